Background: an optimization exercise with open tools, aiming at small area. Do not read the settings as production practice.
In this exercise RTL edits were held to simulation tests only and were not proved equivalent to the original.
Runs are listed by start time; runs that overlapped did not see each other's results, and the first one shown may already differ from the original design.
Not every run is shown, and edits may drop behaviour that the tests do not exercise.
Power figures rest on the tool's default switching activity, not on a simulated workload.

[design/flow/run.sh]
#!/bin/bash
# synth_recipe.tcl (not shown) runs the flow's synth.tcl, then flattens the netlist and writes it again
# the make line also repeats each setting of config.mk as NAME=value (left out here)
make -C /OpenROAD-flow-scripts/flow DESIGN_CONFIG=/design/flow/config.mk WORK_HOME=/design/flow/orfs CLKGATE_MAP_FILE= SYNTH_SCRIPT=/design/flow/synth_recipe.tcl finish
[design/flow/config.mk]
export PLATFORM = sky130hd
export DESIGN_NAME = Interface_BH1750
export DESIGN_NICKNAME = Interface_BH1750
export VERILOG_FILES = /design/flow/design.v
export SDC_FILE = /design/flow/constraint.sdc
export NUM_CORES = 4
export LEC_CHECK = 0
export CAP_MARGIN = 20
export CORE_MARGIN = 2
export CORE_UTILIZATION = 40
export SLEW_MARGIN = 20
[design/flow/constraint.sdc]
create_clock -name core_clock -period 10.0 [get_ports {clk}]
set_input_delay 2.0000 -clock core_clock [delete_from_list [all_inputs] [get_ports {clk}]]
set_output_delay 2.0000 -clock core_clock [all_outputs]
set_load 0.01 [all_outputs]
[design/flow/design.v]
module clk_div #
(
	parameter	COUNTER_NUM = 3464	 
)
(
	input		clk,		 
	input		rst,		 
	output	reg	invert,				 
	output		tick				 
);
	reg		[31:0]		cnt;
	assign tick = (cnt >= COUNTER_NUM - 1) && !invert;
	always @ (posedge clk or negedge rst) 
		begin 
			if(!rst)
				begin
					cnt <= 32'd0;
					invert <= 0;
				end
			else          
				begin
					if(cnt >= COUNTER_NUM - 1)
						begin
							invert <= ~invert;
							cnt <= 1'b0;
						end
					else
						begin
							cnt <= cnt + 1'b1;
						end
				end
		end
endmodule 
module BH1750(clk,rst,scl,sda_i,sda_o,sda_oe,dvi,data_out);
	input			clk;
	input 			rst;
	output 			scl;
	input 			sda_i;		 
	output 			sda_o;		 
	output 			sda_oe;		 
	output  		dvi;
	output	[15:0]	data_out;
	wire	[7:0]	led;
	reg		[7:0]	r_led;
	assign led = r_led;
	reg				r_scl;
	reg 			r_sda;
	reg 			ctl_sda;
	wire			sda;
	assign sda = sda_i;
	assign sda_o = r_sda;
	assign sda_oe = ctl_sda;
	assign scl = r_scl;
	assign dvi = 1;               
	reg		[15:0]	data;
	assign data_out = data;
	reg	[7:0]  cnt_100khz;	
	always@(posedge clk or negedge rst)
		begin
			if(!rst)
				cnt_100khz<=1'b0;
			else if(cnt_100khz==59)
				cnt_100khz<=1'b0;
			else
				cnt_100khz<=cnt_100khz+1'b1;
		end
	reg clk_100khz;
	always@(posedge clk or negedge rst)
		begin	
			if(!rst)
				clk_100khz<=1'b0;
			else if(cnt_100khz==59)
				clk_100khz<=~clk_100khz;
			else
				clk_100khz<=clk_100khz;
		end	
	wire tick_100khz;
	assign tick_100khz = (cnt_100khz==59) && !clk_100khz;
	parameter [7:0] DEVICE_ADDR_W 	 = 8'h46;
	parameter [7:0] DEVICE_ADDR_R 	 = 8'h47;
	parameter [7:0] DEVICE_POWER_OFF = 8'h00;
	parameter [7:0] DEVICE_POWER_ON  = 8'h01;
	parameter [7:0] DEVICE_MEASURE   = 8'h13;
	reg [11:0] cnt;
	always@(posedge clk or negedge rst) begin
		if(!rst) begin
			ctl_sda<=1'b1;r_sda<=1'b1;
			r_scl<=1'b1;
			cnt<=0;
			r_led<=8'b00000000;
			data<=16'h0000;
		end else if(tick_100khz) begin
			cnt<=cnt+1'b1;
			case(cnt)
				0:	begin ctl_sda<=1'b1; r_led<=8'b00000000;	end
				1:	begin r_scl<=1'b1;	 	end
				2:	begin r_sda<=1'b1;		end
				3:	begin r_sda<=1'b0;		end
				4:	begin r_scl<=1'b0;	r_sda<=DEVICE_ADDR_W[7]; end
				5:	begin r_scl<=1'b1;							 end
				6:	begin r_scl<=1'b0;	r_sda<=DEVICE_ADDR_W[6]; end
				7:	begin r_scl<=1'b1;	 end
				8:	begin r_scl<=1'b0;	r_sda<=DEVICE_ADDR_W[5]; end
				9:	begin r_scl<=1'b1;	 end
			   10:	begin r_scl<=1'b0;	r_sda<=DEVICE_ADDR_W[4]; end
			   11:	begin r_scl<=1'b1;	 end				
			   12:	begin r_scl<=1'b0;	r_sda<=DEVICE_ADDR_W[3]; end
			   13:	begin r_scl<=1'b1;	 end
			   14:	begin r_scl<=1'b0;	r_sda<=DEVICE_ADDR_W[2]; end
			   15:	begin r_scl<=1'b1;	 end		
			   16:	begin r_scl<=1'b0;	r_sda<=DEVICE_ADDR_W[1]; end
			   17:	begin r_scl<=1'b1;	 end	
			   18:	begin r_scl<=1'b0;	r_sda<=DEVICE_ADDR_W[0]; end
			   19:	begin r_scl<=1'b1;	 end
			   20:	begin r_scl<=1'b0;	 end
			   21:	begin ctl_sda<=1'b0; end
			   22:	begin r_scl<=1'b1;	 end
			   23: 	begin 
						r_scl<=1'b0;
						if(sda==1'b0) begin
							cnt<=24;r_led[0]<=0;  
						end else
							cnt<=22; 
						end
			   24:	begin ctl_sda<=1'b1; end
			   25:	begin r_scl<=1'b0 ;  r_sda<=DEVICE_POWER_OFF[7]; end
			   26:	begin r_scl<=1'b1 ;   end	
			   27:	begin r_scl<=1'b0 ;  r_sda<=DEVICE_POWER_OFF[6]; end
			   28:	begin r_scl<=1'b1 ;   end	
			   29:	begin r_scl<=1'b0 ;  r_sda<=DEVICE_POWER_OFF[5]; end
			   30:	begin r_scl<=1'b1 ;   end	
			   31:	begin r_scl<=1'b0 ;  r_sda<=DEVICE_POWER_OFF[4]; end
			   32:	begin r_scl<=1'b1 ;   end	
			   33:	begin r_scl<=1'b0 ;  r_sda<=DEVICE_POWER_OFF[3]; end
			   34:	begin r_scl<=1'b1 ;   end	
			   35:	begin r_scl<=1'b0 ;  r_sda<=DEVICE_POWER_OFF[2]; end
			   36:	begin r_scl<=1'b1 ;   end	
			   37:	begin r_scl<=1'b0 ;  r_sda<=DEVICE_POWER_OFF[1]; end
			   38:	begin r_scl<=1'b1 ;   end		
			   39:	begin r_scl<=1'b0 ;  r_sda<=DEVICE_POWER_OFF[0]; end
			   40:	begin r_scl<=1'b1 ;   end	
			   41:  begin r_scl<=1'b0;	  end
			   42:	begin ctl_sda<=1'b0;  end
			   43:	begin r_scl<=1'b1;	  end
			   44:	begin 
						r_scl<=1'b0;
						if(sda==1'b0) begin
							cnt<=45;r_led[1]<=0;  
						end else
							cnt<=43; 
						end				
			   45: 	begin ctl_sda<=1'b1;	end		
			   46:	begin r_scl<=1'b1;	   end
			   47:  begin r_sda<=1'b0;	   end
			   48:	begin r_sda<=1'b1;	   end
				49:	begin ctl_sda<=1'b1;	end
				50:	begin r_scl<=1'b1;	 	end
				51:	begin r_sda<=1'b1;		end
				52:	begin r_sda<=1'b0;		end
				53:	begin r_scl<=1'b0;	r_sda<=DEVICE_ADDR_W[7]; end
				54:	begin r_scl<=1'b1;							 end
				55:	begin r_scl<=1'b0;	r_sda<=DEVICE_ADDR_W[6]; end
				56:	begin r_scl<=1'b1;	 end
				57:	begin r_scl<=1'b0;	r_sda<=DEVICE_ADDR_W[5]; end
				58:	begin r_scl<=1'b1;	 end
			    59:	begin r_scl<=1'b0;	r_sda<=DEVICE_ADDR_W[4]; end
			    60:	begin r_scl<=1'b1;	 end				
			    61:	begin r_scl<=1'b0;	r_sda<=DEVICE_ADDR_W[3]; end
			    62:	begin r_scl<=1'b1;	 end
			    63:	begin r_scl<=1'b0;	r_sda<=DEVICE_ADDR_W[2]; end
			    64:	begin r_scl<=1'b1;	 end		
			    65:	begin r_scl<=1'b0;	r_sda<=DEVICE_ADDR_W[1]; end
			    66:	begin r_scl<=1'b1;	 end	
			    67:	begin r_scl<=1'b0;	r_sda<=DEVICE_ADDR_W[0]; end
			    68:	begin r_scl<=1'b1;	 end
			    69:	begin r_scl<=1'b0;	 end
			    70:	begin ctl_sda<=1'b0; end
			    71:	begin r_scl<=1'b1;	 end
			    72: begin 
						r_scl<=1'b0;
						if(sda==1'b0) begin
							cnt<=73;r_led[2]<=0;  
						end else
							cnt<=71; 
						end
			    73:	begin ctl_sda<=1'b1; end
			    74:	begin r_scl<=1'b0 ;  r_sda<=DEVICE_POWER_ON[7]; end
			    75:	begin r_scl<=1'b1 ;   end	
			    76:	begin r_scl<=1'b0 ;  r_sda<=DEVICE_POWER_ON[6]; end
			    77:	begin r_scl<=1'b1 ;   end	
			    78:	begin r_scl<=1'b0 ;  r_sda<=DEVICE_POWER_ON[5]; end
			    79:	begin r_scl<=1'b1 ;   end	
			    80:	begin r_scl<=1'b0 ;  r_sda<=DEVICE_POWER_ON[4]; end
			    81:	begin r_scl<=1'b1 ;   end	
			    82:	begin r_scl<=1'b0 ;  r_sda<=DEVICE_POWER_ON[3]; end
			    83:	begin r_scl<=1'b1 ;   end	
			    84:	begin r_scl<=1'b0 ;  r_sda<=DEVICE_POWER_ON[2]; end
			    85:	begin r_scl<=1'b1 ;   end	
			    86:	begin r_scl<=1'b0 ;  r_sda<=DEVICE_POWER_ON[1]; end
			    87:	begin r_scl<=1'b1 ;   end		
			    88:	begin r_scl<=1'b0 ;  r_sda<=DEVICE_POWER_ON[0]; end
			    89:	begin r_scl<=1'b1 ;   end	
			    90:  begin r_scl<=1'b0;	  end
			    91:	begin ctl_sda<=1'b0;  end
			    92:	begin r_scl<=1'b1;	  end
			    93:	begin 
						r_scl<=1'b0;
						if(sda==1'b0) begin
							cnt<=94;r_led[3]<=0;  
						end else
							cnt<=92; 
						end				
			    94: begin ctl_sda<=1'b1;	end		
			    95:	begin r_scl<=1'b1;	   end
			    96: begin r_sda<=1'b0;	   end
			    97:	begin r_sda<=1'b1;	   end	
				98:		begin ctl_sda<=1'b1;	end
				99:		begin r_scl<=1'b1;	 	end
				100:	begin r_sda<=1'b1;		end
				101:	begin r_sda<=1'b0;		end
				102:	begin r_scl<=1'b0;	r_sda<=DEVICE_ADDR_W[7]; end
				103:	begin r_scl<=1'b1;							 end
				104:	begin r_scl<=1'b0;	r_sda<=DEVICE_ADDR_W[6]; end
				105:	begin r_scl<=1'b1;	 end
				106:	begin r_scl<=1'b0;	r_sda<=DEVICE_ADDR_W[5]; end
				107:	begin r_scl<=1'b1;	 end
			    108:	begin r_scl<=1'b0;	r_sda<=DEVICE_ADDR_W[4]; end
			    109:	begin r_scl<=1'b1;	 end				
			    110:	begin r_scl<=1'b0;	r_sda<=DEVICE_ADDR_W[3]; end
			    111:	begin r_scl<=1'b1;	 end
			    112:	begin r_scl<=1'b0;	r_sda<=DEVICE_ADDR_W[2]; end
			    113:	begin r_scl<=1'b1;	 end		
			    114:	begin r_scl<=1'b0;	r_sda<=DEVICE_ADDR_W[1]; end
			    115:	begin r_scl<=1'b1;	 end	
			    116:	begin r_scl<=1'b0;	r_sda<=DEVICE_ADDR_W[0]; end
			    117:	begin r_scl<=1'b1;	 end
			    118:	begin r_scl<=1'b0;	 end
			    119:	begin ctl_sda<=1'b0; end
			    120:	begin r_scl<=1'b1;	 end
			    121:	begin 
						r_scl<=1'b0;
						if(sda==1'b0) begin
							cnt<=122;r_led[4]<=0;  
						end else
							cnt<=120; 
						end
			    122:	begin ctl_sda<=1'b1; end
			    123:	begin r_scl<=1'b0 ;  r_sda<=DEVICE_MEASURE[7]; end
			    124:	begin r_scl<=1'b1 ;   end	
			    125:	begin r_scl<=1'b0 ;  r_sda<=DEVICE_MEASURE[6]; end
			    126:	begin r_scl<=1'b1 ;   end	
			    127:	begin r_scl<=1'b0 ;  r_sda<=DEVICE_MEASURE[5]; end
			    128:	begin r_scl<=1'b1 ;   end	
			    129:	begin r_scl<=1'b0 ;  r_sda<=DEVICE_MEASURE[4]; end
			    130:	begin r_scl<=1'b1 ;   end	
			    131:	begin r_scl<=1'b0 ;  r_sda<=DEVICE_MEASURE[3]; end
			    132:	begin r_scl<=1'b1 ;   end	
			    133:	begin r_scl<=1'b0 ;  r_sda<=DEVICE_MEASURE[2]; end
			    134:	begin r_scl<=1'b1 ;   end	
			    135:	begin r_scl<=1'b0 ;  r_sda<=DEVICE_MEASURE[1]; end
			    136:	begin r_scl<=1'b1 ;   end		
			    137:	begin r_scl<=1'b0 ;  r_sda<=DEVICE_MEASURE[0]; end
			    138:	begin r_scl<=1'b1 ;   end	
			    139:    begin r_scl<=1'b0;	  end
			    140:	begin ctl_sda<=1'b0;  end
			    141:	begin r_scl<=1'b1;	  end
			    142:	begin 
						r_scl<=1'b0;
						if(sda==1'b0) begin
							cnt<=143;r_led[5]<=0;  
						end else
							cnt<=141; 
						end				
			    143:    begin ctl_sda<=1'b1;	end		
			    144:	begin r_scl<=1'b1;	   end
			    145:	begin r_sda<=1'b0;	   end
			    146:	begin r_sda<=1'b1;	   end	
				2147:	begin ctl_sda<=1'b1;	end
				2148:	begin r_scl<=1'b1;	 	end
				2149:	begin r_sda<=1'b1;		end
				2150:	begin r_sda<=1'b0;		end
				2151:	begin r_scl<=1'b0;	r_sda<=DEVICE_ADDR_R[7]; end
				2152:	begin r_scl<=1'b1;							 end
				2153:	begin r_scl<=1'b0;	r_sda<=DEVICE_ADDR_R[6]; end
				2154:	begin r_scl<=1'b1;	 end
				2155:	begin r_scl<=1'b0;	r_sda<=DEVICE_ADDR_R[5]; end
				2156:	begin r_scl<=1'b1;	 end
			    2157:	begin r_scl<=1'b0;	r_sda<=DEVICE_ADDR_R[4]; end
			    2158:	begin r_scl<=1'b1;	 end				
			    2159:	begin r_scl<=1'b0;	r_sda<=DEVICE_ADDR_R[3]; end
			    2160:	begin r_scl<=1'b1;	 end
			    2161:	begin r_scl<=1'b0;	r_sda<=DEVICE_ADDR_R[2]; end
			    2162:	begin r_scl<=1'b1;	 end		
			    2163:	begin r_scl<=1'b0;	r_sda<=DEVICE_ADDR_R[1]; end
			    2164:	begin r_scl<=1'b1;	 end	
			    2165:	begin r_scl<=1'b0;	r_sda<=DEVICE_ADDR_R[0]; end
			    2166:	begin r_scl<=1'b1;	 end
			    2167:	begin r_scl<=1'b0;	r_sda<=1; end
			    2168:	begin ctl_sda<=1'b0; end
				2169:	begin r_scl<=1'b1;	 end
			    2170:	begin r_scl<=1'b0;	
						if(sda==1'b0)
							begin 
								cnt<=2171;  	end
							else
								cnt<=2169;
						end			 
			    2171:	begin r_scl<=1'b1 ;    end
			    2172:	begin data[15]<=sda ;   end
			    2173:	begin r_scl<=1'b0 ;   end	
			    2174:	begin r_scl<=1'b1 ;   end
			    2175:	begin data[14]<=sda ;  end	
			    2176:	begin r_scl<=1'b0 ;   end
  			    2177:	begin r_scl<=1'b1 ;   end	
			    2178:	begin data[13]<=sda ;  end
			    2179:	begin r_scl<=1'b0 ;   end	
			    2180:	begin r_scl<=1'b1 ;   end
			    2181:	begin data[12]<=sda ;  end	
			    2182:	begin r_scl<=1'b0 ;   end
				2183:	begin r_scl<=1'b1 ;   end	
			    2184:	begin data[11]<=sda ;  end
			    2185:	begin r_scl<=1'b0 ;   end		
			    2186:	begin r_scl<=1'b1 ;   end
			    2187:	begin data[10]<=sda ;  end	
			    2188:   begin r_scl<=1'b0;	  end
			    2189:	begin r_scl<=1'b1;  end
			    2190:	begin data[9]<=sda ;  end
			    2191:	begin r_scl<=1'b0;  end	
			    2192:   begin r_scl<=1'b1;	end		
				2193:	begin data[8]<=sda ;  end
				2194:	begin r_scl<=1'b0;	  end
				2195:	begin r_scl<=1'b1;ctl_sda<=1'b1;r_sda<=1'b0;end
				2196:	begin r_scl<=1'b1; end           
				2197:	begin r_scl<=1'b0; ctl_sda<=1'b1; r_sda<=1'b1;	end
				2198:	begin ctl_sda<=0;end
				2199:	begin r_scl<=1'b1 ;   end
			    2200:	begin data[7]<=sda ;   end
			    2201:	begin r_scl<=1'b0 ;   end	
			    2202:	begin r_scl<=1'b1 ;   end
			    2203:	begin data[6]<=sda ;   end	
			    2204:	begin r_scl<=1'b0 ;   end
  			    2205:	begin r_scl<=1'b1 ;   end	
			    2206:	begin data[5]<=sda ;   end
			    2207:	begin r_scl<=1'b0 ;   end	
			    2208:	begin r_scl<=1'b1 ;   end
			    2209:	begin data[4]<=sda ;   end	
			    2210:	begin r_scl<=1'b0 ;   end
				2211:	begin r_scl<=1'b1 ;   end	
			    2212:	begin data[3]<=sda ;   end
			    2213:	begin r_scl<=1'b0 ;   end		
			    2214:	begin r_scl<=1'b1 ;   end
			    2215:	begin data[2]<=sda ;   end	
			    2216:   begin r_scl<=1'b0;	  end
			    2217:	begin r_scl<=1'b1;    end
			    2218:	begin data[1]<=sda ;   end
			    2219:	begin r_scl<=1'b0;    end	
			    2220:   begin r_scl<=1'b1;	  end		
				2221:	begin data[0]<=sda ;   end
				2222:	begin r_scl<=1'b0;	  end
				2223:   begin ctl_sda<=1'b1; r_sda<=1;end
			   default:begin r_scl<=1'b1; ctl_sda<=1'b0;  end
			endcase
		end
	end
endmodule 
module Data_Process(data_input,data_output);
	input		[15:0]	data_input;
	output	reg	[7:0]	data_output;
	always@(data_input)
		begin
			data_output<=(data_input>>10);
		end
endmodule
module BIN_To_BCD(number, tens, ones);
   input  		[7:0]	number;
   output	reg	[3:0]	tens;
   output	reg	[3:0]	ones;
   reg 			[19:0]	shift;
   integer i;
   always@(number)
   begin
      shift[19:8] = 0;
	  shift[7:0] = number[7:0];
      for (i=0; i<8; i=i+1) begin
         if (shift[11:8] >= 5)
            shift[11:8] = shift[11:8] + 3;
         if (shift[15:12] >= 5)
            shift[15:12] = shift[15:12] + 3;
         if (shift[19:16] >= 5)
            shift[19:16] = shift[19:16] + 3;
         shift = shift << 1;
      end
      tens     = shift[15:12];
      ones     = shift[11:8];
   end
endmodule
module seg_led(tens,ones,segment_led_1,segment_led_2);
	input	[3:0]	tens;
	input	[3:0]	ones;
	output	[8:0]	segment_led_1;   
	output	[8:0]	segment_led_2;   
	function [8:0] seg;
		input [3:0] d;
		case (d)
			4'd0: seg = 9'h3f;    
			4'd1: seg = 9'h06;    
			4'd2: seg = 9'h5b;    
			4'd3: seg = 9'h4f;    
			4'd4: seg = 9'h66;    
			4'd5: seg = 9'h6d;    
			4'd6: seg = 9'h7d;    
			4'd7: seg = 9'h07;    
			4'd8: seg = 9'h7f;    
			4'd9: seg = 9'h6f;    
			default: seg = 9'h000;
		endcase
	endfunction
	assign segment_led_1 = seg(tens);
	assign segment_led_2 = seg(ones);
endmodule
module led_scan(clk,rst,number,tens,ones,row,line);
	input				clk;
	input				rst;
	input		[7:0]	number;
    input   	[3:0]	tens;
    input   	[3:0]	ones;
	output	reg	[15:0]	row;
	output	reg	[7:0]	line;
	wire	clk16Hz;	
	wire	tick16Hz;
	clk_div #
	(
	.COUNTER_NUM (100000)
	)
	clk16Hz_uut
	(
	.clk(clk),		 
	.rst(rst),		 
	.invert(clk16Hz),		 
	.tick(tick16Hz)
	);
	reg		[3:0] temp_num;
	reg		[3:0] temp_cnt;
	reg			  get_num_flag;
	always@(posedge clk or negedge rst)
		begin
			if (!rst)
				begin
					temp_num <= 0;
					temp_cnt <= 0;
					get_num_flag <= 1;
				end
			else if (tick16Hz)
				begin
					if (get_num_flag == 1)
						begin
							temp_num <= number[5:2];
							get_num_flag <= 0;
						end
					else if (temp_num == 15)
						begin
							temp_num <= 0;
							get_num_flag <= 1;
							temp_cnt <= temp_cnt + 1;
						end
					else
						temp_num <= temp_num + 1;
				end
		end
	wire	clk10KHz;
	wire	tick10KHz;
	clk_div #
	(
	.COUNTER_NUM (1200)		
	)
	clk10KHz_uut
	(
	.clk(clk),		 
	.rst(rst),		 
	.invert(clk10KHz),	 
	.tick(tick10KHz)
	);
	always@(posedge clk or negedge rst)
		begin
			if (!rst)
				row <= 16'h0001;
			else if (tick10KHz)
				row <= {row[14:0],row[15]};
		end
	function [7:0] cache;
		input [3:0] i;
		case (i[2:0])
			3'd0: cache = ~8'h00;
			3'd1: cache = ~8'h18;
			3'd2: cache = ~8'h3C;
			3'd3: cache = ~8'h7E;
			3'd4: cache = ~8'hDB;
			3'd5: cache = ~8'h99;
			3'd6: cache = ~8'h18;
			default: cache = ~8'h18;
		endcase
	endfunction
	always @ (*)
		begin
			case (row)
				16'h0001 : line = cache(temp_cnt+4'd0);
				16'h0002 : line = cache(temp_cnt+4'd1);
				16'h0004 : line = cache(temp_cnt+4'd2);
				16'h0008 : line = cache(temp_cnt+4'd3);
				16'h0010 : line = cache(temp_cnt+4'd4);
				16'h0020 : line = cache(temp_cnt+4'd5);
				16'h0040 : line = cache(temp_cnt+4'd6);
				16'h0080 : line = cache(temp_cnt+4'd7);
				16'h0100 : line = cache(temp_cnt+4'd8);
				16'h0200 : line = cache(temp_cnt+4'd9);
				16'h0400 : line = cache(temp_cnt+4'd10);
				16'h0800 : line = cache(temp_cnt+4'd11);
				16'h1000 : line = cache(temp_cnt+4'd12);
				16'h2000 : line = cache(temp_cnt+4'd13);
				16'h4000 : line = cache(temp_cnt+4'd14);
				16'h8000 : line = cache(temp_cnt+4'd15);
				default  : line = 8'hFF;
			endcase
		end
endmodule
module rgb_led(clk,rst,pwm_duty,led1,led2);
	input				clk;
	input				rst;
	input		[7:0]	pwm_duty;
	output	reg	[2:0]	led1;
	output	reg	[2:0]	led2;
	reg		[5:0]	count;
	localparam	cycle=6'd63;
		always@(posedge clk)
			if (!rst)
				count<=0;
			else if(count==cycle-1)
				count<=0;
			else
				count<=count+1;			
		always@(*)
			begin
			if(count<pwm_duty)
				begin
					led1<=3'b000;
					led2<=3'b000;
				end
			else
				begin
					led1<=3'b111;
					led2<=3'b111;
				end
			end	
endmodule
module Interface_BH1750(clk,rst,scl,sda_i,sda_o,sda_oe,dvi,seg_led1,seg_led2,row,line,rgb_led1,rgb_led2);
	input 			clk;
	input 			rst;
	output 			scl;
	input 			sda_i;		 
	output 			sda_o;		 
	output 			sda_oe;		 
	output  		dvi;
	output	[15:0]	row;
	output	[7:0]	line;
	output	[8:0]	seg_led1;  
	output	[8:0]	seg_led2;
	output	[2:0]	rgb_led1;
	output	[2:0]	rgb_led2;
	wire	[15:0]	BH1750_data_out;
	wire 	[7:0]	BH1750_processed_data;
	wire 	[3:0]	tens;
	wire 	[3:0]	ones;
	BH1750 u1
	(
	.clk(clk),
	.rst(rst),
	.scl(scl),
	.sda_i(sda_i),
	.sda_o(sda_o),
	.sda_oe(sda_oe),
	.dvi(dvi),
	.data_out(BH1750_data_out)
	);
	Data_Process u2
	(
	.data_input(BH1750_data_out),
	.data_output(BH1750_processed_data)
	);
	BIN_To_BCD u3
	(
	.number(BH1750_processed_data), 
	.tens(tens), 
	.ones(ones)
	);
	seg_led u4
	(
	.tens(tens),
	.ones(ones),
	.segment_led_1(seg_led1),   
	.segment_led_2(seg_led2)    
	);
	led_scan u5
	(
	.clk(clk),
	.rst(rst),
	.number(BH1750_processed_data),
	.tens(tens),
	.ones(ones),
	.row(row),
	.line(line)	
	);
	rgb_led u6
	(
	.clk(clk),
	.rst(rst),
	.pwm_duty(BH1750_processed_data),
	.led1(rgb_led1),
	.led2(rgb_led2)
	);
endmodule
==> summary.md, run 1 <==
| Metric | Value |
|---|---|
| Tot Pwr | between 1000 and 1500 µW |
| Met1 GRT Util | 26.91% |
| Nets | approximately 1100 |
| Least-Margin Pin Slew | 1.030 ns |
| Worst vdd ir | about 0.12 mV |
| Vias in the first global route | 7019 |
| RSZ-0062 raised after global routing | false |
| Buffers on Ports | slightly below 50 |
| EDFF count, synth | 0 |
| WP data arrival | 5.32 ns |
| Clock skew | 0.01572 ns |
| Pins over their slew limit | 0 |
| Gr ovfl total | 0 |
| Core ar. | 21690 µm² |
| CTS clk-pin slew, worst paths | 0.06 ns |
| CP max stage delay | 0.60 ns |
| Die ar. | 23200 µm² |
| Switch Pwr | 355.8 µW |
| Leak | approximately 0.0041 µW |
| Die width | 152.3 µm |
| Slew headroom | around 30% |
| Drt wl/cell | 16.55 µm |
| Io pins | 55 |
| Critical path peak fanout | 7 |
| Switching Share | a little over a quarter |
| Cts hold-fix bufs | 0 |
| Post-synth top area share | 32.71% |
| CTS buffer count | 17 |
| CTS tree | done |
| Yosys warns | 8 |
| Ys flop type | dfrtp_1 |
| Critical-path cell list | inv_1 > ha_1 > inv_1 > ha_1 > a21oi_2 > xnor2_1 > inv_1 > ha_1 > nand2b_1 > o211a_1 > nor3_1 > or2_2 > ha_1 > nor2b_1 > o31ai_2 > mux2_4 > nor2b_2 > a2111oi_2 > clkdlybuf4s50_1 |
| Met2 usage | 27.28% |
| Post-synth top cells | 115 x dfrtp_1, 99 x nor2_1, 67 x nand2_1 |
| Max-Cap Viols | 0 |
| Initial core utilization | 40.56% |
| Yosys top cell by area | dfrtp_1 |
| Most Used Layer, Global Route | met2 |
| Largest net degree at the start of global routing | 73 |
| CP max-delay cell | clkdlybuf4s50_1 |
| Clk pwr share | between 40% and 50% |
| Seq/Total Area, Yosys | between 30% and 40% |
| ANT cells | 0 |
| Mapped Cells | 996 |
| Antenna violations before repair | 0 |
| Logic pwr share | between 10 and 15% |
| Most frequent CP cell | ha_1 |
| First-pass GRT wire length | 36.58 mm |
| R2R setup slack | 6.54 ns |
| Crit Path Category | register to output pin |
| Hold WC Path Type | register to register |
| DP HPWL | roughly 15 mm |
| Met3 Use GR | 5.319% |
| Final worst-path cycle share | 73.21% |
| Initial DRC Count | 1011 |
| Synth cell types | 102 |
| P&R area growth vs syn | 14.00% |
| Die height | 152.3 µm |
| H-tree levels | 4 |
| Status | finished clean |
| Crit path capture type | output pin |
| Fillers | between 2000 and 2500 |
| Layout cells sized above 1 | around a tenth |
| Crit path launch type | register |
| Top cells by area, synth | dfrtp_1 33%, ha_1 5.8%, nor2_1 4.2% |
| CTS Buffer Depth | 2 |
| Vias | 7709 |
| Gr usage total | 18.97% |
| Cell Area, Placed | 9452 µm² |
| Most common cell in the netlist | dfrtp_1 |
| Buf+Inv Stages, Crit Path | 4 |
| Final WL | ~22 mm |
| Hold Fails Final Rpt | 0 |
| Clock Sink Count | roughly 130 |
| Critical path's top delay family | compound AO/OA/AOI/OAI gates |
| P per Cell Area | 130.9 nW/µm² |
| GP Congestion | 0.9598 |
| Clock Latency Late Sink | around 0.43 ns |
| Post-route DRC | 0 |
| Seq pwr share | 41.7% |
| Total negative setup slack | 0 ns |
| Antenna-violating nets left | 0 |
| Highest Clock Rate | 0.1366 GHz |
| #FFs+latches synth | ~130 |
| Std cell rows | 54 |
| Final setup vio count | 0 |
| Root Driver | clkbuf_16 |
| DRT Pass-1 Iters | 10 |
| Final min period | 7.321 ns |
| Post-Syn Area | 8797 µm² |
| Vias/cell | 5.788 |
| Share of synthesized registers carrying an async set or reset | a little over nine tenths |
| Internal | 956.7 µW |
| Setup bufs post-CTS | 0 |
| Worst Hold Margin | 0.4565 ns |
| Post-layout util | between 40 and 50% |
| Post_cts resized | 0 |
| Final instance area | between 10000 and 15000 µm² |
| Mean Syn Cell Area | slightly below 9 µm² |
| Crit path required time | 8.00 ns |
## path summary, 6_finish.rpt
check | from | end | cells after the start
setup / recovery | u1.data[14] | seg_led2[6] | 19
hold / removal | u5.clk10KHz_uut.cnt[0] | u5.clk10KHz_uut.cnt[0] | 1
setup reg to reg | u1.cnt[6] | u1.cnt[0] | 7
hold reg to reg | u5.clk10KHz_uut.cnt[0] | u5.clk10KHz_uut.cnt[0] | 1
max in group asynchronous | rst | u1.cnt[3] | 2
min in group asynchronous | rst | u5.clk10KHz_uut.cnt[0] | 1
## per-layer routing
metal,vias to the layer above,share of wire [%]
met1,3562,45
met2,403,43
met5,-,0
li1,3668,-
met4,0,3.2
met3,76,9.2
## per-stage QoR
stage	worst slack (ns)	cells
detailed placement	3.145	1300
global route	2.285	1332
global placement	3.272	1300
floorplan	4.010	1035
finish	2.679	1332
CTS	2.664	1332
## cells in the final DEF, fill, tap and decap left out, types with 4 or more instances in the layout
cell / n
a211oi_1: 11
a21o_1: 4
a21oi_1: 47
a31oi_1: 8
a32oi_1: 5
and2_1: 4
and3_1: 12
buf_4: 10
clkbuf_16: 17
clkdlybuf4s50_1: 48
conb_1: 41
dfrtp_1: 115
dfstp_2: 5
dfxtp_1: 6
ha_1: 41
inv_1: 40
mux2_2: 25
mux2i_1: 16
nand2_1: 67
nand2b_1: 19
nand3_1: 46
nand3b_1: 6
nand4_1: 13
nor2_1: 99
nor2b_1: 10
nor3_1: 22
nor4_1: 20
nor4_2: 4
o211ai_1: 10
o21ai_0: 59
o21ai_1: 7
o22ai_1: 23
o31ai_1: 8
o32ai_1: 6
or4_1: 9
or4b_1: 6
xnor2_1: 23
xor2_1: 27
## cell families after synthesis
logic type | after synthesis | share of synthesized area [%]
AND/OR/NAND/NOR | 373 | 22.93
AO/OA/AOI/OAI | 246 | 18.65
flip-flops | 126 | 35.57
buffers and inverters | 113 | 6.229
XOR/XNOR | 50 | 4.978
multiplexers | 45 | 5.732
adder cells (fa/ha/maj) | 41 | 5.831
other | 2 | 0.08537
## power groups by stage
stage	clock network [µW]	logic (µW)	registers (µW)
2_1_floorplan	0	127	551
3_3_place_gp	0	161	556
3_5_place_dp	0	162	556
4_1_cts	617	163	547
5_1_grt	644	185	552
6_report	602	163	548
## layout make-up
type                            instances  area [µm²]  share of cell area, %
Multi-Input combinational cell        796        5266                  52.51
Sequential cell                       126        3129                  31.20
Timing Repair Buffer                   58       555.5                  5.540
Clock buffer                           22       474.2                  4.729
Tap cell                              280       350.3                  3.493
Inverter                               40       150.1                  1.497
Clock inverter                         10       102.6                  1.023
## worst reg2reg max path, stage by stage (launching register included)
cell      delay (ns)
dfrtp_1         0.89
nand4b_2        0.64
nor4_1          0.83
nor3_1          0.24
nand3_2         0.22
nor2_1          0.06
o41ai_1         0.33
o21ai_1         0.11
## state kept, by name, summed over array words and instances (netlist names)
name and flops:
u1.clk_100khz 1, u1.cnt 12, u1.cnt_100khz 8, u1.ctl_sda 1, u1.data 6, u1.r_scl 1, u1.r_sda 1, u5.clk10KHz_uut.cnt 32
u5.clk10KHz_uut.invert 1, u5.clk16Hz_uut.cnt 32, u5.clk16Hz_uut.invert 1, u5.get_num_flag 1, u5.row 16, u5.temp_cnt 3, u5.temp_num 4, u6.count 6
==> run 2, diff against run 1 <==
==> design/flow/design.v (replaced) <==
module Interface_BH1750(clk, rst, scl, sda_i, sda_o, sda_oe, dvi, seg_led1, seg_led2, row, line, rgb_led1, rgb_led2);
  input clk;
  wire clk;
  input rst;
  wire rst;
  output scl;
  wire scl;
  input sda_i;
  wire sda_i;
  output sda_o;
  wire sda_o;
  output sda_oe;
  wire sda_oe;
  output dvi;
  wire dvi;
  output [8:0] seg_led1;
  wire [8:0] seg_led1;
  output [8:0] seg_led2;
  wire [8:0] seg_led2;
  output [15:0] row;
  wire [15:0] row;
  output [7:0] line;
  wire [7:0] line;
  output [2:0] rgb_led1;
  wire [2:0] rgb_led1;
  output [2:0] rgb_led2;
  wire [2:0] rgb_led2;
  wire _000_;
  wire _001_;
  wire _002_;
  wire _003_;
  wire _004_;
  wire _005_;
  wire _006_;
  wire _007_;
  wire _008_;
  wire _009_;
  wire _010_;
  wire _011_;
  wire _012_;
  wire _013_;
  wire _014_;
  wire _015_;
  wire _016_;
  wire _017_;
  wire _018_;
  wire _019_;
  wire _020_;
  wire _021_;
  wire _022_;
  wire _023_;
  wire _024_;
  wire _025_;
  wire _026_;
  wire _027_;
  wire _028_;
  wire _029_;
  wire _030_;
  wire _031_;
  wire _032_;
  wire _033_;
  wire _034_;
  wire _035_;
  wire _036_;
  wire _037_;
  wire _038_;
  wire _039_;
  wire _040_;
  wire _041_;
  wire _042_;
  wire _043_;
  wire _044_;
  wire _045_;
  wire _046_;
  wire _047_;
  wire _048_;
  wire _049_;
  wire _050_;
  wire _051_;
  wire _052_;
  wire _053_;
  wire _054_;
  wire _055_;
  wire _056_;
  wire _057_;
  wire _058_;
  wire _059_;
  wire _060_;
  wire _061_;
  wire _062_;
  wire _063_;
  wire _064_;
  wire _065_;
  wire _066_;
  wire _067_;
  wire _068_;
  wire _069_;
  wire _070_;
  wire _071_;
  wire _072_;
  wire _073_;
  wire _074_;
  wire _075_;
  wire _076_;
  wire _077_;
  wire _078_;
  wire _079_;
  wire _080_;
  wire _081_;
  wire _082_;
  wire _083_;
  wire _084_;
  wire _085_;
  wire _086_;
  wire _087_;
  wire _088_;
  wire _089_;
  wire _090_;
  wire _091_;
  wire _092_;
  wire _093_;
  wire _094_;
  wire _095_;
  wire _096_;
  wire _097_;
  wire _098_;
  wire _099_;
  wire _100_;
  wire _101_;
  wire _102_;
  wire _103_;
  wire _104_;
  wire _105_;
  wire _106_;
  wire _107_;
  wire _108_;
  wire _109_;
  wire _110_;
  wire _111_;
  wire _112_;
  wire _113_;
  wire _114_;
  wire _115_;
  wire _116_;
  wire _117_;
  wire _118_;
  wire _119_;
  wire _120_;
  wire _121_;
  wire _122_;
  wire _123_;
  wire _124_;
  wire _125_;
  wire _126_;
  wire _127_;
  wire _128_;
  wire _129_;
  wire _130_;
  wire _131_;
  wire _132_;
  wire _133_;
  wire _134_;
  wire _135_;
  wire _136_;
  wire _137_;
  wire _138_;
  wire _139_;
  wire _140_;
  wire _141_;
  wire _142_;
  wire _143_;
  wire _144_;
  wire _145_;
  wire _146_;
  wire _147_;
  wire _148_;
  wire _149_;
  wire _150_;
  wire _151_;
  wire _152_;
  wire _153_;
  wire _154_;
  wire _155_;
  wire _156_;
  wire _157_;
  wire _158_;
  wire _159_;
  wire _160_;
  wire _161_;
  wire _162_;
  wire _163_;
  wire _164_;
  wire _165_;
  wire _166_;
  wire _167_;
  wire _168_;
  wire _169_;
  wire _170_;
  wire _171_;
  wire _172_;
  wire _173_;
  wire _174_;
  wire _175_;
  wire _176_;
  wire _177_;
  wire _178_;
  wire _179_;
  wire _180_;
  wire _181_;
  wire _182_;
  wire _183_;
  wire _184_;
  wire _185_;
  wire _186_;
  wire _187_;
  wire _188_;
  wire _189_;
  wire _190_;
  wire _191_;
  wire _192_;
  wire _193_;
  wire _194_;
  wire _195_;
  wire _196_;
  wire _197_;
  wire _198_;
  wire _199_;
  wire _200_;
  wire _201_;
  wire _202_;
  wire _203_;
  wire _204_;
  wire _205_;
  wire _206_;
  wire _207_;
  wire _208_;
  wire _209_;
  wire _210_;
  wire _211_;
  wire _212_;
  wire _213_;
  wire _214_;
  wire _215_;
  wire _216_;
  wire _217_;
  wire _218_;
  wire _219_;
  wire _220_;
  wire _221_;
  wire _222_;
  wire _223_;
  wire _224_;
  wire _225_;
  wire _226_;
  wire _227_;
  wire _228_;
  wire _229_;
  wire _230_;
  wire _231_;
  wire _232_;
  wire _233_;
  wire _234_;
  wire _235_;
  wire _236_;
  wire _237_;
  wire _238_;
  wire _239_;
  wire _240_;
  wire _241_;
  wire _242_;
  wire _243_;
  wire _244_;
  wire _245_;
  wire _246_;
  wire _247_;
  wire _248_;
  wire _249_;
  wire _250_;
  wire _251_;
  wire _252_;
  wire _253_;
  wire _254_;
  wire _255_;
  wire _256_;
  wire _257_;
  wire _258_;
  wire _259_;
  wire _260_;
  wire _261_;
  wire _262_;
  wire _263_;
  wire _264_;
  wire _265_;
  wire _266_;
  wire _267_;
  wire _268_;
  wire _269_;
  wire _270_;
  wire _271_;
  wire _272_;
  wire _273_;
  wire _274_;
  wire _275_;
  wire _276_;
  wire _277_;
  wire _278_;
  wire _279_;
  wire _280_;
  wire _281_;
  wire _282_;
  wire _283_;
  wire _284_;
  wire _285_;
  wire _286_;
  wire _287_;
  wire _288_;
  wire _289_;
  wire _290_;
  wire _291_;
  wire _292_;
  wire _293_;
  wire _294_;
  wire _295_;
  wire _296_;
  wire _297_;
  wire _298_;
  wire _299_;
  wire _300_;
  wire _301_;
  wire _302_;
  wire _303_;
  wire _304_;
  wire _305_;
  wire _306_;
  wire _307_;
  wire _308_;
  wire _309_;
  wire _310_;
  wire _311_;
  wire _312_;
  wire _313_;
  wire _314_;
  wire _315_;
  wire _316_;
  wire _317_;
  wire _318_;
  wire _319_;
  wire _320_;
  wire _321_;
  wire _322_;
  wire _323_;
  wire _324_;
  wire _325_;
  wire _326_;
  wire _327_;
  wire _328_;
  wire _329_;
  wire _330_;
  wire _331_;
  wire _332_;
  wire _333_;
  wire _334_;
  wire _335_;
  wire _336_;
  wire _337_;
  wire _338_;
  wire _339_;
  wire _340_;
  wire _341_;
  wire _342_;
  wire _343_;
  wire _344_;
  wire _345_;
  wire _346_;
  wire _347_;
  wire _348_;
  wire _349_;
  wire _350_;
  wire _351_;
  wire _352_;
  wire _353_;
  wire _354_;
  wire _355_;
  wire _356_;
  reg [5:0] number;
  reg [19:0] u0_cur ;
  wire [19:0] u0_inc ;
  reg [6:0] u1_hi ;
  wire [6:0] u1_hi_inc ;
  reg [5:0] u1_j ;
  wire [5:0] u1_j_inc ;
  reg u1_retry ;
  reg [3:0] u5_r ;
  wire [3:0] u5_r_inc ;
  reg [2:0] u5_s ;
  wire [2:0] u5_s_inc ;
  reg [4:0] u5_w ;
  reg [5:0] u6_c ;
  wire [5:0] u6_c_inc ;
  assign _027_ = (~(number[2]));
  assign _028_ = (~(number[4]));
  assign _029_ = (~(number[3]));
  assign _030_ = (~(number[5])&~(_029_));
  assign _031_ = (~(_029_)&~(number[1])) | (~(number[5])&~(number[1]));
  assign _032_ = (~(number[2])&~(_030_)&~(_031_)) | (~(_028_)&~(_030_)&~(_031_));
  assign _033_ = (~(number[2])&~(_032_)) | (~(_028_)&~(_032_)) | (~(_030_)&~(_032_));
  assign _034_ = (~(_027_)&~(_033_)) | (~(number[4])&~(_033_));
  assign _035_ = (~(number[0]));
  assign _036_ = (~(number[1]));
  assign _037_ = (~(number[5]));
  assign _038_ = (~(number[3])&~(_036_)&~(_037_));
  assign _039_ = (~(_038_));
  assign _040_ = (~(number[4])&~(_039_));
  assign _041_ = (~(_030_));
  assign _042_ = (~(_041_)) | (~(_031_));
  assign _043_ = (~(_030_)) | (~(number[1]));
  assign _044_ = (~(_042_)) | (~(_043_));
  assign _045_ = (~(_044_)&~(_038_)) | (~(_028_)&~(_038_));
  assign _046_ = (~(_040_)&~(_045_));
  assign _047_ = (~(_046_));
  assign _048_ = (~(number[1])&~(_041_));
  assign _049_ = (~(_048_));
  assign _050_ = (~(_045_)) | (~(_049_)) | (~(_033_));
  assign _051_ = (~(number[2])&~(_047_)) | (~(_050_));
  assign _052_ = (~(_051_));
  assign _053_ = (~(_035_)&~(_052_));
  assign _054_ = (~(number[2])&~(_040_));
  assign _055_ = (~(_028_)&~(_049_)) | (~(_054_));
  assign _056_ = (~(_027_)&~(_046_)) | (~(_055_));
  assign seg_led2[5] = (~(_034_)&~(_053_)) | (~(_056_));
  assign _057_ = (~(_056_));
  assign seg_led2[4] = (~(number[0])&~(_057_));
  assign _058_ = (~(number[0])&~(_056_));
  assign seg_led2[3] = (~(_058_)&~(_053_));
  assign seg_led2[2] = (~(seg_led2[4])) | (~(_034_));
  assign _059_ = (~(u1_j [1]));
  assign _060_ = (~(u1_j [0]));
  assign _061_ = (~(_059_)&~(_060_));
  assign _062_ = (~(_061_));
  assign _063_ = (~(u1_j [2])&~(_062_));
  assign _064_ = (~(u1_j [2])&~(_063_)) | (~(_059_)&~(_063_));
  assign _065_ = (~(_064_));
  assign _066_ = (~(u1_hi [1])&~(u1_hi [0]));
  assign _067_ = (~(u1_j [3]));
  assign _068_ = (~(u1_j [5]));
  assign _069_ = (~(u1_j [4]));
  assign _070_ = (~(_068_)&~(_069_));
  assign _071_ = (~(_070_));
  assign _072_ = (~(_067_)&~(_071_));
  assign _073_ = (~(_072_));
  assign _074_ = (~(u1_hi [6])) | (~(u1_hi [3]));
  assign _075_ = (~(_074_));
  assign _076_ = (~(u1_hi [2]));
  assign _077_ = (~(u1_hi [5]));
  assign _078_ = (~(_075_)) | (~(_076_)) | (~(u1_hi [4])) | (~(_077_));
  assign _079_ = (~(_073_)&~(_078_)) | (~(_066_)&~(_078_));
  assign _080_ = (~(u1_j [2]));
  assign _081_ = (~(u1_j [1])&~(u1_j [0]));
  assign _082_ = (~(_080_)&~(_081_));
  assign _083_ = (~(u1_j [5])&~(_069_));
  assign _084_ = (~(_083_));
  assign _085_ = (~(u1_j [3])&~(_082_)&~(_084_));
  assign _086_ = (~(_080_)&~(_067_));
  assign _087_ = (~(_086_));
  assign _088_ = (~(_062_)&~(_087_));
  assign _089_ = (~(_088_));
  assign _090_ = (~(u1_j [5])&~(u1_j [4])&~(_089_));
  assign _091_ = (~(u1_j [2])&~(u1_j [3]));
  assign _092_ = (~(_091_)&~(_086_));
  assign _093_ = (~(_092_));
  assign _094_ = (~(u1_j [1])&~(_093_)) | (~(_060_)&~(_093_));
  assign _095_ = (~(_094_));
  assign _096_ = (~(_081_));
  assign _097_ = (~(u1_j [2])&~(_096_));
  assign _098_ = (~(_082_)&~(_097_));
  assign _099_ = (~(_063_));
  assign _100_ = (~(u1_j [0])&~(_098_)) | (~(_099_));
  assign _101_ = (~(_067_)&~(_061_)&~(_100_)) | (~(_070_));
  assign _102_ = (~(_065_)&~(_095_)&~(_101_));
  assign _103_ = (~(u1_hi [0]));
  assign _104_ = (~(u1_hi [1])&~(_103_)&~(_078_));
  assign _105_ = (~(_085_)&~(_090_)&~(_102_)) | (~(_104_));
  assign _106_ = (~(_091_));
  assign _107_ = (~(u1_hi [1]));
  assign _108_ = (~(_107_)&~(_103_));
  assign _109_ = (~(_108_));
  assign _110_ = (~(_109_)&~(_089_)) | (~(u1_j [1])&~(_106_));
  assign _111_ = (~(u1_hi [6])&~(_077_));
  assign _112_ = (~(u1_hi [4]));
  assign _113_ = (~(_111_)) | (~(u1_hi [3])) | (~(u1_hi [2])) | (~(_112_));
  assign _114_ = (~(_113_));
  assign _115_ = (~(_068_)&~(_066_)) | (~(_069_)&~(_066_));
  assign _116_ = (~(_114_)) | (~(_115_));
  assign _117_ = (~(_110_)&~(_116_)) | (~(_069_)&~(_116_));
  assign _118_ = (~(u1_j [2])&~(_067_)) | (~(_068_)) | (~(_064_));
  assign _119_ = (~(_103_)&~(_098_)) | (~(_067_));
  assign _120_ = (~(_119_)) | (~(u1_hi [1])) | (~(_070_)) | (~(_089_));
  assign _121_ = (~(_117_)) | (~(_118_)) | (~(_120_));
  assign _122_ = (~(_065_)&~(_095_)&~(_119_)&~(_101_));
  assign _123_ = (~(_105_)&~(_122_)) | (~(_121_)&~(_122_));
  assign sda_o = (~(_065_)&~(_123_)) | (~(_066_)&~(_123_)) | (~(_079_)&~(_123_));
  assign _124_ = (~(number[2])&~(_046_)) | (~(number[4])&~(_046_));
  assign _125_ = (~(_124_)) | (~(_035_));
  assign _126_ = (~(_050_)&~(_125_));
  assign seg_led2[1] = (~(number[0])&~(_126_)) | (~(_057_)&~(_126_));
  assign _127_ = (~(_124_));
  assign seg_led2[0] = (~(_053_)&~(_058_)) | (~(_127_)&~(_058_));
  assign _128_ = (~(_027_)) | (~(_029_)) | (~(number[4]));
  assign _129_ = (~(_128_)) | (~(number[4]));
  assign seg_led1[6] = (~(_129_)) | (~(_037_));
  assign _130_ = ((number[3])&(_129_)) | ((number[4])&(_129_));
  assign _131_ = (~(_128_)) | (~(_036_)) | (~(_027_));
  assign _132_ = (~(number[2])&~(_037_)) | (~(number[3])&~(_037_));
  assign _133_ = (~(_130_)&~(_132_)) | (~(_131_)&~(_132_));
  assign _134_ = (~(_133_)) | (~(_028_));
  assign _135_ = (~(number[3])&~(number[4])) | (~(number[5]));
  assign seg_led1[5] = (~(_134_)) | (~(_135_));
  assign seg_led1[4] = ((_027_)&(_133_)) | ((_043_)&(_133_));
  assign seg_led1[2] = (~(seg_led1[4])) | (~(_134_)) | (~(_135_));
  assign seg_led1[0] = (~(_134_)) | (~(_039_)) | (~(_130_));
  assign seg_led1[1] = (~(number[3])&~(number[4])) | (~(number[5])) | (~(seg_led1[0]));
  assign u0_inc [0] = (~(u0_cur [0]));
  assign _136_ = (~(u0_cur [0])) | (~(u0_cur [1]));
  assign _137_ = (~(_136_));
  assign _138_ = (~(_137_)) | (~(u0_cur [2]));
  assign _139_ = (~(_138_));
  assign _140_ = (~(u0_cur [3])&~(_139_));
  assign _141_ = (~(u0_cur [4]));
  assign _142_ = (~(u0_cur [6]));
  assign _143_ = (~(u0_cur [5])&~(_142_));
  assign _144_ = (~(_140_)) | (~(_141_)) | (~(_137_)) | (~(_143_));
  assign _026_ = (~(_144_));
  assign _145_ = (~(u0_cur [7]));
  assign _146_ = (~(u0_cur [3]));
  assign _147_ = (~(_146_)&~(_141_)&~(_138_));
  assign _148_ = (~(_147_)) | (~(u0_cur [5]));
  assign _149_ = (~(_142_)&~(_148_));
  assign _150_ = (~(_149_));
  assign _151_ = (~(_145_)&~(_150_));
  assign _152_ = (~(u0_cur [11])) | (~(u0_cur [13]));
  assign _153_ = (~(u0_cur [8])&~(u0_cur [17])&~(_152_));
  assign _154_ = (~(u0_cur [12]));
  assign _155_ = (~(u0_cur [19]));
  assign _156_ = (~(u0_cur [16])&~(u0_cur [18])&~(_154_)&~(_155_));
  assign _157_ = (~(u0_cur [9]));
  assign _158_ = (~(u0_cur [10])&~(u0_cur [15])&~(u0_cur [14])&~(_157_));
  assign _159_ = (~(_151_)) | (~(_153_)) | (~(_156_)) | (~(_158_));
  assign _160_ = (~(_142_)) | (~(_141_)) | (~(u0_cur [3])) | (~(u0_cur [5]));
  assign _161_ = (~(u0_cur [15]));
  assign _162_ = (~(u0_cur [14]));
  assign _163_ = (~(_161_)) | (~(_162_)) | (~(u0_cur [17])) | (~(u0_cur [16]));
  assign _164_ = (~(u0_cur [8]));
  assign _165_ = (~(u0_cur [11])&~(u0_cur [13])&~(_164_)&~(_145_));
  assign _166_ = (~(u0_cur [18]));
  assign _167_ = (~(_165_)) | (~(_154_)) | (~(_155_)) | (~(_166_));
  assign _168_ = (~(u0_cur [3])&~(u0_cur [7])&~(u0_cur [12])&~(_141_));
  assign _169_ = (~(_155_)&~(_166_));
  assign _170_ = (~(_168_)) | (~(_143_)) | (~(_169_));
  assign _171_ = (~(_153_)) | (~(_161_)) | (~(u0_cur [14])) | (~(u0_cur [16]));
  assign _172_ = (~(_160_)&~(_163_)&~(_167_)) | (~(_170_)&~(_171_));
  assign _173_ = (~(_172_)) | (~(u0_cur [10])) | (~(u0_cur [9])) | (~(_139_));
  assign _174_ = (~(u5_w [4]));
  assign _175_ = (~(_159_)&~(_174_)) | (~(_173_)&~(_174_));
  assign _176_ = (~(_159_)) | (~(_173_));
  assign _177_ = (~(_176_)) | (~(u5_w [0]));
  assign _178_ = (~(_177_));
  assign _179_ = (~(_178_)) | (~(u5_w [1]));
  assign _180_ = (~(_179_));
  assign _181_ = (~(_180_)) | (~(u5_w [2]));
  assign _182_ = (~(_181_));
  assign _183_ = ((u5_w [3])) | ((_182_));
  assign _184_ = (~(_182_)) | (~(u5_w [3]));
  assign _185_ = (~(_183_)&~(_175_)) | (~(_184_)&~(_175_));
  assign _024_ = (~(_037_)&~(_185_)) | (~(_175_)&~(_185_));
  assign _186_ = (~(u5_w [2])&~(_180_));
  assign _187_ = (~(_175_)) | (~(number[4]));
  assign _023_ = (~(_175_)&~(_186_)&~(_182_)) | (~(_187_));
  assign _188_ = (~(u5_w [1])&~(_178_));
  assign _189_ = (~(_175_)) | (~(number[3]));
  assign _022_ = (~(_175_)&~(_188_)&~(_180_)) | (~(_189_));
  assign _190_ = (~(_178_)) | (~(_174_));
  assign _191_ = (~(u5_w [0])&~(_176_)) | (~(_190_));
  assign _021_ = (~(_027_)&~(_191_)) | (~(_175_)&~(_191_));
  assign _192_ = (~(u5_r [2])) | (~(u5_r [3]));
  assign _193_ = (~(u5_r [0]));
  assign _194_ = (~(u5_r [1]));
  assign _195_ = (~(_193_)&~(_194_));
  assign _196_ = (~(_195_));
  assign row[15] = (~(_192_)&~(_196_));
  assign _197_ = (~(_193_)) | (~(u5_r [1]));
  assign row[14] = (~(_192_)&~(_197_));
  assign _198_ = (~(_194_)) | (~(u5_r [0]));
  assign row[13] = (~(_192_)&~(_198_));
  assign _199_ = (~(_193_)) | (~(_194_));
  assign row[12] = (~(_192_)&~(_199_));
  assign _200_ = (~(u5_r [2]));
  assign _201_ = (~(_200_)) | (~(u5_r [3]));
  assign row[11] = (~(_201_)&~(_196_));
  assign row[10] = (~(_197_)&~(_201_));
  assign row[9] = (~(_198_)&~(_201_));
  assign row[8] = (~(_201_)&~(_199_));
  assign _202_ = (~(u5_r [3]));
  assign _203_ = (~(_202_)) | (~(u5_r [2]));
  assign row[7] = (~(_203_)&~(_196_));
  assign row[6] = (~(_197_)&~(_203_));
  assign row[5] = (~(_198_)&~(_203_));
  assign row[4] = (~(_203_)&~(_199_));
  assign _204_ = (~(_200_)) | (~(_202_));
  assign row[3] = (~(_204_)&~(_196_));
  assign _205_ = (~(_076_)&~(_109_));
  assign _206_ = (~(_205_));
  assign _207_ = (~(u1_j [1])&~(_060_));
  assign _208_ = (~(_207_));
  assign _209_ = (~(u1_hi [1])&~(_103_)&~(_078_));
  assign _210_ = (~(_084_)&~(_087_));
  assign _211_ = (~(_209_)) | (~(_210_));
  assign _212_ = (~(_098_)) | (~(_072_)) | (~(_208_));
  assign _213_ = (~(u1_j [4])&~(_068_));
  assign _214_ = (~(_082_)) | (~(_067_)) | (~(_213_));
  assign _215_ = (~(_212_)) | (~(_214_));
  assign _216_ = (~(_117_)) | (~(_100_)) | (~(_215_));
  assign _217_ = (~(_208_)&~(_211_)) | (~(_216_));
  assign _218_ = (~(_217_)) | (~(sda_i));
  assign _219_ = (~(_104_)) | (~(_207_)) | (~(_210_));
  assign _220_ = (~(_216_)) | (~(_219_));
  assign _221_ = (~(_220_)) | (~(u1_retry ));
  assign _222_ = (~(_218_)) | (~(_221_)) | (~(_026_));
  assign _223_ = (~(_089_)&~(_222_));
  assign _224_ = (~(_223_));
  assign _225_ = (~(_071_)&~(_224_));
  assign _226_ = (~(_225_));
  assign _227_ = (~(_206_)&~(_226_));
  assign _228_ = (~(u1_hi [3])&~(_227_));
  assign _229_ = (~(_227_)) | (~(u1_hi [3]));
  assign _230_ = (~(_229_));
  assign _231_ = (~(_075_)) | (~(u1_hi [4])) | (~(u1_hi [5]));
  assign _001_ = (~(_228_)&~(_230_)) | (~(_231_));
  assign _232_ = (~(_225_)&~(u1_hi [2])) | (~(_108_)&~(u1_hi [2]));
  assign _000_ = (~(_227_)&~(_232_)) | (~(_231_)&~(_232_));
  assign _233_ = (~(_164_)&~(_145_)&~(_150_));
  assign _234_ = (~(_233_)) | (~(u0_cur [9]));
  assign _235_ = (~(_234_));
  assign _236_ = (~(u0_cur [9])&~(_233_));
  assign _237_ = (~(u0_cur [11]));
  assign _238_ = (~(u0_cur [10]));
  assign _239_ = (~(_238_)&~(_234_));
  assign _240_ = (~(_239_));
  assign _241_ = (~(_237_)&~(_240_));
  assign _242_ = (~(_241_));
  assign _004_ = (~(_235_)&~(_236_)) | (~(_242_));
  assign _243_ = (~(_154_)&~(_242_));
  assign _244_ = (~(_243_)) | (~(u0_cur [13]));
  assign _245_ = (~(_244_));
  assign _246_ = (~(u0_cur [15])) | (~(u0_cur [17])) | (~(u0_cur [16]));
  assign _247_ = (~(_162_)&~(_246_));
  assign _248_ = (~(_247_)) | (~(_169_));
  assign _249_ = (~(u0_cur [13])&~(_243_));
  assign _006_ = (~(_245_)&~(_249_)) | (~(_248_)&~(_249_));
  assign _250_ = (~(_062_)&~(_222_));
  assign _251_ = (~(_250_));
  assign _252_ = (~(_080_)&~(_251_));
  assign _253_ = (~(u1_j [3])&~(_252_)) | (~(_224_));
  assign _254_ = (~(_206_)&~(_231_)) | (~(_225_));
  assign _011_ = (~(_253_)) | (~(_254_));
  assign _255_ = (~(u1_j [2])&~(_250_));
  assign _010_ = (~(_252_)&~(_255_)) | (~(_254_));
  assign _256_ = (~(_222_));
  assign _257_ = (~(_222_)) | (~(u1_j [0]));
  assign _258_ = (~(_081_)&~(_061_));
  assign _259_ = (~(_257_)) | (~(_258_));
  assign _009_ = (~(_062_)&~(_256_)) | (~(_259_)) | (~(_226_));
  assign _260_ = (~(_256_)) | (~(_060_));
  assign _008_ = (~(_226_)) | (~(_257_)) | (~(_260_));
  assign row[2] = (~(_197_)&~(_204_));
  assign row[1] = (~(_198_)&~(_204_));
  assign line[3] = (~(u5_s [2])&~(u5_s [1])&~(u5_s [0]));
  assign _261_ = (~(u5_s [1]));
  assign _262_ = (~(u5_s [2])&~(_261_));
  assign line[2] = (~(_262_));
  assign seg_led2[6] = (~(_051_)) | (~(_125_));
  assign line[0] = (~(_261_)) | (~(u5_s [2]));
  assign _263_ = (~(u5_s [1])&~(u5_s [0]));
  assign line[1] = (~(u5_s [2])&~(_262_)) | (~(u5_s [2])&~(u5_s [0])) | (~(_263_)&~(_262_)) | (~(_263_)&~(u5_s [0]));
  assign _264_ = (~(_028_)&~(u6_c [4])) | (~(u6_c [5])&~(_037_));
  assign _265_ = (~(u6_c [3])&~(_029_));
  assign _266_ = (~(u6_c [2]));
  assign _267_ = (~(u6_c [1])&~(_036_));
  assign _268_ = (~(_036_)&~(_035_)) | (~(_036_)&~(u6_c [0])) | (~(u6_c [1])&~(_035_)) | (~(u6_c [1])&~(u6_c [0]));
  assign _269_ = (~(_267_)&~(_268_)) | (~(number[2])&~(_266_));
  assign _270_ = (~(_027_)&~(u6_c [2])) | (~(_269_));
  assign _271_ = (~(_265_)&~(_270_));
  assign _272_ = (~(_029_)&~(_028_)&~(_271_)) | (~(_029_)&~(u6_c [4])&~(_271_)) | (~(u6_c [3])&~(_028_)&~(_271_)) | (~(u6_c [3])&~(u6_c [4])&~(_271_));
  assign _273_ = (~(_037_)) | (~(u6_c [5]));
  assign rgb_led1[0] = (~(_264_)&~(_272_)) | (~(_273_));
  assign _274_ = (~(u5_r [0])&~(_241_));
  assign _275_ = (~(_193_)&~(_242_));
  assign u5_r_inc [0] = (~(_274_)&~(_275_));
  assign _276_ = (~(_196_)&~(_242_));
  assign _277_ = (~(u5_r [1])&~(_275_));
  assign u5_r_inc [1] = (~(_276_)&~(_277_));
  assign u5_r_inc [2] = ((u5_r [2])&~(_276_)) | (~(u5_r [2])&(_276_));
  assign _278_ = (~(_276_));
  assign _279_ = (~(_200_)&~(_278_)) | (~(u5_r [3]));
  assign u5_r_inc [3] = (~(_203_)&~(_278_)) | (~(_279_));
  assign _280_ = (~(u6_c [1])) | (~(u6_c [0]));
  assign _281_ = (~(_280_)&~(_266_));
  assign _282_ = ((_281_)&(u6_c [4])&(u6_c [3]));
  assign _283_ = (~(_282_)) | (~(u6_c [5]));
  assign _013_ = (~(_283_)) | (~(u6_c [0]));
  assign _284_ = (~(_184_)) | (~(_242_));
  assign _285_ = (~(u5_s [0])&~(_284_));
  assign _286_ = (~(_284_)) | (~(u5_s [0]));
  assign _287_ = (~(_286_));
  assign u5_s_inc [0] = (~(_285_)&~(_287_));
  assign _288_ = (~(_261_)&~(_286_));
  assign _289_ = (~(u5_s [1])&~(_287_));
  assign u5_s_inc [1] = (~(_288_)&~(_289_));
  assign u5_s_inc [2] = ((u5_s [2])&~(_288_)) | (~(u5_s [2])&(_288_));
  assign _025_ = (~(_184_)&~(_175_)) | (~(_174_)&~(_175_));
  assign row[0] = (~(_199_)&~(_204_));
  assign _290_ = (~(u1_j [4])&~(_223_));
  assign _291_ = (~(_069_)&~(_224_));
  assign u1_j_inc [4] = (~(_290_)&~(_291_));
  assign _292_ = (~(u1_hi [0])&~(_225_));
  assign _293_ = (~(_103_)&~(_226_));
  assign u1_hi_inc [0] = (~(_292_)&~(_293_));
  assign _294_ = (~(u1_hi [1])&~(_293_));
  assign u1_hi_inc [1] = (~(_108_)&~(_294_)) | (~(_225_)&~(_294_));
  assign _295_ = (~(_112_)&~(_229_));
  assign _296_ = (~(u1_hi [4])&~(_230_));
  assign u1_hi_inc [4] = (~(_295_)&~(_296_));
  assign _297_ = (~(_295_)) | (~(u1_hi [5]));
  assign _298_ = (~(_297_)) | (~(u1_hi [6]));
  assign _299_ = (~(_295_)) | (~(_111_));
  assign u1_hi_inc [6] = (~(_298_)) | (~(_299_));
  assign u6_c_inc [5] = ((u6_c [5])&~(_282_)) | (~(u6_c [5])&(_282_));
  assign _300_ = (~(_207_)&~(_100_)) | (~(_092_));
  assign _301_ = (~(_092_)&~(_207_)) | (~(_213_)) | (~(_300_));
  assign _302_ = (~(_207_)&~(_071_)) | (~(_067_)&~(_071_));
  assign _303_ = (~(_093_)) | (~(u1_j [1])) | (~(_060_));
  assign _304_ = (~(_091_)&~(_258_)) | (~(_302_)) | (~(_303_));
  assign _305_ = (~(_060_)&~(_086_));
  assign _306_ = (~(u1_j [0])&~(_087_));
  assign _307_ = (~(_305_)&~(_306_)) | (~(_083_));
  assign _308_ = (~(_103_)&~(_090_));
  assign _309_ = (~(_301_)) | (~(_304_)) | (~(_307_)) | (~(_308_));
  assign _310_ = (~(u1_j [0])&~(_087_)) | (~(_066_));
  assign _311_ = (~(_213_));
  assign _312_ = (~(_258_));
  assign _313_ = (~(_106_)&~(_311_)&~(_312_));
  assign _314_ = (~(_312_)) | (~(_080_)) | (~(u1_j [3]));
  assign _315_ = (~(_207_)) | (~(u1_j [2])) | (~(_067_));
  assign _316_ = (~(_303_)&~(_084_)) | (~(_314_)&~(_084_)) | (~(_315_)&~(_084_));
  assign _317_ = (~(_313_)&~(_090_)&~(_316_));
  assign _318_ = (~(u1_hi [0])&~(_317_)) | (~(u1_hi [1]));
  assign _319_ = (~(u1_j [0])&~(_091_));
  assign _320_ = (~(_319_)&~(_305_)) | (~(_069_));
  assign _321_ = (~(u1_j [3])&~(_060_));
  assign _322_ = (~(u1_j [5])&~(_319_));
  assign _323_ = (~(_322_)&~(_116_));
  assign _324_ = (~(_321_)&~(_101_)) | (~(_094_)&~(_320_)) | (~(_323_));
  assign _325_ = (~(_221_)) | (~(_324_));
  assign scl = (~(_079_)&~(_325_)) | (~(_309_)&~(_325_)) | (~(_310_)&~(_325_)) | (~(_318_)&~(_325_));
  assign _326_ = (~(_088_)&~(_115_)) | (~(u1_hi [1])&~(_115_));
  assign _327_ = (~(u1_hi [3])&~(u1_hi [2])&~(_112_));
  assign _328_ = (~(_090_)) | (~(_111_)) | (~(_066_)) | (~(_327_));
  assign _329_ = (~(_113_)&~(_215_)&~(_326_)) | (~(_328_));
  assign _330_ = (~(_064_)) | (~(_094_)) | (~(u1_j [4]));
  assign _331_ = (~(_087_)) | (~(_083_));
  assign _332_ = (~(_313_)) | (~(u1_j [1]));
  assign _333_ = (~(_332_)) | (~(u1_hi [1]));
  assign _334_ = (~(_333_)) | (~(_079_));
  assign _335_ = (~(_308_)&~(_334_)) | (~(_330_)&~(_334_)) | (~(_331_)&~(_334_));
  assign sda_oe = ((_216_)&(u1_retry )&(_219_)) | ((_329_)) | ((_335_));
  assign _012_ = ((u1_j [5])&(_254_)) | ((_291_)&(_254_));
  assign _002_ = ((u1_hi [5])&(_299_)) | ((_295_)&(_299_));
  assign _014_ = (~(u1_retry )&~(_218_));
  assign _015_ = (~(_211_)&~(_251_));
  assign _336_ = (~(_026_)) | (~(_209_));
  assign _016_ = (~(_332_)&~(_336_));
  assign _017_ = (~(_311_)&~(_315_)&~(_336_));
  assign _337_ = (~(_026_)) | (~(u1_j [3])) | (~(_209_)) | (~(_213_));
  assign _018_ = (~(u1_j [2])&~(_096_)&~(_337_));
  assign _019_ = (~(_099_)&~(_337_));
  assign _020_ = (~(_303_)&~(_337_));
  assign _338_ = (~(_281_)&~(u6_c [4])) | (~(u6_c [3])&~(u6_c [4]));
  assign u6_c_inc [4] = (~(_338_)&~(_282_));
  assign u6_c_inc [3] = ((u6_c [3])&~(_281_)) | (~(u6_c [3])&(_281_));
  assign _339_ = (~(u0_cur [0])&~(u0_cur [1]));
  assign u0_inc [1] = (~(_339_)&~(_137_));
  assign _340_ = (~(u0_cur [2])&~(_137_));
  assign u0_inc [2] = (~(_340_)&~(_139_));
  assign _341_ = (~(_146_)&~(_138_));
  assign _342_ = (~(u0_cur [4])&~(_341_));
  assign u0_inc [4] = (~(_147_)&~(_342_));
  assign u0_inc [5] = ((u0_cur [5])&~(_147_)) | (~(u0_cur [5])&(_147_));
  assign _343_ = (~(_147_)&~(u0_cur [6])) | (~(u0_cur [5])&~(u0_cur [6]));
  assign u0_inc [6] = (~(_343_)&~(_149_));
  assign _344_ = (~(u0_cur [7])&~(_149_));
  assign u0_inc [7] = (~(_344_)&~(_151_));
  assign _345_ = (~(u0_cur [8])&~(_151_));
  assign u0_inc [8] = (~(_233_)&~(_345_));
  assign u0_inc [11] = ((u0_cur [11])&~(_239_)) | (~(u0_cur [11])&(_239_));
  assign _346_ = (~(u0_cur [12])&~(_241_));
  assign u0_inc [12] = (~(_346_)&~(_243_));
  assign _347_ = (~(_162_)&~(_244_));
  assign _348_ = (~(u0_cur [15])&~(_347_));
  assign _349_ = (~(_347_));
  assign _350_ = (~(_161_)&~(_349_));
  assign u0_inc [15] = (~(_348_)&~(_350_));
  assign u0_inc [16] = ((u0_cur [16])&~(_350_)) | (~(u0_cur [16])&(_350_));
  assign _351_ = (~(_246_)&~(_349_));
  assign _352_ = (~(_350_)&~(u0_cur [17])) | (~(u0_cur [16])&~(u0_cur [17]));
  assign u0_inc [17] = (~(_351_)&~(_352_));
  assign u0_inc [18] = ((u0_cur [18])&~(_351_)) | (~(u0_cur [18])&(_351_));
  assign _353_ = (~(_351_)&~(u0_cur [19])) | (~(u0_cur [18])&~(u0_cur [19]));
  assign u0_inc [19] = (~(_169_)&~(_353_)) | (~(_351_)&~(_353_));
  assign _354_ = (~(u6_c [1])&~(u6_c [2])) | (~(u6_c [0])&~(u6_c [2]));
  assign u6_c_inc [2] = (~(_354_)&~(_281_));
  assign _003_ = (~(_140_)&~(_341_)) | (~(_150_));
  assign _355_ = (~(u0_cur [10])&~(_235_));
  assign _005_ = (~(_237_)&~(_355_)) | (~(_239_)&~(_355_));
  assign _356_ = (~(u0_cur [14])&~(_245_));
  assign _007_ = (~(_347_)&~(_356_)) | (~(_248_));
  assign u6_c_inc [1] = ((u6_c [1])&~(u6_c [0])) | (~(u6_c [1])&(u6_c [0]));
  always @(posedge clk, negedge rst)
    if (!rst) u1_retry  <= 1'h1;
    else if (_026_) u1_retry  <= _014_;
  always @(posedge clk, negedge rst)
    if (!rst) number[5] <= 1'h0;
    else if (_015_) number[5] <= sda_i;
  always @(posedge clk, negedge rst)
    if (!rst) number[4] <= 1'h0;
    else if (_016_) number[4] <= sda_i;
  always @(posedge clk, negedge rst)
    if (!rst) number[3] <= 1'h0;
    else if (_017_) number[3] <= sda_i;
  always @(posedge clk, negedge rst)
    if (!rst) number[2] <= 1'h0;
    else if (_018_) number[2] <= sda_i;
  always @(posedge clk, negedge rst)
    if (!rst) number[1] <= 1'h0;
    else if (_019_) number[1] <= sda_i;
  always @(posedge clk, negedge rst)
    if (!rst) number[0] <= 1'h0;
    else if (_020_) number[0] <= sda_i;
  always @(posedge clk)
    if (!rst) u6_c [0] <= 1'h1;
    else u6_c [0] <= _013_;
  always @(posedge clk)
    if (!rst) u6_c [1] <= 1'h0;
    else u6_c [1] <= u6_c_inc [1];
  always @(posedge clk)
    if (!rst) u6_c [2] <= 1'h0;
    else u6_c [2] <= u6_c_inc [2];
  always @(posedge clk)
    if (!rst) u6_c [3] <= 1'h0;
    else u6_c [3] <= u6_c_inc [3];
  always @(posedge clk)
    if (!rst) u6_c [4] <= 1'h0;
    else u6_c [4] <= u6_c_inc [4];
  always @(posedge clk)
    if (!rst) u6_c [5] <= 1'h0;
    else u6_c [5] <= u6_c_inc [5];
  always @(posedge clk, negedge rst)
    if (!rst) u0_cur [12] <= 1'h0;
    else u0_cur [12] <= u0_inc [12];
  always @(posedge clk, negedge rst)
    if (!rst) u0_cur [13] <= 1'h1;
    else u0_cur [13] <= _006_;
  always @(posedge clk, negedge rst)
    if (!rst) u0_cur [14] <= 1'h1;
    else u0_cur [14] <= _007_;
  always @(posedge clk, negedge rst)
    if (!rst) u0_cur [15] <= 1'h0;
    else u0_cur [15] <= u0_inc [15];
  always @(posedge clk, negedge rst)
    if (!rst) u0_cur [16] <= 1'h0;
    else u0_cur [16] <= u0_inc [16];
  always @(posedge clk, negedge rst)
    if (!rst) u0_cur [17] <= 1'h0;
    else u0_cur [17] <= u0_inc [17];
  always @(posedge clk, negedge rst)
    if (!rst) u0_cur [18] <= 1'h0;
    else u0_cur [18] <= u0_inc [18];
  always @(posedge clk, negedge rst)
    if (!rst) u0_cur [19] <= 1'h0;
    else u0_cur [19] <= u0_inc [19];
  always @(posedge clk, negedge rst)
    if (!rst) u0_cur [0] <= 1'h0;
    else u0_cur [0] <= u0_inc [0];
  always @(posedge clk, negedge rst)
    if (!rst) u0_cur [1] <= 1'h0;
    else u0_cur [1] <= u0_inc [1];
  always @(posedge clk, negedge rst)
    if (!rst) u0_cur [2] <= 1'h0;
    else u0_cur [2] <= u0_inc [2];
  always @(posedge clk, negedge rst)
    if (!rst) u0_cur [3] <= 1'h1;
    else u0_cur [3] <= _003_;
  always @(posedge clk, negedge rst)
    if (!rst) u0_cur [4] <= 1'h0;
    else u0_cur [4] <= u0_inc [4];
  always @(posedge clk, negedge rst)
    if (!rst) u0_cur [5] <= 1'h0;
    else u0_cur [5] <= u0_inc [5];
  always @(posedge clk, negedge rst)
    if (!rst) u0_cur [6] <= 1'h0;
    else u0_cur [6] <= u0_inc [6];
  always @(posedge clk, negedge rst)
    if (!rst) u0_cur [7] <= 1'h0;
    else u0_cur [7] <= u0_inc [7];
  always @(posedge clk, negedge rst)
    if (!rst) u0_cur [8] <= 1'h1;
    else u0_cur [8] <= u0_inc [8];
  always @(posedge clk, negedge rst)
    if (!rst) u0_cur [9] <= 1'h1;
    else u0_cur [9] <= _004_;
  always @(posedge clk, negedge rst)
    if (!rst) u0_cur [10] <= 1'h0;
    else u0_cur [10] <= _005_;
  always @(posedge clk, negedge rst)
    if (!rst) u0_cur [11] <= 1'h1;
    else u0_cur [11] <= u0_inc [11];
  always @(posedge clk, negedge rst)
    if (!rst) u1_j [0] <= 1'h1;
    else u1_j [0] <= _008_;
  always @(posedge clk, negedge rst)
    if (!rst) u1_j [1] <= 1'h1;
    else u1_j [1] <= _009_;
  always @(posedge clk, negedge rst)
    if (!rst) u1_j [2] <= 1'h1;
    else u1_j [2] <= _010_;
  always @(posedge clk, negedge rst)
    if (!rst) u1_j [3] <= 1'h1;
    else u1_j [3] <= _011_;
  always @(posedge clk, negedge rst)
    if (!rst) u1_j [4] <= 1'h0;
    else u1_j [4] <= u1_j_inc [4];
  always @(posedge clk, negedge rst)
    if (!rst) u1_j [5] <= 1'h0;
    else u1_j [5] <= _012_;
  always @(posedge clk, negedge rst)
    if (!rst) u1_hi [0] <= 1'h1;
    else u1_hi [0] <= u1_hi_inc [0];
  always @(posedge clk, negedge rst)
    if (!rst) u1_hi [1] <= 1'h0;
    else u1_hi [1] <= u1_hi_inc [1];
  always @(posedge clk, negedge rst)
    if (!rst) u1_hi [2] <= 1'h1;
    else u1_hi [2] <= _000_;
  always @(posedge clk, negedge rst)
    if (!rst) u1_hi [3] <= 1'h1;
    else u1_hi [3] <= _001_;
  always @(posedge clk, negedge rst)
    if (!rst) u1_hi [4] <= 1'h0;
    else u1_hi [4] <= u1_hi_inc [4];
  always @(posedge clk, negedge rst)
    if (!rst) u1_hi [5] <= 1'h1;
    else u1_hi [5] <= _002_;
  always @(posedge clk, negedge rst)
    if (!rst) u1_hi [6] <= 1'h0;
    else u1_hi [6] <= u1_hi_inc [6];
  always @(posedge clk, negedge rst)
    if (!rst) u5_w [0] <= 1'h0;
    else u5_w [0] <= _021_;
  always @(posedge clk, negedge rst)
    if (!rst) u5_w [1] <= 1'h0;
    else u5_w [1] <= _022_;
  always @(posedge clk, negedge rst)
    if (!rst) u5_w [2] <= 1'h0;
    else u5_w [2] <= _023_;
  always @(posedge clk, negedge rst)
    if (!rst) u5_w [3] <= 1'h0;
    else u5_w [3] <= _024_;
  always @(posedge clk, negedge rst)
    if (!rst) u5_w [4] <= 1'h1;
    else u5_w [4] <= _025_;
  always @(posedge clk, negedge rst)
    if (!rst) u5_s [0] <= 1'h0;
    else u5_s [0] <= u5_s_inc [0];
  always @(posedge clk, negedge rst)
    if (!rst) u5_s [1] <= 1'h0;
    else u5_s [1] <= u5_s_inc [1];
  always @(posedge clk, negedge rst)
    if (!rst) u5_s [2] <= 1'h0;
    else u5_s [2] <= u5_s_inc [2];
  always @(posedge clk, negedge rst)
    if (!rst) u5_r [0] <= 1'h0;
    else u5_r [0] <= u5_r_inc [0];
  always @(posedge clk, negedge rst)
    if (!rst) u5_r [1] <= 1'h0;
    else u5_r [1] <= u5_r_inc [1];
  always @(posedge clk, negedge rst)
    if (!rst) u5_r [2] <= 1'h0;
    else u5_r [2] <= u5_r_inc [2];
  always @(posedge clk, negedge rst)
    if (!rst) u5_r [3] <= 1'h0;
    else u5_r [3] <= u5_r_inc [3];
  assign rgb_led2 = { rgb_led1[0], rgb_led1[0], rgb_led1[0] };
  assign rgb_led1[2:1] = { rgb_led1[0], rgb_led1[0] };
  assign seg_led2[8:7] = 2'h0;
  assign { seg_led1[8:7], seg_led1[3] } = { 2'h0, seg_led1[0] };
  assign line[7:4] = { line[0], line[1], line[2], line[3] };
  assign dvi = 1'h1;
endmodule
--- a/design/flow/config.mk
+++ b/design/flow/config.mk
@@ -5,6 +5,7 @@
 export SDC_FILE = /design/flow/constraint.sdc
 export NUM_CORES = 4
 export LEC_CHECK = 0
+export ABC_AREA = 1
 export CAP_MARGIN = 20
 export CORE_MARGIN = 2
 export CORE_UTILIZATION = 40
==> summary.md, run 2 <==
| Metric | Value |
|---|---|
| RSZ-0062 raised after global routing | false |
| Area taken by multi-input logic gates | approximately 2000 µm² |
| Yosys top cell by area | dfrtp_1 |
| Share of synthesized registers carrying an async set or reset | 89.66% |
| Cts hold-fix bufs | 0 |
| Post-synthesis compound-gate area fraction | between 10% and 20% |
| Hold Startpoint | u0_cur[0] |
| Layout cells sized above 1 | 10.85% |
| Synth cell types | 47 |
| Max-Cap Viols | 0 |
| Setup crit start | u1_j[0] |
| Final min period | 5.043 ns |
| Die width | between 100 and 150 µm |
| First-pass GRT wire length | 14.52 mm |
| Post-Syn Area | 3899 µm² |
| Post-layout util | 48.15% |
| DRT Pass-1 Iters | 5 |
| Post-synth top cells | 88 x inv_1, 82 x nand2_1, 65 x nor2_1 |
| Setup bufs post-CTS | 0 |
| Final setup vio count | 0 |
| Internal | 352.5 µW |
| Nets | 596 |
| Crit path launch type | register |
| Logic pwr share | about 3.9% |
| Yosys warns | 1 |
| CTS tree | done |
| Commonest non-fill, non-tap cells in the layout | 88 x inv_1, 82 x nand2_1, 65 x nor2_1, 48 x clkdlybuf4s50_1 |
| Die ar. | 10550 µm² |
| Std cell rows | 36 |
| Pins over their slew limit | 0 |
| XOR/XNOR Fraction of Synth Area | 0.6739% |
| Seq. cell area | 1441 µm² |
| Slew headroom | a little over half |
| Gr ovfl total | 0 |
| Core ar. | about 9600 µm² |
| Vias | around 3400 |
| Vias in the first global route | 3203 |
| Clock Sink Count | 58 |
| Seq/Total Area, Yosys | 36.97% |
| Crit path capture type | output pin |
| Initial core utilization | 40.64% |
| Critical path peak fanout | 7 |
| Vias/cell | 4.917 |
| Fillers | 962 |
| Mean Syn Cell Area | 7.630 µm² |
| Post-route DRC | 0 |
| R2R Path Start | u0_cur[0] |
| GP Congestion | 0.8996 |
| Most common cell after layout, fill and taps aside | inv_1 |
| Drt wl/cell | around 12 µm |
| Most common cell in the netlist | inv_1 |
| Antenna violations before repair | 0 |
| Clock Latency Late Sink | about 0.33 ns |
| Largest family of logic cells by synthesized area | simple AND/OR/NAND/NOR gates |
| Final WL | 8.578 mm |
| #FFs+latches synth | 58 |
| Die height | just over 100 µm |
| Status | finished clean |
| Gr usage total | 17.61% |
| Max reg flops | 20 |
| Post-synth top area share | 23.11% |
| Clock skew | between 0.005 and 0.006 ns |
| WP data arrival | 3.04 ns |
| Largest net degree at the start of global routing | 57 |
| Least-Margin Pin Slew | 0.7110 ns |
| Ys flop type | dfrtp_1 |
| Io pins | 55 |
| Switching Share | 22.64% |
| CTS buffer count | 9 |
| Top cells by area, synth | dfrtp_1 23%, ha_1 12%, dfstp_2 11% |
| Crit Path Category | register to output pin |
| Final worst-path cycle share | 50.43% |
| DP HPWL | 6.612 mm |
| Mapped Cells | around 510 |
| ANT cells | 0 |
| Initial DRC Count | 130 |
| Worst vdd ir | 0.05165 mV |
| Hold WC Path Type | register to register |
| Synth Area in Simple Gates | ~25% |
| Buffers on Ports | 49 |
| Highest Clock Rate | 0.1983 GHz |
| Total negative setup slack | 0 ns |
| CTS clk-pin slew, worst paths | 0.07 ns |
| Seq pwr share | a little over half |
| Antenna-violating nets left | 0 |
| Largest Register | u0_cur |
| Switch Pwr | 103.2 µW |
| Root Driver | clkbuf_8 |
| Post_cts resized | 0 |
| Leak | 0.002287 µW |
| Adder-cell share of the synthesized area | 11.55% |
| Clk pwr share | 43.7% |
| CTS Buffer Depth | 2 |
| P&R area growth vs syn | 18.49% |
| Hold Fails Final Rpt | 0 |
| P per Cell Area | 98.63 nW/µm² |
| Multiplexer area fraction after synthesis | 0.2567% |
| EDFF count, synth | 0 |
| H-tree levels | 3 |
| Crit path required time | 8.00 ns |
==> run 2: changes by cell type in the layout (fill, tap and decap cells not counted), moves of 19 or more <==
| cell | previous run | this run |
|---|---|---|
| a21oi_1 | 47 | 19 |
| conb_1 | 41 | 5 |
| dfrtp_1 | 115 | 36 |
| inv_1 | 40 | 88 |
| mux2_2 | 25 | 0 |
| nand2b_1 | 19 | 0 |
| nand3_1 | 46 | 19 |
| nor2_1 | 99 | 65 |
| o21ai_0 | 59 | 24 |
| xnor2_1 | 23 | 0 |
| xor2_1 | 27 | 3 |
==> run 2: metrics by stage <==
stage / instance area [µm²] / setup slack (ns) / power, µW / cells / hold slack, ns
after floorplan: 3910 / 6.014 / 251.7 / 514 / 0.4006
after global placement: 4437 / 5.367 / 260.7 / 679 / 0.4134
after detailed placement: 4437 / 5.325 / 261.1 / 679 / 0.4256
after CTS: 4619 / 4.937 / 464.4 / 695 / 0.4355
after global routing: 4619 / 4.763 / 478.2 / 695 / 0.4757
final: 4619 / 4.957 / 455.6 / 695 / 0.4239
==> run 2: worst paths after layout <==
check / slack [ns] / cells past startpoint / endpoint
worst min register to register: 0.42 / 1 / u0_cur[0]
worst max register to register: 6.90 / 16 / u0_cur[17]
min in group asynchronous: 1.80 / 2 / u1_hi[4]
worst min-delay path: 0.42 / 1 / u0_cur[0]
max in group asynchronous: 7.72 / 2 / number[1]
worst max-delay path: 4.96 / 11 / scl
==> run 2: layout make-up <==
type | instances | area share [%]
Multi-Input combinational cell | 345 | 43.01
Clock buffer | 14 | 3.738
Timing Repair Buffer | 50 | 10.67
Clock inverter | 2 | 0.2167
Tap cell | 133 | 3.602
Sequential cell | 58 | 31.20
Inverter | 93 | 7.557
==> run 2: power by group through the flow <==
stage / clock, µW / sequential (µW) / combinational, µW
5_1_grt: 219 / 239 / 20.6
3_5_place_dp: 0 / 243 / 18.2
4_1_cts: 207 / 239 / 18.3
3_3_place_gp: 0 / 243 / 17.9
6_report: 199 / 239 / 17.7
2_1_floorplan: 0 / 242 / 9.91
==> run 2: kinds of logic after synthesis <==
logic type,after synthesis
other cells,2
compound gates,81
buf+inv,111
fa+ha+maj,36
xor+xnor,3
flops,58
mux,1
simple gates,219
==> run 2: layer usage <==
| layer | global-route usage, % | vias to the layer above | part of all wire (%) |
|---|---|---|---|
| met5 | 0 | - | 0 |
| li1 | - | 1728 | - |
| met1 | 22.15 | 1575 | 46 |
| met3 | 4.271 | 18 | 4.4 |
| met2 | 28.91 | 96 | 47 |
| met4 | 7.590 | 0 | 2.6 |
==> run 2: worst max-delay path, stage by stage (launching register included) <==
cell	delay [ns]
dfstp_2	0.58
inv_1	0.14
ha_1	0.24
ha_1	0.27
inv_1	0.09
nand2_1	0.08
nand2_1	0.10
o21ai_0	0.08
a2111oi_0	0.41
nor2_1	0.08
nor2_1	0.11
clkdlybuf4s50_1	0.54
==> run 3, diff against run 2 <==
==> design/flow/design.v (replaced) <==
module clk_div(clk,rst,tick_seq,tick_row,tick_temp);
	input	clk;
	input	rst;
	output	tick_seq;
	output	tick_row;
	output	tick_temp;
	reg	[6:0]	p;
	reg	[4:0]	q1;
	reg	[7:0]	q2;
	wire [19:0]	cur = {q2, q1, p};
	reg	[19:0]	inc;
	reg			c;
	integer		i;
	always @(*) begin
		c = 1'b1;
		for (i = 0; i < 20; i = i + 1) begin
			inc[i] = cur[i] ^ c;
			c = c & cur[i];
		end
	end
	wire c1 = &p;
	wire c2 = c1 & (&q1);
	wire c3 = c2 & (&q2);
	always @(posedge clk or negedge rst) begin
		if (!rst) begin
			p  <= 7'd8;
			q1 <= 5'd22;
			q2 <= 8'd6;
		end else begin
			p  <= inc[6:0]   | (c1 ? 7'd8  : 7'd0);
			q1 <= inc[11:7]  | (c2 ? 5'd12 : 5'd0);
			q2 <= inc[19:12] | (c3 ? 8'd6  : 8'd0);
		end
	end
	assign tick_seq  = (p == 7'd67);
	assign tick_row  = c2;
	assign tick_temp = (p == 7'd47  && q1 == 5'd15 && q2 == 8'd48)
	                || (c1          && q1 == 5'd21 && q2 == 8'd131)
	                || (p == 7'd87  && q1 == 5'd28 && q2 == 8'd214);
endmodule
module BH1750(clk,rst,tick,scl,sda_i,sda_o,sda_oe,data_out);
	input			clk;
	input			rst;
	input			tick;		 
	output			scl;
	input			sda_i;
	output			sda_o;
	output			sda_oe;
	output	[5:0]	data_out;
	reg		[6:0]	hi;
	reg		[5:0]	j;
	reg				retry;
	reg		[5:0]	data;
	assign data_out = data;
	wire ack = (hi == 7'd45 && j == 6'd38) || (hi == 7'd45 && j == 6'd59) || (hi == 7'd46 && j == 6'd38) || (hi == 7'd46 && j == 6'd59) || (hi == 7'd47 && j == 6'd38) || (hi == 7'd47 && j == 6'd59) || (hi == 7'd89 && j == 6'd29);
	wire adv = tick & ~(ack & (retry | sda_i));
	reg [5:0] j_inc;
	reg [6:0] hi_inc;
	reg c;
	integer i;
	always @(*) begin
		c = adv;
		for (i = 0; i < 6; i = i + 1) begin
			j_inc[i] = j[i] ^ c;
			c = c & j[i];
		end
		for (i = 0; i < 7; i = i + 1) begin
			hi_inc[i] = hi[i] ^ c;
			c = c & hi[i];
		end
	end
	wire jc = adv & (&j);		 
	wire gc = jc & (&hi);		 
	reg [2:0] fW, fR;
	always @(*) begin
		case ({hi[1:0], j})
			8'd0: fW = 3'b110;
			8'd1: fW = 3'b110;
			8'd2: fW = 3'b110;
			8'd3: fW = 3'b110;
			8'd4: fW = 3'b110;
			8'd5: fW = 3'b110;
			8'd6: fW = 3'b110;
			8'd7: fW = 3'b110;
			8'd8: fW = 3'b110;
			8'd9: fW = 3'b110;
			8'd10: fW = 3'b110;
			8'd11: fW = 3'b110;
			8'd12: fW = 3'b110;
			8'd13: fW = 3'b110;
			8'd14: fW = 3'b110;
			8'd15: fW = 3'b110;
			8'd16: fW = 3'b110;
			8'd17: fW = 3'b110;
			8'd18: fW = 3'b110;
			8'd19: fW = 3'b110;
			8'd20: fW = 3'b110;
			8'd21: fW = 3'b110;
			8'd22: fW = 3'b110;
			8'd23: fW = 3'b110;
			8'd24: fW = 3'b110;
			8'd25: fW = 3'b110;
			8'd26: fW = 3'b110;
			8'd27: fW = 3'b110;
			8'd28: fW = 3'b110;
			8'd29: fW = 3'b110;
			8'd30: fW = 3'b110;
			8'd31: fW = 3'b110;
			8'd32: fW = 3'b110;
			8'd33: fW = 3'b110;
			8'd34: fW = 3'b110;
			8'd35: fW = 3'b110;
			8'd36: fW = 3'b110;
			8'd37: fW = 3'b110;
			8'd38: fW = 3'b110;
			8'd39: fW = 3'b110;
			8'd40: fW = 3'b110;
			8'd41: fW = 3'b110;
			8'd42: fW = 3'b110;
			8'd43: fW = 3'b110;
			8'd44: fW = 3'b110;
			8'd45: fW = 3'b110;
			8'd46: fW = 3'b110;
			8'd47: fW = 3'b110;
			8'd48: fW = 3'b110;
			8'd49: fW = 3'b110;
			8'd50: fW = 3'b110;
			8'd51: fW = 3'b110;
			8'd52: fW = 3'b110;
			8'd53: fW = 3'b110;
			8'd54: fW = 3'b110;
			8'd55: fW = 3'b110;
			8'd56: fW = 3'b110;
			8'd57: fW = 3'b110;
			8'd58: fW = 3'b110;
			8'd59: fW = 3'b110;
			8'd60: fW = 3'b110;
			8'd61: fW = 3'b110;
			8'd62: fW = 3'b110;
			8'd63: fW = 3'b110;
			8'd64: fW = 3'b110;
			8'd65: fW = 3'b110;
			8'd66: fW = 3'b110;
			8'd67: fW = 3'b110;
			8'd68: fW = 3'b110;
			8'd69: fW = 3'b110;
			8'd70: fW = 3'b110;
			8'd71: fW = 3'b110;
			8'd72: fW = 3'b110;
			8'd73: fW = 3'b110;
			8'd74: fW = 3'b110;
			8'd75: fW = 3'b110;
			8'd76: fW = 3'b110;
			8'd77: fW = 3'b110;
			8'd78: fW = 3'b110;
			8'd79: fW = 3'b110;
			8'd80: fW = 3'b111;
			8'd81: fW = 3'b111;
			8'd82: fW = 3'b111;
			8'd83: fW = 3'b101;
			8'd84: fW = 3'b001;
			8'd85: fW = 3'b101;
			8'd86: fW = 3'b011;
			8'd87: fW = 3'b111;
			8'd88: fW = 3'b001;
			8'd89: fW = 3'b101;
			8'd90: fW = 3'b001;
			8'd91: fW = 3'b101;
			8'd92: fW = 3'b001;
			8'd93: fW = 3'b101;
			8'd94: fW = 3'b011;
			8'd95: fW = 3'b111;
			8'd96: fW = 3'b011;
			8'd97: fW = 3'b111;
			8'd98: fW = 3'b001;
			8'd99: fW = 3'b101;
			8'd100: fW = 3'b001;
			8'd101: fW = 3'b000;
			8'd102: fW = 3'b100;
			8'd103: fW = 3'b000;
			8'd104: fW = 3'b001;
			8'd105: fW = 3'b001;
			8'd106: fW = 3'b101;
			8'd107: fW = 3'b001;
			8'd108: fW = 3'b101;
			8'd109: fW = 3'b001;
			8'd110: fW = 3'b101;
			8'd111: fW = 3'b001;
			8'd112: fW = 3'b101;
			8'd113: fW = 3'b001;
			8'd114: fW = 3'b101;
			8'd115: fW = 3'b001;
			8'd116: fW = 3'b101;
			8'd117: fW = 3'b001;
			8'd118: fW = 3'b101;
			8'd119: fW = 3'b001;
			8'd120: fW = 3'b101;
			8'd121: fW = 3'b001;
			8'd122: fW = 3'b000;
			8'd123: fW = 3'b100;
			8'd124: fW = 3'b000;
			8'd125: fW = 3'b001;
			8'd126: fW = 3'b101;
			8'd127: fW = 3'b101;
			8'd128: fW = 3'b110;
			8'd129: fW = 3'b110;
			8'd130: fW = 3'b110;
			8'd131: fW = 3'b110;
			8'd132: fW = 3'b110;
			8'd133: fW = 3'b110;
			8'd134: fW = 3'b110;
			8'd135: fW = 3'b110;
			8'd136: fW = 3'b110;
			8'd137: fW = 3'b110;
			8'd138: fW = 3'b110;
			8'd139: fW = 3'b110;
			8'd140: fW = 3'b110;
			8'd141: fW = 3'b110;
			8'd142: fW = 3'b110;
			8'd143: fW = 3'b111;
			8'd144: fW = 3'b111;
			8'd145: fW = 3'b111;
			8'd146: fW = 3'b111;
			8'd147: fW = 3'b101;
			8'd148: fW = 3'b001;
			8'd149: fW = 3'b101;
			8'd150: fW = 3'b011;
			8'd151: fW = 3'b111;
			8'd152: fW = 3'b001;
			8'd153: fW = 3'b101;
			8'd154: fW = 3'b001;
			8'd155: fW = 3'b101;
			8'd156: fW = 3'b001;
			8'd157: fW = 3'b101;
			8'd158: fW = 3'b011;
			8'd159: fW = 3'b111;
			8'd160: fW = 3'b011;
			8'd161: fW = 3'b111;
			8'd162: fW = 3'b001;
			8'd163: fW = 3'b101;
			8'd164: fW = 3'b001;
			8'd165: fW = 3'b000;
			8'd166: fW = 3'b100;
			8'd167: fW = 3'b000;
			8'd168: fW = 3'b001;
			8'd169: fW = 3'b001;
			8'd170: fW = 3'b101;
			8'd171: fW = 3'b001;
			8'd172: fW = 3'b101;
			8'd173: fW = 3'b001;
			8'd174: fW = 3'b101;
			8'd175: fW = 3'b001;
			8'd176: fW = 3'b101;
			8'd177: fW = 3'b001;
			8'd178: fW = 3'b101;
			8'd179: fW = 3'b001;
			8'd180: fW = 3'b101;
			8'd181: fW = 3'b001;
			8'd182: fW = 3'b101;
			8'd183: fW = 3'b011;
			8'd184: fW = 3'b111;
			8'd185: fW = 3'b011;
			8'd186: fW = 3'b010;
			8'd187: fW = 3'b110;
			8'd188: fW = 3'b010;
			8'd189: fW = 3'b011;
			8'd190: fW = 3'b111;
			8'd191: fW = 3'b101;
			8'd192: fW = 3'b110;
			8'd193: fW = 3'b110;
			8'd194: fW = 3'b110;
			8'd195: fW = 3'b110;
			8'd196: fW = 3'b110;
			8'd197: fW = 3'b110;
			8'd198: fW = 3'b110;
			8'd199: fW = 3'b110;
			8'd200: fW = 3'b110;
			8'd201: fW = 3'b110;
			8'd202: fW = 3'b110;
			8'd203: fW = 3'b110;
			8'd204: fW = 3'b110;
			8'd205: fW = 3'b110;
			8'd206: fW = 3'b110;
			8'd207: fW = 3'b111;
			8'd208: fW = 3'b111;
			8'd209: fW = 3'b111;
			8'd210: fW = 3'b111;
			8'd211: fW = 3'b101;
			8'd212: fW = 3'b001;
			8'd213: fW = 3'b101;
			8'd214: fW = 3'b011;
			8'd215: fW = 3'b111;
			8'd216: fW = 3'b001;
			8'd217: fW = 3'b101;
			8'd218: fW = 3'b001;
			8'd219: fW = 3'b101;
			8'd220: fW = 3'b001;
			8'd221: fW = 3'b101;
			8'd222: fW = 3'b011;
			8'd223: fW = 3'b111;
			8'd224: fW = 3'b011;
			8'd225: fW = 3'b111;
			8'd226: fW = 3'b001;
			8'd227: fW = 3'b101;
			8'd228: fW = 3'b001;
			8'd229: fW = 3'b000;
			8'd230: fW = 3'b100;
			8'd231: fW = 3'b000;
			8'd232: fW = 3'b001;
			8'd233: fW = 3'b001;
			8'd234: fW = 3'b101;
			8'd235: fW = 3'b001;
			8'd236: fW = 3'b101;
			8'd237: fW = 3'b001;
			8'd238: fW = 3'b101;
			8'd239: fW = 3'b011;
			8'd240: fW = 3'b111;
			8'd241: fW = 3'b001;
			8'd242: fW = 3'b101;
			8'd243: fW = 3'b001;
			8'd244: fW = 3'b101;
			8'd245: fW = 3'b011;
			8'd246: fW = 3'b111;
			8'd247: fW = 3'b011;
			8'd248: fW = 3'b111;
			8'd249: fW = 3'b011;
			8'd250: fW = 3'b010;
			8'd251: fW = 3'b110;
			8'd252: fW = 3'b010;
			8'd253: fW = 3'b011;
			8'd254: fW = 3'b111;
			8'd255: fW = 3'b101;
		endcase
		case ({hi[1:0], j})
			8'd0: fR = 3'b110;
			8'd1: fR = 3'b110;
			8'd2: fR = 3'b110;
			8'd3: fR = 3'b110;
			8'd4: fR = 3'b110;
			8'd5: fR = 3'b110;
			8'd6: fR = 3'b110;
			8'd7: fR = 3'b110;
			8'd8: fR = 3'b110;
			8'd9: fR = 3'b110;
			8'd10: fR = 3'b110;
			8'd11: fR = 3'b110;
			8'd12: fR = 3'b110;
			8'd13: fR = 3'b110;
			8'd14: fR = 3'b110;
			8'd15: fR = 3'b110;
			8'd16: fR = 3'b110;
			8'd17: fR = 3'b110;
			8'd18: fR = 3'b110;
			8'd19: fR = 3'b110;
			8'd20: fR = 3'b110;
			8'd21: fR = 3'b110;
			8'd22: fR = 3'b110;
			8'd23: fR = 3'b110;
			8'd24: fR = 3'b110;
			8'd25: fR = 3'b110;
			8'd26: fR = 3'b110;
			8'd27: fR = 3'b110;
			8'd28: fR = 3'b110;
			8'd29: fR = 3'b110;
			8'd30: fR = 3'b110;
			8'd31: fR = 3'b110;
			8'd32: fR = 3'b110;
			8'd33: fR = 3'b110;
			8'd34: fR = 3'b110;
			8'd35: fR = 3'b110;
			8'd36: fR = 3'b110;
			8'd37: fR = 3'b110;
			8'd38: fR = 3'b110;
			8'd39: fR = 3'b110;
			8'd40: fR = 3'b110;
			8'd41: fR = 3'b110;
			8'd42: fR = 3'b110;
			8'd43: fR = 3'b110;
			8'd44: fR = 3'b110;
			8'd45: fR = 3'b110;
			8'd46: fR = 3'b110;
			8'd47: fR = 3'b110;
			8'd48: fR = 3'b110;
			8'd49: fR = 3'b110;
			8'd50: fR = 3'b110;
			8'd51: fR = 3'b110;
			8'd52: fR = 3'b110;
			8'd53: fR = 3'b110;
			8'd54: fR = 3'b110;
			8'd55: fR = 3'b110;
			8'd56: fR = 3'b111;
			8'd57: fR = 3'b111;
			8'd58: fR = 3'b111;
			8'd59: fR = 3'b101;
			8'd60: fR = 3'b001;
			8'd61: fR = 3'b101;
			8'd62: fR = 3'b011;
			8'd63: fR = 3'b111;
			8'd64: fR = 3'b110;
			8'd65: fR = 3'b110;
			8'd66: fR = 3'b110;
			8'd67: fR = 3'b110;
			8'd68: fR = 3'b110;
			8'd69: fR = 3'b110;
			8'd70: fR = 3'b110;
			8'd71: fR = 3'b110;
			8'd72: fR = 3'b110;
			8'd73: fR = 3'b110;
			8'd74: fR = 3'b110;
			8'd75: fR = 3'b110;
			8'd76: fR = 3'b110;
			8'd77: fR = 3'b110;
			8'd78: fR = 3'b110;
			8'd79: fR = 3'b001;
			8'd80: fR = 3'b101;
			8'd81: fR = 3'b001;
			8'd82: fR = 3'b101;
			8'd83: fR = 3'b001;
			8'd84: fR = 3'b101;
			8'd85: fR = 3'b011;
			8'd86: fR = 3'b111;
			8'd87: fR = 3'b011;
			8'd88: fR = 3'b111;
			8'd89: fR = 3'b011;
			8'd90: fR = 3'b111;
			8'd91: fR = 3'b011;
			8'd92: fR = 3'b010;
			8'd93: fR = 3'b110;
			8'd94: fR = 3'b010;
			8'd95: fR = 3'b110;
			8'd96: fR = 3'b110;
			8'd97: fR = 3'b010;
			8'd98: fR = 3'b110;
			8'd99: fR = 3'b110;
			8'd100: fR = 3'b010;
			8'd101: fR = 3'b110;
			8'd102: fR = 3'b110;
			8'd103: fR = 3'b010;
			8'd104: fR = 3'b110;
			8'd105: fR = 3'b110;
			8'd106: fR = 3'b010;
			8'd107: fR = 3'b110;
			8'd108: fR = 3'b110;
			8'd109: fR = 3'b010;
			8'd110: fR = 3'b110;
			8'd111: fR = 3'b110;
			8'd112: fR = 3'b010;
			8'd113: fR = 3'b110;
			8'd114: fR = 3'b110;
			8'd115: fR = 3'b010;
			8'd116: fR = 3'b110;
			8'd117: fR = 3'b110;
			8'd118: fR = 3'b010;
			8'd119: fR = 3'b101;
			8'd120: fR = 3'b101;
			8'd121: fR = 3'b011;
			8'd122: fR = 3'b010;
			8'd123: fR = 3'b110;
			8'd124: fR = 3'b110;
			8'd125: fR = 3'b010;
			8'd126: fR = 3'b110;
			8'd127: fR = 3'b110;
			8'd128: fR = 3'b110;
			8'd129: fR = 3'b110;
			8'd130: fR = 3'b110;
			8'd131: fR = 3'b110;
			8'd132: fR = 3'b110;
			8'd133: fR = 3'b110;
			8'd134: fR = 3'b110;
			8'd135: fR = 3'b110;
			8'd136: fR = 3'b110;
			8'd137: fR = 3'b110;
			8'd138: fR = 3'b110;
			8'd139: fR = 3'b110;
			8'd140: fR = 3'b110;
			8'd141: fR = 3'b110;
			8'd142: fR = 3'b110;
			8'd143: fR = 3'b010;
			8'd144: fR = 3'b110;
			8'd145: fR = 3'b110;
			8'd146: fR = 3'b010;
			8'd147: fR = 3'b110;
			8'd148: fR = 3'b110;
			8'd149: fR = 3'b010;
			8'd150: fR = 3'b110;
			8'd151: fR = 3'b110;
			8'd152: fR = 3'b010;
			8'd153: fR = 3'b110;
			8'd154: fR = 3'b110;
			8'd155: fR = 3'b010;
			8'd156: fR = 3'b110;
			8'd157: fR = 3'b110;
			8'd158: fR = 3'b010;
			8'd159: fR = 3'b110;
			8'd160: fR = 3'b110;
			8'd161: fR = 3'b010;
			8'd162: fR = 3'b011;
			8'd163: fR = 3'b110;
			8'd164: fR = 3'b110;
			8'd165: fR = 3'b110;
			8'd166: fR = 3'b110;
			8'd167: fR = 3'b110;
			8'd168: fR = 3'b110;
			8'd169: fR = 3'b110;
			8'd170: fR = 3'b110;
			8'd171: fR = 3'b110;
			8'd172: fR = 3'b110;
			8'd173: fR = 3'b110;
			8'd174: fR = 3'b110;
			8'd175: fR = 3'b110;
			8'd176: fR = 3'b110;
			8'd177: fR = 3'b110;
			8'd178: fR = 3'b110;
			8'd179: fR = 3'b110;
			8'd180: fR = 3'b110;
			8'd181: fR = 3'b110;
			8'd182: fR = 3'b110;
			8'd183: fR = 3'b110;
			8'd184: fR = 3'b110;
			8'd185: fR = 3'b110;
			8'd186: fR = 3'b110;
			8'd187: fR = 3'b110;
			8'd188: fR = 3'b110;
			8'd189: fR = 3'b110;
			8'd190: fR = 3'b110;
			8'd191: fR = 3'b110;
			8'd192: fR = 3'b110;
			8'd193: fR = 3'b110;
			8'd194: fR = 3'b110;
			8'd195: fR = 3'b110;
			8'd196: fR = 3'b110;
			8'd197: fR = 3'b110;
			8'd198: fR = 3'b110;
			8'd199: fR = 3'b110;
			8'd200: fR = 3'b110;
			8'd201: fR = 3'b110;
			8'd202: fR = 3'b110;
			8'd203: fR = 3'b110;
			8'd204: fR = 3'b110;
			8'd205: fR = 3'b110;
			8'd206: fR = 3'b110;
			8'd207: fR = 3'b110;
			8'd208: fR = 3'b110;
			8'd209: fR = 3'b110;
			8'd210: fR = 3'b110;
			8'd211: fR = 3'b110;
			8'd212: fR = 3'b110;
			8'd213: fR = 3'b110;
			8'd214: fR = 3'b110;
			8'd215: fR = 3'b110;
			8'd216: fR = 3'b110;
			8'd217: fR = 3'b110;
			8'd218: fR = 3'b110;
			8'd219: fR = 3'b110;
			8'd220: fR = 3'b110;
			8'd221: fR = 3'b110;
			8'd222: fR = 3'b110;
			8'd223: fR = 3'b110;
			8'd224: fR = 3'b110;
			8'd225: fR = 3'b110;
			8'd226: fR = 3'b110;
			8'd227: fR = 3'b110;
			8'd228: fR = 3'b110;
			8'd229: fR = 3'b110;
			8'd230: fR = 3'b110;
			8'd231: fR = 3'b110;
			8'd232: fR = 3'b110;
			8'd233: fR = 3'b110;
			8'd234: fR = 3'b110;
			8'd235: fR = 3'b110;
			8'd236: fR = 3'b110;
			8'd237: fR = 3'b110;
			8'd238: fR = 3'b110;
			8'd239: fR = 3'b110;
			8'd240: fR = 3'b110;
			8'd241: fR = 3'b110;
			8'd242: fR = 3'b110;
			8'd243: fR = 3'b110;
			8'd244: fR = 3'b110;
			8'd245: fR = 3'b110;
			8'd246: fR = 3'b110;
			8'd247: fR = 3'b110;
			8'd248: fR = 3'b110;
			8'd249: fR = 3'b110;
			8'd250: fR = 3'b110;
			8'd251: fR = 3'b110;
			8'd252: fR = 3'b110;
			8'd253: fR = 3'b110;
			8'd254: fR = 3'b110;
			8'd255: fR = 3'b110;
		endcase
	end
	wire inW = (hi[6:2] == 5'b01011);	 
	wire inR = (hi[6:2] == 5'b10110);	 
	wire [2:0] f = inW ? fW : inR ? fR : 3'b110;
	assign scl    = f[2] & ~(retry & ack);
	assign sda_o  = f[1];
	wire xoe = (hi == 7'd48 && j == 6'd15);	 
	assign sda_oe = f[0] | xoe | (retry & ~ack);
	always @(posedge clk or negedge rst) begin
		if (!rst) begin
			hi <= 7'd45;
			j <= 6'd15;
			retry <= 1'b1;
			data <= 6'd0;
		end else begin
			j  <= j_inc  | (jc ? (gc ? 6'd35 : 6'd15) : 6'd0);
			hi <= hi_inc | (gc ? 7'd44 : 7'd0);
			if (tick)
				retry <= ack & ~retry & sda_i;
			if (tick && (hi == 7'd89 && j == 6'd31)) data[5] <= sda_i;
			if (tick && (hi == 7'd89 && j == 6'd34)) data[4] <= sda_i;
			if (tick && (hi == 7'd89 && j == 6'd37)) data[3] <= sda_i;
			if (tick && (hi == 7'd89 && j == 6'd40)) data[2] <= sda_i;
			if (tick && (hi == 7'd89 && j == 6'd43)) data[1] <= sda_i;
			if (tick && (hi == 7'd89 && j == 6'd46)) data[0] <= sda_i;
		end
	end
endmodule
module Data_Process(data_input,data_output);
	input	[5:0]	data_input;
	output	[5:0]	data_output;
	assign data_output = data_input;
endmodule
module seg_led(number,segment_led_1,segment_led_2);
	input		[5:0]	number;
	output	reg	[8:0]	segment_led_1;
	output	reg	[8:0]	segment_led_2;
	always @(*) begin
		case (number)
			6'd0: begin segment_led_1 = 9'h03f; segment_led_2 = 9'h03f; end
			6'd1: begin segment_led_1 = 9'h03f; segment_led_2 = 9'h006; end
			6'd2: begin segment_led_1 = 9'h03f; segment_led_2 = 9'h05b; end
			6'd3: begin segment_led_1 = 9'h03f; segment_led_2 = 9'h04f; end
			6'd4: begin segment_led_1 = 9'h03f; segment_led_2 = 9'h066; end
			6'd5: begin segment_led_1 = 9'h03f; segment_led_2 = 9'h06d; end
			6'd6: begin segment_led_1 = 9'h03f; segment_led_2 = 9'h07d; end
			6'd7: begin segment_led_1 = 9'h03f; segment_led_2 = 9'h007; end
			6'd8: begin segment_led_1 = 9'h03f; segment_led_2 = 9'h07f; end
			6'd9: begin segment_led_1 = 9'h03f; segment_led_2 = 9'h06f; end
			6'd10: begin segment_led_1 = 9'h006; segment_led_2 = 9'h03f; end
			6'd11: begin segment_led_1 = 9'h006; segment_led_2 = 9'h006; end
			6'd12: begin segment_led_1 = 9'h006; segment_led_2 = 9'h05b; end
			6'd13: begin segment_led_1 = 9'h006; segment_led_2 = 9'h04f; end
			6'd14: begin segment_led_1 = 9'h006; segment_led_2 = 9'h066; end
			6'd15: begin segment_led_1 = 9'h006; segment_led_2 = 9'h06d; end
			6'd16: begin segment_led_1 = 9'h006; segment_led_2 = 9'h07d; end
			6'd17: begin segment_led_1 = 9'h006; segment_led_2 = 9'h007; end
			6'd18: begin segment_led_1 = 9'h006; segment_led_2 = 9'h07f; end
			6'd19: begin segment_led_1 = 9'h006; segment_led_2 = 9'h06f; end
			6'd20: begin segment_led_1 = 9'h05b; segment_led_2 = 9'h03f; end
			6'd21: begin segment_led_1 = 9'h05b; segment_led_2 = 9'h006; end
			6'd22: begin segment_led_1 = 9'h05b; segment_led_2 = 9'h05b; end
			6'd23: begin segment_led_1 = 9'h05b; segment_led_2 = 9'h04f; end
			6'd24: begin segment_led_1 = 9'h05b; segment_led_2 = 9'h066; end
			6'd25: begin segment_led_1 = 9'h05b; segment_led_2 = 9'h06d; end
			6'd26: begin segment_led_1 = 9'h05b; segment_led_2 = 9'h07d; end
			6'd27: begin segment_led_1 = 9'h05b; segment_led_2 = 9'h007; end
			6'd28: begin segment_led_1 = 9'h05b; segment_led_2 = 9'h07f; end
			6'd29: begin segment_led_1 = 9'h05b; segment_led_2 = 9'h06f; end
			6'd30: begin segment_led_1 = 9'h04f; segment_led_2 = 9'h03f; end
			6'd31: begin segment_led_1 = 9'h04f; segment_led_2 = 9'h006; end
			6'd32: begin segment_led_1 = 9'h04f; segment_led_2 = 9'h05b; end
			6'd33: begin segment_led_1 = 9'h04f; segment_led_2 = 9'h04f; end
			6'd34: begin segment_led_1 = 9'h04f; segment_led_2 = 9'h066; end
			6'd35: begin segment_led_1 = 9'h04f; segment_led_2 = 9'h06d; end
			6'd36: begin segment_led_1 = 9'h04f; segment_led_2 = 9'h07d; end
			6'd37: begin segment_led_1 = 9'h04f; segment_led_2 = 9'h007; end
			6'd38: begin segment_led_1 = 9'h04f; segment_led_2 = 9'h07f; end
			6'd39: begin segment_led_1 = 9'h04f; segment_led_2 = 9'h06f; end
			6'd40: begin segment_led_1 = 9'h066; segment_led_2 = 9'h03f; end
			6'd41: begin segment_led_1 = 9'h066; segment_led_2 = 9'h006; end
			6'd42: begin segment_led_1 = 9'h066; segment_led_2 = 9'h05b; end
			6'd43: begin segment_led_1 = 9'h066; segment_led_2 = 9'h04f; end
			6'd44: begin segment_led_1 = 9'h066; segment_led_2 = 9'h066; end
			6'd45: begin segment_led_1 = 9'h066; segment_led_2 = 9'h06d; end
			6'd46: begin segment_led_1 = 9'h066; segment_led_2 = 9'h07d; end
			6'd47: begin segment_led_1 = 9'h066; segment_led_2 = 9'h007; end
			6'd48: begin segment_led_1 = 9'h066; segment_led_2 = 9'h07f; end
			6'd49: begin segment_led_1 = 9'h066; segment_led_2 = 9'h06f; end
			6'd50: begin segment_led_1 = 9'h06d; segment_led_2 = 9'h03f; end
			6'd51: begin segment_led_1 = 9'h06d; segment_led_2 = 9'h006; end
			6'd52: begin segment_led_1 = 9'h06d; segment_led_2 = 9'h05b; end
			6'd53: begin segment_led_1 = 9'h06d; segment_led_2 = 9'h04f; end
			6'd54: begin segment_led_1 = 9'h06d; segment_led_2 = 9'h066; end
			6'd55: begin segment_led_1 = 9'h06d; segment_led_2 = 9'h06d; end
			6'd56: begin segment_led_1 = 9'h06d; segment_led_2 = 9'h07d; end
			6'd57: begin segment_led_1 = 9'h06d; segment_led_2 = 9'h007; end
			6'd58: begin segment_led_1 = 9'h06d; segment_led_2 = 9'h07f; end
			6'd59: begin segment_led_1 = 9'h06d; segment_led_2 = 9'h06f; end
			6'd60: begin segment_led_1 = 9'h07d; segment_led_2 = 9'h03f; end
			6'd61: begin segment_led_1 = 9'h07d; segment_led_2 = 9'h006; end
			6'd62: begin segment_led_1 = 9'h07d; segment_led_2 = 9'h05b; end
			6'd63: begin segment_led_1 = 9'h07d; segment_led_2 = 9'h04f; end
		endcase
	end
endmodule
module led_scan(clk,rst,tick_row,tick_temp,number,row,line);
	input				clk;
	input				rst;
	input				tick_row;
	input				tick_temp;
	input		[5:0]	number;
	output		[15:0]	row;
	output	reg	[7:0]	line;
	reg	[3:0]	r;
	reg	[4:0]	w;
	reg	[2:0]	s;
	wire	temp_step = tick_temp & (&w[3:0]);
	reg	[3:0]	r_inc;
	reg	[4:0]	w_inc;
	reg	[2:0]	s_inc;
	reg			c;
	integer		i;
	always @(*) begin
		c = tick_row;
		for (i = 0; i < 4; i = i + 1) begin
			r_inc[i] = r[i] ^ c;
			c = c & r[i];
		end
		c = tick_temp;
		for (i = 0; i < 5; i = i + 1) begin
			w_inc[i] = w[i] ^ c;
			c = c & w[i];
		end
		c = tick_row | temp_step;
		for (i = 0; i < 3; i = i + 1) begin
			s_inc[i] = s[i] ^ c;
			c = c & s[i];
		end
	end
	always @(posedge clk or negedge rst) begin
		if (!rst) begin
			r <= 4'd0;
			w <= 5'd16;
			s <= 3'd0;
		end else begin
			r <= r_inc;
			w <= (tick_temp & w[4]) ? {1'b0, number[5:2]} : w_inc;
			s <= s_inc;
		end
	end
	assign row = 16'd1 << r;
	always @(*) begin
		case (s)
			3'd0: line = ~8'h00;
			3'd1: line = ~8'h18;
			3'd2: line = ~8'h3C;
			3'd3: line = ~8'h7E;
			3'd4: line = ~8'hDB;
			3'd5: line = ~8'h99;
			default: line = ~8'h18;
		endcase
	end
endmodule
module rgb_led(clk,rst,pwm_duty,led1,led2);
	input			clk;
	input			rst;
	input	[5:0]	pwm_duty;
	output	[2:0]	led1;
	output	[2:0]	led2;
	reg	[5:0]	c;
	reg	[5:0]	c_inc;
	reg			k;
	reg			gt;
	integer		i;
	always @(*) begin
		k = 1'b1;
		for (i = 0; i < 6; i = i + 1) begin
			c_inc[i] = c[i] ^ k;
			k = k & c[i];
		end
		gt = 1'b0;
		for (i = 0; i < 6; i = i + 1)
			gt = (c[i] & ~pwm_duty[i]) | (~(c[i] ^ pwm_duty[i]) & gt);
	end
	always @(posedge clk)
		if (!rst)
			c <= 6'd1;
		else
			c <= c_inc | {5'd0, k};
	assign led1 = {3{gt}};
	assign led2 = {3{gt}};
endmodule
module Interface_BH1750(clk,rst,scl,sda_i,sda_o,sda_oe,dvi,seg_led1,seg_led2,row,line,rgb_led1,rgb_led2);
	input 			clk;
	input 			rst;
	output 			scl;
	input 			sda_i;		 
	output 			sda_o;		 
	output 			sda_oe;		 
	output  		dvi;
	output	[15:0]	row;
	output	[7:0]	line;
	output	[8:0]	seg_led1;
	output	[8:0]	seg_led2;
	output	[2:0]	rgb_led1;
	output	[2:0]	rgb_led2;
	wire	tick_seq, tick_row, tick_temp;
	wire	[5:0]	reading;
	wire	[5:0]	number;
	assign dvi = 1'b1;
	clk_div u0 (.clk(clk), .rst(rst), .tick_seq(tick_seq), .tick_row(tick_row), .tick_temp(tick_temp));
	BH1750 u1 (.clk(clk), .rst(rst), .tick(tick_seq), .scl(scl), .sda_i(sda_i),
	           .sda_o(sda_o), .sda_oe(sda_oe), .data_out(reading));
	Data_Process u2 (.data_input(reading), .data_output(number));
	seg_led u4 (.number(number), .segment_led_1(seg_led1), .segment_led_2(seg_led2));
	led_scan u5 (.clk(clk), .rst(rst), .tick_row(tick_row), .tick_temp(tick_temp),
	             .number(number), .row(row), .line(line));
	rgb_led u6 (.clk(clk), .rst(rst), .pwm_duty(number), .led1(rgb_led1), .led2(rgb_led2));
endmodule
==> design/flow/flow/run.sh (new file) <==
#!/bin/bash
# Layout flow: the standard synthesis, then its combinational logic re-mapped
# by a stronger ABC script (registers untouched), then the standard ORFS steps
# with 1x port buffers and a clock tree of small buffers without dummy loads.
# Each tool's output goes to a log file of its own in this folder.
set -euo pipefail
R=$PWD/orfs/results/$FLOW_PLATFORM/Interface_BH1750/base
LIB=$FLOW_HOME/platforms/$FLOW_PLATFORM/lib/sky130_fd_sc_hd__tt_025C_1v80.lib

bash standard.sh synth > 1_synth_standard.log 2>&1
cp $R/1_2_yosys.v 1_2_yosys_standard.v

python3 flow/cellfuncs.py $LIB cellfuncs.v > cellfuncs.log 2>&1
REOPT_IN=1_2_yosys_standard.v REOPT_OUT=1_2_yosys_reopt.v REOPT_LIB=$LIB \
REOPT_FUNCS=cellfuncs.v REOPT_TOP=$FLOW_TOP REOPT_T=${REOPT_T:-40} \
  yosys -c flow/reopt.tcl > 1_reopt_yosys.log 2>&1
cp 1_2_yosys_reopt.v $R/1_2_yosys.v
touch $R/1_2_yosys.v

export BUFFER_PORTS_ARGS="-buffer_cell sky130_fd_sc_hd__buf_1"
export CTS_ARGS="-sink_clustering_enable -repair_clock_nets -dont_use_dummy_load -buf_list {sky130_fd_sc_hd__clkbuf_2 sky130_fd_sc_hd__clkbuf_4 sky130_fd_sc_hd__clkbuf_8}"
bash standard.sh finish > 2_finish_standard.log 2>&1
==> design/flow/flow/cellfuncs.py (new file) <==
# Writes Verilog modules with the logic function of every combinational cell of
# a liberty file (used to flatten a mapped netlist back into logic).
# usage: python3 cellfuncs.py LIB OUT.v
import re, sys
txt = open(sys.argv[1]).read()
out = []
for m in re.finditer(r'\n\s*cell\s*\(\s*"?(\w+)"?\s*\)\s*\{', txt):
    name = m.group(1); start = m.end()
    nxt = txt.find('\n    cell (', start)
    body = txt[start: nxt if nxt > 0 else len(txt)]
    if re.search(r'\b(ff|latch|statetable)\s*\(', body): continue
    pins = []
    for pm in re.finditer(r'pin\s*\(\s*"?(\w+)"?\s*\)\s*\{(.*?)\n\s{8}\}', body, re.S):
        pb = pm.group(2)
        d = re.search(r'direction\s*:\s*"?(\w+)"?', pb)
        f = re.search(r'function\s*:\s*"([^"]*)"', pb)
        pins.append((pm.group(1), d.group(1) if d else None, f.group(1) if f else None))
    ins = [p for p, d, f in pins if d == 'input']
    outs = [(p, f) for p, d, f in pins if d == 'output']
    if not outs or any(f is None for p, f in outs) or not ins: continue
    def conv(func):
        f = re.sub(r'\b([A-Za-z_][A-Za-z0-9_]*)\b', lambda m: '@' + m.group(1) + '@', func)
        f = f.replace('!', '~').replace('+', '|').replace('*', '&')
        f = re.sub(r'@\s+(?=[@(~])', '@ & ', f)
        f = re.sub(r'\)\s+(?=[@(~])', ') & ', f)
        return re.sub(r'@(\w+)@', r'\1', f)
    out.append('module %s(%s);\n' % (name, ', '.join(ins + [p for p, f in outs])) +
               ''.join('  input %s;\n' % p for p in ins) +
               ''.join('  output %s;\n  assign %s = %s;\n' % (p, p, conv(f)) for p, f in outs) +
               'endmodule\n')
open(sys.argv[2], 'w').write('\n'.join(out))
==> design/flow/flow/reopt.tcl (new file) <==
# Re-maps the combinational logic of the standard synthesis netlist with a
# stronger ABC script. Registers (and tie cells) are kept as they are: same
# instances, names and cell types.
# env: REOPT_IN, REOPT_OUT, REOPT_LIB, REOPT_FUNCS, REOPT_TOP, REOPT_T
yosys -import
set lib $::env(REOPT_LIB)
read_liberty -lib $lib
read_verilog -overwrite $::env(REOPT_FUNCS)
read_verilog $::env(REOPT_IN)
hierarchy -top $::env(REOPT_TOP)
flatten
yosys proc
techmap
opt -fast -purge
opt_clean -purge
tee -o reopt_before.txt stat -liberty $lib
set dont {}
foreach c {sky130_fd_sc_hd__probe_p_8 sky130_fd_sc_hd__probec_p_8 sky130_fd_sc_hd__ha_1 sky130_fd_sc_hd__ha_2 sky130_fd_sc_hd__ha_4 sky130_fd_sc_hd__fa_1 sky130_fd_sc_hd__fa_2 sky130_fd_sc_hd__fa_4 sky130_fd_sc_hd__clkinv_1} {
  lappend dont -dont_use $c
}
lappend dont -dont_use {sky130_fd_sc_hd__lpflow_*}
abc -liberty $lib {*}$dont -script "+strash;&get -n;&deepsyn -T $::env(REOPT_T);&put;dch -f;map -a;topo;dnsize"
opt_clean -purge
hilomap -singleton -hicell sky130_fd_sc_hd__conb_1 HI -locell sky130_fd_sc_hd__conb_1 LO
insbuf -buf sky130_fd_sc_hd__buf_1 A X
opt_clean -purge
tee -o reopt_after.txt stat -liberty $lib
write_verilog -noattr -nohex -nodec $::env(REOPT_OUT)
==> design/flow/standard.sh (new file) <==
#!/bin/bash
# synth_recipe.tcl (not shown) runs the flow's synth.tcl, then flattens the netlist and writes it again
# the make line also repeats each setting of config.mk as NAME=value (left out here)
make -C /OpenROAD-flow-scripts/flow DESIGN_CONFIG=/design/flow/config.mk WORK_HOME=/design/flow/orfs CLKGATE_MAP_FILE= SYNTH_SCRIPT=/design/flow/synth_recipe.tcl "${@:-finish}"
--- a/design/flow/config.mk
+++ b/design/flow/config.mk
@@ -5,8 +5,7 @@
 export SDC_FILE = /design/flow/constraint.sdc
 export NUM_CORES = 4
 export LEC_CHECK = 0
-export ABC_AREA = 1
 export CAP_MARGIN = 20
 export CORE_MARGIN = 2
-export CORE_UTILIZATION = 40
+export CORE_UTILIZATION = 50
 export SLEW_MARGIN = 20
removed: design/flow/run.sh
==> summary.md, run 3 <==
| Metric | Value |
|---|---|
| P per Cell Area | about 100 nW/µm² |
| Worst reg2reg endpoint | u1.hi[6] |
| Post-Syn Area | roughly 3500 µm² |
| Leading registers by flop count | u0.q2 (8), u0.p (7), u1.hi (7) |
| Hold WC Path Type | register to register |
| Reg2Reg Depth | 20 |
| Least-Margin Pin Slew | 0.6716 ns |
| Tot Pwr | between 400 and 500 µW |
| Cts hold-fix bufs | 0 |
| Largest net degree at the start of global routing | 57 |
| Post_cts resized | 0 |
| Clock Latency Late Sink | 0.34 ns |
| Post-route DRC | 0 |
| Mapped Cells | 521 |
| Vias/cell | between 5 and 6 |
| Clock Sink Count | slightly below 60 |
| Seq. cell area | between 1000 and 1500 µm² |
| Critical path peak fanout | 12 |
| Initial core utilization | 51.93% |
| Max-Cap Viols | 0 |
| Gr usage total | 24.40% |
| RSZ-0062 raised after global routing | false |
| Placed insts | about 660 |
| CTS buffer count | 9 |
| Gr ovfl total | 0 |
| Die width | 88.01 µm |
| Die ar. | just under 8000 µm² |
| Clock skew | 0.02643 ns |
| Largest Register | u0.q2 |
| R2R setup slack | 6.21 ns |
| Crit path capture type | output pin |
| Final min period | just under 5 ns |
| Drt wl/cell | around 13 µm |
| Yosys warns | 5 |
| Setup bufs post-CTS | 0 |
| Commonest non-fill, non-tap cells in the layout | 138 x nor2_1, 95 x inv_1, 56 x nand2_1, 48 x buf_1, 36 x dfrtp_1 |
| First-pass GRT wire length | 14.52 mm |
| Max reg flops | 8 |
| Crit Path Category | register to output pin |
| Root Driver | clkbuf_8 |
| Most common cell after layout, fill and taps aside | nor2_1 |
| GP Congestion | 1.011 |
| CTS clk-pin slew, worst paths | 0.06 ns |
| CTS tree | done |
| CP max stage delay | 0.56 ns |
| CTS Buffer Depth | 2 |
| Logic pwr share | 1.9% |
| Core ar. | 6794 µm² |
| Final setup vio count | 0 |
| Non-filler instance count after layout | 665 |
| Fillers | 680 |
| Total negative setup slack | 0 ns |
| End of the worst hold path | u0.p[0] |
| H-tree levels | 3 |
| P&R area growth vs syn | 11.21% |
| Hold Crit Depth | 1 |
| Final WL | 8.666 mm |
| Status | finished clean |
| Switching Share | about a fifth |
| Hold Startpoint | u0.p[0] |
| Switch Pwr | 86.13 µW |
| Antenna violations before repair | 0 |
| Highest Clock Rate | 0.2057 GHz |
| Pins over their slew limit | 0 |
| Die height | a little under 90 µm |
| Vias in the first global route | just over 3000 |
| Worst vdd ir | 0.07633 mV |
| Nets | 574 |
| Std cell rows | 30 |
| Initial DRC Count | approximately 300 |
| Cell Area, Placed | ~3800 µm² |
| Final worst-path cycle share | 48.61% |
| WP data arrival | ~2.9 ns |
| R2R Path Start | u1.j[3] |
| Antenna-violating nets left | 0 |
| ANT cells | 0 |
| DRT Pass-1 Iters | 5 |
| Mean Syn Cell Area | 6.772 µm² |
| Buffers on Ports | 49 |
| CP max-delay cell | dfstp_2 |
| Layout cells sized above 1 | 5.624% |
| Leak | about 0.0017 µW |
| Final instance area | around 3900 µm² |
| Crit path launch type | register |
| Area taken by multi-input logic gates | 1689 µm² |
| Vias | 3456 |
| Clk pwr share | 39.2% |
| DP HPWL | 6.668 mm |
| Io pins | 55 |
| Seq pwr share | 58.9% |
| Slew headroom | 55.23% |
| Hold Fails Final Rpt | 0 |
| Critical-path cell list | inv_1 > nor2_1 > inv_1 > nor2_1 > inv_1 > nor2_1 > o21ai_0 > o2111ai_1 > a41oi_1 > nor3_1 > o22a_1 > a31oi_1 > buf_1 |
| Crit path required time | 8.00 ns |
| Internal | approximately 320 µW |
## run 3: worst max path at each step
stage	from	to	slack (ns)	cells past startpoint
3_3_place_gp	u1.j[3]	sda_o	5.43	13
6_report	u1.j[3]	sda_o	5.14	13
5_1_grt	u1.j[3]	sda_o	4.85	13
3_5_place_dp	u1.j[3]	sda_o	5.51	13
4_1_cts	u1.j[3]	sda_o	5.15	13
2_1_floorplan	u1.data[5]	seg_led2[1]	5.83	11
## run 3: critical path, delay by kind of cell, from the launching register on
kind            cells  cell delay [ns]
buf+inv             4             0.54
flops               1             0.56
compound gates      5             0.63
simple gates        4             0.81
## run 3: layer usage
layer	vias to the layer above	routed length (µm)	global-route usage (%)
met5	-	0	0
met4	0	252	10.91
met3	24	467	5.278
met1	1538	4045	32.55
met2	140	3900	38.22
li1	1754	-	-
## run 3: layout make-up
| cell class | count | share of cell area, % |
|---|---|---|
| timing repair buffer | 50 | 4.911 |
| clock buffer | 9 | 3.157 |
| tap | 96 | 3.061 |
| multi-input combinational | 357 | 43.05 |
| sequential | 58 | 36.73 |
| inverter | 95 | 9.088 |
## run 3: per-stage QoR
| stage | utilization, % | setup slack, ns | hold WS [ns] |
|---|---|---|---|
| 6_report | 57.75 | 5.139 | 0.4441 |
| 3_3_place_gp | 55.93 | 5.428 | 0.4343 |
| 4_1_cts | 57.75 | 5.155 | 0.4491 |
| 5_1_grt | 57.75 | 4.850 | 0.4912 |
| 3_5_place_dp | 55.93 | 5.507 | 0.4417 |
| 2_1_floorplan | - | 5.826 | 0.4130 |
## run 3: power groups by stage
stage	clock network, µW	registers [µW]	logic [µW]
final	158	237	7.85
after global routing	174	237	9.51
after CTS	163	237	8.25
after detailed placement	0	241	8.22
after global placement	0	241	8.17
after floorplan	0	241	3.06
==> run 4, diff against run 3 <==
==> design/flow/design.v (replaced) <==
module clk_div(clk,rst,tick_seq,tick_row,tick_temp);
	input	clk;
	input	rst;
	output	tick_seq;
	output	tick_row;
	output	tick_temp;
	reg	[6:0]	p_x;
	reg	[4:0]	q1_x;
	reg	[7:0]	q2_x;
	wire [6:0]	p  = p_x  ^ 7'd8;
	wire [4:0]	q1 = q1_x ^ 5'd22;
	wire [7:0]	q2 = q2_x ^ 8'd6;
	wire [19:0]	cur = {q2, q1, p};
	reg	[19:0]	inc;
	reg			c;
	integer		i;
	always @(*) begin
		c = 1'b1;
		for (i = 0; i < 20; i = i + 1) begin
			inc[i] = cur[i] ^ c;
			c = c & cur[i];
		end
	end
	wire c1 = &p;
	wire c2 = c1 & (&q1);
	wire c3 = c2 & (&q2);
	always @(posedge clk or negedge rst) begin
		if (!rst) begin
			p_x  <= 7'd0;
			q1_x <= 5'd0;
			q2_x <= 8'd0;
		end else begin
			p_x  <= (inc[6:0]   | (c1 ? 7'd8  : 7'd0)) ^ 7'd8;
			q1_x <= (inc[11:7]  | (c2 ? 5'd12 : 5'd0)) ^ 5'd22;
			q2_x <= (inc[19:12] | (c3 ? 8'd6  : 8'd0)) ^ 8'd6;
		end
	end
	assign tick_seq  = (p == 7'd67);
	assign tick_row  = c2;
	assign tick_temp = (p == 7'd47  && q1 == 5'd15 && q2 == 8'd48)
	                || (c1          && q1 == 5'd21 && q2 == 8'd131)
	                || (p == 7'd87  && q1 == 5'd28 && q2 == 8'd214);
endmodule
module BH1750(clk,rst,tick,scl,sda_i,sda_o,sda_oe,data_out);
	input			clk;
	input			rst;
	input			tick;		 
	output			scl;
	input			sda_i;
	output			sda_o;
	output			sda_oe;
	output	[5:0]	data_out;
	reg		[6:0]	hi_x;
	reg		[5:0]	j_x;
	reg				retry_x;
	reg		[5:0]	data;
	wire	[6:0]	hi = hi_x ^ 7'd44;
	wire	[5:0]	j = j_x ^ 6'd15;
	wire			retry = ~retry_x;
	assign data_out = data;
	wire ack = (hi == 7'd44 || hi == 7'd45 || hi == 7'd46 || hi == 7'd88) && (j == 6'd38 || j == 6'd59);
	wire adv = tick & ~(ack & (retry | sda_i));
	wire skip = (j[1:0] == 2'b10) &&
	            ((hi == 7'd88 && j[5:3] >= 3'd5) ||
	             (hi == 7'd89 && j[5:2] != 4'd6 && j[5:2] != 4'd15));
	wire [5:0] js = {j[5:1], j[0] | (skip & adv)};
	reg [5:0] j_inc;
	reg [6:0] hi_inc;
	reg c;
	integer i;
	always @(*) begin
		c = adv;
		for (i = 0; i < 6; i = i + 1) begin
			j_inc[i] = js[i] ^ c;
			c = c & js[i];
		end
		for (i = 0; i < 7; i = i + 1) begin
			hi_inc[i] = hi[i] ^ c;
			c = c & hi[i];
		end
	end
	wire jc = adv & (&js);		 
	wire gc = jc & (&hi);		 
	wire [5:0] j0 = (hi == 7'd86) ? 6'd24 : (hi == 7'd88) ? 6'd16 : (hi == 7'd126) ? 6'd9 : 6'd15;
	reg [2:0] f;
	always @(*) begin
		case ({hi[6], hi[1:0], j})
			9'd0: f = 3'bxxx;
			9'd1: f = 3'bxxx;
			9'd2: f = 3'bxxx;
			9'd3: f = 3'bxxx;
			9'd4: f = 3'bxxx;
			9'd5: f = 3'bxxx;
			9'd6: f = 3'bxxx;
			9'd7: f = 3'bxxx;
			9'd8: f = 3'bxxx;
			9'd9: f = 3'bxxx;
			9'd10: f = 3'bxxx;
			9'd11: f = 3'bxxx;
			9'd12: f = 3'bxxx;
			9'd13: f = 3'bxxx;
			9'd14: f = 3'bxxx;
			9'd15: f = 3'b110;
			9'd16: f = 3'b111;
			9'd17: f = 3'b111;
			9'd18: f = 3'b111;
			9'd19: f = 3'b101;
			9'd20: f = 3'b001;
			9'd21: f = 3'b101;
			9'd22: f = 3'b011;
			9'd23: f = 3'b111;
			9'd24: f = 3'b001;
			9'd25: f = 3'b101;
			9'd26: f = 3'b001;
			9'd27: f = 3'b101;
			9'd28: f = 3'b001;
			9'd29: f = 3'b101;
			9'd30: f = 3'b011;
			9'd31: f = 3'b111;
			9'd32: f = 3'b011;
			9'd33: f = 3'b111;
			9'd34: f = 3'b001;
			9'd35: f = 3'b101;
			9'd36: f = 3'b001;
			9'd37: f = 3'b000;
			9'd38: f = 3'b100;
			9'd39: f = 3'b000;
			9'd40: f = 3'b001;
			9'd41: f = 3'b001;
			9'd42: f = 3'b101;
			9'd43: f = 3'b001;
			9'd44: f = 3'b101;
			9'd45: f = 3'b001;
			9'd46: f = 3'b101;
			9'd47: f = 3'b001;
			9'd48: f = 3'b101;
			9'd49: f = 3'b001;
			9'd50: f = 3'b101;
			9'd51: f = 3'b001;
			9'd52: f = 3'b101;
			9'd53: f = 3'b001;
			9'd54: f = 3'b101;
			9'd55: f = 3'b001;
			9'd56: f = 3'b101;
			9'd57: f = 3'b001;
			9'd58: f = 3'b000;
			9'd59: f = 3'b100;
			9'd60: f = 3'b000;
			9'd61: f = 3'b001;
			9'd62: f = 3'b101;
			9'd63: f = 3'b101;
			9'd64: f = 3'bxxx;
			9'd65: f = 3'bxxx;
			9'd66: f = 3'bxxx;
			9'd67: f = 3'bxxx;
			9'd68: f = 3'bxxx;
			9'd69: f = 3'bxxx;
			9'd70: f = 3'bxxx;
			9'd71: f = 3'bxxx;
			9'd72: f = 3'bxxx;
			9'd73: f = 3'bxxx;
			9'd74: f = 3'bxxx;
			9'd75: f = 3'bxxx;
			9'd76: f = 3'bxxx;
			9'd77: f = 3'bxxx;
			9'd78: f = 3'bxxx;
			9'd79: f = 3'b111;
			9'd80: f = 3'b111;
			9'd81: f = 3'b111;
			9'd82: f = 3'b111;
			9'd83: f = 3'b101;
			9'd84: f = 3'b001;
			9'd85: f = 3'b101;
			9'd86: f = 3'b011;
			9'd87: f = 3'b111;
			9'd88: f = 3'b001;
			9'd89: f = 3'b101;
			9'd90: f = 3'b001;
			9'd91: f = 3'b101;
			9'd92: f = 3'b001;
			9'd93: f = 3'b101;
			9'd94: f = 3'b011;
			9'd95: f = 3'b111;
			9'd96: f = 3'b011;
			9'd97: f = 3'b111;
			9'd98: f = 3'b001;
			9'd99: f = 3'b101;
			9'd100: f = 3'b001;
			9'd101: f = 3'b000;
			9'd102: f = 3'b100;
			9'd103: f = 3'b000;
			9'd104: f = 3'b001;
			9'd105: f = 3'b001;
			9'd106: f = 3'b101;
			9'd107: f = 3'b001;
			9'd108: f = 3'b101;
			9'd109: f = 3'b001;
			9'd110: f = 3'b101;
			9'd111: f = 3'b001;
			9'd112: f = 3'b101;
			9'd113: f = 3'b001;
			9'd114: f = 3'b101;
			9'd115: f = 3'b001;
			9'd116: f = 3'b101;
			9'd117: f = 3'b001;
			9'd118: f = 3'b101;
			9'd119: f = 3'b011;
			9'd120: f = 3'b111;
			9'd121: f = 3'b011;
			9'd122: f = 3'b010;
			9'd123: f = 3'b110;
			9'd124: f = 3'b010;
			9'd125: f = 3'b011;
			9'd126: f = 3'b111;
			9'd127: f = 3'b101;
			9'd128: f = 3'bxxx;
			9'd129: f = 3'bxxx;
			9'd130: f = 3'bxxx;
			9'd131: f = 3'bxxx;
			9'd132: f = 3'bxxx;
			9'd133: f = 3'bxxx;
			9'd134: f = 3'bxxx;
			9'd135: f = 3'bxxx;
			9'd136: f = 3'bxxx;
			9'd137: f = 3'bxxx;
			9'd138: f = 3'bxxx;
			9'd139: f = 3'bxxx;
			9'd140: f = 3'bxxx;
			9'd141: f = 3'bxxx;
			9'd142: f = 3'bxxx;
			9'd143: f = 3'b111;
			9'd144: f = 3'b111;
			9'd145: f = 3'b111;
			9'd146: f = 3'b111;
			9'd147: f = 3'b101;
			9'd148: f = 3'b001;
			9'd149: f = 3'b101;
			9'd150: f = 3'b011;
			9'd151: f = 3'b111;
			9'd152: f = 3'b001;
			9'd153: f = 3'b101;
			9'd154: f = 3'b001;
			9'd155: f = 3'b101;
			9'd156: f = 3'b001;
			9'd157: f = 3'b101;
			9'd158: f = 3'b011;
			9'd159: f = 3'b111;
			9'd160: f = 3'b011;
			9'd161: f = 3'b111;
			9'd162: f = 3'b001;
			9'd163: f = 3'b101;
			9'd164: f = 3'b001;
			9'd165: f = 3'b000;
			9'd166: f = 3'b100;
			9'd167: f = 3'b000;
			9'd168: f = 3'b001;
			9'd169: f = 3'b001;
			9'd170: f = 3'b101;
			9'd171: f = 3'b001;
			9'd172: f = 3'b101;
			9'd173: f = 3'b001;
			9'd174: f = 3'b101;
			9'd175: f = 3'b011;
			9'd176: f = 3'b111;
			9'd177: f = 3'b001;
			9'd178: f = 3'b101;
			9'd179: f = 3'b001;
			9'd180: f = 3'b101;
			9'd181: f = 3'b011;
			9'd182: f = 3'b111;
			9'd183: f = 3'b011;
			9'd184: f = 3'b111;
			9'd185: f = 3'b011;
			9'd186: f = 3'b010;
			9'd187: f = 3'b110;
			9'd188: f = 3'b010;
			9'd189: f = 3'b011;
			9'd190: f = 3'b111;
			9'd191: f = 3'b101;
			9'd192: f = 3'bxxx;
			9'd193: f = 3'bxxx;
			9'd194: f = 3'bxxx;
			9'd195: f = 3'bxxx;
			9'd196: f = 3'bxxx;
			9'd197: f = 3'bxxx;
			9'd198: f = 3'bxxx;
			9'd199: f = 3'bxxx;
			9'd200: f = 3'bxxx;
			9'd201: f = 3'bxxx;
			9'd202: f = 3'bxxx;
			9'd203: f = 3'bxxx;
			9'd204: f = 3'bxxx;
			9'd205: f = 3'bxxx;
			9'd206: f = 3'bxxx;
			9'd207: f = 3'b111;
			9'd208: f = 3'b110;
			9'd209: f = 3'b110;
			9'd210: f = 3'b110;
			9'd211: f = 3'b110;
			9'd212: f = 3'b110;
			9'd213: f = 3'b110;
			9'd214: f = 3'b110;
			9'd215: f = 3'b110;
			9'd216: f = 3'b110;
			9'd217: f = 3'b110;
			9'd218: f = 3'b110;
			9'd219: f = 3'b110;
			9'd220: f = 3'b110;
			9'd221: f = 3'b110;
			9'd222: f = 3'b110;
			9'd223: f = 3'b110;
			9'd224: f = 3'b110;
			9'd225: f = 3'b110;
			9'd226: f = 3'b110;
			9'd227: f = 3'b110;
			9'd228: f = 3'b110;
			9'd229: f = 3'b110;
			9'd230: f = 3'b110;
			9'd231: f = 3'b110;
			9'd232: f = 3'b110;
			9'd233: f = 3'b110;
			9'd234: f = 3'b110;
			9'd235: f = 3'b110;
			9'd236: f = 3'b110;
			9'd237: f = 3'b110;
			9'd238: f = 3'b110;
			9'd239: f = 3'b110;
			9'd240: f = 3'b110;
			9'd241: f = 3'b110;
			9'd242: f = 3'b110;
			9'd243: f = 3'b110;
			9'd244: f = 3'b110;
			9'd245: f = 3'b110;
			9'd246: f = 3'b110;
			9'd247: f = 3'b110;
			9'd248: f = 3'b110;
			9'd249: f = 3'b110;
			9'd250: f = 3'b110;
			9'd251: f = 3'b110;
			9'd252: f = 3'b110;
			9'd253: f = 3'b110;
			9'd254: f = 3'b110;
			9'd255: f = 3'b110;
			9'd256: f = 3'bxxx;
			9'd257: f = 3'bxxx;
			9'd258: f = 3'bxxx;
			9'd259: f = 3'bxxx;
			9'd260: f = 3'bxxx;
			9'd261: f = 3'bxxx;
			9'd262: f = 3'bxxx;
			9'd263: f = 3'bxxx;
			9'd264: f = 3'bxxx;
			9'd265: f = 3'bxxx;
			9'd266: f = 3'bxxx;
			9'd267: f = 3'bxxx;
			9'd268: f = 3'bxxx;
			9'd269: f = 3'bxxx;
			9'd270: f = 3'bxxx;
			9'd271: f = 3'b110;
			9'd272: f = 3'b111;
			9'd273: f = 3'b111;
			9'd274: f = 3'b111;
			9'd275: f = 3'b101;
			9'd276: f = 3'b001;
			9'd277: f = 3'b101;
			9'd278: f = 3'b011;
			9'd279: f = 3'b111;
			9'd280: f = 3'b001;
			9'd281: f = 3'b101;
			9'd282: f = 3'b001;
			9'd283: f = 3'b101;
			9'd284: f = 3'b001;
			9'd285: f = 3'b101;
			9'd286: f = 3'b011;
			9'd287: f = 3'b111;
			9'd288: f = 3'b011;
			9'd289: f = 3'b111;
			9'd290: f = 3'b011;
			9'd291: f = 3'b111;
			9'd292: f = 3'b011;
			9'd293: f = 3'b010;
			9'd294: f = 3'b110;
			9'd295: f = 3'b010;
			9'd296: f = 3'b110;
			9'd297: f = 3'b110;
			9'd298: f = 3'b010;
			9'd299: f = 3'bxxx;
			9'd300: f = 3'b110;
			9'd301: f = 3'b110;
			9'd302: f = 3'b010;
			9'd303: f = 3'bxxx;
			9'd304: f = 3'b110;
			9'd305: f = 3'b110;
			9'd306: f = 3'b010;
			9'd307: f = 3'bxxx;
			9'd308: f = 3'b110;
			9'd309: f = 3'b110;
			9'd310: f = 3'b010;
			9'd311: f = 3'bxxx;
			9'd312: f = 3'b110;
			9'd313: f = 3'b110;
			9'd314: f = 3'b010;
			9'd315: f = 3'bxxx;
			9'd316: f = 3'b110;
			9'd317: f = 3'b110;
			9'd318: f = 3'b010;
			9'd319: f = 3'bxxx;
			9'd320: f = 3'bxxx;
			9'd321: f = 3'bxxx;
			9'd322: f = 3'bxxx;
			9'd323: f = 3'bxxx;
			9'd324: f = 3'bxxx;
			9'd325: f = 3'bxxx;
			9'd326: f = 3'bxxx;
			9'd327: f = 3'bxxx;
			9'd328: f = 3'bxxx;
			9'd329: f = 3'bxxx;
			9'd330: f = 3'bxxx;
			9'd331: f = 3'bxxx;
			9'd332: f = 3'bxxx;
			9'd333: f = 3'bxxx;
			9'd334: f = 3'bxxx;
			9'd335: f = 3'bxxx;
			9'd336: f = 3'b110;
			9'd337: f = 3'b110;
			9'd338: f = 3'b010;
			9'd339: f = 3'bxxx;
			9'd340: f = 3'b110;
			9'd341: f = 3'b110;
			9'd342: f = 3'b010;
			9'd343: f = 3'bxxx;
			9'd344: f = 3'b101;
			9'd345: f = 3'b101;
			9'd346: f = 3'b011;
			9'd347: f = 3'b010;
			9'd348: f = 3'b110;
			9'd349: f = 3'b110;
			9'd350: f = 3'b010;
			9'd351: f = 3'bxxx;
			9'd352: f = 3'b110;
			9'd353: f = 3'b110;
			9'd354: f = 3'b010;
			9'd355: f = 3'bxxx;
			9'd356: f = 3'b110;
			9'd357: f = 3'b110;
			9'd358: f = 3'b010;
			9'd359: f = 3'bxxx;
			9'd360: f = 3'b110;
			9'd361: f = 3'b110;
			9'd362: f = 3'b010;
			9'd363: f = 3'bxxx;
			9'd364: f = 3'b110;
			9'd365: f = 3'b110;
			9'd366: f = 3'b010;
			9'd367: f = 3'bxxx;
			9'd368: f = 3'b110;
			9'd369: f = 3'b110;
			9'd370: f = 3'b010;
			9'd371: f = 3'bxxx;
			9'd372: f = 3'b110;
			9'd373: f = 3'b110;
			9'd374: f = 3'b010;
			9'd375: f = 3'bxxx;
			9'd376: f = 3'b110;
			9'd377: f = 3'b110;
			9'd378: f = 3'b010;
			9'd379: f = 3'bxxx;
			9'd380: f = 3'b011;
			9'd381: f = 3'b110;
			9'd382: f = 3'b110;
			9'd383: f = 3'b110;
			9'd384: f = 3'bxxx;
			9'd385: f = 3'bxxx;
			9'd386: f = 3'bxxx;
			9'd387: f = 3'bxxx;
			9'd388: f = 3'bxxx;
			9'd389: f = 3'bxxx;
			9'd390: f = 3'bxxx;
			9'd391: f = 3'bxxx;
			9'd392: f = 3'bxxx;
			9'd393: f = 3'bxxx;
			9'd394: f = 3'bxxx;
			9'd395: f = 3'bxxx;
			9'd396: f = 3'bxxx;
			9'd397: f = 3'bxxx;
			9'd398: f = 3'bxxx;
			9'd399: f = 3'b110;
			9'd400: f = 3'b110;
			9'd401: f = 3'b110;
			9'd402: f = 3'b110;
			9'd403: f = 3'b110;
			9'd404: f = 3'b110;
			9'd405: f = 3'b110;
			9'd406: f = 3'b110;
			9'd407: f = 3'b110;
			9'd408: f = 3'b110;
			9'd409: f = 3'b110;
			9'd410: f = 3'b110;
			9'd411: f = 3'b110;
			9'd412: f = 3'b110;
			9'd413: f = 3'b110;
			9'd414: f = 3'b110;
			9'd415: f = 3'b110;
			9'd416: f = 3'b110;
			9'd417: f = 3'b110;
			9'd418: f = 3'b110;
			9'd419: f = 3'b110;
			9'd420: f = 3'b110;
			9'd421: f = 3'b110;
			9'd422: f = 3'b110;
			9'd423: f = 3'b110;
			9'd424: f = 3'b110;
			9'd425: f = 3'b110;
			9'd426: f = 3'b110;
			9'd427: f = 3'b110;
			9'd428: f = 3'b110;
			9'd429: f = 3'b110;
			9'd430: f = 3'b110;
			9'd431: f = 3'b110;
			9'd432: f = 3'b110;
			9'd433: f = 3'b110;
			9'd434: f = 3'b110;
			9'd435: f = 3'b110;
			9'd436: f = 3'b110;
			9'd437: f = 3'b110;
			9'd438: f = 3'b110;
			9'd439: f = 3'b110;
			9'd440: f = 3'b110;
			9'd441: f = 3'b110;
			9'd442: f = 3'b110;
			9'd443: f = 3'b110;
			9'd444: f = 3'b110;
			9'd445: f = 3'b110;
			9'd446: f = 3'b110;
			9'd447: f = 3'b110;
			9'd448: f = 3'bxxx;
			9'd449: f = 3'bxxx;
			9'd450: f = 3'bxxx;
			9'd451: f = 3'bxxx;
			9'd452: f = 3'bxxx;
			9'd453: f = 3'bxxx;
			9'd454: f = 3'bxxx;
			9'd455: f = 3'bxxx;
			9'd456: f = 3'bxxx;
			9'd457: f = 3'bxxx;
			9'd458: f = 3'bxxx;
			9'd459: f = 3'bxxx;
			9'd460: f = 3'bxxx;
			9'd461: f = 3'bxxx;
			9'd462: f = 3'bxxx;
			9'd463: f = 3'b110;
			9'd464: f = 3'b110;
			9'd465: f = 3'b110;
			9'd466: f = 3'b110;
			9'd467: f = 3'b110;
			9'd468: f = 3'b110;
			9'd469: f = 3'b110;
			9'd470: f = 3'b110;
			9'd471: f = 3'b110;
			9'd472: f = 3'b110;
			9'd473: f = 3'b110;
			9'd474: f = 3'b110;
			9'd475: f = 3'b110;
			9'd476: f = 3'b110;
			9'd477: f = 3'b110;
			9'd478: f = 3'b110;
			9'd479: f = 3'b110;
			9'd480: f = 3'b110;
			9'd481: f = 3'b110;
			9'd482: f = 3'b110;
			9'd483: f = 3'b110;
			9'd484: f = 3'b110;
			9'd485: f = 3'b110;
			9'd486: f = 3'b110;
			9'd487: f = 3'b110;
			9'd488: f = 3'b110;
			9'd489: f = 3'b110;
			9'd490: f = 3'b110;
			9'd491: f = 3'b110;
			9'd492: f = 3'b110;
			9'd493: f = 3'b110;
			9'd494: f = 3'b110;
			9'd495: f = 3'b110;
			9'd496: f = 3'b110;
			9'd497: f = 3'b110;
			9'd498: f = 3'b110;
			9'd499: f = 3'b110;
			9'd500: f = 3'b110;
			9'd501: f = 3'b110;
			9'd502: f = 3'b110;
			9'd503: f = 3'b110;
			9'd504: f = 3'b110;
			9'd505: f = 3'b110;
			9'd506: f = 3'b110;
			9'd507: f = 3'b110;
			9'd508: f = 3'b110;
			9'd509: f = 3'b110;
			9'd510: f = 3'b110;
			9'd511: f = 3'b110;
		endcase
	end
	wire in_tab = (hi[6:2] == 5'b01011) | (hi[6:2] == 5'b10110);	 
	wire [2:0] fv = in_tab ? f : 3'b110;
	assign scl    = fv[2] & ~(retry & ack);
	assign sda_o  = fv[1];
	assign sda_oe = fv[0] | (retry & ~ack);
	always @(posedge clk or negedge rst) begin
		if (!rst) begin
			hi_x <= 7'd0;
			j_x <= 6'd0;
			retry_x <= 1'b0;
			data <= 6'd0;
		end else begin
			j_x  <= (j_inc  | (jc ? j0 : 6'd0)) ^ 6'd15;
			hi_x <= (hi_inc | (gc ? 7'd44 : 7'd0)) ^ 7'd44;
			if (tick)
				retry_x <= ~(ack & ~retry & sda_i);
			if (tick && hi == 7'd88 && j == 6'd40) data[5] <= sda_i;
			if (tick && hi == 7'd88 && j == 6'd44) data[4] <= sda_i;
			if (tick && hi == 7'd88 && j == 6'd48) data[3] <= sda_i;
			if (tick && hi == 7'd88 && j == 6'd52) data[2] <= sda_i;
			if (tick && hi == 7'd88 && j == 6'd56) data[1] <= sda_i;
			if (tick && hi == 7'd88 && j == 6'd60) data[0] <= sda_i;
		end
	end
endmodule
module Data_Process(data_input,data_output);
	input	[5:0]	data_input;
	output	[5:0]	data_output;
	assign data_output = data_input;
endmodule
module seg_led(number,segment_led_1,segment_led_2);
	input		[5:0]	number;
	output	reg	[8:0]	segment_led_1;
	output	reg	[8:0]	segment_led_2;
	always @(*) begin
		case (number)
			6'd0: begin segment_led_1 = 9'h03f; segment_led_2 = 9'h03f; end
			6'd1: begin segment_led_1 = 9'h03f; segment_led_2 = 9'h006; end
			6'd2: begin segment_led_1 = 9'h03f; segment_led_2 = 9'h05b; end
			6'd3: begin segment_led_1 = 9'h03f; segment_led_2 = 9'h04f; end
			6'd4: begin segment_led_1 = 9'h03f; segment_led_2 = 9'h066; end
			6'd5: begin segment_led_1 = 9'h03f; segment_led_2 = 9'h06d; end
			6'd6: begin segment_led_1 = 9'h03f; segment_led_2 = 9'h07d; end
			6'd7: begin segment_led_1 = 9'h03f; segment_led_2 = 9'h007; end
			6'd8: begin segment_led_1 = 9'h03f; segment_led_2 = 9'h07f; end
			6'd9: begin segment_led_1 = 9'h03f; segment_led_2 = 9'h06f; end
			6'd10: begin segment_led_1 = 9'h006; segment_led_2 = 9'h03f; end
			6'd11: begin segment_led_1 = 9'h006; segment_led_2 = 9'h006; end
			6'd12: begin segment_led_1 = 9'h006; segment_led_2 = 9'h05b; end
			6'd13: begin segment_led_1 = 9'h006; segment_led_2 = 9'h04f; end
			6'd14: begin segment_led_1 = 9'h006; segment_led_2 = 9'h066; end
			6'd15: begin segment_led_1 = 9'h006; segment_led_2 = 9'h06d; end
			6'd16: begin segment_led_1 = 9'h006; segment_led_2 = 9'h07d; end
			6'd17: begin segment_led_1 = 9'h006; segment_led_2 = 9'h007; end
			6'd18: begin segment_led_1 = 9'h006; segment_led_2 = 9'h07f; end
			6'd19: begin segment_led_1 = 9'h006; segment_led_2 = 9'h06f; end
			6'd20: begin segment_led_1 = 9'h05b; segment_led_2 = 9'h03f; end
			6'd21: begin segment_led_1 = 9'h05b; segment_led_2 = 9'h006; end
			6'd22: begin segment_led_1 = 9'h05b; segment_led_2 = 9'h05b; end
			6'd23: begin segment_led_1 = 9'h05b; segment_led_2 = 9'h04f; end
			6'd24: begin segment_led_1 = 9'h05b; segment_led_2 = 9'h066; end
			6'd25: begin segment_led_1 = 9'h05b; segment_led_2 = 9'h06d; end
			6'd26: begin segment_led_1 = 9'h05b; segment_led_2 = 9'h07d; end
			6'd27: begin segment_led_1 = 9'h05b; segment_led_2 = 9'h007; end
			6'd28: begin segment_led_1 = 9'h05b; segment_led_2 = 9'h07f; end
			6'd29: begin segment_led_1 = 9'h05b; segment_led_2 = 9'h06f; end
			6'd30: begin segment_led_1 = 9'h04f; segment_led_2 = 9'h03f; end
			6'd31: begin segment_led_1 = 9'h04f; segment_led_2 = 9'h006; end
			6'd32: begin segment_led_1 = 9'h04f; segment_led_2 = 9'h05b; end
			6'd33: begin segment_led_1 = 9'h04f; segment_led_2 = 9'h04f; end
			6'd34: begin segment_led_1 = 9'h04f; segment_led_2 = 9'h066; end
			6'd35: begin segment_led_1 = 9'h04f; segment_led_2 = 9'h06d; end
			6'd36: begin segment_led_1 = 9'h04f; segment_led_2 = 9'h07d; end
			6'd37: begin segment_led_1 = 9'h04f; segment_led_2 = 9'h007; end
			6'd38: begin segment_led_1 = 9'h04f; segment_led_2 = 9'h07f; end
			6'd39: begin segment_led_1 = 9'h04f; segment_led_2 = 9'h06f; end
			6'd40: begin segment_led_1 = 9'h066; segment_led_2 = 9'h03f; end
			6'd41: begin segment_led_1 = 9'h066; segment_led_2 = 9'h006; end
			6'd42: begin segment_led_1 = 9'h066; segment_led_2 = 9'h05b; end
			6'd43: begin segment_led_1 = 9'h066; segment_led_2 = 9'h04f; end
			6'd44: begin segment_led_1 = 9'h066; segment_led_2 = 9'h066; end
			6'd45: begin segment_led_1 = 9'h066; segment_led_2 = 9'h06d; end
			6'd46: begin segment_led_1 = 9'h066; segment_led_2 = 9'h07d; end
			6'd47: begin segment_led_1 = 9'h066; segment_led_2 = 9'h007; end
			6'd48: begin segment_led_1 = 9'h066; segment_led_2 = 9'h07f; end
			6'd49: begin segment_led_1 = 9'h066; segment_led_2 = 9'h06f; end
			6'd50: begin segment_led_1 = 9'h06d; segment_led_2 = 9'h03f; end
			6'd51: begin segment_led_1 = 9'h06d; segment_led_2 = 9'h006; end
			6'd52: begin segment_led_1 = 9'h06d; segment_led_2 = 9'h05b; end
			6'd53: begin segment_led_1 = 9'h06d; segment_led_2 = 9'h04f; end
			6'd54: begin segment_led_1 = 9'h06d; segment_led_2 = 9'h066; end
			6'd55: begin segment_led_1 = 9'h06d; segment_led_2 = 9'h06d; end
			6'd56: begin segment_led_1 = 9'h06d; segment_led_2 = 9'h07d; end
			6'd57: begin segment_led_1 = 9'h06d; segment_led_2 = 9'h007; end
			6'd58: begin segment_led_1 = 9'h06d; segment_led_2 = 9'h07f; end
			6'd59: begin segment_led_1 = 9'h06d; segment_led_2 = 9'h06f; end
			6'd60: begin segment_led_1 = 9'h07d; segment_led_2 = 9'h03f; end
			6'd61: begin segment_led_1 = 9'h07d; segment_led_2 = 9'h006; end
			6'd62: begin segment_led_1 = 9'h07d; segment_led_2 = 9'h05b; end
			6'd63: begin segment_led_1 = 9'h07d; segment_led_2 = 9'h04f; end
		endcase
	end
endmodule
module led_scan(clk,rst,tick_row,tick_temp,number,row,line);
	input				clk;
	input				rst;
	input				tick_row;
	input				tick_temp;
	input		[5:0]	number;
	output		[15:0]	row;
	output	reg	[7:0]	line;
	reg	[3:0]	r;
	reg	[4:0]	w_x;		 
	wire [4:0]	w = w_x ^ 5'd16;
	reg	[2:0]	s;
	wire	temp_step = tick_temp & (&w[3:0]);
	reg	[3:0]	r_inc;
	reg	[4:0]	w_inc;
	reg	[2:0]	s_inc;
	reg			c;
	integer		i;
	always @(*) begin
		c = tick_row;
		for (i = 0; i < 4; i = i + 1) begin
			r_inc[i] = r[i] ^ c;
			c = c & r[i];
		end
		c = tick_temp;
		for (i = 0; i < 5; i = i + 1) begin
			w_inc[i] = w[i] ^ c;
			c = c & w[i];
		end
		c = tick_row | temp_step;
		for (i = 0; i < 3; i = i + 1) begin
			s_inc[i] = s[i] ^ c;
			c = c & s[i];
		end
	end
	always @(posedge clk or negedge rst) begin
		if (!rst) begin
			r <= 4'd0;
			w_x <= 5'd0;
			s <= 3'd0;
		end else begin
			r <= r_inc;
			w_x <= ((tick_temp & w[4]) ? {1'b0, number[5:2]} : w_inc) ^ 5'd16;
			s <= s_inc;
		end
	end
	assign row = 16'd1 << r;
	always @(*) begin
		case (s)
			3'd0: line = ~8'h00;
			3'd1: line = ~8'h18;
			3'd2: line = ~8'h3C;
			3'd3: line = ~8'h7E;
			3'd4: line = ~8'hDB;
			3'd5: line = ~8'h99;
			default: line = ~8'h18;
		endcase
	end
endmodule
module rgb_led(clk,rst,pwm_duty,led1,led2);
	input			clk;
	input			rst;
	input	[5:0]	pwm_duty;
	output	[2:0]	led1;
	output	[2:0]	led2;
	reg	[5:0]	c;
	reg	[5:0]	c_inc;
	reg			k;
	reg			gt;
	integer		i;
	always @(*) begin
		k = 1'b1;
		for (i = 0; i < 6; i = i + 1) begin
			c_inc[i] = c[i] ^ k;
			k = k & c[i];
		end
		gt = 1'b0;
		for (i = 0; i < 6; i = i + 1)
			gt = (c[i] & ~pwm_duty[i]) | (~(c[i] ^ pwm_duty[i]) & gt);
	end
	always @(posedge clk)
		if (!rst)
			c <= 6'd1;
		else
			c <= c_inc | {5'd0, k};
	assign led1 = {3{gt}};
	assign led2 = {3{gt}};
endmodule
module Interface_BH1750(clk,rst,scl,sda_i,sda_o,sda_oe,dvi,seg_led1,seg_led2,row,line,rgb_led1,rgb_led2);
	input 			clk;
	input 			rst;
	output 			scl;
	input 			sda_i;		 
	output 			sda_o;		 
	output 			sda_oe;		 
	output  		dvi;
	output	[15:0]	row;
	output	[7:0]	line;
	output	[8:0]	seg_led1;
	output	[8:0]	seg_led2;
	output	[2:0]	rgb_led1;
	output	[2:0]	rgb_led2;
	wire	tick_seq, tick_row, tick_temp;
	wire	[5:0]	reading;
	wire	[5:0]	number;
	assign dvi = 1'b1;
	clk_div u0 (.clk(clk), .rst(rst), .tick_seq(tick_seq), .tick_row(tick_row), .tick_temp(tick_temp));
	BH1750 u1 (.clk(clk), .rst(rst), .tick(tick_seq), .scl(scl), .sda_i(sda_i),
	           .sda_o(sda_o), .sda_oe(sda_oe), .data_out(reading));
	Data_Process u2 (.data_input(reading), .data_output(number));
	seg_led u4 (.number(number), .segment_led_1(seg_led1), .segment_led_2(seg_led2));
	led_scan u5 (.clk(clk), .rst(rst), .tick_row(tick_row), .tick_temp(tick_temp),
	             .number(number), .row(row), .line(line));
	rgb_led u6 (.clk(clk), .rst(rst), .pwm_duty(number), .led1(rgb_led1), .led2(rgb_led2));
endmodule
--- a/design/flow/flow/run.sh
+++ b/design/flow/flow/run.sh
@@ -11,12 +11,24 @@
 cp $R/1_2_yosys.v 1_2_yosys_standard.v
 
 python3 flow/cellfuncs.py $LIB cellfuncs.v > cellfuncs.log 2>&1
-REOPT_IN=1_2_yosys_standard.v REOPT_OUT=1_2_yosys_reopt.v REOPT_LIB=$LIB \
-REOPT_FUNCS=cellfuncs.v REOPT_TOP=$FLOW_TOP REOPT_T=${REOPT_T:-40} \
-  yosys -c flow/reopt.tcl > 1_reopt_yosys.log 2>&1
+# re-map; if ABC fails, try a plainer script, and keep the standard netlist
+# if every script fails
+cp 1_2_yosys_standard.v 1_2_yosys_reopt.v
+k=0
+for S in "+strash;&get -n;&deepsyn -T 40;&put;dch -f;amap;topo" \
+         "+strash;&get -n;&deepsyn -T 20;&put;dch -f;map -a;topo" \
+         "+strash;dch -f;map -a;topo"; do
+  k=$((k+1))
+  if REOPT_IN=1_2_yosys_standard.v REOPT_OUT=1_2_yosys_try$k.v REOPT_LIB=$LIB \
+     REOPT_FUNCS=cellfuncs.v REOPT_TOP=$FLOW_TOP REOPT_PREFIX=reopt${k}_ REOPT_SCRIPT="$S" \
+     yosys -c flow/reopt.tcl > 1_reopt${k}_yosys.log 2>&1; then
+    cp 1_2_yosys_try$k.v 1_2_yosys_reopt.v
+    break
+  fi
+done
 cp 1_2_yosys_reopt.v $R/1_2_yosys.v
 touch $R/1_2_yosys.v
 
 export BUFFER_PORTS_ARGS="-buffer_cell sky130_fd_sc_hd__buf_1"
-export CTS_ARGS="-sink_clustering_enable -repair_clock_nets -dont_use_dummy_load -buf_list {sky130_fd_sc_hd__clkbuf_2 sky130_fd_sc_hd__clkbuf_4 sky130_fd_sc_hd__clkbuf_8}"
+export CTS_ARGS="-sink_clustering_enable -repair_clock_nets -dont_use_dummy_load -buf_list {sky130_fd_sc_hd__clkbuf_4} -root_buf sky130_fd_sc_hd__clkbuf_4 -sink_clustering_size 20"
 bash standard.sh finish > 2_finish_standard.log 2>&1
--- a/design/flow/flow/reopt.tcl
+++ b/design/flow/flow/reopt.tcl
@@ -13,16 +13,21 @@
 techmap
 opt -fast -purge
 opt_clean -purge
-tee -o reopt_before.txt stat -liberty $lib
+tee -o $::env(REOPT_PREFIX)before.txt stat -liberty $lib
 set dont {}
 foreach c {sky130_fd_sc_hd__probe_p_8 sky130_fd_sc_hd__probec_p_8 sky130_fd_sc_hd__ha_1 sky130_fd_sc_hd__ha_2 sky130_fd_sc_hd__ha_4 sky130_fd_sc_hd__fa_1 sky130_fd_sc_hd__fa_2 sky130_fd_sc_hd__fa_4 sky130_fd_sc_hd__clkinv_1} {
   lappend dont -dont_use $c
 }
 lappend dont -dont_use {sky130_fd_sc_hd__lpflow_*}
-abc -liberty $lib {*}$dont -script "+strash;&get -n;&deepsyn -T $::env(REOPT_T);&put;dch -f;map -a;topo;dnsize"
+if { [info exists ::env(REOPT_SCRIPT)] } {
+  set script $::env(REOPT_SCRIPT)
+} else {
+  set script "+strash;&get -n;&deepsyn -T $::env(REOPT_T);&put;dch -f;map -a;topo;dnsize"
+}
+abc -liberty $lib {*}$dont -script $script
 opt_clean -purge
 hilomap -singleton -hicell sky130_fd_sc_hd__conb_1 HI -locell sky130_fd_sc_hd__conb_1 LO
 insbuf -buf sky130_fd_sc_hd__buf_1 A X
 opt_clean -purge
-tee -o reopt_after.txt stat -liberty $lib
+tee -o $::env(REOPT_PREFIX)after.txt stat -liberty $lib
 write_verilog -noattr -nohex -nodec $::env(REOPT_OUT)
==> summary.md, run 4 <==
| Metric | Value |
|---|---|
| Hold Startpoint | u0.p_x[0] |
| Crit path required time | 8.00 ns |
| Cts hold-fix bufs | 0 |
| Reg2Reg Depth | 21 |
| Worst vdd ir | 0.07269 mV |
| DRT Pass-1 Iters | 5 |
| Slew headroom | about 34% |
| Final min period | 4.969 ns |
| R2R Path Start | u1.j_x[2] |
| Drt wl/cell | 12.43 µm |
| Io pins | 55 |
| Most common cell after layout, fill and taps aside | nor2_1 |
| Post-layout util | 56.20% |
| Largest Register | u0.q2_x |
| Gr ovfl total | 0 |
| Nets | 501 |
| Critical path peak fanout | 7 |
| Post_cts resized | 0 |
| Antenna violations before repair | 0 |
| Fillers | 618 |
| Initial DRC Count | 152 |
| M1 WL | around 3.4 mm |
| WP data arrival | 2.97 ns |
| Vias/cell | 5.349 |
| Yosys warns | 5 |
| Post-route DRC | 0 |
| Hold WC Path Type | register to register |
| Routed met2 length | 3.214 mm |
| CTS clk-pin slew, worst paths | around 0.10 ns |
| Seq pwr share | 64.9% |
| Core ar. | 6314 µm² |
| R2R setup slack | 6.13 ns |
| Switch Pwr | 85.48 µW |
| Hold Crit Depth | 1 |
| Status | finished clean |
| Commonest non-fill, non-tap cells in the layout | 102 x nor2_1, 73 x inv_1, 52 x dfrtp_1, 48 x buf_1, 42 x nand2_1 |
| Worst reg2reg endpoint | u1.hi_x[5] |
| Critical-path cell list | inv_1 > nor2_1 > o21ai_0 > o21ai_0 > nor3_1 > nor4_1 > nor2b_1 > nor2b_1 > a21oi_1 > o21ai_0 > or2_0 > buf_1 |
| Final setup vio count | 0 |
| Final WL | 7.123 mm |
| Layout cells sized above 1 | 2.218% |
| ANT cells | 0 |
| CTS Buffer Depth | 2 |
| Total negative setup slack | 0 ns |
| Buffers on Ports | 49 |
| Internal | 278.4 µW |
| First-pass GRT wire length | 12.22 mm |
| CTS buffer count | 9 |
| Setup bufs post-CTS | 0 |
| CP max-delay cell | dfrtp_1 |
| P per Cell Area | 102.6 nW/µm² |
| Crit path capture type | output pin |
| Non-filler instance count after layout | approximately 570 |
| Antenna-violating nets left | 0 |
| Hold Fails Final Rpt | 0 |
| Area taken by multi-input logic gates | 1496 µm² |
| Clock Latency Late Sink | 0.41 ns |
| Met3 routed WL | 345 µm |
| Die height | approximately 84 µm |
| Crit path launch type | register |
| CTS tree | done |
| Clock Sink Count | 58 |
| Crit Path Category | register to output pin |
| Clk pwr share | approximately 33% |
| Least-Margin Pin Slew | a little under 1 ns |
| CP max stage delay | 0.44 ns |
| Pins over their slew limit | 0 |
| Tot Pwr | roughly 360 µW |
| Leading registers by flop count | u0.q2_x (8), u0.p_x (7), u1.hi_x (7) |
| DP HPWL | 5.314 mm |
| Critical path's top delay family | simple AND/OR/NAND/NOR gates |
| Vias | 3065 |
| Switching Share | a little under a quarter |
| Highest Clock Rate | 0.2012 GHz |
| Logic pwr share | under 10% |
| Vias in the first global route | 2761 |
| Placed insts | 564 |
| Most frequent CP cell | o21ai_0 |
| Seq. cell area | between 1000 and 1500 µm² |
| Root Driver | clkbuf_4 |
| RSZ-0062 raised after global routing | false |
| End of the worst hold path | u0.p_x[0] |
| Mean Syn Cell Area | slightly above 7 µm² |
| H-tree levels | 3 |
| Worst Hold Margin | 0.4498 ns |
| Max reg flops | 8 |
| Die width | 84.41 µm |
| Max-Cap Viols | 0 |
| Leak | approximately 0.0016 µW |
| Top Metal Used | met4 |
| Clock skew | around 0.03 ns |
| Die ar. | 7125 µm² |
| Buf+Inv Stages, Crit Path | 2 |
| Initial core utilization | 51.21% |
| Largest net degree at the start of global routing | 57 |
| Std cell rows | 29 |
| Mapped Cells | approximately 450 |
| Post-Syn Area | 3233 µm² |
| GP Congestion | 0.8630 |
| Gr usage total | a little over a fifth |
| P&R area growth vs syn | 9.752% |
| Final worst-path cycle share | 49.69% |
[run 4: worst max path at each step]
stage               startpoint     endpoint  slack (ns)  cells after the start
floorplan           u1.data[5]  seg_led2[2]        5.60                     11
global placement    u1.data[5]  seg_led2[2]        5.63                     12
detailed placement  u1.data[5]  seg_led2[2]        5.47                     12
CTS                 u1.data[5]  seg_led2[2]        5.02                     12
global route        u1.data[5]  seg_led2[2]        4.47                     12
finish              u1.data[5]  seg_led2[2]        5.03                     12
[run 4: layout make-up]
type                       instances  area share, %
sequential                        58          40.06
inverter                          73          7.722
tap                               77          2.715
timing repair buffer              50          5.430
clock buffer                       9          1.904
multi-input combinational        306          42.17
[run 4: layer usage]
metal | vias up | GRT usage (%)
li1 | 1590 | -
met1 | 1376 | 28.64
met2 | 88 | 32.68
met3 | 11 | 3.835
met4 | 0 | 10.53
met5 | - | 0
[run 4: through the flow]
step                      setup slack (ns)  instance area [µm²]
after floorplan                      5.602                 3244
after detailed placement             5.468                 3481
after CTS                            5.020                 3548
after global placement               5.629                 3481
final                                5.031                 3548
after global routing                 4.472                 3548
[run 4: worst register-to-register path: stages (launching register included)]
cell and delay, ns:
dfrtp_1 0.44, inv_1 0.17, nor2_1 0.18, inv_1 0.08
o21ai_0 0.27, o221ai_1 0.15, a222oi_1 0.39, nor3_1 0.15
inv_1 0.08, o21ai_0 0.09, inv_1 0.13, o21ai_0 0.13
inv_1 0.12, nand3_1 0.14, nor2_1 0.20, inv_1 0.08
nor2_1 0.17, nand3_1 0.15, nor2_1 0.18, and2_0 0.20
nand2_1 0.09, o22ai_1 0.18
[run 4: power by group through the flow]
stage	Sequential (µW)	Combinational, µW	Clock (µW)
global placement	241	8.93	0
global route	236	10.5	134
finish	236	8.74	119
floorplan	241	3.73	0
detailed placement	241	9.07	0
CTS	236	9.07	123
==> run 5, diff against run 4 <==
--- a/design/flow/design.v
+++ b/design/flow/design.v
@@ -7,21 +7,21 @@
 	reg	[6:0]	p_x;
 	reg	[4:0]	q1_x;
 	reg	[7:0]	q2_x;
-	wire [6:0]	p  = p_x  ^ 7'd8;
+	wire [6:0]	p  = p_x  ^ 7'd65;
 	wire [4:0]	q1 = q1_x ^ 5'd22;
 	wire [7:0]	q2 = q2_x ^ 8'd6;
-	wire [19:0]	cur = {q2, q1, p};
-	reg	[19:0]	inc;
+	wire c1 = (~p[0] & ~p[1] & ~p[2] & ~p[3] & ~p[4]);		 
+	wire [12:0]	cur = {q2, q1};
+	reg	[12:0]	inc;
 	reg			c;
 	integer		i;
 	always @(*) begin
-		c = 1'b1;
-		for (i = 0; i < 20; i = i + 1) begin
+		c = c1;
+		for (i = 0; i < 13; i = i + 1) begin
 			inc[i] = cur[i] ^ c;
 			c = c & cur[i];
 		end
 	end
-	wire c1 = &p;
 	wire c2 = c1 & (&q1);
 	wire c3 = c2 & (&q2);
 	always @(posedge clk or negedge rst) begin
@@ -30,16 +30,16 @@
 			q1_x <= 5'd0;
 			q2_x <= 8'd0;
 		end else begin
-			p_x  <= (inc[6:0]   | (c1 ? 7'd8  : 7'd0)) ^ 7'd8;
-			q1_x <= (inc[11:7]  | (c2 ? 5'd12 : 5'd0)) ^ 5'd22;
-			q2_x <= (inc[19:12] | (c3 ? 8'd6  : 8'd0)) ^ 8'd6;
+			p_x  <= {p[5:0], p[6] ^ p[5] ^ c1} ^ 7'd65;
+			q1_x <= (inc[4:0]  | (c2 ? 5'd12 : 5'd0)) ^ 5'd22;
+			q2_x <= (inc[12:5] | (c3 ? 8'd6  : 8'd0)) ^ 8'd6;
 		end
 	end
-	assign tick_seq  = (p == 7'd67);
+	assign tick_seq  = ((~p[0] & ~p[1] & ~p[3] & ~p[4] & ~p[6]));
 	assign tick_row  = c2;
-	assign tick_temp = (p == 7'd47  && q1 == 5'd15 && q2 == 8'd48)
-	                || (c1          && q1 == 5'd21 && q2 == 8'd131)
-	                || (p == 7'd87  && q1 == 5'd28 && q2 == 8'd214);
+	assign tick_temp = ((p[0] & p[1] & p[2] & ~p[3] & ~p[4] & p[5] & ~p[6]) & (q1[0] & q1[1] & ~q1[4]) & (~q2[0] & ~q2[1] & ~q2[2] & ~q2[3] & q2[4] & q2[5] & ~q2[6] & ~q2[7]))
+	                || ((~p[0] & ~p[1] & ~p[2] & ~p[3] & ~p[4]) & (q1[0] & ~q1[1] & q1[2] & ~q1[3]) & (q2[0] & q2[1] & ~q2[2] & ~q2[3] & ~q2[4] & ~q2[5] & ~q2[6]))
+	                || ((~p[0] & ~p[1] & p[2] & p[3] & ~p[4] & p[5] & p[6]) & (~q1[0] & ~q1[1] & q1[2] & q1[3] & q1[4]) & (~q2[0] & q2[1] & q2[2] & ~q2[3] & q2[4] & ~q2[5] & q2[6] & q2[7]));
 endmodule
 module BH1750(clk,rst,tick,scl,sda_i,sda_o,sda_oe,data_out);
 	input			clk;
==> summary.md, run 5 <==
| Metric | Value |
|---|---|
| Final worst setup slack | ~5.0 ns |
| GP Congestion | 0.9167 |
| Vias | around 3000 |
| Switch Pwr | 79.90 µW |
| Post-route DRC | 0 |
| Mean Syn Cell Area | 7.362 µm² |
| Vias/cell | 5.334 |
| Highest Clock Rate | 0.2001 GHz |
| Die width | around 84 µm |
| Root Driver | clkbuf_4 |
| Crit path capture type | output pin |
| Clk pwr share | 31.8% |
| Max reg flops | 8 |
| Buffers on Ports | 49 |
| Leading registers by flop count | u0.q2_x (8), u0.p_x (7), u1.hi_x (7) |
| Largest net degree at the start of global routing | 35 |
| Hold Fails Final Rpt | 0 |
| Layout cells sized above 1 | under 10% |
| Slew headroom | 45.08% |
| Initial DRC Count | 131 |
| Least-Margin Pin Slew | 0.8175 ns |
| Gr ovfl total | 0 |
| Yosys warns | 5 |
| Post-layout util | roughly 56% |
| DP HPWL | 5.444 mm |
| CTS tree | done |
| P&R area growth vs syn | 9.913% |
| Crit Path Category | register to output pin |
| Vias in the first global route | 2870 |
| CTS clk-pin slew, worst paths | 0.10 ns |
| Io pins | 55 |
| Logic pwr share | 2.3% |
| First-pass GRT wire length | 12.71 mm |
| CTS Buffer Depth | 2 |
| Core ar. | 6241 µm² |
| P per Cell Area | 102.5 nW/µm² |
| Critical-path cell list | inv_1 > nor3_1 > nand3_1 > nor3_1 > nor2_1 > and3b_1 > nor4_1 > a2111oi_0 > buf_1 |
| Final min period | 4.997 ns |
| Status | finished clean |
| Worst vdd ir | 0.06684 mV |
| Post_cts resized | 0 |
| Pins over their slew limit | 0 |
| Largest Register | u0.q2_x |
| Antenna violations before repair | 0 |
| Switching Share | 22.31% |
| CP max-delay cell | nor3_1 |
| Most common cell after layout, fill and taps aside | nor2_1 |
| Internal | 278.3 µW |
| Final worst-path cycle share | 49.97% |
| Std cell rows | 29 |
| Dpl ws | 5.441 ns |
| Cts hold-fix bufs | 0 |
| Most frequent CP cell | nor3_1 |
| Final WL | 7.132 mm |
| Area taken by multi-input logic gates | 1463 µm² |
| Clock Latency Late Sink | 0.39 ns |
| RSZ-0062 raised after global routing | false |
| Hold WC Path Type | register to register |
| Mapped Cells | 432 |
| Fillers | 629 |
| DRT Pass-1 Iters | 4 |
| Seq. cell area | 1421 µm² |
| Critical path peak fanout | 6 |
| Post-Syn Area | around 3200 µm² |
| Gr usage total | ~22% |
| CTS buffer count | 9 |
| Clock skew | 0.03388 ns |
| Die height | 83.76 µm |
| CP max stage delay | 0.64 ns |
| Die ar. | 7015 µm² |
| Drt wl/cell | 12.80 µm |
| Crit path required time | 8.00 ns |
| Crit path launch type | register |
| Initial core utilization | slightly above 50% |
| ANT cells | 0 |
| WP data arrival | 3.00 ns |
| Total negative setup slack | 0 ns |
| Seq pwr share | 65.9% |
| Setup bufs post-CTS | 0 |
| Max-Cap Viols | 0 |
| Final setup vio count | 0 |
| Nets | 485 |
| Antenna-violating nets left | 0 |
| Clock Sink Count | 58 |
| H-tree levels | 3 |
| Leak | around 0.0015 µW |
| Commonest non-fill, non-tap cells in the layout | 96 x nor2_1, 68 x inv_1, 52 x dfrtp_1, 48 x buf_1, 44 x nand2_1 |
run 5: path summary, 6_finish.rpt:
kind / start / to / slack (ns) / depth (start not counted)
min: u0.p_x[2] / u0.p_x[3] / 0.40 / 0
min in group asynchronous: rst / u0.q2_x[2] / 1.58 / 1
max reg2reg: u0.p_x[1] / u0.q2_x[7] / 6.26 / 20
max: u1.hi_x[6] / scl / 5.00 / 9
max in group asynchronous: rst / u1.j_x[1] / 7.54 / 2
min reg2reg: u0.p_x[2] / u0.p_x[3] / 0.40 / 0
run 5: through the flow:
stage | total power, µW | area [µm²] | std cells | hold slack [ns]
after global placement | 249.3 | 3428 | 548 | 0.3830
after detailed placement | 249.5 | 3428 | 548 | 0.3954
after CTS | 364.3 | 3496 | 557 | 0.4156
after floorplan | 244.0 | 3192 | 435 | 0.3674
final | 358.2 | 3496 | 557 | 0.4039
after global routing | 375.3 | 3496 | 557 | 0.4322
run 5: power groups by stage:
stage / Sequential, µW / Combinational [µW] / Clock, µW
floorplan: 241 / 3.34 / 0
global placement: 241 / 8.56 / 0
detailed placement: 241 / 8.77 / 0
CTS: 236 / 8.73 / 120
global route: 236 / 10.2 / 129
finish: 236 / 8.31 / 114
run 5: final cells by class:
class / count / area share [%]
clock buffers: 9 / 1.933
inverters: 68 / 7.301
multi-input cells: 295 / 41.84
flip-flops and latches: 58 / 40.66
well taps: 77 / 2.756
repair buffers: 50 / 5.512
run 5: metal layers:
layer | vias up | share of wire, % | wire (µm) | track usage (%)
li1 | 1525 | - | - | -
met1 | 1364 | 48 | 3418 | 29.24
met2 | 72 | 47 | 3326 | 36.36
met3 | 10 | 4.1 | 293 | 3.759
met4 | 0 | 1.3 | 93 | 8.358
met5 | - | 0 | 0 | 0
run 5: worst max-delay path: cells and delay by family, from the launching register on:
family	cells	cell delay, ns
compound gates	1	0.33
buf+inv	2	0.29
flops	1	0.40
simple gates	6	1.61
==> run 6, diff against run 5 <==
--- a/design/flow/flow/run.sh
+++ b/design/flow/flow/run.sh
@@ -15,7 +15,7 @@
 # if every script fails
 cp 1_2_yosys_standard.v 1_2_yosys_reopt.v
 k=0
-for S in "+strash;&get -n;&deepsyn -T 40;&put;dch -f;amap;topo" \
+for S in "+strash;&get -n;&deepsyn -J 200 -T 600;&put;dch -f;amap;topo" \
          "+strash;&get -n;&deepsyn -T 20;&put;dch -f;map -a;topo" \
          "+strash;dch -f;map -a;topo"; do
   k=$((k+1))
==> summary.md, run 6 <==
| Metric | Value |
|---|---|
| Status | finished clean |
| Cts hold-fix bufs | 0 |
| Switching Share | 22.31% |
| Internal | approximately 280 µW |
| Critical-path cell list | inv_1 > nor3_1 > nand3_1 > nor3_1 > nor2_1 > and3b_1 > nor4_1 > a2111oi_0 > buf_1 |
| Seq pwr share | 65.9% |
| Final worst-path cycle share | 49.97% |
| Clock Latency Late Sink | 0.39 ns |
| Crit path required time | 8.00 ns |
| Total negative setup slack | 0 ns |
| Clock skew | 0.03388 ns |
| P&R area growth vs syn | 9.913% |
| Crit path capture type | output pin |
| Initial core utilization | roughly 50% |
| Buf+Inv Stages, Crit Path | 2 |
| Vias in the first global route | approximately 2900 |
| DRT Pass-1 Iters | 4 |
| Hold Fails Final Rpt | 0 |
| Die width | 83.76 µm |
| Nets | between 400 and 500 |
| Max-Cap Viols | 0 |
| Crit path launch type | register |
| Hold Startpoint | u0.p_x[2] |
| Drt wl/cell | approximately 13 µm |
| CTS tree | done |
| Worst Hold Margin | 0.4039 ns |
| Antenna violations before repair | 0 |
| Initial DRC Count | 131 |
| Root Driver | clkbuf_4 |
| Vias/cell | 5.334 |
| GP Congestion | approximately 0.92 |
| Core ar. | 6241 µm² |
| Yosys warns | 5 |
| Final min period | 4.997 ns |
| Mean Syn Cell Area | 7.362 µm² |
| Most common cell after layout, fill and taps aside | nor2_1 |
| Commonest non-fill, non-tap cells in the layout | 96 x nor2_1, 68 x inv_1, 52 x dfrtp_1, 48 x buf_1, 44 x nand2_1 |
| Least-Margin Pin Slew | 0.8175 ns |
| Post-Syn Area | 3181 µm² |
| Antenna-violating nets left | 0 |
| Logic pwr share | 2.3% |
| Leak | 0.001483 µW |
| Io pins | 55 |
| Critical path's top delay family | simple AND/OR/NAND/NOR gates |
| Clk pwr share | 31.8% |
| Die ar. | ~7000 µm² |
| Buffers on Ports | 49 |
| CTS clk-pin slew, worst paths | 0.10 ns |
| Gr ovfl total | 0 |
| Hold WC Path Type | register to register |
| Setup crit start | u1.hi_x[6] |
| Worst vdd ir | 0.06684 mV |
| Pins over their slew limit | 0 |
| Mapped Cells | 432 |
| Std cell rows | 29 |
| CTS buffer count | 9 |
| CP max stage delay | 0.64 ns |
| Largest net degree at the start of global routing | 35 |
| CTS Buffer Depth | 2 |
| First-pass GRT wire length | 12.71 mm |
| Clock Sink Count | 58 |
| Final setup vio count | 0 |
| Critical path peak fanout | 6 |
| DP HPWL | 5.444 mm |
| Largest Register | u0.q2_x |
| P per Cell Area | 102.5 nW/µm² |
| CP max-delay cell | nor3_1 |
| Layout cells sized above 1 | 2.292% |
| Leading registers by flop count | u0.q2_x (8), u0.p_x (7), u1.hi_x (7) |
| Max reg flops | 8 |
| Vias | 2971 |
| ANT cells | 0 |
| Slew headroom | 45.08% |
| H-tree levels | 3 |
| R2R Path Start | u0.p_x[1] |
| Final WL | 7.132 mm |
| RSZ-0062 raised after global routing | false |
| Gr usage total | 22.08% |
| Highest Clock Rate | about 0.2 GHz |
| Switch Pwr | 79.90 µW |
| Most frequent CP cell | nor3_1 |
| WP data arrival | 3.00 ns |
| Die height | 83.76 µm |
| Setup bufs post-CTS | 0 |
| Post_cts resized | 0 |
| Post-route DRC | 0 |
| Crit Path Category | register to output pin |
[run 6: final timing paths]
kind / endpoint / slack, ns / cells past startpoint
min in group asynchronous: u0.q2_x[2] / 1.58 / 1
max in group asynchronous: u1.j_x[1] / 7.54 / 2
min: u0.p_x[3] / 0.40 / 0
max: scl / 5.00 / 9
min reg2reg: u0.p_x[3] / 0.40 / 0
max reg2reg: u0.q2_x[7] / 6.26 / 20
[run 6: cell type report]
class,instances,area [µm²]
fillers,629,2745
multi-input cells,295,1463
flip-flops and latches,58,1421
inverters,68,255.2
repair buffers,50,192.7
well taps,77,96.34
clock buffers,9,67.56
[run 6: routing by layer]
layer	GRT usage, %	share of wire (%)	wire length [µm]	up-vias
met5	0	0	0	-
met4	8.358	1.3	93	0
met3	3.759	4.1	293	10
met2	36.36	47	3326	72
met1	29.24	48	3418	1364
li1	-	-	-	1525
[run 6: power by group through the flow]
stage | clock [µW] | combinational [µW] | sequential (µW)
CTS | 120 | 8.73 | 236
detailed placement | 0 | 8.77 | 241
global placement | 0 | 8.56 | 241
floorplan | 0 | 3.34 | 241
finish | 114 | 8.31 | 236
global route | 129 | 10.2 | 236
[run 6: stage by stage]
step	power, µW	instance area [µm²]	util (%)	std cells	setup WS, ns
floorplan	244.0	3192	-	435	5.769
global placement	249.3	3428	54.93	548	5.470
detailed placement	249.5	3428	54.93	548	5.441
CTS	364.3	3496	56.01	557	5.010
global route	375.3	3496	56.01	557	4.597
finish	358.2	3496	56.01	557	5.003
==> run 7, diff against run 6 <==
--- a/design/flow/config.mk
+++ b/design/flow/config.mk
@@ -7,5 +7,5 @@
 export LEC_CHECK = 0
 export CAP_MARGIN = 20
 export CORE_MARGIN = 2
-export CORE_UTILIZATION = 50
+export CORE_UTILIZATION = 65
 export SLEW_MARGIN = 20
==> summary.md, run 7 <==
| Metric | Value |
|---|---|
| Status | finished clean |
| GP Congestion | 0.9561 |
| Mean Syn Cell Area | ~7.4 µm² |
| Crit path capture type | output pin |
| Final min period | 4.929 ns |
| Antenna-violating nets left | 0 |
| RSZ-0062 raised after global routing | false |
| Crit Path Category | register to output pin |
| Hold Fails Final Rpt | 0 |
| Most frequent CP cell | nor3_1 |
| CP max stage delay | 0.52 ns |
| CTS Buffer Depth | 2 |
| Total negative setup slack | 0 ns |
| P&R area growth vs syn | 9.520% |
| Yosys warns | 5 |
| Die width | about 74 µm |
| Io pins | 55 |
| P per Cell Area | 102.7 nW/µm² |
| Fillers | 378 |
| Final setup vio count | 0 |
| Nets | 485 |
| Buffers on Ports | 49 |
| Crit path launch type | register |
| H-tree levels | 3 |
| Initial DRC Count | 197 |
| DP HPWL | 5.146 mm |
| Highest Clock Rate | ~0.20 GHz |
| Crit path required time | 8.00 ns |
| Mapped Cells | around 430 |
| Leading registers by flop count | u0.q2_x (8), u0.p_x (7), u1.hi_x (7) |
| Antenna violations before repair | 0 |
| CTS clk-pin slew, worst paths | 0.09 ns |
| Critical-path cell list | inv_1 > nor3_1 > nand3_1 > nor3_1 > nor2_1 > and3b_1 > nor4_1 > a2111oi_0 > buf_1 |
| CP max-delay cell | nor3_1 |
| Tot Pwr | 357.6 µW |
| Hold WC Path Type | register to register |
| WP data arrival | 2.93 ns |
| Clock Latency Late Sink | ~0.39 ns |
| First-pass GRT wire length | approximately 11 mm |
| Area taken by multi-input logic gates | around 1500 µm² |
| R2R setup slack | 6.25 ns |
| CTS tree | done |
| Cts hold-fix bufs | 0 |
| Vias/cell | 5.596 |
| Core ar. | about 4700 µm² |
| Largest Register | u0.q2_x |
| Max-Cap Viols | 0 |
| Die height | 73.95 µm |
| DRT Pass-1 Iters | 6 |
| Most common cell after layout, fill and taps aside | nor2_1 |
| Least-Margin Pin Slew | 0.6739 ns |
| Clock skew | 0.04210 ns |
| Slew headroom | 55.07% |
| Vias | 3061 |
| Reg2Reg Depth | 20 |
| Root Driver | clkbuf_4 |
| CTS buffer count | 9 |
| Drt wl/cell | 12.45 µm |
| Gr ovfl total | 0 |
| ANT cells | 0 |
| Final WL | 6.809 mm |
| Final worst-path cycle share | 49.29% |
| Max reg flops | 8 |
| Gr usage total | 26.75% |
| Commonest non-fill, non-tap cells in the layout | 96 x nor2_1, 68 x inv_1, 52 x dfrtp_1, 48 x buf_1, 44 x nand2_1 |
| Clock Sink Count | a little under 60 |
| Std cell rows | 25 |
| Critical path peak fanout | 6 |
| Largest net degree at the start of global routing | 57 |
| Post_cts resized | 0 |
| Initial core utilization | between 60% and 70% |
| Worst vdd ir | slightly below 0.08 mV |
| Vias in the first global route | 2627 |
| Post-Syn Area | between 3000 and 4000 µm² |
| Die ar. | 5469 µm² |
| Layout cells sized above 1 | 2.292% |
| Leak | 0.001483 µW |
| Seq. cell area | 1421 µm² |
| Post-route DRC | 0 |
| Setup bufs post-CTS | 0 |
| Hold Crit Depth | 0 |
| Pins over their slew limit | 0 |
run 7: layer usage:
layer  wire length (µm)  GRT usage [%]
met2               3065          42.16
met1               3167          34.63
met4                174          15.15
met3                402          5.556
met5                  0              0
run 7: cell type report:
cell class / instances / share of cell area (%)
Tap cell: 67 / 2.407
Multi-Input combinational cell: 295 / 41.99
Clock buffer: 9 / 1.940
Sequential cell: 58 / 40.80
Timing Repair Buffer: 50 / 5.532
Inverter: 68 / 7.328
run 7: worst paths after layout:
path / to / startpoint
setup / recovery: scl / u1.hi_x[4]
min in group asynchronous: u5.r[3] / rst
hold / removal: u0.p_x[2] / u0.p_x[1]
hold reg to reg: u0.p_x[2] / u0.p_x[1]
setup reg to reg: u0.q2_x[7] / u0.p_x[1]
max in group asynchronous: u1.j_x[0] / rst
run 7: power breakdown:
part	switching, µW	total (µW)	internal [µW]	leakage [µW]
Combinational	6.96	8.30	1.34	0.000732
Sequential	0.980	236	235	0.000709
Clock	71.4	113	41.6	0.0000414
Total	79.4	358	278	0.00148
run 7: worst max-delay path: cells and delay by family, from the launching register on:
kind / cells / cell delay (ns)
buffers and inverters: 2 / 0.27
AND/OR/NAND/NOR: 6 / 1.47
AO/OA/AOI/OAI: 1 / 0.39
flip-flops: 1 / 0.40
run 7: stage by stage:
step | util, % | area, µm² | instances | hold WS (ns) | setup slack (ns)
after floorplan | - | 3192 | 435 | 0.3674 | 5.769
after global placement | 72.32 | 3416 | 538 | 0.3813 | 5.670
after detailed placement | 72.32 | 3416 | 538 | 0.3833 | 5.552
after CTS | 73.75 | 3483 | 547 | 0.4041 | 5.105
after global routing | 73.75 | 3483 | 547 | 0.4108 | 4.808
final | 73.75 | 3483 | 547 | 0.4031 | 5.071
==> run 8, diff against run 7 <==
--- a/design/flow/config.mk
+++ b/design/flow/config.mk
@@ -5,7 +5,7 @@
 export SDC_FILE = /design/flow/constraint.sdc
 export NUM_CORES = 4
 export LEC_CHECK = 0
-export CAP_MARGIN = 20
+export CAP_MARGIN = 0
 export CORE_MARGIN = 2
 export CORE_UTILIZATION = 65
-export SLEW_MARGIN = 20
+export SLEW_MARGIN = 0
==> summary.md, run 8 <==
| Metric | Value |
|---|---|
| Status | finished clean |
| Commonest non-fill, non-tap cells in the layout | 96 x nor2_1, 68 x inv_1, 52 x dfrtp_1, 48 x buf_1, 44 x nand2_1 |
| Leading registers by flop count | u0.q2_x (8), u0.p_x (7), u1.hi_x (7) |
| R2R setup slack | ~6.3 ns |
| Critical path peak fanout | 6 |
| Cts hold-fix bufs | 0 |
| Gr usage total | about a quarter |
| Mean Syn Cell Area | 7.362 µm² |
| Final WL | 6.809 mm |
| Worst Hold Margin | 0.4031 ns |
| Antenna violations before repair | 0 |
| Dpl ws | between 5 and 6 ns |
| Mapped Cells | about 430 |
| Final worst setup slack | 5.071 ns |
| ANT cells | 0 |
| Vias/cell | 5.596 |
| Die ar. | 5469 µm² |
| Reg2Reg Depth | 20 |
| Setup bufs post-CTS | 0 |
| WP data arrival | 2.93 ns |
| Drt wl/cell | between 10 and 15 µm |
| Largest net degree at the start of global routing | 57 |
| Hold Crit Depth | 0 |
| CTS clk-pin slew, worst paths | 0.09 ns |
| Antenna-violating nets left | 0 |
| Max reg flops | 8 |
| First-pass GRT wire length | 11.12 mm |
| Most common cell after layout, fill and taps aside | nor2_1 |
| Total negative setup slack | 0 ns |
| DRT Pass-1 Iters | 6 |
| Crit path capture type | output pin |
| P per Cell Area | 102.7 nW/µm² |
| Yosys warns | 5 |
| Die width | 73.95 µm |
| Layout cells sized above 1 | 2.292% |
| Worst vdd ir | between 0.07 and 0.08 mV |
| CTS tree | done |
| Io pins | 55 |
| Nets | around 490 |
| Worst reg2reg endpoint | u0.q2_x[7] |
| Vias | 3061 |
| Die height | 73.95 µm |
| Initial DRC Count | ~200 |
| Buffers on Ports | roughly 50 |
| End of the worst hold path | u0.p_x[2] |
| Slew headroom | between 50% and 60% |
| Gr ovfl total | 0 |
| Post_cts resized | 0 |
| Core ar. | 4723 µm² |
| Post-Syn Area | roughly 3200 µm² |
| GP Congestion | 0.9561 |
| DP HPWL | approximately 5.1 mm |
| Clock skew | 0.04210 ns |
| Crit path launch type | register |
| Final setup vio count | 0 |
| CTS buffer count | 9 |
| CTS Buffer Depth | 2 |
| Crit path required time | 8.00 ns |
| R2R Path Start | u0.p_x[1] |
| Clock Sink Count | 58 |
| Highest Clock Rate | 0.2029 GHz |
| Hold Fails Final Rpt | 0 |
| Leak | 0.001483 µW |
| Hold WC Path Type | register to register |
| Std cell rows | 25 |
| Vias in the first global route | 2627 |
| Crit Path Category | register to output pin |
| Initial core utilization | 67.34% |
| Hold Startpoint | u0.p_x[1] |
| Max-Cap Viols | 0 |
| RSZ-0062 raised after global routing | false |
| Post-route DRC | 0 |
| Root Driver | clkbuf_4 |
| Clock Latency Late Sink | ~0.4 ns |
| Final min period | between 4 and 5 ns |
| Largest Register | u0.q2_x |
| H-tree levels | 3 |
| Final worst-path cycle share | 49.29% |
| Pins over their slew limit | 0 |
| P&R area growth vs syn | 9.520% |
| Least-Margin Pin Slew | 0.6739 ns |
-- run 8: worst max-delay path by stage --
| stage | startpoint | endpoint | slack (ns) |
|---|---|---|---|
| finish | u1.hi_x[4] | scl | 5.07 |
| global route | u1.data[3] | seg_led2[2] | 4.81 |
| CTS | u1.hi_x[4] | scl | 5.10 |
| detailed placement | u1.data[5] | seg_led2[2] | 5.55 |
| global placement | u1.data[3] | seg_led2[2] | 5.67 |
| floorplan | u1.data[3] | seg_led2[2] | 5.77 |
-- run 8: power by group --
| group | switching, µW | internal (µW) |
|---|---|---|
| clock | 71.4 | 41.6 |
| sequential | 0.980 | 235 |
| combinational | 6.96 | 1.34 |
-- run 8: cell type report --
class | instances | area [µm²]
clock buffer | 9 | 67.56
tap | 67 | 83.83
multi-input combinational | 295 | 1463
inverter | 68 | 255.2
fill | 378 | 1240
timing repair buffer | 50 | 192.7
sequential | 58 | 1421
-- run 8: critical path, stage by stage (launching register included) --
cell,delay (ns)
dfrtp_1,0.40
inv_1,0.07
nor3_1,0.27
nand3_1,0.14
nor3_1,0.52
nor2_1,0.18
and3b_1,0.31
nor4_1,0.05
a2111oi_0,0.39
buf_1,0.20
-- run 8: metal layers --
metal	share of wire, %	GRT usage [%]	vias to the layer above
li1	-	-	1538
met1	47	34.63	1372
met2	45	42.16	131
met3	5.9	5.556	20
met4	2.6	15.15	0
met5	0	0	-
-- run 8: per-stage QoR --
step / total power, µW / instances / utilization (%) / cell area, µm²
final: 357.6 / 547 / 73.75 / 3483
after global routing: 370.6 / 547 / 73.75 / 3483
after CTS: 360.5 / 547 / 73.75 / 3483
after detailed placement: 249.4 / 538 / 72.32 / 3416
after global placement: 249.1 / 538 / 72.32 / 3416
after floorplan: 244.0 / 435 / - / 3192

## static timing again, ports no longer ideal
Ports are ideal in the flow. The routed layouts listed here were re-timed in OpenROAD.
Step 1 (the two cells are an assumption about what drives the block):
set clk [get_ports {clk}]
set_driving_cell -lib_cell sky130_fd_sc_hd__clkbuf_16 $clk
set_driving_cell -lib_cell sky130_fd_sc_hd__buf_2 [delete_from_list [all_inputs] $clk]
Step 2 also shifts input and output timing later by t, the mid clock arrival at the registers, as if the neighbouring blocks saw the same clock.
Three values: ideal, step 1, step 2; two values: the first two.
run | t (ns) | setup WS [ns] | worst setup path after step 2 | cell pins on the clock port's net
run 1 | 0.469 | 2.679 / 2.630 / 3.099 | register to output | 1
run 2 | 0.363 | 4.957 / 4.924 / 5.287 | register to output | 1
run 3 | 0.357 | 5.139 / 5.109 / 5.466 | register to output | 1
run 4 | 0.424 | 5.031 / 5.004 / 5.428 | register to output | 1
run 5 | 0.400 | 5.003 / 4.976 / 5.376 | register to output | 1
run 6 | 0.400 | 5.003 / 4.976 / 5.376 | register to output | 1
run 7 | 0.400 | 5.071 / 5.044 / 5.444 | register to output | 1
run 8 | 0.400 | 5.071 / 5.044 / 5.444 | register to output | 1
After both steps setup and hold are still met in every run listed.
